From an optimization exercise on the open Yosys and OpenROAD flow, aimed at small area; shortcuts taken in it are not production practice. Where RTL was checked, it was by simulation tests only, not by an equivalence proof against the original. Runs are listed by start time; runs that overlapped did not see each other's results, and the first one shown may already differ from the original design. Not every run is shown, and edits may drop behaviour that the tests do not exercise. No functional check of the RTL was part of runs 9 and 12. No activity file was given, so power comes from the tool's default toggle rates.

--- constraint.sdc ---
create_clock -name core_clock -period 4.0 [get_ports {clk_i}]
set_input_delay 0.8000 -clock core_clock [delete_from_list [all_inputs] [get_ports {clk_i}]]
set_output_delay 0.8000 -clock core_clock [all_outputs]
set_load 0.01 [all_outputs]
--- design.v ---
module ras #(
	parameter DATA_WIDTH = 64,
	parameter DATA_DEPTH = 4
)(
	input  logic                  rst_ni,
	input  logic                  clk_i,
	input  logic                  bp_flush_i,
	input  logic                  ras_push_i,
	input  logic                  ras_pop_i,
	input  logic [DATA_WIDTH-1:0] ras_data_i,
	output logic                  ras_data_vld_o,
	output logic [DATA_WIDTH-1:0] ras_data_o
);
	logic [DATA_DEPTH-1:0] [DATA_WIDTH-1:0] data_d, data_q;
	logic [DATA_DEPTH-1:0] data_vld_d, data_vld_q;
	assign ras_data_vld_o = data_vld_q[0];
	assign ras_data_o     = data_q[0];
  always_comb begin
    data_d     = data_q;
    data_vld_d = data_vld_q;
    if(ras_push_i) begin
      data_vld_d[0]              = 1'b1;
      data_d[0]                  = ras_data_i;
      data_vld_d[DATA_DEPTH-1:1] = data_vld_q[DATA_DEPTH-2:0];
      data_d[DATA_DEPTH-1:1]     = data_q[DATA_DEPTH-2:0];
    end
    if(ras_pop_i) begin
      data_vld_d[DATA_DEPTH-1]   = 1'b0;
      data_d[DATA_DEPTH-1]       = '0;
      data_vld_d[DATA_DEPTH-2:0] = data_vld_q[DATA_DEPTH-1:1];
      data_d[DATA_DEPTH-2:0]     = data_q[DATA_DEPTH-1:1];
    end
    if(ras_push_i && ras_pop_i) begin
      data_vld_d    = data_vld_q;
      data_d        = data_q;
      data_vld_d[0] = 1'b1;
      data_d[0]     = ras_data_i;
    end
    if(bp_flush_i) begin
      data_d     = '0;
      data_vld_d = '0;
    end
  end
  always_ff @(posedge clk_i or negedge rst_ni) begin
    if(~rst_ni) begin
        data_vld_q <= '0;
        data_q     <= '0;
    end
    else begin
        data_vld_q <= data_vld_d;
        data_q     <= data_d;
    end
  end
endmodule
--- run.sh ---
#!/bin/bash
# synth_recipe.tcl (not shown) runs the flow's synth.tcl, then flattens the netlist and writes it again
# the make line also repeats each setting of config.mk as NAME=value (left out here)
make -C /OpenROAD-flow-scripts/flow DESIGN_CONFIG=/design/flow/config.mk WORK_HOME=/design/flow/orfs CLKGATE_MAP_FILE= SYNTH_SCRIPT=/design/flow/synth_recipe.tcl finish
--- config.mk ---
export PLATFORM = sky130hd
export DESIGN_NAME = ras
export DESIGN_NICKNAME = ras
export VERILOG_FILES = /design/flow/design.v
export SDC_FILE = /design/flow/constraint.sdc
export NUM_CORES = 4
export LEC_CHECK = 0
export CAP_MARGIN = 20
export CORE_MARGIN = 2
export CORE_UTILIZATION = 40
export SLEW_MARGIN = 20
==> summary.md, run 1 <==
| Metric | Value |
|---|---|
| Run status | `complete, no violations` |
| Leak pwr | `6.14 nW` |
| Most frequent cell after synthesis | `dfrtp_1` |
| Fillers | `2,759` |
| Storage cell area | `6510 µm²` |
| Synth warn | `1` |
| FF-to-FF path depth | `2` |
| Area of the multi-input gates | `4610 µm²` |
| WL/cell | `18.0 µm` |
| Nets@finish | `1,104` |
| Unrepaired setup endpoints after global routing | `false` |
| Number of vias per cell | `5.40` |
| Syn Area/Cell | `12.2 µm²` |
| DRC errors left | `0` |
| Initial Utilization | `40.5%` |
| Core area | `30,500 µm²` |
| TNS Setup | `0 ns` |
| Final hold viol count | `0` |
| Overall Global Routing Usage | `16.0%` |
| CTS max path bufs | `3` |
| Drt total wl | `26,100 µm` |
| Rows | `64` |
| Maximum level of the CTS H-tree | `1` |
| Antenna cells | `0` |
| Crit-path max cell delay | `0.57 ns` |
| Vias in the first global route | `8,467` |
| Max stage delay cell, worst path | `clkdlybuf4s50_1` |
| Fmax | `0.427 GHz` |
| R2R Setup Slk | `3.07 ns` |
| Most frequent cells after synthesis | `dfrtp_1 (260), mux2i_1 (196), o22ai_1 (129), buf_4 (84)` |
| Syn Nets | `1,082` |
| Worst Path Arrival | `1.54 ns` |
| Placed cell area | `13,400 µm²` |
| Synth async-reset ratio | `100%` |
| Final setup viols | `0` |
| Synth area leaders | `dfrtp_1 (53%), mux2i_1 (16%), o22ai_1 (6.5%)` |
| Critical path required time | `3.20 ns` |
| Share of cells above drive strength 1 | `10.5%` |
| RePlAce Congestion | `0.692` |
| # hold bufs at CTS | `0` |
| First-pass GRT wire length | `43,500 µm` |
| Worst Max-Slew Pin Slew | `0.840 ns` |
| RR Startpoint | `data_q[103]` |
| DR vias | `7,841` |
| Num CTS Buffers | `29` |
| Mapped cell area | `12,300 µm²` |
| Clk Latency, worst-skew pair | `0.53 ns` |
| Synth cell types | `22` |
| Post-route ant nets | `0` |
| Cell chain of the critical path | `clkdlybuf4s50_1` |
| Place WS | `1.18 ns` |
| Antenna violations before repair | `1` |
| Post-synth EDFFs | `0` |
| Post-synthesis sequential area ratio | `52.7%` |
| Sinks on Clock Net | `260` |
| First DRT Iteration DRCs | `447` |
| Die area | `32,300 µm²` |
| Prevailing post-synth register cell | `dfrtp_1` |
| Final worst slack | `1.66 ns` |
| Power Density | `415 nW/µm²` |
| Largest delay share family, worst path | `buffers and inverters` |
| Cells after Synth | `1,013` |
| I/O Buffers | `133` |
| Clk slew on worst S/H paths | `0.06 ns` |
| Final period utilization | `58.6%` |
| PostCTS Resize Cnt | `0` |
| Grt ovf | `0` |
| Critical path capture point type | `output pin` |
| Maximum vdd drop | `0.314 mV` |
| Yosys top cell area share | `52.7%` |
| Slew Limit Fails | `0` |
| Final Critical Period | `2.34 ns` |
| Register bit total from synthesis | `260` |
| Die Ht | `180 µm` |
| Final Cell Area | `14,400 µm²` |
| Maxcap violations | `0` |
| Die W | `180 µm` |
| DP HPWL | `15,200 µm` |
| IO Count | `134` |
| Startpoint types | `flip-flop` |
| Crit Path Class | `flip-flop to output pin` |
| Crit path max fanout | `3` |
| Worst R2R End | `data_q[103]` |
| Largest net degree at the start of global routing | `105` |
| Worst min-delay path class | `input pin to async pin` |
| Setup Skew | `0.00837 ns` |
| Total iterations of the first detailed-routing run | `5` |
| Synth-to-Final Area Change | `16.3%` |
| Root buffer cell | `clkbuf_16` |
| Post-CTS setup buffer count | `0` |
| Max-Slew Margin vs Limit | `44.0%` |
| WP buf/inv | `1` |
| Area leader, netlist | `dfrtp_1` |
| CTS tree | `yes` |
final cells by class:
| cell class | instances | area share, % |
|---|---|---|
| flip-flops and latches | 260 | 45.3 |
| multi-input cells | 529 | 32.1 |
| repair buffers | 149 | 10.8 |
| clock buffers | 41 | 5.79 |
| well taps | 396 | 3.45 |
| inverters | 66 | 1.73 |
| clock inverters | 12 | 0.828 |
where the power goes:
group | total (mW) | leakage (nW) | internal [mW] | switching (mW)
logic | 0.596 | 2.10 | 0.264 | 0.333
registers | 2.74 | 3.56 | 2.70 | 0.0424
clock network | 2.63 | 0.473 | 1.57 | 1.06
total | 5.96 | 6.14 | 4.53 | 1.43
registers in the layout, indices dropped and copies added (netlist names):
name        flops
data_q        256
data_vld_q      4
cells in the final DEF, fill, tap and decap left out, drive strengths merged:
cell           count
clkbuf            41
o221ai             1
xor2               1
a21boi             1
nor2b             64
nand4bb            1
nand2b             3
bufinv             2
nand2              1
clkinv             8
dfrtp            260
buf               20
clkinvlp           1
mux2i            196
clkdlybuf4s50    129
or2                2
a211oi            65
o32ai             64
o22ai            129
inv               67
a21oi              1
worst reg2reg max path: cells and delay by family (launching register included):
kind            cells  cell delay, ns
mux                 1            0.24
flops               1            0.40
compound gates      1            0.14
stage by stage:
| stage | hold slack [ns] | util, % | power [mW] | cells |
|---|---|---|---|---|
| 6_report | 0.307 | 47.1 | 5.96 | 1453 |
| 5_1_grt | 0.391 | 47.1 | 6.20 | 1453 |
| 4_1_cts | 0.362 | 47.1 | 6.05 | 1453 |
| 3_5_place_dp | 0.541 | 44.0 | 3.39 | 1400 |
| 3_3_place_gp | 0.533 | 44.0 | 3.39 | 1400 |
| 2_1_floorplan | 0.504 | - | 3.16 | 1013 |
worst max path at each step:
stage	slack [ns]	end	cells after the start	start
floorplan	2.22	data_q[138]	5	ras_pop_i
global placement	1.19	data_q[191]	4	bp_flush_i
detailed placement	1.18	data_q[190]	4	bp_flush_i
CTS	1.64	ras_data_vld_o	1	data_vld_q[0]
global route	1.62	ras_data_vld_o	1	data_vld_q[0]
finish	1.66	ras_data_vld_o	1	data_vld_q[0]
layer usage:
layer	GRT usage, %	vias up	share of wire, %	routed length, µm
li1	-	3728	-	-
met1	21.5	3974	47	12200
met2	27.4	108	48	12600
met3	2.43	31	3.3	865
met4	3.51	0	1.7	443
met5	0	-	0	0
cells by family (layout without fill, tap and decap cells):
kind of cell / count (synthesis) / count (layout) / share of synthesized area [%]
buffers and inverters: 224 / 268 / 10.1
AO/OA/AOI/OAI: 261 / 261 / 17.6
flip-flops: 260 / 260 / 52.7
AND/OR/NAND/NOR: 71 / 71 / 3.62
XOR/XNOR: 1 / 1 / 0.0709
multiplexers: 196 / 196 / 15.9
==> inputs of run 2 (changes only) <==
==> design.v (replaced) <==
module ras #(
	parameter DATA_WIDTH = 64,
	parameter DATA_DEPTH = 4
)(
	input  logic                  rst_ni,
	input  logic                  clk_i,
	input  logic                  bp_flush_i,
	input  logic                  ras_push_i,
	input  logic                  ras_pop_i,
	input  logic [DATA_WIDTH-1:0] ras_data_i,
	output logic                  ras_data_vld_o,
	output logic [DATA_WIDTH-1:0] ras_data_o
);
  logic [DATA_DEPTH-1:0] [DATA_WIDTH-1:0] data_d, data_q;
  logic [DATA_DEPTH-1:0] data_vld_d, data_vld_q;
  assign ras_data_vld_o = data_vld_q[0];
  assign ras_data_o     = data_q[0];
  logic sel_push, sel_pop, sel_hold, sel_in;
  assign sel_push = ras_push_i & ~ras_pop_i;    
  assign sel_pop  = ras_pop_i  & ~ras_push_i;   
  assign sel_hold = ~(sel_push | sel_pop);      
  assign sel_in   = ras_push_i;                 
  always_comb begin
    data_d[0] = ({DATA_WIDTH{sel_in}}                    & ras_data_i)
              | ({DATA_WIDTH{sel_pop}}                   & data_q[1])
              | ({DATA_WIDTH{~ras_push_i & ~ras_pop_i}}  & data_q[0]);
    for (int i = 1; i < DATA_DEPTH-1; i++) begin
      data_d[i] = ({DATA_WIDTH{sel_push}} & data_q[i-1])
                | ({DATA_WIDTH{sel_pop}}  & data_q[i+1])
                | ({DATA_WIDTH{sel_hold}} & data_q[i]);
    end
    data_d[DATA_DEPTH-1] = sel_push ? data_q[DATA_DEPTH-2] : data_q[DATA_DEPTH-1];
  end
  always_comb begin
    data_vld_d = data_vld_q;
    if (bp_flush_i) begin
      data_vld_d = '0;
    end else if (ras_push_i && ras_pop_i) begin
      data_vld_d[0] = 1'b1;
    end else if (ras_push_i) begin
      data_vld_d = {data_vld_q[DATA_DEPTH-2:0], 1'b1};
    end else if (ras_pop_i) begin
      data_vld_d = {1'b0, data_vld_q[DATA_DEPTH-1:1]};
    end
  end
  always_ff @(posedge clk_i) begin
    data_q <= data_d;
  end
  always_ff @(posedge clk_i or negedge rst_ni) begin
    if (~rst_ni) data_vld_q <= '0;
    else         data_vld_q <= data_vld_d;
  end
endmodule
==> run 2 against run 1 <==
Synthesized cell count is 9.3% lower. Clock-buffer cell count is 3 lower. Routed wire length is 24% lower. Highest routed layer unchanged.
==> summary.md, run 2 <==
| Metric | Value |
|---|---|
| Overall Global Routing Usage | `15.2% (was 16.0%)` |
| Gr busiest metal | `met2 (unchanged)` |
| First-pass GRT wire length | `33,000 µm (was 43,500 µm)` |
| Final Cell Area | `11,800 µm² (was 14,400 µm²)` |
| Clk Latency, worst-skew pair | `0.52 ns (was 0.53 ns)` |
| Cells after Synth | `919 (was 1,013)` |
| GR Util met1 | `21.1% (was 21.5%)` |
| Final period utilization | `59.5% (was 58.6%)` |
| Max-Slew Margin vs Limit | `38.5% (was 44.0%)` |
| Rows | `57 (was 64)` |
| PostCTS Resize Cnt | `0 (unchanged)` |
| Clk slew on worst S/H paths | `0.06 ns (about the same)` |
| DP Cell Count | `1,257 (was 1,400)` |
| Drt total wl | `19,900 µm (was 26,100 µm)` |
| Final hold viol count | `0 (unchanged)` |
| Synth warn | `1 (unchanged)` |
| Worst Max-Slew Pin Slew | `0.922 ns (was 0.840 ns)` |
| Root buffer cell | `clkbuf_16 (unchanged)` |
| Met3 usage | `3.46% (was 2.43%)` |
| First DRT Iteration DRCs | `817 (was 447)` |
| CTS tree | `yes (unchanged)` |
| Largest delay share family, worst path | `buffers and inverters (unchanged)` |
| Max FFs per register | `256 (unchanged)` |
| Syn Nets | `992 (was 1,082)` |
| Most frequent cell after synthesis | `inv_1 (was dfrtp_1)` |
| Area leader, netlist | `dfxtp_1 (was dfrtp_1)` |
| I/O Buffers | `133 (unchanged)` |
| IO Count | `134 (unchanged)` |
| Maxcap violations | `0 (unchanged)` |
| WL/cell | `15.2 µm (was 18.0 µm)` |
| Most common cell after layout, fill and taps aside | `inv_1 (was dfrtp_1)` |
| TNS Setup | `0 ns (unchanged)` |
| Worst Path Arrival | `2.81 ns (was 1.54 ns)` |
| Die Ht | `161 µm (was 180 µm)` |
| Cell chain of the critical path | `clkdlybuf4s50_1 -> ha_4 -> buf_4 -> a22oi_1 -> o21ai_0 (was clkdlybuf4s50_1)` |
| Crit path max fanout | `67 (was 3)` |
| Num CTS Buffers | `27 (was 29)` |
| Regs by FF count | `data_q x256, data_vld_q x4 (unchanged)` |
| Vias in the first global route | `6,344 (was 8,467)` |
| Total iterations of the first detailed-routing run | `7 (was 5)` |
| Power Density | `567 nW/µm² (was 415 nW/µm²)` |
| Run status | `complete, no violations (unchanged)` |
| Register bit total from synthesis | `260 (unchanged)` |
| Fillers | `2,148 (was 2,759)` |
| Initial Utilization | `40.5% (about the same)` |
| Largest net degree at the start of global routing | `81 (was 105)` |
| Synth-to-Final Area Change | `20.3% (was 16.3%)` |
| Grt ovf | `0 (unchanged)` |
| Most frequent cells after synthesis | `inv_1 (194), dfxtp_1 (192), a22oi_1 (128), o21ai_0 (127), buf_4 (65) (was dfrtp_1 (260), mux2i_1 (196), o22ai_1 (129), buf_4 (84))` |
| Slew Limit Fails | `0 (unchanged)` |
| CTS max path bufs | `3 (unchanged)` |
| Unrepaired setup endpoints after global routing | `false (unchanged)` |
| DP HPWL | `11,300 µm (was 15,200 µm)` |
| Placed cell area | `10,900 µm² (was 13,400 µm²)` |
| Die area | `25,800 µm² (was 32,300 µm²)` |
| Yosys top cell area share | `39.2% (was 52.7%)` |
| Antenna cells | `0 (unchanged)` |
| Sinks on Clock Net | `260 (unchanged)` |
| Post-CTS setup buffer count | `0 (unchanged)` |
| Synth async-reset ratio | `1.54% (was 100%)` |
| Share of cells above drive strength 1 | `6.01% (was 10.5%)` |
| Post-route ant nets | `0 (unchanged)` |
| Critical path required time | `4.43 ns (was 3.20 ns)` |
| Worst min-delay path class | `flip-flop to flip-flop (was input pin to async pin)` |
| Max stage delay cell, worst path | `ha_4 (was clkdlybuf4s50_1)` |
| # hold bufs at CTS | `0 (unchanged)` |
| Largest Register | `data_q (unchanged)` |
| Critical path capture point type | `flip-flop (was output pin)` |
| Startpoint types | `input pin (was flip-flop)` |
| Final core utilization | `48.7% (was 47.1%)` |
| Final Critical Period | `2.38 ns (was 2.34 ns)` |
| Post-synth EDFFs | `64 (was 0)` |
| Post-synthesis sequential area ratio | `59.9% (was 52.7%)` |
| WP buf/inv | `2 (was 1)` |
| RePlAce Congestion | `0.708 (was 0.692)` |
| Final Non-Filler Cells | `1,306 (was 1,453)` |
| Setup Skew | `0.0137 ns (was 0.00837 ns)` |
| Nets@finish | `1,035 (was 1,104)` |
| Mapped cell area | `9800 µm² (was 12,300 µm²)` |
| Fmax | `0.420 GHz (was 0.427 GHz)` |
| Maximum vdd drop | `0.328 mV (was 0.314 mV)` |
| DR vias | `6,695 (was 7,841)` |
| Maximum level of the CTS H-tree | `1 (unchanged)` |
| Syn Area/Cell | `10.7 µm² (was 12.2 µm²)` |
| Design Power | `6.68 mW (was 5.96 mW)` |
| Number of vias per cell | `5.13 (was 5.40)` |
| Leak pwr | `4.77 nW (was 6.14 nW)` |
| Commonest cells after routing, fill and taps aside | `inv_1 (194), dfxtp_1 (192), clkdlybuf4s50_1 (132), a22oi_1 (128), o21ai_0 (127) (was dfrtp_1 (260), mux2i_1 (196), o22ai_1 (129), clkdlybuf4s50_1 (129))` |
| Synth cell types | `21 (was 22)` |
| Synth area leaders | `dfxtp_1 (39%), edfxtp_1 (20%), a22oi_1 (9.8%) (was dfrtp_1 (53%), mux2i_1 (16%), o22ai_1 (6.5%))` |
| Core area | `24,200 µm² (was 30,500 µm²)` |
| Crit-path max cell delay | `0.69 ns (was 0.57 ns)` |
| Grt met2 use | `24.2% (was 27.4%)` |
| Prevailing post-synth register cell | `dfxtp_1 (was dfrtp_1)` |
| Antenna violations before repair | `0 (was 1)` |
| DRC errors left | `0 (unchanged)` |
| Final setup viols | `0 (unchanged)` |
| Crit Path Class | `input pin to flip-flop (was flip-flop to output pin)` |
| Die W | `161 µm (was 180 µm)` |
==> run 2: cell count changes after synthesis, sizes merged, moves of 128 or more <==
| cell | before | now |
|---|---|---|
| a22oi | 0 | 128 |
| dfrtp | 260 | 4 |
| dfxtp | 0 | 192 |
| inv | 66 | 194 |
| mux2i | 196 | 3 |
| o21ai | 0 | 128 |
| o22ai | 129 | 0 |
==> run 2: cell families (layout without fill, tap and decap cells) <==
logic type	after synthesis	after routing	synth area share [%]
AO/OA/AOI/OAI	325	325	23.2
adder cells (fa/ha/maj)	4	4	0.511
buffers and inverters	322	385	15.8
flip-flops	260	260	59.9
multiplexers	3	3	0.306
AND/OR/NAND/NOR	5	5	0.255
==> run 2: through the flow <==
| stage | worst slack (ns) | hold slack [ns] |
|---|---|---|
| 2_1_floorplan | 0.646 | 0.431 |
| 5_1_grt | 1.41 | 0.471 |
| 3_3_place_gp | 1.16 | 0.441 |
| 4_1_cts | 1.61 | 0.457 |
| 6_report | 1.62 | 0.457 |
| 3_5_place_dp | 1.07 | 0.442 |
==> run 2: worst reg2reg max path, cell delays in order, from the launching register on <==
cell and delay, ns:
dfxtp_1 0.33, a222oi_1 0.34, inv_1 0.07
==> run 2: layout make-up <==
cell class | instances | area [µm²] | share of cell area (%)
Clock inverter | 11 | 113 | 0.956
Clock buffer | 38 | 810 | 6.87
Timing Repair Buffer | 142 | 1440 | 12.3
Multi-Input combinational cell | 337 | 2420 | 20.5
Inverter | 194 | 728 | 6.18
Tap cell | 324 | 405 | 3.44
Sequential cell | 260 | 5870 | 49.8
==> run 2: worst paths after layout <==
kind	startpoint	end	slack (ns)	cells after the start
min	data_q[128]	data_q[192]	0.46	0
max reg2reg	data_q[76]	data_q[12]	3.15	2
max in group asynchronous	rst_ni	data_vld_q[0]	3.34	1
min in group asynchronous	rst_ni	data_vld_q[1]	0.48	1
max	ras_pop_i	data_q[179]	1.62	5
min reg2reg	data_q[128]	data_q[192]	0.46	0
==> run 2: per-layer routing <==
layer | part of all wire [%] | vias up
li1 | - | 3294
met1 | 47 | 3211
met2 | 46 | 159
met3 | 5.9 | 31
met4 | 1.8 | 0
met5 | 0 | -
==> run 2: report_power, final <==
| group | switching (mW) | internal, mW | total [mW] |
|---|---|---|---|
| Sequential | 0.276 | 3.10 | 3.38 |
| Clock | 1.00 | 1.54 | 2.54 |
| Combinational | 0.357 | 0.401 | 0.758 |
==> inputs of run 3 (changes only) <==
--- a/config.mk
+++ b/config.mk
@@ -9,3 +9,5 @@
 export CORE_MARGIN = 2
 export CORE_UTILIZATION = 40
+export CTS_BUF_LIST = sky130_fd_sc_hd__clkbuf_4
+export CTS_CLUSTER_SIZE = 20
 export SLEW_MARGIN = 20
==> run 3 against run 2 <==
Still clean. Die area did not move. Maximum frequency is 1.8% lower. Non-clock buffer count unchanged. Largest cell class unchanged.
==> summary.md, run 3 <==
| Metric | Value |
|---|---|
| Core area | `24,200 µm² (unchanged)` |
| Worst Max-Slew Pin Slew | `0.918 ns (was 0.922 ns)` |
| Mapped cell area | `9800 µm² (unchanged)` |
| Crit-path max cell delay | `0.57 ns (was 0.69 ns)` |
| FF-to-FF path depth | `2 (unchanged)` |
| Total iterations of the first detailed-routing run | `7 (unchanged)` |
| I/O Buffers | `133 (unchanged)` |
| Largest net degree at the start of global routing | `81 (unchanged)` |
| Post-synthesis sequential area ratio | `59.9% (unchanged)` |
| Synth async-reset ratio | `1.54% (unchanged)` |
| Max FFs per register | `256 (unchanged)` |
| Final Critical Period | `2.42 ns (was 2.38 ns)` |
| Leak pwr | `4.86 nW (was 4.77 nW)` |
| Comb power frac | `11.7% (was 11.4%)` |
| Grt ovf | `0 (unchanged)` |
| Die area | `25,800 µm² (unchanged)` |
| Overall Global Routing Usage | `15.8% (was 15.2%)` |
| Area of the multi-input gates | `2420 µm² (unchanged)` |
| Synth warn | `1 (unchanged)` |
| Maximum level of the CTS H-tree | `3 (was 1)` |
| Final setup viols | `0 (unchanged)` |
| First-pass GRT wire length | `33,700 µm (was 33,000 µm)` |
| Fmax | `0.413 GHz (was 0.420 GHz)` |
| Most frequent cell after synthesis | `inv_1 (unchanged)` |
| Cell chain of the critical path | `clkdlybuf4s50_1 (was clkdlybuf4s50_1 -> ha_4 -> buf_4 -> a22oi_1 -> o21ai_0)` |
| Synth-to-Final Area Change | `20.2% (was 20.3%)` |
| Vias in the first global route | `6,716 (was 6,344)` |
| RR Startpoint | `data_q[13] (was data_q[76])` |
| Sw Pwr | `1.70 mW (was 1.63 mW)` |
| Final Non-Filler Cells | `1,387 (was 1,306)` |
| Max stage delay cell, worst path | `clkdlybuf4s50_1 (was ha_4)` |
| Yosys top cell area share | `39.2% (unchanged)` |
| IO Count | `134 (unchanged)` |
| Power Density | `552 nW/µm² (was 567 nW/µm²)` |
| Most common cell after layout, fill and taps aside | `inv_1 (unchanged)` |
| Fillers | `2,216 (was 2,148)` |
| Switching Fraction | `26.1% (was 24.5%)` |
| Startpoint types | `flip-flop (was input pin)` |
| CP endpoint | `ras_data_o[4] (was data_q[179])` |
| DRC errors left | `0 (unchanged)` |
| DP Cell Count | `1,257 (unchanged)` |
| Synth cell types | `21 (unchanged)` |
| CTS tree | `yes (unchanged)` |
| Maxcap violations | `0 (unchanged)` |
| Critical path required time | `3.20 ns (was 4.43 ns)` |
| CTS max path bufs | `3 (unchanged)` |
| WL/cell | `14.7 µm (was 15.2 µm)` |
| Sinks on Clock Net | `260 (unchanged)` |
| Critical path capture point type | `output pin (was flip-flop)` |
| DP HPWL | `11,300 µm (unchanged)` |
| Worst min-delay path class | `input pin to async pin (was flip-flop to flip-flop)` |
| Regs by FF count | `data_q x256, data_vld_q x4 (unchanged)` |
| Slew Limit Fails | `0 (unchanged)` |
| Synth area leaders | `dfxtp_1 (39%), edfxtp_1 (20%), a22oi_1 (9.8%) (unchanged)` |
| Clock Power Share | `36.3% (was 38.0%)` |
| Area leader, netlist | `dfxtp_1 (unchanged)` |
| Post-route ant nets | `0 (unchanged)` |
| Crit path from | `data_q[4] (was ras_pop_i)` |
| Largest delay share family, worst path | `buffers and inverters (unchanged)` |
| WP buf/inv | `1 (was 2)` |
| Syn Area/Cell | `10.7 µm² (unchanged)` |
| Register bit total from synthesis | `260 (unchanged)` |
| Most frequent cells after synthesis | `inv_1 (194), dfxtp_1 (192), a22oi_1 (128), o21ai_0 (127), buf_4 (65) (unchanged)` |
| Cells after Synth | `919 (unchanged)` |
| Final period utilization | `60.5% (was 59.5%)` |
| Num CTS Buffers | `69 (was 27)` |
| Sequential share of power | `52.0% (was 50.6%)` |
| Prevailing post-synth register cell | `dfxtp_1 (unchanged)` |
| Syn Nets | `992 (unchanged)` |
| Die Ht | `161 µm (unchanged)` |
| Clk Latency, worst-skew pair | `0.64 ns (was 0.52 ns)` |
| Worst R2R End | `data_q[13] (was data_q[12])` |
| WP depth | `1 (was 5)` |
| Initial Utilization | `40.5% (unchanged)` |
| Worst Path Arrival | `1.62 ns (was 2.81 ns)` |
| Antenna violations before repair | `1 (was 0)` |
| DR vias | `6,992 (was 6,695)` |
| Number of vias per cell | `5.04 (was 5.13)` |
| R2R Setup Slk | `3.13 ns (was 3.15 ns)` |
| First DRT Iteration DRCs | `858 (was 817)` |
| Final hold viol count | `0 (unchanged)` |
| Rows | `57 (unchanged)` |
| Crit path max fanout | `3 (was 67)` |
| Max-Slew Margin vs Limit | `38.8% (was 38.5%)` |
| Clk slew on worst S/H paths | `0.07 ns (was 0.06 ns)` |
| Post-synth EDFFs | `64 (unchanged)` |
| Unrepaired setup endpoints after global routing | `false (unchanged)` |
| Post-CTS setup buffer count | `0 (unchanged)` |
| Drt total wl | `20,400 µm (was 19,900 µm)` |
| TNS Setup | `0 ns (unchanged)` |
| Maximum vdd drop | `0.264 mV (was 0.328 mV)` |
| Commonest cells after routing, fill and taps aside | `inv_1 (194), dfxtp_1 (192), clkdlybuf4s50_1 (132), a22oi_1 (128), o21ai_0 (127) (unchanged)` |
| RePlAce Congestion | `0.708 (unchanged)` |
| Setup Skew | `0.0312 ns (was 0.0137 ns)` |
| Storage cell area | `5870 µm² (unchanged)` |
| Internal power | `4.80 mW (was 5.04 mW)` |
| PostCTS Resize Cnt | `0 (unchanged)` |
| Die W | `161 µm (unchanged)` |
| Run status | `complete, no violations (unchanged)` |
| # hold bufs at CTS | `0 (unchanged)` |
| Largest Register | `data_q (unchanged)` |
| Root buffer cell | `clkbuf_4 (was clkbuf_16)` |
| Share of cells above drive strength 1 | `12.2% (was 6.01%)` |
| Nets@finish | `1,077 (was 1,035)` |
| Crit Path Class | `flip-flop to output pin (was input pin to flip-flop)` |
-- run 3: cell types whose count changed in the layout (fill, tap and decap cells not counted) --
cell        previous run  this run
clkbuf_1               4         0
bufinv_16              2         1
clkbuf_4               0       108
clkinv_2               6         2
inv_4                  1         0
clkbuf_16             29         0
inv_2                  0         4
clkinvlp_4             1         0
clkinv_4               1         0
diode_2                0         3
clkbuf_8               5         0
clkinv_1               0        12
-- run 3: cell families after synthesis --
family / after synthesis / share of synthesized area (%)
AOI/OAI and AO/OA: 325 / 23.2
adders and majority gates: 4 / 0.511
buffers and inverters: 322 / 15.8
DFF: 260 / 59.9
muxes: 3 / 0.306
and+or+nand+nor: 5 / 0.255
-- run 3: layer usage --
metal  wire length, µm  track usage [%]  vias to the layer above
met2              9230             24.1                      222
met1              9400             20.9                     3289
li1                  -                -                     3441
met3              1420             5.24                       40
met4               383             5.98                        0
met5                 0                0                        -
-- run 3: metrics by stage --
stage          utilization [%]  power [mW]  instance area, µm²  worst slack, ns  hold slack (ns)
2_1_floorplan                -        3.91                9800            0.646            0.431
3_3_place_gp              44.9        4.17               10900             1.16            0.441
4_1_cts                   48.7        6.60               11800             1.53            0.317
3_5_place_dp              44.9        4.20               10900             1.07            0.442
5_1_grt                   48.7        6.89               11800             1.45            0.311
6_report                  48.7        6.50               11800             1.58            0.371
-- run 3: power groups by stage --
stage	Clock (mW)	Sequential (mW)	Combinational, mW
after floorplan	0	3.34	0.562
after global placement	0	3.43	0.743
after detailed placement	0	3.43	0.765
after CTS	2.45	3.38	0.770
after global routing	2.59	3.43	0.861
final	2.36	3.38	0.759
-- run 3: layout make-up --
| class | count | share of cell area, % |
|---|---|---|
| antenna | 3 | 0.0637 |
| inverter | 194 | 6.18 |
| tap | 324 | 3.44 |
| timing repair buffer | 142 | 12.3 |
| sequential | 260 | 49.8 |
| clock inverter | 19 | 0.850 |
| multi-input combinational | 337 | 20.5 |
| clock buffer | 108 | 6.88 |
-- run 3: worst min path at each step --
| stage | startpoint | to | slack, ns | cells past startpoint |
|---|---|---|---|---|
| floorplan | data_q[128] | data_q[192] | 0.43 | 0 |
| global placement | data_q[128] | data_q[192] | 0.44 | 0 |
| detailed placement | data_q[128] | data_q[192] | 0.44 | 0 |
| CTS | rst_ni | data_vld_q[3] | 0.32 | 1 |
| global route | rst_ni | data_vld_q[0] | 0.31 | 1 |
| finish | rst_ni | data_vld_q[0] | 0.37 | 1 |
==> inputs of run 4 (changes only) <==
==> flow/run.sh (new file) <==
#!/bin/bash
# Standard ORFS layout, with the smallest buffer on the ports and no CTS dummy loads.
set -euo pipefail
bash standard.sh \
  BUFFER_PORTS_ARGS="-buffer_cell sky130_fd_sc_hd__buf_1" \
  CTS_ARGS="-sink_clustering_enable -repair_clock_nets -sink_clustering_size 20 -buf_list sky130_fd_sc_hd__clkbuf_4 -dont_use_dummy_load" \
  finish > standard.log 2>&1
==> standard.sh (new file) <==
#!/bin/bash
# synth_recipe.tcl (not shown) runs the flow's synth.tcl, then flattens the netlist and writes it again
# the make line also repeats each setting of config.mk as NAME=value (left out here)
make -C /OpenROAD-flow-scripts/flow DESIGN_CONFIG=/design/flow/config.mk WORK_HOME=/design/flow/orfs CLKGATE_MAP_FILE= SYNTH_SCRIPT=/design/flow/synth_recipe.tcl "${@:-finish}"
removed: run.sh
==> run 4 against run 3 <==
Still clean. Worst setup slack improved by 0.43 ns. First-iteration DRC count is 8.7% lower. Routed wire length is 2.4% lower. Combinational power down 18%. Register-to-register slack better by 0.03 ns. Clock-buffer cell count shrank 36. Power decreased by 12%. Critical path type unchanged. Critical endpoint is now ras_data_o[0]. Largest cell class unchanged. Largest power group unchanged.
==> summary.md, run 4 <==
| Metric | Value |
|---|---|
| Initial Utilization | `40.5% (unchanged)` |
| Final setup viols | `0 (unchanged)` |
| Worst Path Arrival | `1.20 ns (was 1.62 ns)` |
| CTS max path bufs | `3 (unchanged)` |
| Fmax | `0.501 GHz (was 0.413 GHz)` |
| Cells after Synth | `919 (unchanged)` |
| Post-synthesis mux area share | `0.306% (unchanged)` |
| Post-route ant nets | `0 (unchanged)` |
| Slew Limit Fails | `0 (unchanged)` |
| Antenna violations before repair | `1 (unchanged)` |
| Maximum level of the CTS H-tree | `3 (unchanged)` |
| Max FFs per register | `256 (unchanged)` |
| Final hold viol count | `0 (unchanged)` |
| Nets@finish | `1,079 (was 1,077)` |
| TNS Setup | `0 ns (unchanged)` |
| # hold bufs at CTS | `1 (was 0)` |
| Post-synth EDFFs | `64 (unchanged)` |
| Crit-path max cell delay | `0.37 ns (was 0.57 ns)` |
| Place WS | `1.41 ns (was 1.07 ns)` |
| Area leader, netlist | `dfxtp_1 (unchanged)` |
| WP depth | `1 (unchanged)` |
| DRC errors left | `0 (unchanged)` |
| CTS tree | `yes (unchanged)` |
| Regs by FF count | `data_q x256, data_vld_q x4 (unchanged)` |
| Clk Latency, worst-skew pair | `0.62 ns (was 0.64 ns)` |
| First DRT Iteration DRCs | `783 (was 858)` |
| Largest net degree at the start of global routing | `88 (was 81)` |
| Maximum vdd drop | `0.274 mV (was 0.264 mV)` |
| IO Count | `134 (unchanged)` |
| Maxcap violations | `0 (unchanged)` |
| Largest family of logic cells by synthesized area | `compound AO/OA/AOI/OAI gates (unchanged)` |
| Most frequent cell after synthesis | `inv_1 (unchanged)` |
| Mapped cell area | `9800 µm² (unchanged)` |
| Largest Register | `data_q (unchanged)` |
| Critical path capture point type | `output pin (unchanged)` |
| Clk slew on worst S/H paths | `0.06 ns (was 0.07 ns)` |
| Leak pwr | `4.28 nW (was 4.86 nW)` |
| Synth cell types | `21 (unchanged)` |
| Drt total wl | `19,900 µm (was 20,400 µm)` |
| Unrepaired setup endpoints after global routing | `false (unchanged)` |
| Synth-to-Final Area Change | `7.98% (was 20.2%)` |
| Setup Skew | `0.0433 ns (was 0.0312 ns)` |
| Post-synthesis compound-gate area fraction | `23.2% (unchanged)` |
| Synth warn | `1 (unchanged)` |
| Final worst slack | `2.00 ns (was 1.58 ns)` |
| Storage cell area | `5870 µm² (unchanged)` |
| Rows | `57 (unchanged)` |
| Number of vias per cell | `5.18 (was 5.04)` |
| Startpoint types | `flip-flop (unchanged)` |
| Worst Max-Slew Pin Slew | `0.911 ns (was 0.918 ns)` |
| Register bit total from synthesis | `260 (unchanged)` |
| Hold path cells | `3` |
| Synth async-reset ratio | `1.54% (unchanged)` |
| Run status | `complete, no violations (unchanged)` |
| Commonest cells after routing, fill and taps aside | `inv_1 (194), dfxtp_1 (192), buf_1 (132), a22oi_1 (128), o21ai_0 (127) (was inv_1 (194), dfxtp_1 (192), clkdlybuf4s50_1 (132), a22oi_1 (128), o21ai_0 (127))` |
| Num CTS Buffers | `72 (was 69)` |
| Adder-Cell Fraction of Synth Area | `0.511% (unchanged)` |
| Overall Global Routing Usage | `15.4% (was 15.8%)` |
| Synth Area in Simple Gates | `0.255% (unchanged)` |
| Final period utilization | `49.9% (was 60.5%)` |
| Worst min-delay path class | `input pin to flip-flop (was input pin to async pin)` |
| Most frequent cells after synthesis | `inv_1 (194), dfxtp_1 (192), a22oi_1 (128), o21ai_0 (127), buf_4 (65) (unchanged)` |
| Vias in the first global route | `6,804 (was 6,716)` |
| DP HPWL | `11,100 µm (was 11,300 µm)` |
| Root buffer cell | `clkbuf_4 (unchanged)` |
| Prevailing post-synth register cell | `dfxtp_1 (unchanged)` |
| FF-to-FF path depth | `2 (unchanged)` |
| Total iterations of the first detailed-routing run | `8 (was 7)` |
| WL/cell | `15.0 µm (was 14.7 µm)` |
| Syn Nets | `992 (unchanged)` |
| Die area | `25,800 µm² (unchanged)` |
| Share of cells above drive strength 1 | `8.37% (was 12.2%)` |
| Post-CTS setup buffer count | `0 (unchanged)` |
| Final Cell Area | `10,600 µm² (was 11,800 µm²)` |
| RePlAce Congestion | `0.686 (was 0.708)` |
| Crit Path Class | `flip-flop to output pin (unchanged)` |
| Critical path required time | `3.20 ns (about the same)` |
| Cell chain of the critical path | `buf_1 (was clkdlybuf4s50_1)` |
| Xor and xnor area share after synthesis | `0% (unchanged)` |
| Crit path max fanout | `3 (unchanged)` |
| Sinks on Clock Net | `260 (unchanged)` |
| PostCTS Resize Cnt | `0 (unchanged)` |
| Grt ovf | `0 (unchanged)` |
| WP buf/inv | `1 (unchanged)` |
| Syn Area/Cell | `10.7 µm² (unchanged)` |
| Final Critical Period | `2.00 ns (was 2.42 ns)` |
| Power Density | `540 nW/µm² (was 552 nW/µm²)` |
| DR vias | `6,891 (was 6,992)` |
| Synth area leaders | `dfxtp_1 (39%), edfxtp_1 (20%), a22oi_1 (9.8%) (unchanged)` |
| Max stage delay cell, worst path | `dfxtp_1 (was clkdlybuf4s50_1)` |
| Die Ht | `161 µm (unchanged)` |
| Design Power | `5.72 mW (was 6.50 mW)` |
| Fillers | `2,352 (was 2,216)` |
| Max-Slew Margin vs Limit | `39.2% (was 38.8%)` |
| I/O Buffers | `133 (unchanged)` |
| First-pass GRT wire length | `32,900 µm (was 33,700 µm)` |
| Most common cell after layout, fill and taps aside | `inv_1 (unchanged)` |
| Post-synthesis sequential area ratio | `59.9% (unchanged)` |
| Area of the multi-input gates | `2420 µm² (unchanged)` |
| Placed cell area | `10,000 µm² (was 10,900 µm²)` |
| Largest delay share family, worst path | `flip-flops (was buffers and inverters)` |
| Die W | `161 µm (unchanged)` |
| Yosys top cell area share | `39.2% (unchanged)` |
| Core area | `24,200 µm² (unchanged)` |
-- run 4: cell counts after synthesis --
No cell type changed its count.
-- run 4: cell families after synthesis --
logic type	count (synthesis)
AOI/OAI and AO/OA	325
and+or+nand+nor	5
adders and majority gates	4
DFF	260
buffers and inverters	322
muxes	3
-- run 4: routing by layer --
layer,vias to the layer above,track usage (%),part of all wire (%)
met1,3286,19.8,46
met3,28,5.01,6.6
li1,3377,-,-
met5,-,0,0
met2,200,24.2,46
met4,0,6.10,1.5
-- run 4: power breakdown --
part / internal [mW] / leakage, nW / total [mW] / switching, mW
Sequential: 3.11 / 2.28 / 3.38 / 0.268
Clock: 0.816 / 0.331 / 1.72 / 0.903
Combinational: 0.262 / 1.67 / 0.622 / 0.361
Total: 4.19 / 4.28 / 5.72 / 1.53
-- run 4: path summary, 6_finish.rpt --
kind,from,end,slack [ns]
max in group asynchronous,rst_ni,data_vld_q[2],3.20
min reg2reg,data_q[153],data_q[217],0.45
min in group asynchronous,rst_ni,data_vld_q[0],0.58
min,ras_data_i[21],data_q[21],0.38
max reg2reg,data_q[90],data_q[26],3.16
max,data_q[0],ras_data_o[0],2.00
-- run 4: layout make-up --
| cell class | count | share of cell area [%] |
|---|---|---|
| clock buffer | 72 | 5.11 |
| sequential | 260 | 55.4 |
| tap | 324 | 3.83 |
| timing repair buffer | 141 | 5.79 |
| multi-input combinational | 337 | 22.9 |
| inverter | 194 | 6.88 |
| antenna | 3 | 0.0710 |
-- run 4: per-stage QoR --
stage | utilization, % | instances | hold WS (ns)
floorplan | - | 919 | 0.431
global placement | 41.5 | 1255 | 0.442
detailed placement | 41.5 | 1255 | 0.442
CTS | 43.7 | 1328 | 0.298
global route | 43.8 | 1331 | 0.312
finish | 43.8 | 1331 | 0.380
==> inputs of run 5 (changes only) <==
--- a/design.v
+++ b/design.v
@@ -21,15 +21,19 @@
   assign sel_hold = ~(sel_push | sel_pop);      
   assign sel_in   = ras_push_i;                 
-  always_comb begin
-    data_d[0] = ({DATA_WIDTH{sel_in}}                    & ras_data_i)
-              | ({DATA_WIDTH{sel_pop}}                   & data_q[1])
-              | ({DATA_WIDTH{~ras_push_i & ~ras_pop_i}}  & data_q[0]);
-    for (int i = 1; i < DATA_DEPTH-1; i++) begin
-      data_d[i] = ({DATA_WIDTH{sel_push}} & data_q[i-1])
-                | ({DATA_WIDTH{sel_pop}}  & data_q[i+1])
-                | ({DATA_WIDTH{sel_hold}} & data_q[i]);
-    end
-    data_d[DATA_DEPTH-1] = sel_push ? data_q[DATA_DEPTH-2] : data_q[DATA_DEPTH-1];
+  ras_sel3 #(.W(DATA_WIDTH)) u_sel_top (
+    .sa(sel_in),  .a(ras_data_i),
+    .sb(sel_pop), .b(data_q[1]),
+    .sc(~ras_push_i & ~ras_pop_i), .c(data_q[0]),
+    .y(data_d[0])
+  );
+  for (genvar i = 1; i < DATA_DEPTH-1; i++) begin : g_mid
+    ras_sel3 #(.W(DATA_WIDTH)) u_sel (
+      .sa(sel_push), .a(data_q[i-1]),
+      .sb(sel_pop),  .b(data_q[i+1]),
+      .sc(sel_hold), .c(data_q[i]),
+      .y(data_d[i])
+    );
   end
+  assign data_d[DATA_DEPTH-1] = sel_push ? data_q[DATA_DEPTH-2] : data_q[DATA_DEPTH-1];
   always_comb begin
     data_vld_d = data_vld_q;
@@ -52,2 +56,15 @@
   end
 endmodule
+module ras_sel3 #(
+	parameter W = 64
+)(
+	input  logic         sa,
+	input  logic [W-1:0] a,
+	input  logic         sb,
+	input  logic [W-1:0] b,
+	input  logic         sc,
+	input  logic [W-1:0] c,
+	output logic [W-1:0] y
+);
+  assign y = ({W{sa}} & a) | ({W{sb}} & b) | ({W{sc}} & c);
+endmodule
==> flow/run.sh (replaced) <==
#!/bin/bash
# Standard ORFS layout, with the smallest buffer on the ports and a clock tree
# of larger clusters and no dummy loads.
set -euo pipefail
bash standard.sh \
  BUFFER_PORTS_ARGS="-buffer_cell sky130_fd_sc_hd__buf_1" \
  CTS_ARGS="-sink_clustering_enable -repair_clock_nets -sink_clustering_size 20 -sink_clustering_max_diameter 200 -buf_list sky130_fd_sc_hd__clkbuf_8 -dont_use_dummy_load" \
  finish > standard.log 2>&1
--- a/config.mk
+++ b/config.mk
@@ -8,6 +8,6 @@
 export CAP_MARGIN = 20
 export CORE_MARGIN = 2
-export CORE_UTILIZATION = 40
-export CTS_BUF_LIST = sky130_fd_sc_hd__clkbuf_4
-export CTS_CLUSTER_SIZE = 20
+export CORE_UTILIZATION = 70
 export SLEW_MARGIN = 20
+export SYNTH_HIERARCHICAL = 1
+export SYNTH_MINIMUM_KEEP_SIZE = 0
==> run 5 against run 4 <==
Clock power is 37% lower. First-iteration DRC count is 60% higher. Still clean. Largest power group unchanged. Register-to-register slack worse by 0.08 ns. Final cell count is 24% lower. Maximum frequency is 19% lower. Worst hold slack worse by 0.28 ns. Non-clock buffer count is 5 higher. Power is 11% lower.
==> summary.md, run 5 <==
| Metric | Value |
|---|---|
| Run status | `complete, no violations (unchanged)` |
| Total iterations of the first detailed-routing run | `8 (unchanged)` |
| PostCTS Resize Cnt | `0 (unchanged)` |
| Final period utilization | `61.8% (was 49.9%)` |
| Maximum vdd drop | `0.315 mV (was 0.274 mV)` |
| First-pass GRT wire length | `28,800 µm (was 32,900 µm)` |
| Maxcap violations | `0 (unchanged)` |
| Critical path capture point type | `flip-flop (was output pin)` |
| Power Density | `520 nW/µm² (was 540 nW/µm²)` |
| TNS Setup | `0 ns (unchanged)` |
| RePlAce Congestion | `0.716 (was 0.686)` |
| Worst Max-Slew Pin Slew | `0.910 ns (was 0.911 ns)` |
| Register bit total from synthesis | `260 (unchanged)` |
| Core area | `13,700 µm² (was 24,200 µm²)` |
| Root buffer cell | `clkbuf_8 (was clkbuf_4)` |
| Synth-to-Final Area Change | `0.914% (was 7.98%)` |
| Nets@finish | `901 (was 1,079)` |
| Clk Latency, worst-skew pair | `0.50 ns (was 0.62 ns)` |
| Yosys top cell area share | `39.5% (was 39.2%)` |
| Worst R2R End | `data_q[98] (was data_q[26])` |
| Initial Utilization | `70.9% (was 40.5%)` |
| R2R Setup Slk | `3.08 ns (was 3.16 ns)` |
| Critical path required time | `4.18 ns (was 3.20 ns)` |
| Startpoint types | `input pin (was flip-flop)` |
| Synth area leaders | `dfxtp_1 (40%), a222oi_1 (20%), edfxtp_1 (20%) (was dfxtp_1 (39%), edfxtp_1 (20%), a22oi_1 (9.8%))` |
| CTS tree | `yes (unchanged)` |
| First DRT Iteration DRCs | `1,254 (was 783)` |
| Cell chain of the critical path | `clkbuf_2 -> buf_4 -> ha_4 -> buf_4 (was buf_1)` |
| Final setup viols | `0 (unchanged)` |
| Most frequent CP cell | `buf_4` |
| Die W | `122 µm (was 161 µm)` |
| Max FFs per register | `256 (unchanged)` |
| Crit path max fanout | `70 (was 3)` |
| DR vias | `6,436 (was 6,891)` |
| Die area | `14,900 µm² (was 25,800 µm²)` |
| FF-to-FF path depth | `2 (unchanged)` |
| Most frequent cell after synthesis | `inv_1 (unchanged)` |
| Post-synth EDFFs | `64 (unchanged)` |
| Overall Global Routing Usage | `23.7% (was 15.4%)` |
| Worst Path Arrival | `2.65 ns (was 1.20 ns)` |
| Clk slew on worst S/H paths | `0.12 ns (was 0.06 ns)` |
| Synth async-reset ratio | `1.54% (unchanged)` |
| Design Power | `5.10 mW (was 5.72 mW)` |
| Vias in the first global route | `5,914 (was 6,804)` |
| Regs by FF count | `data_q x256, data_vld_q x4 (unchanged)` |
| I/O Buffers | `133 (unchanged)` |
| Maximum level of the CTS H-tree | `1 (was 3)` |
| Fmax | `0.404 GHz (was 0.501 GHz)` |
| Final Critical Period | `2.47 ns (was 2.00 ns)` |
| Most common cell after layout, fill and taps aside | `inv_1 (unchanged)` |
| Synth cell types | `16 (was 21)` |
| Grt ovf | `0 (unchanged)` |
| Largest net degree at the start of global routing | `73 (was 88)` |
| Syn Nets | `864 (was 992)` |
| Sinks on Clock Net | `260 (unchanged)` |
| DRC errors left | `0 (unchanged)` |
| Crit Path Class | `input pin to flip-flop (was flip-flop to output pin)` |
| Die Ht | `122 µm (was 161 µm)` |
| RR Startpoint | `data_q[34] (was data_q[90])` |
| CTS max path bufs | `3 (unchanged)` |
| # hold bufs at CTS | `0 (was 1)` |
| Antenna cells | `0 (was 3)` |
| Number of vias per cell | `6.40 (was 5.18)` |
| Antenna violations before repair | `0 (was 1)` |
| Max stage delay cell, worst path | `buf_4 (was dfxtp_1)` |
| Final core utilization | `71.5% (was 43.8%)` |
| Share of cells above drive strength 1 | `4.24% (was 8.37%)` |
| Most frequent cells after synthesis | `inv_1 (195), a222oi_1 (192), dfxtp_1 (192), buf_4 (64), edfxtp_1 (64) (was inv_1 (194), dfxtp_1 (192), a22oi_1 (128), o21ai_0 (127), buf_4 (65))` |
| Cells after Synth | `791 (was 919)` |
| Slew Limit Fails | `0 (unchanged)` |
| IO Count | `134 (unchanged)` |
| Leak pwr | `4.50 nW (was 4.28 nW)` |
| Setup Skew | `0.0160 ns (was 0.0433 ns)` |
| Syn Area/Cell | `12.3 µm² (was 10.7 µm²)` |
| DP HPWL | `11,200 µm (was 11,100 µm)` |
| Post-synthesis sequential area ratio | `60.3% (was 59.9%)` |
| WL/cell | `18.2 µm (was 15.0 µm)` |
| Unrepaired setup endpoints after global routing | `false (unchanged)` |
| Max-Slew Margin vs Limit | `39.4% (was 39.2%)` |
| Post-CTS setup buffer count | `0 (unchanged)` |
| Mapped cell area | `9720 µm² (was 9800 µm²)` |
| Drt total wl | `18,300 µm (was 19,900 µm)` |
| Largest Register | `data_q (unchanged)` |
| Synth warn | `7 (was 1)` |
| Commonest cells after routing, fill and taps aside | `inv_1 (194), a222oi_1 (192), dfxtp_1 (192), buf_1 (132), edfxtp_1 (64) (was inv_1 (194), dfxtp_1 (192), buf_1 (132), a22oi_1 (128), o21ai_0 (127))` |
| Prevailing post-synth register cell | `dfxtp_1 (unchanged)` |
| Worst min-delay path class | `input pin to async pin (was input pin to flip-flop)` |
| Num CTS Buffers | `16 (was 72)` |
| Post-route ant nets | `0 (unchanged)` |
| Rows | `43 (was 57)` |
| Crit-path max cell delay | `0.69 ns (was 0.37 ns)` |
| Final hold viol count | `0 (unchanged)` |
| Area leader, netlist | `dfxtp_1 (unchanged)` |
==> run 5: cell count changes after synthesis, sizes merged <==
cell	delta
a222oi	+128
clkbuf	-24
inv	+1
a22oi	-128
buf	+23
o21ai	-128
==> run 5: stage by stage <==
| step | worst slack (ns) | instances | cell area (µm²) | hold slack [ns] |
|---|---|---|---|---|
| detailed placement | 1.01 | 990 | 9590 | 0.443 |
| floorplan | 0.912 | 791 | 9720 | 0.430 |
| global route | 1.42 | 1006 | 9810 | 0.0884 |
| CTS | 1.57 | 1006 | 9810 | 0.0894 |
| finish | 1.53 | 1006 | 9810 | 0.101 |
| global placement | 1.07 | 990 | 9590 | 0.433 |
==> run 5: how the worst max path moves through the flow <==
stage / from / end / slack, ns / depth (start not counted)
finish: ras_push_i / data_q[215] / 1.53 / 4
global route: ras_push_i / data_q[95] / 1.42 / 6
CTS: ras_push_i / data_q[215] / 1.57 / 4
detailed placement: ras_push_i / data_q[217] / 1.01 / 4
global placement: ras_push_i / data_q[221] / 1.07 / 4
floorplan: ras_pop_i / data_q[100] / 0.91 / 6
==> run 5: kinds of logic (layout without fill, tap and decap cells) <==
group / Yosys count / in the layout / share of synthesized area (%)
AO/OA/AOI/OAI: 197 / 197 / 20.2
adder cells (fa/ha/maj): 4 / 4 / 0.515
AND/OR/NAND/NOR: 5 / 5 / 0.257
buffers and inverters: 322 / 357 / 18.4
multiplexers: 3 / 3 / 0.309
flip-flops: 260 / 260 / 60.3
==> run 5: power breakdown <==
part	switching (mW)	total (mW)	internal (mW)
logic	0.362	0.658	0.296
clock network	0.716	1.08	0.365
registers	0.268	3.36	3.09
total	1.35	5.10	3.76
==> run 5: metal layers <==
| layer | GRT usage [%] | part of all wire [%] | up-vias | wire (µm) |
|---|---|---|---|---|
| met4 | 4.89 | 1.1 | 0 | 194 |
| li1 | - | - | 2990 | - |
| met3 | 3.75 | 7.8 | 16 | 1430 |
| met1 | 33.1 | 42 | 3136 | 7650 |
| met5 | 0 | 0 | - | 0 |
| met2 | 39.5 | 49 | 294 | 9050 |
==> run 5: area by class of cell <==
type                       instances  area [µm²]
tap                              180         225
clock buffer                      16         220
timing repair buffer             146         673
sequential                       260        5870
fill                            1036        3910
inverter                         195         733
multi-input combinational        209        2100
==> run 5: critical path, delay by kind of cell <==
kind	cells	cell delay (ns)
adders and majority gates	1	0.62
buffers and inverters	3	1.20
==> inputs of run 6 (changes only) <==
--- a/config.mk
+++ b/config.mk
@@ -8,5 +8,5 @@
 export CAP_MARGIN = 20
 export CORE_MARGIN = 2
-export CORE_UTILIZATION = 70
+export CORE_UTILIZATION = 40
 export SLEW_MARGIN = 20
 export SYNTH_HIERARCHICAL = 1
==> run 6 against run 5 <==
Utilization down 30 points. Area after synthesis unchanged. Die area rose by 72%. Maximum frequency up 7.4%. Largest power group unchanged. Final cell count grew 14%. Combinational power decreased by 4.0%. Critical path depth increased by 2.
==> summary.md, run 6 <==
| Metric | Value |
|---|---|
| Final hold viol count | `0 (unchanged)` |
| Final setup viols | `0 (unchanged)` |
| Die W | `160 µm (was 122 µm)` |
| DP Cell Count | `1,129 (was 990)` |
| Max FFs per register | `256 (unchanged)` |
| Cell chain of the critical path | `clkbuf_2 -> buf_4 -> ha_4 -> buf_12 -> a222oi_1 -> inv_1 (was clkbuf_2 -> buf_4 -> ha_4 -> buf_4)` |
| Largest Register | `data_q (unchanged)` |
| Grt ovf | `0 (unchanged)` |
| Final period utilization | `57.6% (was 61.8%)` |
| First-pass GRT wire length | `29,600 µm (was 28,800 µm)` |
| Max stage delay cell, worst path | `buf_4 (unchanged)` |
| Total iterations of the first detailed-routing run | `9 (was 8)` |
| DP HPWL | `10,700 µm (was 11,200 µm)` |
| Commonest cells after routing, fill and taps aside | `inv_1 (194), a222oi_1 (192), dfxtp_1 (192), buf_1 (132), edfxtp_1 (64) (unchanged)` |
| Post-CTS setup buffer count | `0 (unchanged)` |
| Largest delay share family, worst path | `buffers and inverters (unchanged)` |
| Rows | `57 (was 43)` |
| Crit path max fanout | `84 (was 70)` |
| Initial Utilization | `40.3% (was 70.9%)` |
| Drt total wl | `18,500 µm (was 18,300 µm)` |
| Regs by FF count | `data_q x256, data_vld_q x4 (unchanged)` |
| Maxcap violations | `0 (unchanged)` |
| Number of vias per cell | `5.57 (was 6.40)` |
| Critical path capture point type | `flip-flop (unchanged)` |
| Post-route ant nets | `0 (unchanged)` |
| Overall Global Routing Usage | `13.6% (was 23.7%)` |
| Max-Slew Margin vs Limit | `31.8% (was 39.4%)` |
| First DRT Iteration DRCs | `1,124 (was 1,254)` |
| Power Density | `516 nW/µm² (was 520 nW/µm²)` |
| Leak pwr | `4.47 nW (was 4.50 nW)` |
| Critical path required time | `4.44 ns (was 4.18 ns)` |
| Most frequent cells after synthesis | `inv_1 (195), a222oi_1 (192), dfxtp_1 (192), buf_4 (64), edfxtp_1 (64) (unchanged)` |
| Nets@finish | `896 (was 901)` |
| Die Ht | `160 µm (was 122 µm)` |
| Final core utilization | `41.2% (was 71.5%)` |
| Area leader, netlist | `dfxtp_1 (unchanged)` |
| Most frequent cell after synthesis | `inv_1 (unchanged)` |
| WP buf/inv | `4 (was 3)` |
| Core area | `24,100 µm² (was 13,700 µm²)` |
| Crit-path max cell delay | `0.65 ns (was 0.69 ns)` |
| Vias in the first global route | `5,764 (was 5,914)` |
| Most common cell after layout, fill and taps aside | `inv_1 (unchanged)` |
| Share of cells above drive strength 1 | `3.65% (was 4.24%)` |
| WL/cell | `16.2 µm (was 18.2 µm)` |
| WHS | `0.104 ns (was 0.101 ns)` |
| Startpoint types | `input pin (unchanged)` |
| DR vias | `6,373 (was 6,436)` |
| Antenna cells | `0 (unchanged)` |
| Synth cell types | `16 (unchanged)` |
| Antenna violations before repair | `0 (unchanged)` |
| Synth-to-Final Area Change | `2.14% (was 0.914%)` |
| Worst Max-Slew Pin Slew | `1.02 ns (was 0.910 ns)` |
| Final Critical Period | `2.30 ns (was 2.47 ns)` |
| Register bit total from synthesis | `260 (unchanged)` |
| Mapped cell area | `9720 µm² (unchanged)` |
| TNS Setup | `0 ns (unchanged)` |
| Unrepaired setup endpoints after global routing | `false (unchanged)` |
| Synth area leaders | `dfxtp_1 (40%), a222oi_1 (20%), edfxtp_1 (20%) (unchanged)` |
| Setup Skew | `0.0255 ns (was 0.0160 ns)` |
| Prevailing post-synth register cell | `dfxtp_1 (unchanged)` |
| Clk slew on worst S/H paths | `0.12 ns (about the same)` |
| Die area | `25,600 µm² (was 14,900 µm²)` |
| Final Non-Filler Cells | `1,145 (was 1,006)` |
| Largest net degree at the start of global routing | `107 (was 73)` |
| Yosys top cell area share | `39.5% (unchanged)` |
| Crit Path Class | `input pin to flip-flop (unchanged)` |
| Synth async-reset ratio | `1.54% (unchanged)` |
| Maximum vdd drop | `0.253 mV (was 0.315 mV)` |
| CTS tree | `yes (unchanged)` |
| Run status | `complete, no violations (unchanged)` |
| Syn Area/Cell | `12.3 µm² (unchanged)` |
| Root buffer cell | `clkbuf_8 (unchanged)` |
| Clk Latency, worst-skew pair | `0.52 ns (was 0.50 ns)` |
| Num CTS Buffers | `16 (unchanged)` |
| Post-synthesis sequential area ratio | `60.3% (unchanged)` |
| Worst min-delay path class | `input pin to async pin (unchanged)` |
| Post-synth EDFFs | `64 (unchanged)` |
| I/O Buffers | `133 (unchanged)` |
| Syn Nets | `864 (unchanged)` |
| DRC errors left | `0 (unchanged)` |
| Worst Path Arrival | `2.74 ns (was 2.65 ns)` |
| Design Power | `5.13 mW (was 5.10 mW)` |
| Sinks on Clock Net | `260 (unchanged)` |
| RePlAce Congestion | `0.675 (was 0.716)` |
| Synth warn | `7 (unchanged)` |
| CTS max path bufs | `3 (unchanged)` |
| PostCTS Resize Cnt | `0 (unchanged)` |
| Maximum level of the CTS H-tree | `1 (unchanged)` |
| Slew Limit Fails | `0 (unchanged)` |
| Cells after Synth | `791 (unchanged)` |
| # hold bufs at CTS | `0 (unchanged)` |
| IO Count | `134 (unchanged)` |
| Fmax | `0.434 GHz (was 0.404 GHz)` |
-- run 6: worst reg2reg max path, cell delays in order (launching register included) --
cell      delay, ns
dfxtp_1        0.35
a222oi_1       0.35
inv_1          0.08
-- run 6: worst paths after layout --
check	from	to	slack, ns	cells past startpoint
setup / recovery	ras_push_i	data_q[153]	1.70	6
hold / removal	rst_ni	data_vld_q[0]	0.10	1
setup reg to reg	data_q[89]	data_q[153]	3.11	2
hold reg to reg	data_q[135]	data_q[199]	0.47	0
max in group asynchronous	rst_ni	data_vld_q[3]	3.72	1
min in group core_clock	data_q[135]	data_q[199]	0.47	0
-- run 6: cell families (layout without fill, tap and decap cells) --
kind of cell / Yosys count / count (layout) / synth area share, %
mux: 3 / 3 / 0.309
fa+ha+maj: 4 / 4 / 0.515
buf+inv: 322 / 352 / 18.4
flops: 260 / 260 / 60.3
simple gates: 5 / 5 / 0.257
compound gates: 197 / 197 / 20.2
-- run 6: final cells by class --
type / count / area, µm²
Sequential cell: 260 / 5870
Fill cell: 2366 / 14200
Multi-Input combinational cell: 209 / 2100
Tap cell: 324 / 405
Clock buffer: 16 / 220
Timing Repair Buffer: 141 / 611
Inverter: 195 / 734
-- run 6: through the flow --
stage,cell area (µm²),setup WS [ns]
after global placement,9710,1.23
final,9930,1.70
after CTS,9930,1.76
after global routing,9930,1.59
after detailed placement,9710,1.20
after floorplan,9720,0.912
-- run 6: power by group --
part	switching [mW]	internal (mW)	leakage (nW)	total, mW
Sequential	0.277	3.09	2.27	3.37
Combinational	0.344	0.288	2.08	0.632
Clock	0.757	0.366	0.115	1.12
-- run 6: per-layer routing --
metal / track usage, % / wire (µm) / vias to the layer above
li1: - / - / 2985
met1: 20.0 / 8680 / 3138
met2: 21.3 / 8380 / 229
met3: 1.95 / 1190 / 21
met4: 3.19 / 272 / 0
met5: 0 / 0 / -
==> inputs of run 7 (changes only) <==
--- a/config.mk
+++ b/config.mk
@@ -6,8 +6,9 @@
 export NUM_CORES = 4
 export LEC_CHECK = 0
-export CAP_MARGIN = 20
+export CAP_MARGIN = 0
 export CORE_MARGIN = 2
 export CORE_UTILIZATION = 40
-export SLEW_MARGIN = 20
+export GPL_TIMING_DRIVEN = 0
+export SLEW_MARGIN = 0
 export SYNTH_HIERARCHICAL = 1
 export SYNTH_MINIMUM_KEEP_SIZE = 0
==> run 7 against run 6 <==
Still clean on timing, DRC and antenna. Via count increased by 7.7%. Sequential power about the same. Global-route usage increased by 3.3 points. Critical endpoint is now data_q[76]. Largest cell class unchanged.
==> summary.md, run 7 <==
| Metric | Value |
|---|---|
| Worst Path Arrival | `2.67 ns (was 2.74 ns)` |
| Synth cell types | `16 (unchanged)` |
| Die Ht | `160 µm (unchanged)` |
| Final setup viols | `0 (unchanged)` |
| Synth warn | `7 (unchanged)` |
| I/O Buffers | `133 (unchanged)` |
| DR WL met2 | `10,300 µm (was 8380 µm)` |
| Nets@finish | `1,016 (was 896)` |
| Critical path required time | `4.46 ns (was 4.44 ns)` |
| Drt total wl | `22,500 µm (was 18,500 µm)` |
| Maximum vdd drop | `0.197 mV (was 0.253 mV)` |
| WL met3 | `1750 µm (was 1190 µm)` |
| Final Non-Filler Cells | `1,265 (was 1,145)` |
| Run status | `complete, no violations (unchanged)` |
| Area leader, netlist | `dfxtp_1 (unchanged)` |
| CTS max path bufs | `3 (unchanged)` |
| Fmax | `0.452 GHz (was 0.434 GHz)` |
| Startpoint types | `input pin (unchanged)` |
| Overall Global Routing Usage | `16.9% (was 13.6%)` |
| # hold bufs at CTS | `0 (unchanged)` |
| Synth-to-Final Area Change | `11.9% (was 2.14%)` |
| Critical path capture point type | `flip-flop (unchanged)` |
| Most frequent cells after synthesis | `inv_1 (195), a222oi_1 (192), dfxtp_1 (192), buf_4 (64), edfxtp_1 (64) (unchanged)` |
| Worst R2R End | `data_q[183] (was data_q[153])` |
| Grt ovf | `0 (unchanged)` |
| Initial Utilization | `40.3% (unchanged)` |
| Worst Max-Slew Pin Slew | `0.550 ns (was 1.02 ns)` |
| FF-to-FF path depth | `2 (unchanged)` |
| Most frequent cell after synthesis | `inv_1 (unchanged)` |
| PostCTS Resize Cnt | `0 (unchanged)` |
| Maxcap violations | `0 (unchanged)` |
| Largest Register | `data_q (unchanged)` |
| Post-synthesis sequential area ratio | `60.3% (unchanged)` |
| Num CTS Buffers | `16 (unchanged)` |
| Final period utilization | `55.4% (was 57.6%)` |
| Final core utilization | `45.1% (was 41.2%)` |
| Power Density | `489 nW/µm² (was 516 nW/µm²)` |
| Die W | `160 µm (unchanged)` |
| CTS tree | `yes (unchanged)` |
| DRC errors left | `0 (unchanged)` |
| Core area | `24,100 µm² (unchanged)` |
| Largest net degree at the start of global routing | `35 (was 107)` |
| Sinks on Clock Net | `260 (unchanged)` |
| Post-CTS setup buffer count | `0 (unchanged)` |
| Post-route ant nets | `0 (unchanged)` |
| Root buffer cell | `clkbuf_8 (unchanged)` |
| Max-Slew Margin vs Limit | `63.4% (was 31.8%)` |
| Vias in the first global route | `6,457 (was 5,764)` |
| Synth async-reset ratio | `1.54% (unchanged)` |
| Most common cell after layout, fill and taps aside | `inv_1 (unchanged)` |
| Setup Skew | `0.0195 ns (was 0.0255 ns)` |
| Mapped cell area | `9720 µm² (unchanged)` |
| Unrepaired setup endpoints after global routing | `false (unchanged)` |
| Rows | `57 (unchanged)` |
| Final Critical Period | `2.21 ns (was 2.30 ns)` |
| WHS | `0.0975 ns (was 0.104 ns)` |
| Yosys top cell area share | `39.5% (unchanged)` |
| Clk Latency, worst-skew pair | `0.52 ns (about the same)` |
| Die area | `25,600 µm² (unchanged)` |
| Commonest cells after routing, fill and taps aside | `inv_1 (195), a222oi_1 (192), dfxtp_1 (192), buf_1 (133) (was inv_1 (194), a222oi_1 (192), dfxtp_1 (192), buf_1 (132), edfxtp_1 (64))` |
| R2R Setup Slk | `3.11 ns (about the same)` |
| Syn Area/Cell | `12.3 µm² (unchanged)` |
| Maximum level of the CTS H-tree | `1 (unchanged)` |
| RePlAce Congestion | `0.750 (was 0.675)` |
| Number of vias per cell | `5.43 (was 5.57)` |
| Syn Nets | `864 (unchanged)` |
| Leak pwr | `5.08 nW (was 4.47 nW)` |
| Crit path max fanout | `34 (was 84)` |
| Antenna violations before repair | `0 (unchanged)` |
| Final hold viol count | `0 (unchanged)` |
| Prevailing post-synth register cell | `dfxtp_1 (unchanged)` |
| TNS Setup | `0 ns (unchanged)` |
| Worst min-delay path class | `input pin to async pin (unchanged)` |
| First DRT Iteration DRCs | `1,228 (was 1,124)` |
| DR vias | `6,864 (was 6,373)` |
| Total iterations of the first detailed-routing run | `8 (was 9)` |
| Max FFs per register | `256 (unchanged)` |
| Post-synth EDFFs | `64 (unchanged)` |
| Metal1 wirelength | `10,100 µm (was 8680 µm)` |
| Clk slew on worst S/H paths | `0.11 ns (was 0.12 ns)` |
| DP Cell Count | `1,249 (was 1,129)` |
| Slew Limit Fails | `0 (unchanged)` |
| Fillers | `2,300 (was 2,366)` |
| Share of cells above drive strength 1 | `15.5% (was 3.65%)` |
| Register bit total from synthesis | `260 (unchanged)` |
| DP HPWL | `14,300 µm (was 10,700 µm)` |
| IO Count | `134 (unchanged)` |
| RR Startpoint | `data_q[119] (was data_q[89])` |
| WL/cell | `17.8 µm (was 16.2 µm)` |
| Cells after Synth | `791 (unchanged)` |
| Synth area leaders | `dfxtp_1 (40%), a222oi_1 (20%), edfxtp_1 (20%) (unchanged)` |
| Antenna cells | `0 (unchanged)` |
| First-pass GRT wire length | `35,300 µm (was 29,600 µm)` |
| Regs by FF count | `data_q x256, data_vld_q x4 (unchanged)` |
| Crit Path Class | `input pin to flip-flop (unchanged)` |
| Highest routed metal layer | `met4 (unchanged)` |
-- run 7: cell types whose count changed in the layout (fill, tap and decap cells not counted) --
cell      before  now
buf_1        132  133
buf_12         4    1
buf_2          0   21
buf_4          4   64
buf_6          0   42
clkbuf_2       1    0
ha_1           1    3
ha_2           1    0
ha_4           2    1
inv_1        194  195
inv_4          1    0
-- run 7: worst max path at each step --
stage	from	endpoint	slack [ns]	cells after the start
global placement	ras_push_i	data_q[76]	-0.68	6
floorplan	ras_pop_i	data_q[100]	0.91	6
detailed placement	ras_push_i	data_q[76]	1.23	7
global route	ras_push_i	data_q[145]	1.64	7
finish	ras_push_i	data_q[76]	1.79	7
CTS	ras_push_i	data_q[76]	1.76	7
-- run 7: cell type report --
type | count | area [µm²] | area share, %
sequential | 260 | 5870 | 53.9
multi-input combinational | 209 | 2080 | 19.1
buffer | 127 | 1060 | 9.73
inverter | 195 | 732 | 6.73
timing repair buffer | 134 | 519 | 4.77
tap | 324 | 405 | 3.73
clock buffer | 16 | 220 | 2.02
-- run 7: routing by layer --
metal  track usage [%]  vias up
li1                  -     3230
met1              24.6     3350
met2              27.2      264
met3              2.23       20
met4              3.36        0
met5                 0        -
-- run 7: power breakdown --
part	switching, mW	leakage (nW)	internal (mW)
Sequential	0.271	2.27	3.09
Combinational	0.402	2.69	0.414
Clock	0.768	0.115	0.366
-- run 7: metrics by stage --
stage	cell area, µm²	power (mW)	setup slack, ns
2_1_floorplan	9720	3.95	0.912
5_1_grt	10900	5.60	1.64
6_report	10900	5.32	1.79
4_1_cts	10900	5.38	1.76
3_3_place_gp	10600	4.21	-0.680
3_5_place_dp	10700	4.25	1.23
-- run 7: cells by family (layout without fill, tap and decap cells) --
group | Yosys count | in the layout | share of synthesized area, %
buffers and inverters | 322 | 472 | 18.4
AOI/OAI and AO/OA | 197 | 197 | 20.2
and+or+nand+nor | 5 | 5 | 0.257
muxes | 3 | 3 | 0.309
adders and majority gates | 4 | 4 | 0.515
DFF | 260 | 260 | 60.3
-- run 7: worst max-delay path, cell delays in order --
cell	delay [ns]
buf_1	0.41
ha_4	0.58
buf_12	0.30
buf_6	0.23
buf_6	0.17
a222oi_1	0.11
inv_1	0.06
==> inputs of run 8 (changes only) <==
--- a/config.mk
+++ b/config.mk
@@ -9,5 +9,4 @@
 export CORE_MARGIN = 2
 export CORE_UTILIZATION = 40
-export GPL_TIMING_DRIVEN = 0
 export SLEW_MARGIN = 0
 export SYNTH_HIERARCHICAL = 1
==> run 8 against run 7 <==
Global-route usage shrank 3.3 points. Final area down 8.7%. First-iteration DRC count down 8.5%. Non-clock buffer count decreased by 120. Routed wire length fell by 18%. Utilization is 3.9 points lower. Largest power group unchanged.
==> summary.md, run 8 <==
| Metric | Value |
|---|---|
| Run status | `complete, no violations (unchanged)` |
| Most common cell after layout, fill and taps aside | `inv_1 (unchanged)` |
| Num CTS Buffers | `16 (unchanged)` |
| Prevailing post-synth register cell | `dfxtp_1 (unchanged)` |
| Die W | `160 µm (unchanged)` |
| Grt ovf | `0 (unchanged)` |
| Post-synth EDFFs | `64 (unchanged)` |
| Antenna cells | `0 (unchanged)` |
| Post-CTS setup buffer count | `0 (unchanged)` |
| Maximum vdd drop | `0.253 mV (was 0.197 mV)` |
| DP HPWL | `10,700 µm (was 14,300 µm)` |
| Worst Max-Slew Pin Slew | `1.02 ns (was 0.550 ns)` |
| Clock Power Share | `21.9% (was 21.3%)` |
| Mapped cell area | `9720 µm² (unchanged)` |
| Nets@finish | `896 (was 1,016)` |
| Worst min-delay path class | `input pin to async pin (unchanged)` |
| Final Critical Period | `2.30 ns (was 2.21 ns)` |
| Sinks on Clock Net | `260 (unchanged)` |
| Clk Latency, worst-skew pair | `0.52 ns (about the same)` |
| First DRT Iteration DRCs | `1,124 (was 1,228)` |
| CTS max path bufs | `3 (unchanged)` |
| WHS | `0.104 ns (was 0.0975 ns)` |
| Post-route ant nets | `0 (unchanged)` |
| Root buffer cell | `clkbuf_8 (unchanged)` |
| Drt total wl | `18,500 µm (was 22,500 µm)` |
| Commonest cells after routing, fill and taps aside | `inv_1 (194), a222oi_1 (192), dfxtp_1 (192), buf_1 (132), edfxtp_1 (64) (was inv_1 (195), a222oi_1 (192), dfxtp_1 (192), buf_1 (133))` |
| Register bit total from synthesis | `260 (unchanged)` |
| Clk slew on worst S/H paths | `0.12 ns (was 0.11 ns)` |
| Crit path max fanout | `84 (was 34)` |
| Largest Register | `data_q (unchanged)` |
| Fmax | `0.434 GHz (was 0.452 GHz)` |
| Number of vias per cell | `5.57 (was 5.43)` |
| Maxcap violations | `0 (unchanged)` |
| Synth-to-Final Area Change | `2.14% (was 11.9%)` |
| First-pass GRT wire length | `29,600 µm (was 35,300 µm)` |
| Syn Area/Cell | `12.3 µm² (unchanged)` |
| # hold bufs at CTS | `0 (unchanged)` |
| Overall Global Routing Usage | `13.6% (was 16.9%)` |
| Syn Nets | `864 (unchanged)` |
| Vias in the first global route | `5,764 (was 6,457)` |
| Regs by FF count | `data_q x256, data_vld_q x4 (unchanged)` |
| Most frequent cell after synthesis | `inv_1 (unchanged)` |
| Switching Fraction | `26.9% (was 27.1%)` |
| Synth cell types | `16 (unchanged)` |
| Final hold viol count | `0 (unchanged)` |
| Synth async-reset ratio | `1.54% (unchanged)` |
| Startpoint types | `input pin (unchanged)` |
| Sw Pwr | `1.38 mW (was 1.44 mW)` |
| RePlAce Congestion | `0.675 (was 0.750)` |
| Critical path capture point type | `flip-flop (unchanged)` |
| Critical path required time | `4.44 ns (was 4.46 ns)` |
| Internal power | `3.75 mW (was 3.87 mW)` |
| Max-Slew Margin vs Limit | `31.8% (was 63.4%)` |
| Max FFs per register | `256 (unchanged)` |
| Place WS | `1.20 ns (was 1.23 ns)` |
| Power Density | `516 nW/µm² (was 489 nW/µm²)` |
| Maximum level of the CTS H-tree | `1 (unchanged)` |
| Comb power frac | `12.3% (was 15.4%)` |
| Antenna violations before repair | `0 (unchanged)` |
| Sequential share of power | `65.8% (was 63.3%)` |
| Setup Skew | `0.0255 ns (was 0.0195 ns)` |
| TNS Setup | `0 ns (unchanged)` |
| Final setup viols | `0 (unchanged)` |
| Cells after Synth | `791 (unchanged)` |
| Area leader, netlist | `dfxtp_1 (unchanged)` |
| DRC errors left | `0 (unchanged)` |
| DP Cell Count | `1,129 (was 1,249)` |
| Most frequent cells after synthesis | `inv_1 (195), a222oi_1 (192), dfxtp_1 (192), buf_4 (64), edfxtp_1 (64) (unchanged)` |
| WL/cell | `16.2 µm (was 17.8 µm)` |
| Leak pwr | `4.47 nW (was 5.08 nW)` |
| Core area | `24,100 µm² (unchanged)` |
| PostCTS Resize Cnt | `0 (unchanged)` |
| CTS tree | `yes (unchanged)` |
| DR vias | `6,373 (was 6,864)` |
| Crit Path Class | `input pin to flip-flop (unchanged)` |
| Yosys top cell area share | `39.5% (unchanged)` |
| Largest net degree at the start of global routing | `107 (was 35)` |
| Die Ht | `160 µm (unchanged)` |
| Final Non-Filler Cells | `1,145 (was 1,265)` |
| Slew Limit Fails | `0 (unchanged)` |
| Total iterations of the first detailed-routing run | `9 (was 8)` |
| Synth area leaders | `dfxtp_1 (40%), a222oi_1 (20%), edfxtp_1 (20%) (unchanged)` |
| I/O Buffers | `133 (unchanged)` |
| Unrepaired setup endpoints after global routing | `false (unchanged)` |
| Die area | `25,600 µm² (unchanged)` |
| Final worst slack | `1.70 ns (was 1.79 ns)` |
| Initial Utilization | `40.3% (unchanged)` |
| Post-synthesis sequential area ratio | `60.3% (unchanged)` |
| Synth warn | `7 (unchanged)` |
| Worst Path Arrival | `2.74 ns (was 2.67 ns)` |
| IO Count | `134 (unchanged)` |
| Rows | `57 (unchanged)` |
| Final period utilization | `57.6% (was 55.4%)` |
| Share of cells above drive strength 1 | `3.65% (was 15.5%)` |
## run 8: cell counts after synthesis
Identical to the previous run, type by type.
## run 8: metrics by stage
| step | total power [mW] | util, % | cell area, µm² |
|---|---|---|---|
| final | 5.13 | 41.2 | 9930 |
| after CTS | 5.21 | 41.2 | 9930 |
| after global placement | 4.03 | 40.3 | 9710 |
| after global routing | 5.42 | 41.2 | 9930 |
| after detailed placement | 4.07 | 40.3 | 9710 |
| after floorplan | 3.95 | - | 9720 |
## run 8: metal layers
| layer | part of all wire, % | GRT usage, % | wire length [µm] | up-vias |
|---|---|---|---|---|
| met5 | 0 | 0 | 0 | - |
| met4 | 1.5 | 3.19 | 272 | 0 |
| met3 | 6.4 | 1.95 | 1190 | 21 |
| met2 | 45 | 21.3 | 8380 | 229 |
| met1 | 47 | 20.0 | 8680 | 3138 |
| li1 | - | - | - | 2985 |
## run 8: final cells by class
class / count / area, µm²
Sequential cell: 260 / 5870
Clock buffer: 16 / 220
Multi-Input combinational cell: 209 / 2100
Timing Repair Buffer: 141 / 611
Tap cell: 324 / 405
Inverter: 195 / 734
Fill cell: 2366 / 14200
## run 8: cells by family after synthesis
kind of cell               Yosys count  synth area share, %
AOI/OAI and AO/OA                  197                 20.2
adders and majority gates            4                0.515
buffers and inverters              322                 18.4
DFF                                260                 60.3
muxes                                3                0.309
and+or+nand+nor                      5                0.257
## run 8: worst paths after layout
path | start | end | slack [ns] | depth (start not counted)
max | ras_push_i | data_q[153] | 1.70 | 6
max reg2reg | data_q[89] | data_q[153] | 3.11 | 2
max in group asynchronous | rst_ni | data_vld_q[3] | 3.72 | 1
min | rst_ni | data_vld_q[0] | 0.10 | 1
min in group core_clock | data_q[135] | data_q[199] | 0.47 | 0
min reg2reg | data_q[135] | data_q[199] | 0.47 | 0
## run 8: power by group through the flow
| stage | logic, mW | clock network, mW | registers [mW] |
|---|---|---|---|
| after global routing | 0.715 | 1.28 | 3.42 |
| after CTS | 0.638 | 1.20 | 3.37 |
| after detailed placement | 0.638 | 0 | 3.43 |
| after floorplan | 0.618 | 0 | 3.33 |
| after global placement | 0.618 | 0 | 3.41 |
| final | 0.632 | 1.12 | 3.37 |
## run 8: critical path: stages
cell and delay, ns:
clkbuf_2 0.09, buf_4 0.65, ha_4 0.47, buf_12 0.36, a222oi_1 0.19, inv_1 0.10
==> inputs of run 9 (changes only) <==
==> design.v (replaced) <==
module ras #(
	parameter DATA_WIDTH = 64,
	parameter DATA_DEPTH = 4
)(
	input  logic                  rst_ni,
	input  logic                  clk_i,
	input  logic                  bp_flush_i,
	input  logic                  ras_push_i,
	input  logic                  ras_pop_i,
	input  logic [DATA_WIDTH-1:0] ras_data_i,
	output logic                  ras_data_vld_o,
	output logic [DATA_WIDTH-1:0] ras_data_o
);
  localparam int NSLOT = DATA_DEPTH - 1;
  logic [DATA_WIDTH-1:0] top_q, top_d;
  logic [NSLOT-1:0] [DATA_WIDTH-1:0] slot_q;
  logic       vld_q;      
  logic [1:0] below_q;    
  logic [1:0] wp_q;       
  assign ras_data_vld_o = vld_q;
  assign ras_data_o     = top_q;
  logic push_only, pop_only, idle;
  assign push_only = ras_push_i & ~ras_pop_i;
  assign pop_only  = ras_pop_i  & ~ras_push_i;
  assign idle      = ~ras_push_i & ~ras_pop_i;
  logic [1:0] rp;
  assign rp = (wp_q == 2'd0) ? 2'd2 : wp_q - 2'd1;
  logic [NSLOT-1:0] slot_we, slot_re;
  for (genvar i = 0; i < NSLOT; i++) begin : g_sel
    assign slot_we[i] = push_only & (wp_q == i);
    assign slot_re[i] = pop_only  & (rp   == i);
  end
  ras_sel5 #(.W(DATA_WIDTH)) u_sel_top (
    .s0(ras_push_i), .d0(ras_data_i),
    .s1(idle),       .d1(top_q),
    .s2(slot_re[0]), .d2(slot_q[0]),
    .s3(slot_re[1]), .d3(slot_q[1]),
    .s4(slot_re[2]), .d4(slot_q[2]),
    .y(top_d)
  );
  always_ff @(posedge clk_i) begin
    top_q <= top_d;
    for (int i = 0; i < NSLOT; i++)
      if (slot_we[i]) slot_q[i] <= top_q;
  end
  always_ff @(posedge clk_i or negedge rst_ni) begin
    if (~rst_ni) begin
      vld_q   <= 1'b0;
      below_q <= '0;
      wp_q    <= '0;
    end else if (bp_flush_i) begin
      vld_q   <= 1'b0;
      below_q <= '0;
    end else if (push_only) begin
      vld_q <= 1'b1;
      if (vld_q) begin
        wp_q <= (wp_q == 2'd2) ? 2'd0 : wp_q + 2'd1;
        if (below_q != 2'd3) below_q <= below_q + 2'd1;
      end
    end else if (pop_only) begin
      if (below_q == 2'd0) begin
        vld_q <= 1'b0;
      end else begin
        wp_q    <= rp;
        below_q <= below_q - 2'd1;
      end
    end else if (ras_push_i) begin
      vld_q <= 1'b1;
    end
  end
endmodule
module ras_sel5 #(
	parameter W = 64
)(
	input  logic         s0,
	input  logic [W-1:0] d0,
	input  logic         s1,
	input  logic [W-1:0] d1,
	input  logic         s2,
	input  logic [W-1:0] d2,
	input  logic         s3,
	input  logic [W-1:0] d3,
	input  logic         s4,
	input  logic [W-1:0] d4,
	output logic [W-1:0] y
);
  assign y = ({W{s0}} & d0) | ({W{s1}} & d1) | ({W{s2}} & d2)
           | ({W{s3}} & d3) | ({W{s4}} & d4);
endmodule
--- a/config.mk
+++ b/config.mk
@@ -6,8 +6,8 @@
 export NUM_CORES = 4
 export LEC_CHECK = 0
-export CAP_MARGIN = 0
+export CAP_MARGIN = 20
 export CORE_MARGIN = 2
 export CORE_UTILIZATION = 40
-export SLEW_MARGIN = 0
+export SLEW_MARGIN = 20
 export SYNTH_HIERARCHICAL = 1
 export SYNTH_MINIMUM_KEEP_SIZE = 0
==> run 9 against run 8 <==
Still clean on timing, DRC and antenna. Clock skew rose by 0.048 ns. Sequential share of layout area rose by 12 points. Sequential cell count rose by 1. Register-to-register slack got worse by 1.4 ns. Final area rose by 1.8%. Critical path depth rose by 1. Synthesized cell count fell by 33%. Clock-buffer cell count rose by 1.
==> summary.md, run 9 <==
| Metric | Value |
|---|---|
| Run status | `complete, no violations (unchanged)` |
| Power Density | `583 nW/µm² (was 516 nW/µm²)` |
| Commonest cells after routing, fill and taps aside | `edfxtp_1 (192), buf_1 (132), nand2_1 (65) (was inv_1 (194), a222oi_1 (192), dfxtp_1 (192), buf_1 (132), edfxtp_1 (64))` |
| PostCTS Resize Cnt | `0 (unchanged)` |
| Largest net degree at the start of global routing | `66 (was 107)` |
| Clock Power Share | `19.2% (was 21.9%)` |
| RePlAce Congestion | `0.706 (was 0.675)` |
| Prevailing post-synth register cell | `edfxtp_1 (was dfxtp_1)` |
| Nets@finish | `736 (was 896)` |
| Share of cells above drive strength 1 | `5.65% (was 3.65%)` |
| Vias in the first global route | `5,457 (was 5,764)` |
| Number of vias per cell | `5.71 (was 5.57)` |
| Synth warn | `7 (unchanged)` |
| Die W | `155 µm (was 160 µm)` |
| I/O Buffers | `133 (unchanged)` |
| Maximum vdd drop | `0.332 mV (was 0.253 mV)` |
| Worst min-delay path class | `input pin to async pin (unchanged)` |
| Worst Path Arrival | `2.82 ns (was 2.74 ns)` |
| Final Critical Period | `2.37 ns (was 2.30 ns)` |
| Crit path max fanout | `42 (was 84)` |
| Cell chain of the critical path | `clkbuf_2 -> inv_1 -> ha_1 -> and2_2 -> buf_4 -> a222oi_1 -> nand2_1 (was clkbuf_2 -> buf_4 -> ha_4 -> buf_12 -> a222oi_1 -> inv_1)` |
| Startpoint types | `input pin (unchanged)` |
| Fillers | `1,973 (was 2,366)` |
| Crit-path max cell delay | `0.61 ns (was 0.65 ns)` |
| Area leader, netlist | `edfxtp_1 (was dfxtp_1)` |
| Sinks on Clock Net | `261 (was 260)` |
| Max stage delay cell, worst path | `buf_4 (unchanged)` |
| Final hold viol count | `0 (unchanged)` |
| CTS tree | `yes (unchanged)` |
| Critical path required time | `4.45 ns (was 4.44 ns)` |
| Most common cell after layout, fill and taps aside | `edfxtp_1 (was inv_1)` |
| WL/cell | `21.8 µm (was 16.2 µm)` |
| Synth area leaders | `edfxtp_1 (63%), dfxtp_1 (14%), a222oi_1 (7.0%) (was dfxtp_1 (40%), a222oi_1 (20%), edfxtp_1 (20%))` |
| Fmax | `0.423 GHz (was 0.434 GHz)` |
| Final setup viols | `0 (unchanged)` |
| Largest Register | `slot_q (was data_q)` |
| Clk slew on worst S/H paths | `0.11 ns (was 0.12 ns)` |
| Yosys top cell area share | `63.2% (was 39.5%)` |
| Slew Limit Fails | `0 (unchanged)` |
| Largest delay share family, worst path | `buffers and inverters (unchanged)` |
| Design Power | `5.90 mW (was 5.13 mW)` |
| Crit Path Class | `input pin to flip-flop (unchanged)` |
| Die Ht | `155 µm (was 160 µm)` |
| Clk Latency, worst-skew pair | `0.51 ns (was 0.52 ns)` |
| CTS max path bufs | `3 (unchanged)` |
| WP buf/inv | `3 (was 4)` |
| Post-synth EDFFs | `192 (was 64)` |
| TNS Setup | `0 ns (unchanged)` |
| Unrepaired setup endpoints after global routing | `false (unchanged)` |
| DRC errors left | `0 (unchanged)` |
| Synth async-reset ratio | `1.92% (was 1.54%)` |
| Num CTS Buffers | `17 (was 16)` |
| Total iterations of the first detailed-routing run | `6 (was 9)` |
| Synth cell types | `26 (was 16)` |
| Drt total wl | `20,500 µm (was 18,500 µm)` |
| Most frequent cells after synthesis | `edfxtp_1 (192), nand2_1 (65), a222oi_1 (64), a22oi_1 (64), dfxtp_1 (64) (was inv_1 (195), a222oi_1 (192), dfxtp_1 (192), buf_4 (64), edfxtp_1 (64))` |
| Post-CTS setup buffer count | `0 (unchanged)` |
| First DRT Iteration DRCs | `611 (was 1,124)` |
| Initial Utilization | `40.6% (was 40.3%)` |
| Rows | `55 (was 57)` |
| Sequential share of power | `64.3% (was 65.8%)` |
| Final period utilization | `59.1% (was 57.6%)` |
| # hold bufs at CTS | `0 (unchanged)` |
| Grt ovf | `0 (unchanged)` |
| IO Count | `134 (unchanged)` |
| Core area | `22,500 µm² (was 24,100 µm²)` |
| DP HPWL | `11,500 µm (was 10,700 µm)` |
| Maximum level of the CTS H-tree | `1 (unchanged)` |
| Max FFs per register | `192 (was 256)` |
| Root buffer cell | `clkbuf_8 (unchanged)` |
| Regs by FF count | `slot_q x192, top_q x64 (was data_q x256, data_vld_q x4)` |
| Mapped cell area | `9130 µm² (was 9720 µm²)` |
| Register bit total from synthesis | `261 (was 260)` |
| Sw Pwr | `1.69 mW (was 1.38 mW)` |
| Overall Global Routing Usage | `16.5% (was 13.6%)` |
| Setup Skew | `0.0734 ns (was 0.0255 ns)` |
| Die area | `24,000 µm² (was 25,600 µm²)` |
| Maxcap violations | `0 (unchanged)` |
| Leak pwr | `3.35 nW (was 4.47 nW)` |
| Worst Max-Slew Pin Slew | `0.864 ns (was 1.02 ns)` |
| Cells after Synth | `531 (was 791)` |
| Antenna violations before repair | `0 (unchanged)` |
| Switching Fraction | `28.7% (was 26.9%)` |
| DR vias | `5,369 (was 6,373)` |
| Most frequent cell after synthesis | `edfxtp_1 (was inv_1)` |
| Max-Slew Margin vs Limit | `42.4% (was 31.8%)` |
| Critical path capture point type | `flip-flop (unchanged)` |
| Comb power frac | `16.5% (was 12.3%)` |
| Syn Area/Cell | `17.2 µm² (was 12.3 µm²)` |
| First-pass GRT wire length | `30,900 µm (was 29,600 µm)` |
| Post-route ant nets | `0 (unchanged)` |
| Antenna cells | `0 (unchanged)` |
| Syn Nets | `610 (was 864)` |
| Synth-to-Final Area Change | `10.8% (was 2.14%)` |
| Internal power | `4.21 mW (was 3.75 mW)` |
| Post-synthesis sequential area ratio | `78.6% (was 60.3%)` |
## run 9: cell types whose count changed in the layout (fill, tap and decap cells not counted), moves of 8 or more
| cell | change |
|---|---|
| a222oi_1 | -128 |
| inv_1 | -189 |
| edfxtp_1 | +128 |
| a22oi_1 | +64 |
| dfxtp_1 | -128 |
| ha_1 | +8 |
| nand2_1 | +65 |
## run 9: metrics by stage
stage	instances	worst slack (ns)	instance area, µm²	utilization, %	hold WS [ns]
floorplan	531	0.927	9130	-	0.431
global placement	923	1.17	9880	43.9	0.433
detailed placement	923	1.13	9880	43.9	0.441
CTS	940	1.69	10100	44.9	0.108
global route	940	1.54	10100	44.9	0.137
finish	940	1.63	10100	44.9	0.132
## run 9: final cells by class
cell class	count	area, µm²	area share [%]
Tap cell	285	357	3.53
Sequential cell	261	7170	70.9
Timing Repair Buffer	142	643	6.36
Inverter	5	18.8	0.186
Multi-Input combinational cell	230	1690	16.7
Clock buffer	17	234	2.31
## run 9: metal layers
layer  up-vias  wire length (µm)  GRT usage (%)  share of wire, %
met4         0               289           3.75               1.4
li1       2403                 -              -                 -
met1      2753              8750           22.2                43
met2       189             10100           28.0                49
met3        24              1410           2.92               6.9
met5         -                 0              0                 0
## run 9: logic make-up after synthesis
logic type      share of synthesized area, %
buf+inv                                 3.09
simple gates                            3.80
compound gates                          12.9
mux                                    0.219
fa+ha+maj                               1.37
flops                                   78.6
## run 9: power by group through the flow
| stage | combinational [mW] | clock [mW] | sequential, mW |
|---|---|---|---|
| after floorplan | 0.501 | 0 | 3.87 |
| after global placement | 0.967 | 0 | 3.81 |
| after detailed placement | 0.990 | 0 | 3.85 |
| after CTS | 0.994 | 1.18 | 3.80 |
| after global routing | 1.07 | 1.27 | 3.85 |
| final | 0.974 | 1.13 | 3.79 |
## run 9: final timing paths
check | from | endpoint | slack [ns] | depth (start not counted)
setup / recovery | ras_push_i | top_q[61] | 1.63 | 7
hold / removal | rst_ni | wp_q[0] | 0.13 | 1
setup reg to reg | wp_q[0] | top_q[61] | 1.73 | 6
hold reg to reg | slot_q[151] | top_q[23] | 0.46 | 2
max in group asynchronous | rst_ni | below_q[0] | 3.54 | 1
min in group core_clock | slot_q[151] | top_q[23] | 0.46 | 2
==> inputs of run 10 (changes only) <==
==> design.v (replaced) <==
module ras #(
	parameter DATA_WIDTH = 64,
	parameter DATA_DEPTH = 4
)(
	input  logic                  rst_ni,
	input  logic                  clk_i,
	input  logic                  bp_flush_i,
	input  logic                  ras_push_i,
	input  logic                  ras_pop_i,
	input  logic [DATA_WIDTH-1:0] ras_data_i,
	output logic                  ras_data_vld_o,
	output logic [DATA_WIDTH-1:0] ras_data_o
);
  logic [DATA_DEPTH-1:0] [DATA_WIDTH-1:0] data_d, data_q;
  logic [DATA_DEPTH-1:0] data_vld_d, data_vld_q;
  assign ras_data_vld_o = data_vld_q[0];
  assign ras_data_o     = data_q[0];
  logic sel_push, sel_pop, sel_hold, sel_in;
  assign sel_push = ras_push_i & ~ras_pop_i;    
  assign sel_pop  = ras_pop_i  & ~ras_push_i;   
  assign sel_hold = ~(sel_push | sel_pop);      
  assign sel_in   = ras_push_i;                 
  ras_sel3 #(.W(DATA_WIDTH)) u_sel_top (
    .sa(sel_in),  .a(ras_data_i),
    .sb(sel_pop), .b(data_q[1]),
    .sc(~ras_push_i & ~ras_pop_i), .c(data_q[0]),
    .y(data_d[0])
  );
  for (genvar i = 1; i < DATA_DEPTH-1; i++) begin : g_mid
    ras_sel3 #(.W(DATA_WIDTH)) u_sel (
      .sa(sel_push), .a(data_q[i-1]),
      .sb(sel_pop),  .b(data_q[i+1]),
      .sc(sel_hold), .c(data_q[i]),
      .y(data_d[i])
    );
  end
  assign data_d[DATA_DEPTH-1] = sel_push ? data_q[DATA_DEPTH-2] : data_q[DATA_DEPTH-1];
  always_comb begin
    data_vld_d = data_vld_q;
    if (bp_flush_i) begin
      data_vld_d = '0;
    end else if (ras_push_i && ras_pop_i) begin
      data_vld_d[0] = 1'b1;
    end else if (ras_push_i) begin
      data_vld_d = {data_vld_q[DATA_DEPTH-2:0], 1'b1};
    end else if (ras_pop_i) begin
      data_vld_d = {1'b0, data_vld_q[DATA_DEPTH-1:1]};
    end
  end
  always_ff @(posedge clk_i) begin
    data_q <= data_d;
  end
  always_ff @(posedge clk_i or negedge rst_ni) begin
    if (~rst_ni) data_vld_q <= '0;
    else         data_vld_q <= data_vld_d;
  end
endmodule
module ras_sel3 #(
	parameter W = 64
)(
	input  logic         sa,
	input  logic [W-1:0] a,
	input  logic         sb,
	input  logic [W-1:0] b,
	input  logic         sc,
	input  logic [W-1:0] c,
	output logic [W-1:0] y
);
  assign y = ({W{sa}} & a) | ({W{sb}} & b) | ({W{sc}} & c);
endmodule
==> flow/run.sh (replaced) <==
#!/bin/bash
# Standard ORFS layout, with the smallest buffer on the ports, a clock tree
# of larger clusters and no dummy loads, and no large buffers after synthesis.
set -euo pipefail
PLATFORM_DONT_USE="$(make -s -C "$FLOW_HOME" DESIGN_CONFIG="$PWD/config.mk" WORK_HOME="$PWD/orfs" print-DONT_USE_CELLS | sed -n 's/^DONT_USE_CELLS: //p')"
EXTRA_DONT_USE="sky130_fd_sc_hd__buf_8 sky130_fd_sc_hd__buf_12 sky130_fd_sc_hd__buf_16 sky130_fd_sc_hd__bufbuf_8 sky130_fd_sc_hd__bufbuf_16 sky130_fd_sc_hd__inv_8 sky130_fd_sc_hd__inv_12 sky130_fd_sc_hd__inv_16 sky130_fd_sc_hd__ha_2 sky130_fd_sc_hd__ha_4 sky130_fd_sc_hd__bufinv_8 sky130_fd_sc_hd__bufinv_16"
bash standard.sh synth > synth.log 2>&1
bash standard.sh \
  DONT_USE_CELLS="$PLATFORM_DONT_USE $EXTRA_DONT_USE" \
  BUFFER_PORTS_ARGS="-buffer_cell sky130_fd_sc_hd__buf_1" \
  CTS_ARGS="-sink_clustering_enable -repair_clock_nets -sink_clustering_size 20 -sink_clustering_max_diameter 200 -buf_list sky130_fd_sc_hd__clkbuf_8 -dont_use_dummy_load" \
  finish > standard.log 2>&1
==> run 10 against run 9 <==
Maximum frequency up 13%. Highest routed layer unchanged. Sequential share of layout area shrank 12 points. Power fell by 13%. Critical path type unchanged. Clock power about the same.
==> summary.md, run 10 <==
| Metric | Value |
|---|---|
| Root buffer cell | `clkbuf_8 (unchanged)` |
| Maximum level of the CTS H-tree | `1 (unchanged)` |
| DRC errors left | `0 (unchanged)` |
| WL/cell | `16.4 µm (was 21.8 µm)` |
| Critical path capture point type | `flip-flop (unchanged)` |
| IO Count | `134 (unchanged)` |
| Synth warn | `7 (unchanged)` |
| Critical path required time | `4.44 ns (was 4.45 ns)` |
| Fillers | `2,357 (was 1,973)` |
| Comb power frac | `12.4% (was 16.5%)` |
| Overall Global Routing Usage | `13.9% (was 16.5%)` |
| Core area | `24,100 µm² (was 22,500 µm²)` |
| Antenna cells | `0 (unchanged)` |
| Most frequent cells after synthesis | `inv_1 (195), a222oi_1 (192), dfxtp_1 (192), buf_4 (64), edfxtp_1 (64) (was edfxtp_1 (192), nand2_1 (65), a222oi_1 (64), a22oi_1 (64), dfxtp_1 (64))` |
| Antenna violations before repair | `0 (unchanged)` |
| Startpoint types | `input pin (unchanged)` |
| Final setup viols | `0 (unchanged)` |
| Synth cell types | `16 (was 26)` |
| Sinks on Clock Net | `260 (was 261)` |
| Nets@finish | `911 (was 736)` |
| WHS | `0.0950 ns (was 0.132 ns)` |
| First DRT Iteration DRCs | `1,137 (was 611)` |
| Internal power | `3.74 mW (was 4.21 mW)` |
| Unrepaired setup endpoints after global routing | `false (unchanged)` |
| Worst Max-Slew Pin Slew | `0.847 ns (was 0.864 ns)` |
| Die area | `25,600 µm² (was 24,000 µm²)` |
| Die Ht | `160 µm (was 155 µm)` |
| Rows | `57 (was 55)` |
| Total iterations of the first detailed-routing run | `9 (was 6)` |
| Sw Pwr | `1.36 mW (was 1.69 mW)` |
| Die W | `160 µm (was 155 µm)` |
| Final core utilization | `41.2% (was 44.9%)` |
| Synth area leaders | `dfxtp_1 (40%), a222oi_1 (20%), edfxtp_1 (20%) (was edfxtp_1 (63%), dfxtp_1 (14%), a222oi_1 (7.0%))` |
| Most frequent cell after synthesis | `inv_1 (was edfxtp_1)` |
| Final worst slack | `1.90 ns (was 1.63 ns)` |
| Final Critical Period | `2.10 ns (was 2.37 ns)` |
| Clock Power Share | `21.7% (was 19.2%)` |
| Sequential share of power | `65.9% (was 64.3%)` |
| Drt total wl | `19,000 µm (was 20,500 µm)` |
| Clk slew on worst S/H paths | `0.12 ns (was 0.11 ns)` |
| Largest family of logic cells by synthesized area | `compound AO/OA/AOI/OAI gates (unchanged)` |
| Xor and xnor area share after synthesis | `0% (unchanged)` |
| Post-route ant nets | `0 (unchanged)` |
| # hold bufs at CTS | `0 (unchanged)` |
| RePlAce Congestion | `0.701 (was 0.706)` |
| Maxcap violations | `0 (unchanged)` |
| First-pass GRT wire length | `30,100 µm (was 30,900 µm)` |
| Crit Path Class | `input pin to flip-flop (unchanged)` |
| Syn Nets | `864 (was 610)` |
| Largest net degree at the start of global routing | `70 (was 66)` |
| Crit path max fanout | `18 (was 42)` |
| Synth Area in Simple Gates | `0.257% (was 3.80%)` |
| Largest Register | `data_q (was slot_q)` |
| CTS tree | `yes (unchanged)` |
| I/O Buffers | `133 (unchanged)` |
| Yosys top cell area share | `39.5% (was 63.2%)` |
| Num CTS Buffers | `16 (was 17)` |
| Most common cell after layout, fill and taps aside | `inv_1 (was edfxtp_1)` |
| Initial Utilization | `40.3% (was 40.6%)` |
| Max FFs per register | `256 (was 192)` |
| Post-synthesis mux area share | `0.309% (was 0.219%)` |
| Maximum vdd drop | `0.315 mV (was 0.332 mV)` |
| Synth async-reset ratio | `1.54% (was 1.92%)` |
| Final period utilization | `52.6% (was 59.1%)` |
| Worst Path Arrival | `2.55 ns (was 2.82 ns)` |
| Share of cells above drive strength 1 | `5.02% (was 5.65%)` |
| Post-synthesis sequential area ratio | `60.3% (was 78.6%)` |
| CTS max path bufs | `3 (unchanged)` |
| Clk Latency, worst-skew pair | `0.51 ns (about the same)` |
| Storage cell area | `5870 µm² (was 7170 µm²)` |
| Syn Area/Cell | `12.3 µm² (was 17.2 µm²)` |
| Regs by FF count | `data_q x256, data_vld_q x4 (was slot_q x192, top_q x64)` |
| Slew Limit Fails | `0 (unchanged)` |
| Register bit total from synthesis | `260 (was 261)` |
| Switching Fraction | `26.7% (was 28.7%)` |
| FF-to-FF path depth | `2 (was 6)` |
| Grt ovf | `0 (unchanged)` |
| Post-synthesis compound-gate area fraction | `20.2% (was 12.9%)` |
| Post-CTS setup buffer count | `0 (unchanged)` |
| Post-synth EDFFs | `64 (was 192)` |
| PostCTS Resize Cnt | `0 (unchanged)` |
| Prevailing post-synth register cell | `dfxtp_1 (was edfxtp_1)` |
| Power Density | `514 nW/µm² (was 583 nW/µm²)` |
| Leak pwr | `4.52 nW (was 3.35 nW)` |
| DR vias | `6,419 (was 5,369)` |
| Place WS | `1.34 ns (was 1.13 ns)` |
| Synth-to-Final Area Change | `2.16% (was 10.8%)` |
| Number of vias per cell | `5.53 (was 5.71)` |
| Worst min-delay path class | `input pin to async pin (unchanged)` |
| Adder-Cell Fraction of Synth Area | `0.515% (was 1.37%)` |
| DP HPWL | `11,500 µm (about the same)` |
| Fmax | `0.476 GHz (was 0.423 GHz)` |
| Final hold viol count | `0 (unchanged)` |
| Area leader, netlist | `dfxtp_1 (was edfxtp_1)` |
| Commonest cells after routing, fill and taps aside | `inv_1 (194), a222oi_1 (192), dfxtp_1 (192), buf_1 (132), edfxtp_1 (64) (was edfxtp_1 (192), buf_1 (132), nand2_1 (65))` |
| Vias in the first global route | `5,877 (was 5,457)` |
| Max-Slew Margin vs Limit | `43.5% (was 42.4%)` |
| Area of the multi-input gates | `2070 µm² (was 1690 µm²)` |
| Run status | `complete, no violations (unchanged)` |
| TNS Setup | `0 ns (unchanged)` |
| Setup Skew | `0.0142 ns (was 0.0734 ns)` |
| Cells after Synth | `791 (was 531)` |
| Mapped cell area | `9720 µm² (was 9130 µm²)` |
[run 10: cell types whose count changed after synthesis, sizes merged, moves of 2 or more]
cell    before  now
a222oi      64  192
a22oi       64    0
and2         6    0
buf         35  127
dfxtp       64  192
edfxtp     192   64
ha          10    4
inv          5  195
nand2       65    0
nor2         5    3
o21a         2    0
[run 10: stage by stage]
stage,total power [mW],instances,area [µm²]
2_1_floorplan,3.95,791,9720
3_3_place_gp,4.03,1144,9710
3_5_place_dp,4.07,1144,9710
4_1_cts,5.19,1160,9930
5_1_grt,5.40,1160,9930
6_report,5.11,1160,9930
[run 10: kinds of logic (layout without fill, tap and decap cells)]
family                   Yosys count  in the layout
flip-flops                       260            260
AO/OA/AOI/OAI                    197            197
multiplexers                       3              3
AND/OR/NAND/NOR                    5              5
buffers and inverters            322            367
adder cells (fa/ha/maj)            4              4
[run 10: final timing paths]
kind	start	to	slack, ns
hold reg to reg	data_q[172]	data_q[236]	0.47
setup reg to reg	data_q[12]	data_q[76]	3.11
max in group asynchronous	rst_ni	data_vld_q[3]	3.72
setup / recovery	ras_pop_i	data_q[45]	1.90
hold / removal	rst_ni	data_vld_q[0]	0.09
min in group core_clock	data_q[172]	data_q[236]	0.47
[run 10: routing by layer]
layer | vias to the layer above | GRT usage (%) | wire (µm)
met5 | - | 0 | 0
met2 | 217 | 22.8 | 8760
met4 | 0 | 3.28 | 263
met1 | 3170 | 19.5 | 8820
li1 | 3013 | - | -
met3 | 19 | 2.16 | 1140
[run 10: worst max-delay path, stage by stage]
cell,delay [ns]
buf_1,0.19
ha_1,0.64
buf_4,0.37
buf_2,0.31
a222oi_1,0.13
inv_1,0.10
[run 10: power groups by stage]
stage | Combinational, mW | Sequential (mW) | Clock, mW
CTS | 0.641 | 3.37 | 1.18
floorplan | 0.618 | 3.33 | 0
detailed placement | 0.640 | 3.43 | 0
finish | 0.633 | 3.37 | 1.11
global placement | 0.621 | 3.41 | 0
global route | 0.715 | 3.42 | 1.27
[run 10: layout make-up]
| type | instances | area share [%] |
|---|---|---|
| multi-input combinational | 209 | 20.8 |
| sequential | 260 | 59.0 |
| tap | 324 | 4.08 |
| clock buffer | 16 | 2.22 |
| timing repair buffer | 156 | 6.45 |
| inverter | 195 | 7.39 |
==> inputs of run 11 (changes only) <==
--- a/design.v
+++ b/design.v
@@ -38,20 +38,24 @@
   always_comb begin
     data_vld_d = data_vld_q;
-    if (bp_flush_i) begin
-      data_vld_d = '0;
-    end else if (ras_push_i && ras_pop_i) begin
-      data_vld_d[0] = 1'b1;
-    end else if (ras_push_i) begin
+    if (sel_push) begin
       data_vld_d = {data_vld_q[DATA_DEPTH-2:0], 1'b1};
-    end else if (ras_pop_i) begin
+    end else if (sel_pop) begin
       data_vld_d = {1'b0, data_vld_q[DATA_DEPTH-1:1]};
+      data_vld_d[0] = data_vld_q[1] & data_vld_q[0];
+    end else begin
+      if (ras_push_i) data_vld_d[0] = 1'b1;
+      data_vld_d[1] = data_vld_q[1] & data_vld_q[0];
     end
+    if (bp_flush_i) data_vld_d[0] = 1'b0;
+  end
+  always_ff @(posedge clk_i or negedge rst_ni) begin
+    if (~rst_ni) data_vld_q[0] <= 1'b0;
+    else         data_vld_q[0] <= data_vld_d[0];
+  end
+  always_ff @(posedge clk_i) begin
+    data_vld_q[DATA_DEPTH-1:1] <= data_vld_d[DATA_DEPTH-1:1];
   end
   always_ff @(posedge clk_i) begin
     data_q <= data_d;
-  end
-  always_ff @(posedge clk_i or negedge rst_ni) begin
-    if (~rst_ni) data_vld_q <= '0;
-    else         data_vld_q <= data_vld_d;
   end
 endmodule
==> flow/run.sh (replaced) <==
#!/bin/bash
# Standard ORFS layout, with the smallest buffer on the ports and a clock tree
# of larger clusters and no dummy loads.
set -euo pipefail
bash standard.sh \
  BUFFER_PORTS_ARGS="-buffer_cell sky130_fd_sc_hd__buf_1" \
  CTS_ARGS="-sink_clustering_enable -repair_clock_nets -sink_clustering_size 20 -sink_clustering_max_diameter 200 -buf_list sky130_fd_sc_hd__clkbuf_8 -dont_use_dummy_load" \
  finish > standard.log 2>&1
==> run 11 against run 10 <==
Still clean on timing, DRC and antenna. Die area fell by 0.36%. Sequential cell count unchanged. Non-clock buffer count down 11. Maximum frequency is 9.1% lower. Critical path depth shrank 2. Clock skew increased by 0.0054 ns. Synthesized cell count down 0.38%. Area after synthesis is 0.37% lower. Worst setup slack lost 0.21 ns. Sequential power about the same. First-iteration DRC count down 8.3%. Critical path type unchanged. Largest cell class unchanged.
==> summary.md, run 11 <==
| Metric | Value |
|---|---|
| Run status | `complete, no violations (unchanged)` |
| Syn Area/Cell | `12.3 µm² (about the same)` |
| Sw Pwr | `1.36 mW (about the same)` |
| Grt ovf | `0 (unchanged)` |
| Number of vias per cell | `5.45 (was 5.53)` |
| Final Cell Area | `9920 µm² (was 9930 µm²)` |
| Internal power | `3.75 mW (was 3.74 mW)` |
| Hold Path End | `data_vld_q[0]` |
| WP buf/inv | `3 (was 4)` |
| Cell chain of the critical path | `clkbuf_2 -> buf_4 -> ha_4 -> buf_12 (was buf_1 -> ha_1 -> buf_4 -> buf_2 -> a222oi_1 -> inv_1)` |
| WL/cell | `16.2 µm (was 16.4 µm)` |
| Hold path cells | `2` |
| Post-CTS setup buffer count | `0 (unchanged)` |
| Synth async-reset ratio | `0.385% (was 1.54%)` |
| Nets@finish | `896 (was 911)` |
| Largest net degree at the start of global routing | `112 (was 70)` |
| Crit-path max cell delay | `0.64 ns (about the same)` |
| DP Cell Count | `1,124 (was 1,144)` |
| Max-Slew Margin vs Limit | `39.3% (was 43.5%)` |
| Antenna violations before repair | `0 (unchanged)` |
| Crit path max fanout | `67 (was 18)` |
| Final Non-Filler Cells | `1,141 (was 1,160)` |
| Vias in the first global route | `5,779 (was 5,877)` |
| Max FFs per register | `256 (unchanged)` |
| Post-route ant nets | `0 (unchanged)` |
| FF-to-FF path depth | `1 (was 2)` |
| Post-synthesis sequential area ratio | `60.6% (was 60.3%)` |
| Regs by FF count | `data_q x256, data_vld_q x4 (unchanged)` |
| RePlAce Congestion | `0.670 (was 0.701)` |
| Register bit total from synthesis | `260 (unchanged)` |
| Die Ht | `160 µm (about the same)` |
| Antenna cells | `0 (unchanged)` |
| Prevailing post-synth register cell | `dfxtp_1 (unchanged)` |
| Final Critical Period | `2.31 ns (was 2.10 ns)` |
| First-pass GRT wire length | `29,700 µm (was 30,100 µm)` |
| Worst hold start | `bp_flush_i` |
| Core area | `23,600 µm² (was 24,100 µm²)` |
| Clk Latency, worst-skew pair | `0.52 ns (was 0.51 ns)` |
| Synth cell types | `17 (was 16)` |
| Share of cells above drive strength 1 | `4.14% (was 5.02%)` |
| Synth warn | `7 (unchanged)` |
| First DRT Iteration DRCs | `1,043 (was 1,137)` |
| Final core utilization | `42.0% (was 41.2%)` |
| Worst Max-Slew Pin Slew | `0.910 ns (was 0.847 ns)` |
| Most frequent cell after synthesis | `inv_1 (unchanged)` |
| Die area | `25,500 µm² (was 25,600 µm²)` |
| Drt total wl | `18,500 µm (was 19,000 µm)` |
| Power Density | `515 nW/µm² (was 514 nW/µm²)` |
| Cells after Synth | `788 (was 791)` |
| Final worst slack | `1.69 ns (was 1.90 ns)` |
| Startpoint types | `input pin (unchanged)` |
| Comb power frac | `12.5% (was 12.4%)` |
| Maxcap violations | `0 (unchanged)` |
| Place WS | `1.09 ns (was 1.34 ns)` |
| Synth-to-Final Area Change | `2.42% (was 2.16%)` |
| Total iterations of the first detailed-routing run | `9 (unchanged)` |
| Area leader, netlist | `dfxtp_1 (unchanged)` |
| Critical path capture point type | `flip-flop (unchanged)` |
| IO Count | `134 (unchanged)` |
| Max stage delay cell, worst path | `buf_4 (was ha_1)` |
| Clk slew on worst S/H paths | `0.12 ns (about the same)` |
| Maximum level of the CTS H-tree | `1 (unchanged)` |
| DR vias | `6,215 (was 6,419)` |
| Worst min-delay path class | `input pin to flip-flop (was input pin to async pin)` |
| CTS max path bufs | `3 (unchanged)` |
| Yosys top cell area share | `39.9% (was 39.5%)` |
| DP HPWL | `10,500 µm (was 11,500 µm)` |
| Most frequent cells after synthesis | `inv_1 (197), dfxtp_1 (193), a222oi_1 (192), edfxtp_1 (66), buf_4 (64) (was inv_1 (195), a222oi_1 (192), dfxtp_1 (192), buf_4 (64), edfxtp_1 (64))` |
| Clock Power Share | `21.8% (was 21.7%)` |
| Largest Register | `data_q (unchanged)` |
| Sequential share of power | `65.8% (was 65.9%)` |
| Final setup viols | `0 (unchanged)` |
| Worst R2R End | `data_vld_q[2] (was data_q[76])` |
| I/O Buffers | `133 (unchanged)` |
| Sinks on Clock Net | `260 (unchanged)` |
| RR Startpoint | `data_vld_q[3] (was data_q[12])` |
| DRC errors left | `0 (unchanged)` |
| Maximum vdd drop | `0.284 mV (was 0.315 mV)` |
| Slew Limit Fails | `0 (unchanged)` |
| Initial Utilization | `41.0% (was 40.3%)` |
| Final period utilization | `57.8% (was 52.6%)` |
| Leak pwr | `4.46 nW (was 4.52 nW)` |
| CTS tree | `yes (unchanged)` |
| Commonest cells after routing, fill and taps aside | `inv_1 (196), dfxtp_1 (193), a222oi_1 (192), buf_1 (132), edfxtp_1 (66) (was inv_1 (194), a222oi_1 (192), dfxtp_1 (192), buf_1 (132), edfxtp_1 (64))` |
| Die W | `160 µm (about the same)` |
| Unrepaired setup endpoints after global routing | `false (unchanged)` |
| Post-synth EDFFs | `66 (was 64)` |
| Mapped cell area | `9690 µm² (was 9720 µm²)` |
| Syn Nets | `860 (was 864)` |
| TNS Setup | `0 ns (unchanged)` |
| Overall Global Routing Usage | `13.8% (was 13.9%)` |
| Final hold viol count | `0 (unchanged)` |
| Largest delay share family, worst path | `buffers and inverters (unchanged)` |
| Placed cell area | `9690 µm² (was 9710 µm²)` |
| Most common cell after layout, fill and taps aside | `inv_1 (unchanged)` |
| Switching Fraction | `26.6% (was 26.7%)` |
| Critical path required time | `4.19 ns (was 4.44 ns)` |
| R2R Setup Slk | `3.11 ns (about the same)` |
| Crit Path Class | `input pin to flip-flop (unchanged)` |
| PostCTS Resize Cnt | `0 (unchanged)` |
| Setup Skew | `0.0196 ns (was 0.0142 ns)` |
| Rows | `56 (was 57)` |
| Synth area leaders | `dfxtp_1 (40%), edfxtp_1 (20%), a222oi_1 (20%) (was dfxtp_1 (40%), a222oi_1 (20%), edfxtp_1 (20%))` |
| Num CTS Buffers | `16 (unchanged)` |
| Root buffer cell | `clkbuf_8 (unchanged)` |
| Worst Path Arrival | `2.51 ns (was 2.55 ns)` |
| Fmax | `0.433 GHz (was 0.476 GHz)` |
run 11: cell count changes after synthesis, sizes merged, moves of 2 or more:
cell,previous run,this run
inv,195,197
mux2i,3,0
nor2,3,1
edfxtp,64,66
a211oi,2,0
dfrtp,4,1
o21ai,0,2
run 11: power groups by stage:
stage	Clock [mW]	Sequential, mW	Combinational, mW
2_1_floorplan	0	3.34	0.618
3_3_place_gp	0	3.41	0.624
3_5_place_dp	0	3.42	0.645
4_1_cts	1.20	3.36	0.646
5_1_grt	1.27	3.42	0.727
6_report	1.11	3.36	0.637
run 11: layout make-up:
class                      count  area [µm²]
clock buffer                  16         220
fill                        2244       13700
inverter                     197         742
multi-input combinational    204        2050
sequential                   260        5870
tap                          319         399
timing repair buffer         145         643
run 11: metrics by stage:
step                hold slack (ns)  power (mW)
floorplan                     0.430        3.96
global placement              0.439        4.03
detailed placement            0.443        4.07
CTS                           0.368        5.20
global route                  0.383        5.42
finish                        0.415        5.11
run 11: metal layers:
metal  share of wire, %  wire length [µm]  global-route usage, %
met5                  0                 0                      0
met4                2.4               435                   3.93
met3                5.8              1070                   2.13
met2                 45              8390                   22.0
met1                 46              8580                   19.4
run 11: cells by family after synthesis:
family,synth area share (%)
simple gates,0.194
fa+ha+maj,0.387
mux,0.155
buf+inv,18.6
compound gates,20.1
flops,60.6
run 11: worst max path at each step:
stage / start / cells after the start / slack, ns / endpoint
after floorplan: ras_pop_i / 3 / 0.82 / data_vld_q[2]
after global placement: ras_push_i / 4 / 1.13 / data_q[206]
after detailed placement: ras_push_i / 4 / 1.09 / data_q[206]
after CTS: ras_push_i / 6 / 1.69 / data_q[128]
after global routing: ras_push_i / 6 / 1.52 / data_q[67]
final: ras_push_i / 4 / 1.69 / data_q[254]
run 11: timing repair:
action	CTS	global route
hold buffers	1	0
endpoints found under the hold margin	1	0
setup endpoints to repair	0	0
==> inputs of run 12 (changes only) <==
--- a/design.v
+++ b/design.v
@@ -1,5 +1,6 @@
 module ras #(
 	parameter DATA_WIDTH = 64,
-	parameter DATA_DEPTH = 4
+	parameter DATA_DEPTH = 4,
+	parameter SLICE      = 16
 )(
 	input  logic                  rst_ni,
@@ -16,24 +17,26 @@
   assign ras_data_vld_o = data_vld_q[0];
   assign ras_data_o     = data_q[0];
-  logic sel_push, sel_pop, sel_hold, sel_in;
+  logic sel_push, sel_pop;
   assign sel_push = ras_push_i & ~ras_pop_i;    
   assign sel_pop  = ras_pop_i  & ~ras_push_i;   
-  assign sel_hold = ~(sel_push | sel_pop);      
-  assign sel_in   = ras_push_i;                 
-  ras_sel3 #(.W(DATA_WIDTH)) u_sel_top (
-    .sa(sel_in),  .a(ras_data_i),
-    .sb(sel_pop), .b(data_q[1]),
-    .sc(~ras_push_i & ~ras_pop_i), .c(data_q[0]),
-    .y(data_d[0])
-  );
-  for (genvar i = 1; i < DATA_DEPTH-1; i++) begin : g_mid
-    ras_sel3 #(.W(DATA_WIDTH)) u_sel (
-      .sa(sel_push), .a(data_q[i-1]),
-      .sb(sel_pop),  .b(data_q[i+1]),
-      .sc(sel_hold), .c(data_q[i]),
-      .y(data_d[i])
+  logic [DATA_WIDTH/SLICE-1:0] en3;
+  for (genvar s = 0; s < DATA_WIDTH / SLICE; s++) begin : g_slice
+    ras_slice #(.W(SLICE)) u_slice (
+      .push_i (ras_push_i),
+      .pop_i  (ras_pop_i),
+      .data_i (ras_data_i[s*SLICE +: SLICE]),
+      .q0_i   (data_q[0][s*SLICE +: SLICE]),
+      .q1_i   (data_q[1][s*SLICE +: SLICE]),
+      .q2_i   (data_q[2][s*SLICE +: SLICE]),
+      .q3_i   (data_q[3][s*SLICE +: SLICE]),
+      .d0_o   (data_d[0][s*SLICE +: SLICE]),
+      .d1_o   (data_d[1][s*SLICE +: SLICE]),
+      .d2_o   (data_d[2][s*SLICE +: SLICE]),
+      .en3_o  (en3[s])
     );
+    always_ff @(posedge clk_i) begin
+      if (en3[s]) data_q[3][s*SLICE +: SLICE] <= data_q[2][s*SLICE +: SLICE];
+    end
   end
-  assign data_d[DATA_DEPTH-1] = sel_push ? data_q[DATA_DEPTH-2] : data_q[DATA_DEPTH-1];
   always_comb begin
     data_vld_d = data_vld_q;
@@ -57,6 +60,46 @@
   end
   always_ff @(posedge clk_i) begin
-    data_q <= data_d;
+    data_q[DATA_DEPTH-2:0] <= data_d[DATA_DEPTH-2:0];
   end
+endmodule
+module ras_slice #(
+	parameter W = 16
+)(
+	input  logic         push_i,
+	input  logic         pop_i,
+	input  logic [W-1:0] data_i,
+	input  logic [W-1:0] q0_i,
+	input  logic [W-1:0] q1_i,
+	input  logic [W-1:0] q2_i,
+	input  logic [W-1:0] q3_i,
+	output logic [W-1:0] d0_o,
+	output logic [W-1:0] d1_o,
+	output logic [W-1:0] d2_o,
+	output logic         en3_o
+);
+  logic push_only, pop_only, same, idle;
+  assign push_only = push_i & ~pop_i;
+  assign pop_only  = pop_i  & ~push_i;
+  assign same      = ~(push_only | pop_only);
+  assign idle      = ~push_i & ~pop_i;
+  ras_sel3 #(.W(W)) u_sel_top (
+    .sa(push_i),   .a(data_i),
+    .sb(pop_only), .b(q1_i),
+    .sc(idle),     .c(q0_i),
+    .y(d0_o)
+  );
+  ras_sel3 #(.W(W)) u_sel_1 (
+    .sa(push_only), .a(q0_i),
+    .sb(pop_only),  .b(q2_i),
+    .sc(same),      .c(q1_i),
+    .y(d1_o)
+  );
+  ras_sel3 #(.W(W)) u_sel_2 (
+    .sa(push_only), .a(q1_i),
+    .sb(pop_only),  .b(q3_i),
+    .sc(same),      .c(q2_i),
+    .y(d2_o)
+  );
+  assign en3_o = push_only;
 endmodule
 module ras_sel3 #(
==> run 12 against run 11 <==
Clock-buffer cell count did not move. Highest routed layer unchanged. Clock skew fell by 0.00097 ns. First-iteration DRC count fell by 2.9%. Still clean on timing, DRC and antenna. Critical endpoint is now data_vld_q[0]. Area after synthesis fell by 0.57%. Combinational power barely moved. Utilization rose by 0.73 points. Sequential share of layout area fell by 0.84 points. Global-route usage fell by 0.33 points. Worst setup slack improved by 0.049 ns.
==> summary.md, run 12 <==
| Metric | Value |
|---|---|
| Vias in the first global route | `5,764 (was 5,779)` |
| R2R Setup Slk | `3.11 ns (about the same)` |
| Mapped cell area | `9630 µm² (was 9690 µm²)` |
| Hold path cells | `2 (unchanged)` |
| Final period utilization | `56.6% (was 57.8%)` |
| Total iterations of the first detailed-routing run | `13 (was 9)` |
| Die area | `25,300 µm² (was 25,500 µm²)` |
| CTS tree | `yes (unchanged)` |
| RePlAce Congestion | `0.677 (was 0.670)` |
| Synth warn | `7 (unchanged)` |
| Startpoint types | `input pin (unchanged)` |
| Unrepaired setup endpoints after global routing | `false (unchanged)` |
| WL/cell | `15.7 µm (was 16.2 µm)` |
| Grt ovf | `0 (unchanged)` |
| Slew Limit Fails | `0 (unchanged)` |
| WP depth | `7 (was 4)` |
| Syn Area/Cell | `12.3 µm² (about the same)` |
| DRC errors left | `0 (unchanged)` |
| Register bit total from synthesis | `260 (unchanged)` |
| Worst Path Arrival | `2.67 ns (was 2.51 ns)` |
| Die W | `159 µm (was 160 µm)` |
| Root buffer cell | `clkbuf_8 (unchanged)` |
| Final Cell Area | `10,100 µm² (was 9920 µm²)` |
| Clk slew on worst S/H paths | `0.12 ns (about the same)` |
| Design Power | `5.13 mW (was 5.11 mW)` |
| Power Density | `510 nW/µm² (was 515 nW/µm²)` |
| Max FFs per register | `256 (unchanged)` |
| Fillers | `2,284 (was 2,244)` |
| Most frequent cells after synthesis | `inv_1 (209), dfxtp_1 (193), a222oi_1 (192), edfxtp_1 (66), buf_4 (64) (was inv_1 (197), dfxtp_1 (193), a222oi_1 (192), edfxtp_1 (66), buf_4 (64))` |
| Number of vias per cell | `5.48 (was 5.45)` |
| Synth area leaders | `dfxtp_1 (40%), edfxtp_1 (21%), a222oi_1 (20%) (was dfxtp_1 (40%), edfxtp_1 (20%), a222oi_1 (20%))` |
| DP HPWL | `10,600 µm (was 10,500 µm)` |
| Synth async-reset ratio | `0.385% (unchanged)` |
| Maxcap violations | `0 (unchanged)` |
| Crit-path max cell delay | `0.63 ns (was 0.64 ns)` |
| First-pass GRT wire length | `29,000 µm (was 29,700 µm)` |
| Drt total wl | `18,400 µm (was 18,500 µm)` |
| Post-synth EDFFs | `66 (unchanged)` |
| Clk Latency, worst-skew pair | `0.52 ns (about the same)` |
| Sinks on Clock Net | `260 (unchanged)` |
| Yosys top cell area share | `40.1% (was 39.9%)` |
| Crit Path Class | `input pin to flip-flop (unchanged)` |
| Final setup viols | `0 (unchanged)` |
| Fmax | `0.442 GHz (was 0.433 GHz)` |
| I/O Buffers | `133 (unchanged)` |
| Nets@finish | `936 (was 896)` |
| DP Cell Count | `1,152 (was 1,124)` |
| Worst min-delay path class | `input pin to flip-flop (unchanged)` |
| Antenna cells | `0 (unchanged)` |
| First DRT Iteration DRCs | `1,013 (was 1,043)` |
| PostCTS Resize Cnt | `0 (unchanged)` |
| Maximum level of the CTS H-tree | `1 (unchanged)` |
| Largest net degree at the start of global routing | `56 (was 112)` |
| Leak pwr | `4.62 nW (was 4.46 nW)` |
| Final Critical Period | `2.26 ns (was 2.31 ns)` |
| Core area | `23,500 µm² (was 23,600 µm²)` |
| TNS Setup | `0 ns (unchanged)` |
| Largest delay share family, worst path | `buffers and inverters (unchanged)` |
| Post-synthesis sequential area ratio | `60.9% (was 60.6%)` |
| Antenna violations before repair | `0 (unchanged)` |
| Commonest cells after routing, fill and taps aside | `inv_1 (209), dfxtp_1 (193), a222oi_1 (192), buf_1 (132), edfxtp_1 (66) (was inv_1 (196), dfxtp_1 (193), a222oi_1 (192), buf_1 (132), edfxtp_1 (66))` |
| Final Non-Filler Cells | `1,169 (was 1,141)` |
| Critical path required time | `4.40 ns (was 4.19 ns)` |
| Most frequent cell after synthesis | `inv_1 (unchanged)` |
| Synth-to-Final Area Change | `4.48% (was 2.42%)` |
| Final core utilization | `42.8% (was 42.0%)` |
| Num CTS Buffers | `16 (unchanged)` |
| Post-route ant nets | `0 (unchanged)` |
| WP buf/inv | `3 (unchanged)` |
| Critical path capture point type | `flip-flop (unchanged)` |
| Overall Global Routing Usage | `13.4% (was 13.8%)` |
| Cell chain of the critical path | `buf_2 -> buf_4 -> inv_1 -> ha_1 -> nor2b_1 -> o21ai_1 -> a21oi_1 (was clkbuf_2 -> buf_4 -> ha_4 -> buf_12)` |
| Max stage delay cell, worst path | `buf_4 (unchanged)` |
| Die Ht | `159 µm (was 160 µm)` |
| Area leader, netlist | `dfxtp_1 (unchanged)` |
| Share of cells above drive strength 1 | `3.88% (was 4.14%)` |
| Crit path max fanout | `55 (was 67)` |
| Run status | `complete, no violations (unchanged)` |
| Rows | `56 (unchanged)` |
| Setup Skew | `0.0186 ns (was 0.0196 ns)` |
| Worst Max-Slew Pin Slew | `0.751 ns (was 0.910 ns)` |
| CTS max path bufs | `3 (unchanged)` |
| Cells after Synth | `785 (was 788)` |
| Maximum vdd drop | `0.277 mV (was 0.284 mV)` |
| DR vias | `6,408 (was 6,215)` |
| Regs by FF count | `data_q x256, data_vld_q x4 (unchanged)` |
| Placed cell area | `9830 µm² (was 9690 µm²)` |
| Syn Nets | `869 (was 860)` |
| Largest Register | `data_q (unchanged)` |
| Initial Utilization | `40.9% (was 41.0%)` |
| Prevailing post-synth register cell | `dfxtp_1 (unchanged)` |
| Max-Slew Margin vs Limit | `49.9% (was 39.3%)` |
| FF-to-FF path depth | `1 (unchanged)` |
| Final hold viol count | `0 (unchanged)` |
| Most common cell after layout, fill and taps aside | `inv_1 (unchanged)` |
| Synth cell types | `17 (unchanged)` |
| IO Count | `134 (unchanged)` |
run 12: cell types whose count changed after synthesis:
| cell | previous run | this run |
|---|---|---|
| mux2_4 | 1 | 0 |
| inv_1 | 197 | 209 |
| and2_2 | 1 | 0 |
| buf_2 | 21 | 12 |
| buf_6 | 42 | 24 |
| ha_1 | 3 | 15 |
| mux2_2 | 0 | 1 |
| and2_1 | 0 | 1 |
| nor2b_1 | 0 | 1 |
| nor2_1 | 1 | 0 |
run 12: final cells by class:
| class | count | area (µm²) | area share [%] |
|---|---|---|---|
| sequential | 260 | 5870 | 58.3 |
| multi-input combinational | 216 | 2170 | 21.5 |
| inverter | 209 | 785 | 7.79 |
| timing repair buffer | 149 | 623 | 6.19 |
| tap | 319 | 399 | 3.97 |
| clock buffer | 16 | 220 | 2.19 |
run 12: cells by family after synthesis:
kind of cell	count (synthesis)	share of synthesized area, %
AOI/OAI and AO/OA	197	20.2
adders and majority gates	15	1.95
buffers and inverters	309	16.6
DFF	260	60.9
muxes	1	0.117
and+or+nand+nor	3	0.208
run 12: metal layers:
layer	global-route usage, %	vias to the layer above	share of wire [%]	wire [µm]
li1	-	3052	-	-
met1	18.9	3092	45	8340
met2	21.4	243	45	8350
met3	2.37	21	7.0	1290
met4	3.72	0	2.1	389
met5	0	-	0	0
run 12: power by group:
part / total (mW) / switching [mW] / internal [mW]
clock: 1.13 / 0.762 / 0.366
sequential: 3.36 / 0.264 / 3.10
combinational: 0.638 / 0.349 / 0.289
total: 5.13 / 1.37 / 3.75
run 12: final timing paths:
check,start,end
hold / removal,bp_flush_i,data_vld_q[0]
setup / recovery,ras_push_i,data_vld_q[0]
hold reg to reg,data_q[188],data_q[252]
min in group asynchronous,rst_ni,data_vld_q[0]
setup reg to reg,data_vld_q[3],data_vld_q[2]
max in group asynchronous,rst_ni,data_vld_q[0]
run 12: per-stage QoR:
step / hold WS (ns) / setup slack [ns]
5_1_grt: 0.402 / 1.64
2_1_floorplan: 0.430 / 1.96
6_report: 0.440 / 1.74
3_5_place_dp: 0.444 / 1.18
4_1_cts: 0.412 / 1.75
3_3_place_gp: 0.433 / 1.19
run 12: timing repair:
item | CTS | global route
endpoints found under the hold margin | 1 | 0
hold buffers | 1 | 0
setup buffers | 0 | 0
==> inputs of run 13 (changes only) <==
==> design.v (replaced) <==
module ras #(
	parameter DATA_WIDTH = 64,
	parameter DATA_DEPTH = 4
)(
	input  logic                  rst_ni,
	input  logic                  clk_i,
	input  logic                  bp_flush_i,
	input  logic                  ras_push_i,
	input  logic                  ras_pop_i,
	input  logic [DATA_WIDTH-1:0] ras_data_i,
	output logic                  ras_data_vld_o,
	output logic [DATA_WIDTH-1:0] ras_data_o
);
  logic [DATA_DEPTH-1:0] [DATA_WIDTH-1:0] data_d, data_q;
  logic [DATA_DEPTH-1:0] data_vld_d, data_vld_q;
  assign ras_data_vld_o = data_vld_q[0];
  assign ras_data_o     = data_q[0];
  logic sel_push, sel_pop, sel_hold, sel_in;
  assign sel_push = ras_push_i & ~ras_pop_i;    
  assign sel_pop  = ras_pop_i  & ~ras_push_i;   
  assign sel_hold = ~(sel_push | sel_pop);      
  assign sel_in   = ras_push_i;                 
  ras_sel3 #(.W(DATA_WIDTH)) u_sel_top (
    .sa(sel_in),  .a(ras_data_i),
    .sb(sel_pop), .b(data_q[1]),
    .sc(~ras_push_i & ~ras_pop_i), .c(data_q[0]),
    .y(data_d[0])
  );
  for (genvar i = 1; i < DATA_DEPTH-1; i++) begin : g_mid
    ras_sel3 #(.W(DATA_WIDTH)) u_sel (
      .sa(sel_push), .a(data_q[i-1]),
      .sb(sel_pop),  .b(data_q[i+1]),
      .sc(sel_hold), .c(data_q[i]),
      .y(data_d[i])
    );
  end
  assign data_d[DATA_DEPTH-1] = sel_push ? data_q[DATA_DEPTH-2] : data_q[DATA_DEPTH-1];
  always_comb begin
    data_vld_d = data_vld_q;
    if (sel_push) begin
      data_vld_d = {data_vld_q[DATA_DEPTH-2:0], 1'b1};
    end else if (sel_pop) begin
      data_vld_d = {1'b0, data_vld_q[DATA_DEPTH-1:1]};
      data_vld_d[0] = data_vld_q[1] & data_vld_q[0];
    end else begin
      if (ras_push_i) data_vld_d[0] = 1'b1;
      data_vld_d[1] = data_vld_q[1] & data_vld_q[0];
    end
    if (bp_flush_i) data_vld_d[0] = 1'b0;
  end
  always_ff @(posedge clk_i or negedge rst_ni) begin
    if (~rst_ni) data_vld_q[0] <= 1'b0;
    else         data_vld_q[0] <= data_vld_d[0];
  end
  always_ff @(posedge clk_i) begin
    data_vld_q[DATA_DEPTH-1:1] <= data_vld_d[DATA_DEPTH-1:1];
  end
  always_ff @(posedge clk_i) begin
    data_q <= data_d;
  end
endmodule
module ras_sel3 #(
	parameter W = 64
)(
	input  logic         sa,
	input  logic [W-1:0] a,
	input  logic         sb,
	input  logic [W-1:0] b,
	input  logic         sc,
	input  logic [W-1:0] c,
	output logic [W-1:0] y
);
  assign y = ({W{sa}} & a) | ({W{sb}} & b) | ({W{sc}} & c);
endmodule
--- a/config.mk
+++ b/config.mk
@@ -8,5 +8,5 @@
 export CAP_MARGIN = 20
 export CORE_MARGIN = 2
-export CORE_UTILIZATION = 40
+export CORE_UTILIZATION = 75
 export SLEW_MARGIN = 20
 export SYNTH_HIERARCHICAL = 1
==> run 13 against run 12 <==
Synthesized cell count increased by 0.38%. Critical path type unchanged. Combinational power rose by 2%. First-iteration DRC count grew 30%. Utilization is 34 points higher. Worst setup slack lost 0.11 ns.
==> summary.md, run 13 <==
| Metric | Value |
|---|---|
| Largest Register | `data_q (unchanged)` |
| Initial Utilization | `76.8% (was 40.9%)` |
| DRC errors left | `0 (unchanged)` |
| DR vias | `6,508 (was 6,408)` |
| Most frequent cell after synthesis | `inv_1 (unchanged)` |
| Clk Latency, worst-skew pair | `0.49 ns (was 0.52 ns)` |
| PostCTS Resize Cnt | `0 (unchanged)` |
| Area leader, netlist | `dfxtp_1 (unchanged)` |
| Root buffer cell | `clkbuf_8 (unchanged)` |
| Die W | `118 µm (was 159 µm)` |
| Grt ovf | `0 (unchanged)` |
| Slew Limit Fails | `0 (unchanged)` |
| Final Non-Filler Cells | `991 (was 1,169)` |
| R2R Setup Slk | `3.07 ns (was 3.11 ns)` |
| Syn Area/Cell | `12.3 µm² (about the same)` |
| Commonest cells after routing, fill and taps aside | `inv_1 (196), dfxtp_1 (193), a222oi_1 (192), buf_1 (132), edfxtp_1 (66) (was inv_1 (209), dfxtp_1 (193), a222oi_1 (192), buf_1 (132), edfxtp_1 (66))` |
| Mapped cell area | `9690 µm² (was 9630 µm²)` |
| Synth area leaders | `dfxtp_1 (40%), edfxtp_1 (20%), a222oi_1 (20%) (was dfxtp_1 (40%), edfxtp_1 (21%), a222oi_1 (20%))` |
| Vias in the first global route | `6,035 (was 5,764)` |
| Die area | `13,800 µm² (was 25,300 µm²)` |
| Antenna cells | `0 (unchanged)` |
| Prevailing post-synth register cell | `dfxtp_1 (unchanged)` |
| I/O Buffers | `133 (unchanged)` |
| Synth async-reset ratio | `0.385% (unchanged)` |
| First DRT Iteration DRCs | `1,315 (was 1,013)` |
| Final period utilization | `59.4% (was 56.6%)` |
| Drt total wl | `18,100 µm (was 18,400 µm)` |
| Power Density | `525 nW/µm² (was 510 nW/µm²)` |
| Die Ht | `118 µm (was 159 µm)` |
| Post-route ant nets | `0 (unchanged)` |
| Crit path max fanout | `64 (was 55)` |
| CTS tree | `yes (unchanged)` |
| Post-CTS setup buffer count | `0 (unchanged)` |
| Fmax | `0.421 GHz (was 0.442 GHz)` |
| Yosys top cell area share | `39.9% (was 40.1%)` |
| Core area | `12,600 µm² (was 23,500 µm²)` |
| Synth cell types | `17 (unchanged)` |
| RePlAce Congestion | `0.722 (was 0.677)` |
| Worst min-delay path class | `input pin to async pin (was input pin to flip-flop)` |
| Sinks on Clock Net | `260 (unchanged)` |
| Antenna violations before repair | `0 (unchanged)` |
| DP Cell Count | `975 (was 1,152)` |
| Maximum vdd drop | `0.409 mV (was 0.277 mV)` |
| Total iterations of the first detailed-routing run | `12 (was 13)` |
| Synth warn | `7 (unchanged)` |
| Unrepaired setup endpoints after global routing | `false (unchanged)` |
| Post-synth EDFFs | `66 (unchanged)` |
| Syn Nets | `860 (was 869)` |
| Overall Global Routing Usage | `25.0% (was 13.4%)` |
| Share of cells above drive strength 1 | `3.91% (was 3.88%)` |
| Synth-to-Final Area Change | `0.245% (was 4.48%)` |
| CTS max path bufs | `3 (unchanged)` |
| Final core utilization | `77.0% (was 42.8%)` |
| Startpoint types | `input pin (unchanged)` |
| Max FFs per register | `256 (unchanged)` |
| WL/cell | `18.3 µm (was 15.7 µm)` |
| IO Count | `134 (unchanged)` |
| Regs by FF count | `data_q x256, data_vld_q x4 (unchanged)` |
| Fillers | `878 (was 2,284)` |
| Cells after Synth | `788 (was 785)` |
| FF-to-FF path depth | `2 (was 1)` |
| TNS Setup | `0 ns (unchanged)` |
| RR Startpoint | `data_q[0] (was data_vld_q[3])` |
| Number of vias per cell | `6.57 (was 5.48)` |
| Worst R2R End | `data_q[64] (was data_vld_q[2])` |
| Num CTS Buffers | `16 (unchanged)` |
| DP HPWL | `10,900 µm (was 10,600 µm)` |
| Setup Skew | `0.00943 ns (was 0.0186 ns)` |
| Worst Max-Slew Pin Slew | `0.850 ns (was 0.751 ns)` |
| Critical path required time | `4.38 ns (was 4.40 ns)` |
| Most frequent cells after synthesis | `inv_1 (197), dfxtp_1 (193), a222oi_1 (192), edfxtp_1 (66), buf_4 (64) (was inv_1 (209), dfxtp_1 (193), a222oi_1 (192), edfxtp_1 (66), buf_4 (64))` |
| Maximum level of the CTS H-tree | `1 (unchanged)` |
| Nets@finish | `893 (was 936)` |
| Rows | `41 (was 56)` |
| Maxcap violations | `0 (unchanged)` |
| Final hold viol count | `0 (unchanged)` |
| Critical path capture point type | `flip-flop (unchanged)` |
| Register bit total from synthesis | `260 (unchanged)` |
| Worst Path Arrival | `2.76 ns (was 2.67 ns)` |
| Final setup viols | `0 (unchanged)` |
| Max-Slew Margin vs Limit | `43.3% (was 49.9%)` |
| Final Critical Period | `2.38 ns (was 2.26 ns)` |
| # hold bufs at CTS | `0 (was 1)` |
| Run status | `complete, no violations (unchanged)` |
| Largest net degree at the start of global routing | `89 (was 56)` |
| Leak pwr | `4.44 nW (was 4.62 nW)` |
| First-pass GRT wire length | `29,300 µm (was 29,000 µm)` |
| Crit Path Class | `input pin to flip-flop (unchanged)` |
| Clk slew on worst S/H paths | `0.11 ns (was 0.12 ns)` |
| Most common cell after layout, fill and taps aside | `inv_1 (unchanged)` |
| Post-synthesis sequential area ratio | `60.6% (was 60.9%)` |
[run 13: routing by layer]
layer | vias to the layer above | global-route usage (%) | routed length, µm
li1 | 2972 | - | -
met2 | 326 | 42.3 | 8940
met5 | - | 0 | 0
met4 | 0 | 6.25 | 297
met1 | 3180 | 33.3 | 7300
met3 | 30 | 5.18 | 1590
[run 13: kinds of logic after synthesis]
kind of cell	count (synthesis)	share of synthesized area [%]
fa+ha+maj	3	0.387
flops	260	60.6
compound gates	197	20.1
simple gates	3	0.194
mux	1	0.155
buf+inv	324	18.6
[run 13: area by class of cell]
class                   count  area (µm²)  share of cell area, %
flip-flops and latches    260        5870                   60.4
multi-input cells         204        2050                   21.1
inverters                 197         741                   7.63
repair buffers            142         618                   6.36
clock buffers              16         220                   2.27
well taps                 172         215                   2.22
[run 13: how the worst max path moves through the flow]
stage,startpoint,to,slack [ns]
2_1_floorplan,ras_pop_i,data_vld_q[2],0.82
3_3_place_gp,ras_push_i,data_q[211],1.17
3_5_place_dp,ras_pop_i,data_q[174],1.12
4_1_cts,ras_pop_i,data_q[170],1.65
5_1_grt,ras_pop_i,data_q[179],1.50
6_report,ras_pop_i,data_q[169],1.62
[run 13: metrics by stage]
step                      power (mW)  area (µm²)  hold WS [ns]  setup slack [ns]
final                           5.10        9710        0.0523              1.62
after global routing            5.35        9710        0.0334              1.50
after CTS                       5.12        9710        0.0304              1.65
after detailed placement        4.08        9490         0.445              1.12
after global placement          4.00        9490         0.436              1.17
after floorplan                 3.96        9690         0.430             0.816
[run 13: critical path: stages]
cell      delay [ns]
buf_1           0.14
inv_1           0.11
ha_2            0.40
clkinv_2        0.45
buf_12          0.41
a222oi_1        0.34
inv_1           0.08
[run 13: where the power goes]
part           switching, mW  leakage (nW)  internal [mW]
clock                  0.713         0.115          0.365
sequential             0.272          2.26           3.10
combinational          0.363          2.07          0.288
total                   1.35          4.44           3.75
==> inputs of run 14 (changes only) <==
--- a/config.mk
+++ b/config.mk
@@ -8,5 +8,5 @@
 export CAP_MARGIN = 20
 export CORE_MARGIN = 2
-export CORE_UTILIZATION = 75
+export CORE_UTILIZATION = 55
 export SLEW_MARGIN = 20
 export SYNTH_HIERARCHICAL = 1
==> run 14 against run 13 <==
Critical path type unchanged. Worst hold slack worse by 0.0093 ns. Utilization shrank 20 points. Area after synthesis is the same. Maximum frequency increased by 22%. Via count decreased by 2.3%. Final cell count up 5.4%. Routed wire length is 2.3% higher. Clock power is essentially flat. Largest power group unchanged. Clock-buffer cell count is the same.
==> summary.md, run 14 <==
| Metric | Value |
|---|---|
| Mapped cell area | `9690 µm² (unchanged)` |
| Share of cells above drive strength 1 | `4.02% (was 3.91%)` |
| Critical path required time | `4.39 ns (was 4.38 ns)` |
| Leak pwr | `4.45 nW (was 4.44 nW)` |
| Overall Global Routing Usage | `19.2% (was 25.0%)` |
| Largest Register | `data_q (unchanged)` |
| DRC errors left | `0 (unchanged)` |
| Sinks on Clock Net | `260 (unchanged)` |
| DR vias | `6,361 (was 6,508)` |
| Clk Latency, worst-skew pair | `0.51 ns (was 0.49 ns)` |
| Synth async-reset ratio | `0.385% (unchanged)` |
| TNS Setup | `0 ns (unchanged)` |
| Max FFs per register | `256 (unchanged)` |
| Yosys top cell area share | `39.9% (unchanged)` |
| Number of vias per cell | `6.09 (was 6.57)` |
| Slew Limit Fails | `0 (unchanged)` |
| Synth cell types | `17 (unchanged)` |
| Startpoint types | `input pin (unchanged)` |
| Final setup viols | `0 (unchanged)` |
| Post-synthesis sequential area ratio | `60.6% (unchanged)` |
| Largest net degree at the start of global routing | `109 (was 89)` |
| Root buffer cell | `clkbuf_8 (unchanged)` |
| Post-route ant nets | `0 (unchanged)` |
| Sequential share of power | `66.1% (about the same)` |
| Clk slew on worst S/H paths | `0.12 ns (was 0.11 ns)` |
| Syn Area/Cell | `12.3 µm² (unchanged)` |
| Worst Path Arrival | `2.33 ns (was 2.76 ns)` |
| Vias in the first global route | `5,884 (was 6,035)` |
| Cell chain of the critical path | `clkbuf_2 -> inv_1 -> ha_4 -> buf_12 -> inv_1 -> o22ai_1 -> a21oi_1 (was buf_1 -> inv_1 -> ha_2 -> clkinv_2 -> buf_12 -> a222oi_1 -> inv_1)` |
| Worst Max-Slew Pin Slew | `0.808 ns (was 0.850 ns)` |
| Drt total wl | `18,500 µm (was 18,100 µm)` |
| Post-synth EDFFs | `66 (unchanged)` |
| Synth area leaders | `dfxtp_1 (40%), edfxtp_1 (20%), a222oi_1 (20%) (unchanged)` |
| Commonest cells after routing, fill and taps aside | `inv_1 (196), dfxtp_1 (193), a222oi_1 (192), buf_1 (132), edfxtp_1 (66) (unchanged)` |
| R2R Setup Slk | `3.09 ns (was 3.07 ns)` |
| Worst R2R End | `data_q[105] (was data_q[64])` |
| Nets@finish | `894 (was 893)` |
| DP Cell Count | `1,029 (was 975)` |
| Core area | `17,200 µm² (was 12,600 µm²)` |
| Die Ht | `137 µm (was 118 µm)` |
| Internal power | `3.75 mW (about the same)` |
| Crit path max fanout | `80 (was 64)` |
| Register bit total from synthesis | `260 (unchanged)` |
| Fmax | `0.514 GHz (was 0.421 GHz)` |
| Post-CTS setup buffer count | `0 (unchanged)` |
| Clock Power Share | `21.4% (was 21.1%)` |
| Antenna violations before repair | `0 (unchanged)` |
| Cells after Synth | `788 (unchanged)` |
| Num CTS Buffers | `16 (unchanged)` |
| Maxcap violations | `0 (unchanged)` |
| Final Non-Filler Cells | `1,045 (was 991)` |
| Comb power frac | `12.5% (was 12.8%)` |
| Final hold viol count | `0 (unchanged)` |
| Syn Nets | `860 (unchanged)` |
| Crit Path Class | `input pin to flip-flop (unchanged)` |
| Grt ovf | `0 (unchanged)` |
| Switching Fraction | `26.4% (about the same)` |
| Critical path capture point type | `flip-flop (unchanged)` |
| Area leader, netlist | `dfxtp_1 (unchanged)` |
| RR Startpoint | `data_q[41] (was data_q[0])` |
| Final Critical Period | `1.94 ns (was 2.38 ns)` |
| WP buf/inv | `4 (was 5)` |
| Most common cell after layout, fill and taps aside | `inv_1 (unchanged)` |
| Initial Utilization | `56.2% (was 76.8%)` |
| Most frequent cell after synthesis | `inv_1 (unchanged)` |
| Most frequent CP cell | `inv_1 (unchanged)` |
| Maximum vdd drop | `0.322 mV (was 0.409 mV)` |
| Total iterations of the first detailed-routing run | `9 (was 12)` |
| CTS max path bufs | `3 (unchanged)` |
| Die W | `137 µm (was 118 µm)` |
| Crit-path max cell delay | `0.53 ns (was 0.45 ns)` |
| Rows | `48 (was 41)` |
| Synth-to-Final Area Change | `0.878% (was 0.245%)` |
| First DRT Iteration DRCs | `1,088 (was 1,315)` |
| # hold bufs at CTS | `0 (unchanged)` |
| DP HPWL | `10,900 µm (about the same)` |
| Fillers | `1,486 (was 878)` |
| WL/cell | `17.7 µm (was 18.3 µm)` |
| Most frequent cells after synthesis | `inv_1 (197), dfxtp_1 (193), a222oi_1 (192), edfxtp_1 (66), buf_4 (64) (unchanged)` |
| Largest delay share family, worst path | `buffers and inverters (unchanged)` |
| Max stage delay cell, worst path | `ha_4 (was clkinv_2)` |
| Max-Slew Margin vs Limit | `46.2% (was 43.3%)` |
| WP depth | `7 (unchanged)` |
| Maximum level of the CTS H-tree | `1 (unchanged)` |
| Regs by FF count | `data_q x256, data_vld_q x4 (unchanged)` |
| Power Density | `522 nW/µm² (was 525 nW/µm²)` |
| Prevailing post-synth register cell | `dfxtp_1 (unchanged)` |
| Antenna cells | `0 (unchanged)` |
| RePlAce Congestion | `0.693 (was 0.722)` |
| Unrepaired setup endpoints after global routing | `false (unchanged)` |
| First-pass GRT wire length | `29,300 µm (about the same)` |
| Final period utilization | `48.6% (was 59.4%)` |
| I/O Buffers | `133 (unchanged)` |
| PostCTS Resize Cnt | `0 (unchanged)` |
| CTS tree | `yes (unchanged)` |
| Run status | `complete, no violations (unchanged)` |
| FF-to-FF path depth | `2 (unchanged)` |
| IO Count | `134 (unchanged)` |
| Worst min-delay path class | `input pin to async pin (unchanged)` |
| Sw Pwr | `1.35 mW (about the same)` |
| Setup Skew | `0.0284 ns (was 0.00943 ns)` |
| Die area | `18,700 µm² (was 13,800 µm²)` |
| Synth warn | `7 (unchanged)` |
[run 14: cell counts after synthesis]
No cell type changed its count.
[run 14: how the worst max path moves through the flow]
stage / start / to
3_3_place_gp: ras_push_i / data_q[62]
6_report: ras_push_i / data_vld_q[0]
5_1_grt: ras_push_i / data_vld_q[1]
2_1_floorplan: ras_pop_i / data_vld_q[2]
3_5_place_dp: ras_pop_i / data_q[190]
4_1_cts: data_q[43] / ras_data_o[43]
[run 14: kinds of logic (layout without fill, tap and decap cells)]
kind of cell	Yosys count	in the layout	share of synthesized area, %
AOI/OAI and AO/OA	197	197	20.1
adders and majority gates	3	3	0.387
buffers and inverters	324	356	18.6
DFF	260	260	60.6
muxes	1	1	0.155
and+or+nand+nor	3	3	0.194
[run 14: stage by stage]
stage | power [mW] | setup WS, ns | instance area (µm²) | hold WS, ns | util [%]
2_1_floorplan | 3.96 | 0.816 | 9690 | 0.430 | -
4_1_cts | 5.17 | 2.06 | 9770 | 0.0105 | 56.7
3_5_place_dp | 4.07 | 1.53 | 9550 | 0.444 | 55.4
5_1_grt | 5.39 | 1.92 | 9770 | 0.0117 | 56.7
3_3_place_gp | 4.01 | 1.56 | 9550 | 0.436 | 55.4
6_report | 5.10 | 2.06 | 9770 | 0.0430 | 56.7
[run 14: worst register-to-register path: stages (launching register included)]
cell	delay (ns)
dfxtp_1	0.35
a222oi_1	0.37
inv_1	0.08
[run 14: layout make-up]
type                       count  area, µm²  share of cell area, %
sequential                   260       5870                   60.1
multi-input combinational    204       2050                   20.9
inverter                     197        741                   7.58
timing repair buffer         143        613                   6.27
tap                          225        282                   2.88
clock buffer                  16        220                   2.25
[run 14: metal layers]
layer / track usage (%) / vias up / routed length (µm) / share of wire (%)
li1: - / 2977 / - / -
met1: 26.4 / 3114 / 7940 / 43
met2: 31.3 / 249 / 8820 / 48
met3: 4.11 / 21 / 1500 / 8.1
met4: 4.22 / 0 / 273 / 1.5
met5: 0 / - / 0 / 0
[run 14: power by group through the flow]
stage	Combinational [mW]	Sequential, mW	Clock [mW]
4_1_cts	0.646	3.37	1.15
6_report	0.640	3.37	1.09
2_1_floorplan	0.618	3.34	0
3_3_place_gp	0.614	3.40	0
3_5_place_dp	0.644	3.43	0
5_1_grt	0.727	3.42	1.25
==> inputs of run 15 (changes only) <==
--- a/design.v
+++ b/design.v
@@ -35,5 +35,9 @@
     );
   end
-  assign data_d[DATA_DEPTH-1] = sel_push ? data_q[DATA_DEPTH-2] : data_q[DATA_DEPTH-1];
+  ras_sel2 #(.W(DATA_WIDTH)) u_sel_bottom (
+    .sa(sel_push), .sa_n(~sel_push), .a(data_q[DATA_DEPTH-2]),
+    .b(data_q[DATA_DEPTH-1]),
+    .y(data_d[DATA_DEPTH-1])
+  );
   always_comb begin
     data_vld_d = data_vld_q;
@@ -73,2 +77,13 @@
   assign y = ({W{sa}} & a) | ({W{sb}} & b) | ({W{sc}} & c);
 endmodule
+module ras_sel2 #(
+	parameter W = 64
+)(
+	input  logic         sa,
+	input  logic         sa_n,
+	input  logic [W-1:0] a,
+	input  logic [W-1:0] b,
+	output logic [W-1:0] y
+);
+  assign y = ({W{sa_n}} | a) & ({W{sa}} | b);
+endmodule
==> run 15 against run 14 <==
Non-clock buffer count is 3 higher. Area after synthesis is 0.53% higher. Clock-buffer cell count stayed put. Clock power hardly changed. Final cell count is 6.3% higher. Worst hold slack better by 0.43 ns. Global-route usage is 1.6 points higher. Still clean. Clock skew is 0.011 ns lower. Via count is 8.5% higher. Power is 6.2% higher. Largest power group unchanged. Sequential power is 3% higher. Maximum frequency is 18% lower.
==> summary.md, run 15 <==
| Metric | Value |
|---|---|
| Maximum level of the CTS H-tree | `1 (unchanged)` |
| WL/cell | `18.1 µm (was 17.7 µm)` |
| Critical path required time | `4.39 ns (about the same)` |
| Cells after Synth | `865 (was 788)` |
| Most frequent cells after synthesis | `dfxtp_1 (257), inv_1 (196), a222oi_1 (192), buf_4 (71), o22a_1 (64) (was inv_1 (197), dfxtp_1 (193), a222oi_1 (192), edfxtp_1 (66), buf_4 (64))` |
| Area leader, netlist | `dfxtp_1 (unchanged)` |
| Switching Fraction | `28.1% (was 26.4%)` |
| Synth async-reset ratio | `0.385% (unchanged)` |
| DP Cell Count | `1,094 (was 1,029)` |
| Yosys top cell area share | `52.8% (was 39.9%)` |
| Crit-path max cell delay | `0.46 ns (was 0.53 ns)` |
| Final hold viol count | `0 (unchanged)` |
| I/O Buffers | `133 (unchanged)` |
| Largest net degree at the start of global routing | `136 (was 109)` |
| Core area | `17,300 µm² (was 17,200 µm²)` |
| Final setup viols | `0 (unchanged)` |
| Post-synthesis sequential area ratio | `53.7% (was 60.6%)` |
| Maximum vdd drop | `0.282 mV (was 0.322 mV)` |
| Crit path from | `ras_push_i (unchanged)` |
| Synth-to-Final Area Change | `-0.0771% (was 0.878%)` |
| Largest Register | `data_q (unchanged)` |
| Die area | `18,800 µm² (was 18,700 µm²)` |
| Worst Path Arrival | `2.77 ns (was 2.33 ns)` |
| Slew Limit Fails | `0 (unchanged)` |
| Fmax | `0.420 GHz (was 0.514 GHz)` |
| Clk slew on worst S/H paths | `0.12 ns (about the same)` |
| Cell chain of the critical path | `clkbuf_2 -> inv_1 -> ha_2 -> inv_4 -> buf_4 -> a222oi_1 -> inv_1 (was clkbuf_2 -> inv_1 -> ha_4 -> buf_12 -> inv_1 -> o22ai_1 -> a21oi_1)` |
| Antenna cells | `0 (unchanged)` |
| Xor and xnor area share after synthesis | `0% (unchanged)` |
| Most frequent CP cell | `inv_1 (unchanged)` |
| Adder-Cell Fraction of Synth Area | `0.385% (was 0.387%)` |
| Worst hold start | `bp_flush_i` |
| Max-Slew Margin vs Limit | `46.7% (was 46.2%)` |
| Leak pwr | `4.56 nW (was 4.45 nW)` |
| Grt ovf | `0 (unchanged)` |
| Fillers | `1,490 (was 1,486)` |
| Design Power | `5.41 mW (was 5.10 mW)` |
| Register bit total from synthesis | `260 (unchanged)` |
| First DRT Iteration DRCs | `1,052 (was 1,088)` |
| Root buffer cell | `clkbuf_8 (unchanged)` |
| Setup Skew | `0.0175 ns (was 0.0284 ns)` |
| Sinks on Clock Net | `260 (unchanged)` |
| Antenna violations before repair | `0 (unchanged)` |
| Sw Pwr | `1.52 mW (was 1.35 mW)` |
| Final Cell Area | `9730 µm² (was 9770 µm²)` |
| Internal power | `3.89 mW (was 3.75 mW)` |
| RePlAce Congestion | `0.709 (was 0.693)` |
| Total iterations of the first detailed-routing run | `13 (was 9)` |
| RR Startpoint | `data_q[8] (was data_q[41])` |
| Clock Power Share | `20.2% (was 21.4%)` |
| Syn Nets | `937 (was 860)` |
| Die W | `137 µm (about the same)` |
| Max stage delay cell, worst path | `clkbuf_2 (was ha_4)` |
| DR vias | `6,904 (was 6,361)` |
| Mapped cell area | `9740 µm² (was 9690 µm²)` |
| CTS tree | `yes (unchanged)` |
| Syn Area/Cell | `11.3 µm² (was 12.3 µm²)` |
| Prevailing post-synth register cell | `dfxtp_1 (unchanged)` |
| Final Non-Filler Cells | `1,111 (was 1,045)` |
| Synth warn | `7 (unchanged)` |
| PostCTS Resize Cnt | `0 (unchanged)` |
| Synth area leaders | `dfxtp_1 (53%), a222oi_1 (20%), inv_1 (7.6%) (was dfxtp_1 (40%), edfxtp_1 (20%), a222oi_1 (20%))` |
| Maxcap violations | `0 (unchanged)` |
| Overall Global Routing Usage | `20.8% (was 19.2%)` |
| Number of vias per cell | `6.21 (was 6.09)` |
| Final Critical Period | `2.38 ns (was 1.94 ns)` |
| Placed cell area | `9500 µm² (was 9550 µm²)` |
| WP buf/inv | `5 (was 4)` |
| Drt total wl | `20,100 µm (was 18,500 µm)` |
| WHS | `0.474 ns (was 0.0430 ns)` |
| Num CTS Buffers | `16 (unchanged)` |
| Most common cell after layout, fill and taps aside | `dfxtp_1 (was inv_1)` |
| Initial Utilization | `56.3% (was 56.2%)` |
| CTS max path bufs | `3 (unchanged)` |
| Share of cells above drive strength 1 | `4.29% (was 4.02%)` |
| Final period utilization | `59.5% (was 48.6%)` |
| Startpoint types | `input pin (unchanged)` |
| Post-synth EDFFs | `2 (was 66)` |
| IO Count | `134 (unchanged)` |
| Crit path max fanout | `51 (was 80)` |
| Die Ht | `137 µm (about the same)` |
| Most frequent cell after synthesis | `dfxtp_1 (was inv_1)` |
| Unrepaired setup endpoints after global routing | `false (unchanged)` |
| TNS Setup | `0 ns (unchanged)` |
| Rows | `48 (unchanged)` |
| Worst min-delay path class | `input pin to flip-flop (was input pin to async pin)` |
| Power Density | `556 nW/µm² (was 522 nW/µm²)` |
| First-pass GRT wire length | `32,300 µm (was 29,300 µm)` |
| Run status | `complete, no violations (unchanged)` |
| Clk Latency, worst-skew pair | `0.50 ns (was 0.51 ns)` |
| Vias in the first global route | `6,415 (was 5,884)` |
| Synth cell types | `18 (was 17)` |
| WP depth | `7 (unchanged)` |
| Commonest cells after routing, fill and taps aside | `dfxtp_1 (257), inv_1 (195), a222oi_1 (192), buf_1 (132), o22a_1 (64) (was inv_1 (196), dfxtp_1 (193), a222oi_1 (192), buf_1 (132), edfxtp_1 (66))` |
| Post-synthesis mux area share | `0.116% (was 0.155%)` |
| Post-synthesis compound-gate area fraction | `25.9% (was 20.1%)` |
| Hold path cells | `2` |
| FF-to-FF path depth | `2 (unchanged)` |
| DRC errors left | `0 (unchanged)` |
| Max FFs per register | `256 (unchanged)` |
| Post-route ant nets | `0 (unchanged)` |
| Comb power frac | `15.5% (was 12.5%)` |
| DP HPWL | `11,900 µm (was 10,900 µm)` |
| Sequential share of power | `64.3% (was 66.1%)` |
| Worst Max-Slew Pin Slew | `0.800 ns (was 0.808 ns)` |
| Nets@finish | `960 (was 894)` |
| Crit Path Class | `input pin to flip-flop (unchanged)` |
| Critical path capture point type | `flip-flop (unchanged)` |
| Regs by FF count | `data_q x256, data_vld_q x4 (unchanged)` |
| Largest family of logic cells by synthesized area | `compound AO/OA/AOI/OAI gates (unchanged)` |
| Synth Area in Simple Gates | `0.116% (was 0.194%)` |
| Largest delay share family, worst path | `buffers and inverters (unchanged)` |
==> run 15: stage by stage <==
step           setup slack, ns  utilization [%]
3_5_place_dp              1.05             54.9
4_1_cts                   1.60             56.2
2_1_floorplan             2.08                -
3_3_place_gp              1.17             54.9
5_1_grt                   1.47             56.3
6_report                  1.62             56.3
==> run 15: routing by layer <==
metal / up-vias / track usage [%] / wire [µm]
li1: 3240 / - / -
met3: 20 / 3.56 / 1420
met4: 0 / 4.75 / 244
met2: 253 / 33.9 / 9480
met1: 3391 / 28.8 / 8930
met5: - / 0 / 0
==> run 15: kinds of logic (layout without fill, tap and decap cells) <==
family                     count (synthesis)  after routing
adders and majority gates                  3              3
AOI/OAI and AO/OA                        261            261
and+or+nand+nor                            2              2
buffers and inverters                    338            359
DFF                                      260            260
muxes                                      1              1
==> run 15: path summary, 6_finish.rpt <==
kind	endpoint	slack, ns
worst min register to register	data_q[211]	0.49
worst min-delay path	data_vld_q[0]	0.47
worst max register to register	data_q[72]	3.09
min in group asynchronous	data_vld_q[0]	0.58
max in group asynchronous	data_vld_q[0]	3.31
worst max-delay path	data_q[72]	1.62
==> run 15: power groups by stage <==
stage | registers (mW) | logic (mW) | clock network [mW]
after floorplan | 3.42 | 0.799 | 0
after global placement | 3.50 | 0.795 | 0
after detailed placement | 3.53 | 0.843 | 0
after CTS | 3.47 | 0.846 | 1.15
after global routing | 3.55 | 0.951 | 1.24
final | 3.48 | 0.837 | 1.09
==> run 15: cell type report <==
cell class,instances,area [µm²],share of cell area [%]
inverter,197,742,7.62
timing repair buffer,146,651,6.69
clock buffer,16,220,2.26
multi-input combinational,267,2610,26.8
sequential,260,5230,53.7
tap,225,282,2.89
==> run 15: repair_timing <==
| action | CTS | global route |
|---|---|---|
| hold buffers | 0 | 1 |
| endpoints found under the hold margin | 0 | 1 |
| buffers inserted | 0 | 0 |
==> inputs of run 16 (changes only) <==
==> flow/run.sh (replaced) <==
#!/bin/bash
# Standard ORFS layout, with the smallest buffer on the ports, the select
# nets' fanout trees rebuilt from small buffers before repair_design, and a
# clock tree of larger clusters and no dummy loads.
set -euo pipefail
bash standard.sh \
  BUFFER_PORTS_ARGS="-buffer_cell sky130_fd_sc_hd__buf_1" \
  PRE_RESIZE_TCL="$PWD/flow/pre_resize.tcl" \
  CTS_ARGS="-sink_clustering_enable -repair_clock_nets -sink_clustering_size 20 -sink_clustering_max_diameter 200 -buf_list sky130_fd_sc_hd__clkbuf_8 -dont_use_dummy_load" \
  finish > standard.log 2>&1
==> flow/fanout.tcl (new file) <==
# Replace the resizer's fanout trees on the high-fanout select nets by a few
# small buffers, each driving the loads of one region of the die.
proc my_rebuffer { max_loads buf_cell {min_loads -1} } {
  set ::my_rebuffered_drivers {}
  if {$min_loads < 0} { set min_loads $max_loads }
  set block [ord::get_db_block]
  # 1. take out every buffer that is not a port buffer
  set bufs {}
  foreach inst [$block getInsts] {
    set m [[$inst getMaster] getName]
    set n [$inst getName]
    if {[regexp {__(buf|clkbuf)_[0-9]+$} $m] && ![string match input* $n] && ![string match output* $n]} {
      lappend bufs $inst
    }
  }
  puts "rebuffer: removing [llength $bufs] buffers"
  foreach inst $bufs {
    set in_net ""; set out_net ""
    foreach it [$inst getITerms] {
      if {[$it isInputSignal]} { set in_net [$it getNet] }
      if {[$it isOutputSignal]} { set out_net [$it getNet] }
    }
    if {$in_net eq "" || $out_net eq "" || $in_net eq "NULL" || $out_net eq "NULL"} continue
    if {[llength [$out_net getBTerms]]} continue
    set moved {}
    foreach it [$out_net getITerms] {
      if {[$it getInst] ne $inst} { lappend moved $it }
    }
    foreach it $moved { $it disconnect; $it connect $in_net }
    odb::dbInst_destroy $inst
    odb::dbNet_destroy $out_net
  }
  # 2. split each high-fanout net's loads into groups by position
  set cnt 0
  foreach net [$block getNets] {
    set sig [$net getSigType]
    if {$sig eq "POWER" || $sig eq "GROUND" || $sig eq "CLOCK"} continue
    set loads {}
    foreach it [$net getITerms] {
      if {[$it isInputSignal]} {
        set inst [$it getInst]
        if {[string match *CLK* [[$it getMTerm] getName]]} { set loads {}; break }
        set loc [$inst getLocation]
        lappend loads [list [lindex $loc 0] [lindex $loc 1] "[$inst getName]/[[$it getMTerm] getName]"]
      }
    }
    set n [llength $loads]
    if {$n <= $min_loads} continue
    set k [expr {int(ceil(double($n) / $max_loads))}]
    # recursive bisection on the wider side
    set groups [list $loads]
    while {[llength $groups] < $k} {
      # split the largest group
      set gi 0; set gm 0
      for {set i 0} {$i < [llength $groups]} {incr i} { if {[llength [lindex $groups $i]] > $gm} { set gm [llength [lindex $groups $i]]; set gi $i } }
      set g [lindex $groups $gi]
      set xs [lsort -integer [lmap l $g {lindex $l 0}]]
      set ys [lsort -integer [lmap l $g {lindex $l 1}]]
      set ax [expr {[lindex $xs end] - [lindex $xs 0] >= [lindex $ys end] - [lindex $ys 0] ? 0 : 1}]
      set g [lsort -integer -index $ax $g]
      set h [expr {[llength $g] / 2}]
      set groups [lreplace $groups $gi $gi [lrange $g 0 [expr {$h-1}]] [lrange $g $h end]]
    }
    foreach g $groups {
      set sx 0; set sy 0
      foreach l $g { set sx [expr {$sx + [lindex $l 0]}]; set sy [expr {$sy + [lindex $l 1]}] }
      set cx [expr {double($sx) / [llength $g] / 1000.0}]
      set cy [expr {double($sy) / [llength $g] / 1000.0}]
      set pins [lmap l $g {get_pins [lindex $l 2]}]
      insert_buffer -buffer_cell $buf_cell -net [get_nets [$net getName]] -load_pins $pins -location [list $cx $cy]
      incr cnt
    }
    puts "rebuffer: net [$net getName] $n loads in $k groups"
    foreach it [$net getITerms] { if {[$it isOutputSignal]} { lappend ::my_rebuffered_drivers [$it getInst] } }
  }
  puts "rebuffer: inserted $cnt buffers"
}

# Size every logic cell the resizer made larger back to its smallest size;
# repair_design afterwards upsizes again whatever then drives too much.
proc my_downsize {} {
  set db [ord::get_db]
  set cnt 0
  foreach inst $::my_rebuffered_drivers {
    set m [[$inst getMaster] getName]
    if {![regexp {^(sky130_fd_sc_hd__[a-z0-9]+)_([0-9]+)$} $m -> base size]} continue
    if {$size <= 1 || [string match *df* $base] || [string match *clk* $base] || [string match *dly* $base]} continue
    set small ""
    foreach s {1 0} { if {[$db findMaster ${base}_$s] ne "NULL"} { set small ${base}_$s; break } }
    if {$small eq ""} continue
    replace_cell [get_cells [$inst getName]] $small
    incr cnt
  }
  puts "downsize: $cnt cells"
}
==> flow/pre_resize.tcl (new file) <==
# Before repair_design: rebuild the select nets' fanout trees from small
# buffers.
source [file join [file dirname [info script]] fanout.tcl]
my_rebuffer 100 sky130_fd_sc_hd__buf_4 24
==> run 16 against run 15 <==
Final area fell by 0.85%. First-iteration DRC count increased by 12%. Sequential share of layout area is 0.46 points higher. Via count is 0.54% higher. Final cell count down 0.36%. Maximum frequency shrank 22%. Register-to-register slack barely moved. Worst setup slack worse by 0.67 ns. Utilization down 0.48 points. Critical path type unchanged.
==> summary.md, run 16 <==
| Metric | Value |
|---|---|
| Crit path max fanout | `97 (was 51)` |
| IO Count | `134 (unchanged)` |
| Final setup viols | `0 (unchanged)` |
| WL/cell | `18.0 µm (was 18.1 µm)` |
| Largest family of logic cells by synthesized area | `compound AO/OA/AOI/OAI gates (unchanged)` |
| Synth warn | `7 (unchanged)` |
| Core area | `17,300 µm² (unchanged)` |
| Synth async-reset ratio | `0.385% (unchanged)` |
| Synth Area in Simple Gates | `0.116% (unchanged)` |
| Vias in the first global route | `6,261 (was 6,415)` |
| Final Critical Period | `3.05 ns (was 2.38 ns)` |
| Mapped cell area | `9740 µm² (unchanged)` |
| CTS max path bufs | `3 (unchanged)` |
| Initial Utilization | `56.3% (unchanged)` |
| Startpoint types | `input pin (unchanged)` |
| Post-CTS setup buffer count | `0 (unchanged)` |
| Run status | `complete, no violations (unchanged)` |
| GR Util met1 | `28.3% (was 28.8%)` |
| Number of vias per cell | `6.27 (was 6.21)` |
| Sequential share of power | `64.5% (was 64.3%)` |
| PostCTS Resize Cnt | `0 (unchanged)` |
| Overall Global Routing Usage | `20.4% (was 20.8%)` |
| Grt met2 use | `32.8% (was 33.9%)` |
| Final Cell Area | `9650 µm² (was 9730 µm²)` |
| Met3 usage | `3.48% (was 3.56%)` |
| Comb power frac | `15.2% (was 15.5%)` |
| Final Non-Filler Cells | `1,107 (was 1,111)` |
| Nets@finish | `956 (was 960)` |
| Maximum vdd drop | `0.352 mV (was 0.282 mV)` |
| Largest Register | `data_q (unchanged)` |
| Most frequent cell after synthesis | `dfxtp_1 (unchanged)` |
| Xor and xnor area share after synthesis | `0% (unchanged)` |
| Rows | `48 (unchanged)` |
| Leak pwr | `4.53 nW (was 4.56 nW)` |
| Prevailing post-synth register cell | `dfxtp_1 (unchanged)` |
| Max-Slew Margin vs Limit | `32.4% (was 46.7%)` |
| Fmax | `0.328 GHz (was 0.420 GHz)` |
| Cells after Synth | `865 (unchanged)` |
| Clk slew on worst S/H paths | `0.12 ns (about the same)` |
| Worst Max-Slew Pin Slew | `1.01 ns (was 0.800 ns)` |
| Syn Nets | `937 (unchanged)` |
| Synth cell types | `18 (unchanged)` |
| Critical path capture point type | `flip-flop (unchanged)` |
| Area of the multi-input gates | `2610 µm² (unchanged)` |
| Num CTS Buffers | `16 (unchanged)` |
| Internal power | `3.88 mW (was 3.89 mW)` |
| Setup Skew | `0.0208 ns (was 0.0175 ns)` |
| Clock Power Share | `20.3% (was 20.2%)` |
| Antenna violations before repair | `0 (unchanged)` |
| Slew Limit Fails | `0 (unchanged)` |
| Area leader, netlist | `dfxtp_1 (unchanged)` |
| Fillers | `1,513 (was 1,490)` |
| Post-route ant nets | `0 (unchanged)` |
| First-pass GRT wire length | `31,500 µm (was 32,300 µm)` |
| Post-synth EDFFs | `2 (unchanged)` |
| Sw Pwr | `1.52 mW (about the same)` |
| CTS tree | `yes (unchanged)` |
| Critical path required time | `4.42 ns (was 4.39 ns)` |
| Crit Path Class | `input pin to flip-flop (unchanged)` |
| RePlAce Congestion | `0.709 (unchanged)` |
| Post-synthesis sequential area ratio | `53.7% (unchanged)` |
| Most common cell after layout, fill and taps aside | `dfxtp_1 (unchanged)` |
| # hold bufs at CTS | `0 (unchanged)` |
| Grt ovf | `0 (unchanged)` |
| Maxcap violations | `0 (unchanged)` |
| Drt total wl | `20,000 µm (was 20,100 µm)` |
| Most frequent cells after synthesis | `dfxtp_1 (257), inv_1 (196), a222oi_1 (192), buf_4 (71), o22a_1 (64) (unchanged)` |
| Syn Area/Cell | `11.3 µm² (unchanged)` |
| Die W | `137 µm (unchanged)` |
| Yosys top cell area share | `52.8% (unchanged)` |
| Register bit total from synthesis | `260 (unchanged)` |
| Total iterations of the first detailed-routing run | `11 (was 13)` |
| Gr busiest metal | `met2 (unchanged)` |
| Maximum level of the CTS H-tree | `1 (unchanged)` |
| Share of cells above drive strength 1 | `3.97% (was 4.29%)` |
| DR vias | `6,941 (was 6,904)` |
| DRC errors left | `0 (unchanged)` |
| Commonest cells after routing, fill and taps aside | `dfxtp_1 (257), inv_1 (195), a222oi_1 (192), buf_1 (132), o22a_1 (64) (unchanged)` |
| First DRT Iteration DRCs | `1,174 (was 1,052)` |
| Adder-Cell Fraction of Synth Area | `0.385% (unchanged)` |
| TNS Setup | `0 ns (unchanged)` |
| Regs by FF count | `data_q x256, data_vld_q x4 (unchanged)` |
| Placed cell area | `9430 µm² (was 9500 µm²)` |
| Die Ht | `137 µm (unchanged)` |
| Antenna cells | `0 (unchanged)` |
| Final period utilization | `76.3% (was 59.5%)` |
| Power Density | `560 nW/µm² (was 556 nW/µm²)` |
| Unrepaired setup endpoints after global routing | `false (unchanged)` |
| Die area | `18,800 µm² (unchanged)` |
| Synth area leaders | `dfxtp_1 (53%), a222oi_1 (20%), inv_1 (7.6%) (unchanged)` |
| Post-synthesis mux area share | `0.116% (unchanged)` |
| DP HPWL | `11,300 µm (was 11,900 µm)` |
| Clk Latency, worst-skew pair | `0.51 ns (was 0.50 ns)` |
| Storage cell area | `5230 µm² (unchanged)` |
| Switching Fraction | `28.1% (about the same)` |
| Max FFs per register | `256 (unchanged)` |
| Worst min-delay path class | `input pin to async pin (was input pin to flip-flop)` |
| Largest net degree at the start of global routing | `99 (was 136)` |
| Post-synthesis compound-gate area fraction | `25.9% (unchanged)` |
| Root buffer cell | `clkbuf_8 (unchanged)` |
| Synth-to-Final Area Change | `-0.925% (was -0.0771%)` |
| Final hold viol count | `0 (unchanged)` |
| Worst Path Arrival | `3.47 ns (was 2.77 ns)` |
| I/O Buffers | `133 (unchanged)` |
| DP Cell Count | `1,091 (was 1,094)` |
| Sinks on Clock Net | `260 (unchanged)` |
[run 16: changes by cell type in the layout (fill, tap and decap cells not counted)]
cell | before | now
dlygate4sd3_1 | 1 | 0
buf_4 | 8 | 9
buf_12 | 4 | 0
[run 16: layout make-up]
class                           instances  area share, %
Clock buffer                           16           2.28
Inverter                              197           7.69
Multi-Input combinational cell        267           27.0
Sequential cell                       260           54.2
Tap cell                              225           2.92
Timing Repair Buffer                  142           5.89
[run 16: path summary, 6_finish.rpt]
kind	from	to	slack (ns)	depth (start not counted)
max reg2reg	data_q[102]	data_q[166]	3.09	2
min reg2reg	data_q[213]	data_q[149]	0.48	2
max	ras_push_i	data_vld_q[1]	0.95	7
min in group core_clock	bp_flush_i	data_vld_q[0]	0.47	2
min	rst_ni	data_vld_q[0]	0.04	1
max in group asynchronous	rst_ni	data_vld_q[0]	3.85	1
[run 16: cell families (layout without fill, tap and decap cells)]
logic type	count (synthesis)	in the layout
buffers and inverters	338	355
AO/OA/AOI/OAI	261	261
flip-flops	260	260
adder cells (fa/ha/maj)	3	3
AND/OR/NAND/NOR	2	2
multiplexers	1	1
[run 16: metrics by stage]
stage / power, mW / utilization, % / hold slack (ns) / worst slack (ns)
floorplan: 4.22 / - / 0.437 / 2.08
global placement: 4.29 / 54.9 / 0.445 / 1.17
detailed placement: 4.36 / 54.5 / 0.464 / 0.405
CTS: 5.46 / 55.8 / 0.00984 / 0.970
global route: 5.72 / 55.8 / 0.00403 / 0.824
finish: 5.40 / 55.8 / 0.0360 / 0.947
[run 16: power by group through the flow]
stage                     Combinational (mW)  Clock [mW]  Sequential [mW]
after floorplan                        0.799           0             3.42
after global placement                 0.795           0             3.50
after detailed placement               0.829           0             3.53
after CTS                              0.832        1.15             3.47
after global routing                   0.934        1.24             3.55
final                                  0.824        1.09             3.48
[run 16: worst max-delay path, cell delays in order]
cell and delay [ns]:
clkbuf_2 0.11, buf_4 0.67, ha_4 0.26, buf_4 0.75
inv_2 0.06, buf_4 0.42, a32o_2 0.37
[run 16: metal layers]
metal  vias to the layer above  share of wire [%]
met1                      3418                 45
li1                       3229                  -
met4                         0                2.1
met5                         -                  0
met2                       264                 46
met3                        30                7.2
==> inputs of run 17 (changes only) <==
==> flow/pre_resize.tcl (replaced) <==
# Before repair_design: rebuild the select nets' fanout trees from small
# buffers and shrink their drivers back.
source [file join [file dirname [info script]] fanout.tcl]
my_rebuffer 100 sky130_fd_sc_hd__buf_4 24
my_downsize
==> run 17 against run 16 <==
Still clean. Worst hold slack improved by 0.0031 ns. Non-clock buffer count unchanged. Final area is 0.31% lower. Final cell count stayed put. Global-route usage is 0.37 points higher. Combinational power is essentially flat. First-iteration DRC count down 0.77%. Routed wire length increased by 0.28%. Register-to-register slack about the same. Power decreased by 0.19%. Critical path depth unchanged. Largest power group unchanged.
==> summary.md, run 17 <==
| Metric | Value |
|---|---|
| Syn Area/Cell | `11.3 µm² (unchanged)` |
| Post-synthesis compound-gate area fraction | `25.9% (unchanged)` |
| Root buffer cell | `clkbuf_8 (unchanged)` |
| Crit-path max cell delay | `0.76 ns (was 0.75 ns)` |
| Maximum level of the CTS H-tree | `1 (unchanged)` |
| Worst R2R End | `data_q[122] (was data_q[166])` |
| Total iterations of the first detailed-routing run | `13 (was 11)` |
| Clk slew on worst S/H paths | `0.12 ns (about the same)` |
| Most frequent cell after synthesis | `dfxtp_1 (unchanged)` |
| Adder-Cell Fraction of Synth Area | `0.385% (unchanged)` |
| Clk Latency, worst-skew pair | `0.50 ns (was 0.51 ns)` |
| Sequential share of power | `64.6% (was 64.5%)` |
| Register bit total from synthesis | `260 (unchanged)` |
| Synth async-reset ratio | `0.385% (unchanged)` |
| Antenna violations before repair | `0 (unchanged)` |
| Final period utilization | `81.0% (was 76.3%)` |
| Slew Limit Fails | `0 (unchanged)` |
| Cell chain of the critical path | `clkbuf_2 -> buf_4 -> ha_1 -> buf_4 -> inv_1 -> buf_4 -> a32o_2 (was clkbuf_2 -> buf_4 -> ha_4 -> buf_4 -> inv_2 -> buf_4 -> a32o_2)` |
| Crit path from | `ras_push_i (unchanged)` |
| Most frequent CP cell | `buf_4 (unchanged)` |
| WHS | `0.0391 ns (was 0.0360 ns)` |
| Largest family of logic cells by synthesized area | `compound AO/OA/AOI/OAI gates (unchanged)` |
| Nets@finish | `956 (unchanged)` |
| Xor and xnor area share after synthesis | `0% (unchanged)` |
| Post-route ant nets | `0 (unchanged)` |
| Worst min-delay path class | `input pin to async pin (unchanged)` |
| Synth warn | `7 (unchanged)` |
| Worst Path Arrival | `3.65 ns (was 3.47 ns)` |
| Post-synthesis mux area share | `0.116% (unchanged)` |
| I/O Buffers | `133 (unchanged)` |
| Most frequent cells after synthesis | `dfxtp_1 (257), inv_1 (196), a222oi_1 (192), buf_4 (71), o22a_1 (64) (unchanged)` |
| Setup Skew | `0.0147 ns (was 0.0208 ns)` |
| Die area | `18,800 µm² (unchanged)` |
| Most common cell after layout, fill and taps aside | `dfxtp_1 (unchanged)` |
| Final hold viol count | `0 (unchanged)` |
| Synth Area in Simple Gates | `0.116% (unchanged)` |
| Cells after Synth | `865 (unchanged)` |
| Power Density | `560 nW/µm² (about the same)` |
| R2R Setup Slk | `3.09 ns (about the same)` |
| Startpoint types | `input pin (unchanged)` |
| RePlAce Congestion | `0.709 (unchanged)` |
| DR vias | `6,890 (was 6,941)` |
| Synth cell types | `18 (unchanged)` |
| Drt total wl | `20,000 µm (about the same)` |
| Overall Global Routing Usage | `20.7% (was 20.4%)` |
| Vias in the first global route | `6,310 (was 6,261)` |
| TNS Setup | `0 ns (unchanged)` |
| Max stage delay cell, worst path | `buf_4 (unchanged)` |
| RR Startpoint | `data_q[58] (was data_q[102])` |
| DRC errors left | `0 (unchanged)` |
| Max-Slew Margin vs Limit | `33.5% (was 32.4%)` |
| Final Critical Period | `3.24 ns (was 3.05 ns)` |
| Maxcap violations | `0 (unchanged)` |
| Mapped cell area | `9740 µm² (unchanged)` |
| Core area | `17,300 µm² (unchanged)` |
| DP HPWL | `11,300 µm (about the same)` |
| Sinks on Clock Net | `260 (unchanged)` |
| Run status | `complete, no violations (unchanged)` |
| Unrepaired setup endpoints after global routing | `false (unchanged)` |
| FF-to-FF path depth | `2 (unchanged)` |
| Yosys top cell area share | `52.8% (unchanged)` |
| Grt ovf | `0 (unchanged)` |
| First DRT Iteration DRCs | `1,165 (was 1,174)` |
| Rows | `48 (unchanged)` |
| IO Count | `134 (unchanged)` |
| Synth area leaders | `dfxtp_1 (53%), a222oi_1 (20%), inv_1 (7.6%) (unchanged)` |
| Post-synth EDFFs | `2 (unchanged)` |
| Largest Register | `data_q (unchanged)` |
| Post-synthesis sequential area ratio | `53.7% (unchanged)` |
| Internal power | `3.88 mW (about the same)` |
| Comb power frac | `15.2% (about the same)` |
| CTS max path bufs | `3 (unchanged)` |
| PostCTS Resize Cnt | `0 (unchanged)` |
| Regs by FF count | `data_q x256, data_vld_q x4 (unchanged)` |
| Maximum vdd drop | `0.295 mV (was 0.352 mV)` |
| Critical path required time | `4.41 ns (was 4.42 ns)` |
| Area leader, netlist | `dfxtp_1 (unchanged)` |
| Num CTS Buffers | `16 (unchanged)` |
| Prevailing post-synth register cell | `dfxtp_1 (unchanged)` |
| WL/cell | `18.1 µm (was 18.0 µm)` |
| Leak pwr | `4.53 nW (about the same)` |
| Post-CTS setup buffer count | `0 (unchanged)` |
| Largest net degree at the start of global routing | `99 (unchanged)` |
| Die Ht | `137 µm (unchanged)` |
| CP endpoint | `data_vld_q[1] (unchanged)` |
| Antenna cells | `0 (unchanged)` |
| First-pass GRT wire length | `32,100 µm (was 31,500 µm)` |
| # hold bufs at CTS | `0 (unchanged)` |
| Clock Power Share | `20.2% (was 20.3%)` |
| Critical path capture point type | `flip-flop (unchanged)` |
| Number of vias per cell | `6.22 (was 6.27)` |
| Final setup viols | `0 (unchanged)` |
| Share of cells above drive strength 1 | `3.40% (was 3.97%)` |
| Fmax | `0.309 GHz (was 0.328 GHz)` |
| Syn Nets | `937 (unchanged)` |
| Sw Pwr | `1.51 mW (was 1.52 mW)` |
| Crit Path Class | `input pin to flip-flop (unchanged)` |
| Max FFs per register | `256 (unchanged)` |
| Worst Max-Slew Pin Slew | `0.997 ns (was 1.01 ns)` |
| Switching Fraction | `28.0% (was 28.1%)` |
| Commonest cells after routing, fill and taps aside | `dfxtp_1 (257), inv_1 (197), a222oi_1 (192), buf_1 (132), o22a_1 (64) (was dfxtp_1 (257), inv_1 (195), a222oi_1 (192), buf_1 (132), o22a_1 (64))` |
| Initial Utilization | `56.3% (unchanged)` |
| CTS tree | `yes (unchanged)` |
| Die W | `137 µm (unchanged)` |
| Synth-to-Final Area Change | `-1.23% (was -0.925%)` |
| Crit path max fanout | `97 (unchanged)` |
run 17: cell families (layout without fill, tap and decap cells):
logic type,Yosys count,count (layout)
buf+inv,338,355
compound gates,261,261
flops,260,260
fa+ha+maj,3,3
simple gates,2,2
mux,1,1
run 17: layout make-up:
cell class              instances  area [µm²]
multi-input cells             267        2580
flip-flops and latches        260        5230
inverters                     197         739
clock buffers                  16         220
fillers                      1525        7680
well taps                     225         282
repair buffers                142         568
run 17: layer usage:
| metal | GRT usage [%] | routed length [µm] |
|---|---|---|
| met1 | 29.1 | 8830 |
| met2 | 33.5 | 9330 |
| met3 | 3.48 | 1550 |
| met4 | 4.75 | 299 |
| met5 | 0 | 0 |
run 17: power by group through the flow:
stage	clock network [mW]	registers, mW	logic [mW]
2_1_floorplan	0	3.42	0.799
3_3_place_gp	0	3.50	0.795
3_5_place_dp	0	3.53	0.828
4_1_cts	1.15	3.47	0.831
5_1_grt	1.24	3.55	0.934
6_report	1.09	3.48	0.821
run 17: critical path, delay by kind of cell:
family / cells / cell delay, ns
AOI/OAI and AO/OA: 1 / 0.37
adders and majority gates: 1 / 0.34
buffers and inverters: 5 / 2.11
run 17: through the flow:
step	setup WS (ns)	cells	power, mW	instance area [µm²]	util, %
after floorplan	2.08	865	4.22	9740	-
after global placement	1.17	1094	4.29	9500	54.9
after detailed placement	0.220	1091	4.36	9400	54.3
after CTS	0.769	1107	5.45	9620	55.6
after global routing	0.579	1107	5.72	9620	55.6
final	0.762	1107	5.39	9620	55.6
run 17: worst min path at each step:
stage / start / to / slack [ns] / cells past startpoint
floorplan: data_q[254] / data_q[190] / 0.44 / 2
global placement: data_q[254] / data_q[190] / 0.45 / 2
detailed placement: data_q[224] / data_q[160] / 0.46 / 2
CTS: rst_ni / data_vld_q[0] / 0.008 / 1
global route: rst_ni / data_vld_q[0] / 0.009 / 1
finish: rst_ni / data_vld_q[0] / 0.04 / 1
==> inputs of run 18 (changes only) <==
--- a/design.v
+++ b/design.v
@@ -13,6 +13,4 @@
 );
   logic [DATA_DEPTH-1:0] [DATA_WIDTH-1:0] data_d, data_q;
-  logic [DATA_DEPTH-1:0] data_vld_d, data_vld_q;
-  assign ras_data_vld_o = data_vld_q[0];
   assign ras_data_o     = data_q[0];
   logic sel_push, sel_pop, sel_hold, sel_in;
@@ -40,23 +38,20 @@
     .y(data_d[DATA_DEPTH-1])
   );
-  always_comb begin
-    data_vld_d = data_vld_q;
-    if (sel_push) begin
-      data_vld_d = {data_vld_q[DATA_DEPTH-2:0], 1'b1};
-    end else if (sel_pop) begin
-      data_vld_d = {1'b0, data_vld_q[DATA_DEPTH-1:1]};
-      data_vld_d[0] = data_vld_q[1] & data_vld_q[0];
-    end else begin
-      if (ras_push_i) data_vld_d[0] = 1'b1;
-      data_vld_d[1] = data_vld_q[1] & data_vld_q[0];
-    end
-    if (bp_flush_i) data_vld_d[0] = 1'b0;
-  end
+  logic       vld_q;
+  logic [1:0] below_q;
+  assign ras_data_vld_o = vld_q;
   always_ff @(posedge clk_i or negedge rst_ni) begin
-    if (~rst_ni) data_vld_q[0] <= 1'b0;
-    else         data_vld_q[0] <= data_vld_d[0];
+    if (~rst_ni)                 vld_q <= 1'b0;
+    else if (bp_flush_i)         vld_q <= 1'b0;
+    else if (ras_push_i)         vld_q <= 1'b1;
+    else if (ras_pop_i)          vld_q <= vld_q & (below_q != 2'd0);
   end
   always_ff @(posedge clk_i) begin
-    data_vld_q[DATA_DEPTH-1:1] <= data_vld_d[DATA_DEPTH-1:1];
+    if (ras_push_i && !vld_q)
+      below_q <= 2'd0;
+    else if (sel_push && below_q != 2'd3)
+      below_q <= below_q + 2'd1;
+    else if (sel_pop)
+      below_q <= below_q - 2'd1;
   end
   always_ff @(posedge clk_i) begin
==> run 18 against run 17 <==
Final area hardly changed. Critical endpoint is now below_q[1]. Sequential power hardly changed. Still clean on timing, DRC and antenna. Maximum frequency decreased by 1.9%. Largest power group unchanged. Highest routed layer unchanged.
==> summary.md, run 18 <==
| Metric | Value |
|---|---|
| Run status | `complete, no violations (unchanged)` |
| Cell chain of the critical path | `clkbuf_2 -> buf_4 -> ha_1 -> buf_4 -> inv_1 -> buf_4 -> a21boi_1 -> nor3_2 (was clkbuf_2 -> buf_4 -> ha_1 -> buf_4 -> inv_1 -> buf_4 -> a32o_2)` |
| Final core utilization | `55.6% (about the same)` |
| Share of cells above drive strength 1 | `3.16% (was 3.40%)` |
| Post-synthesis sequential area ratio | `53.4% (was 53.7%)` |
| PostCTS Resize Cnt | `0 (unchanged)` |
| First-pass GRT wire length | `31,100 µm (was 32,100 µm)` |
| Post-route ant nets | `0 (unchanged)` |
| Core area | `17,300 µm² (unchanged)` |
| Comb power frac | `15.3% (was 15.2%)` |
| Die W | `137 µm (about the same)` |
| WL/cell | `17.7 µm (was 18.1 µm)` |
| Register bit total from synthesis | `259 (was 260)` |
| DR vias | `6,888 (was 6,890)` |
| Syn Nets | `939 (was 937)` |
| Internal power | `3.87 mW (was 3.88 mW)` |
| DRC errors left | `0 (unchanged)` |
| Crit Path Class | `input pin to flip-flop (unchanged)` |
| Grt ovf | `0 (unchanged)` |
| Antenna cells | `0 (unchanged)` |
| Crit path max fanout | `98 (was 97)` |
| Mapped cell area | `9720 µm² (was 9740 µm²)` |
| Sequential share of power | `64.5% (was 64.6%)` |
| Area leader, netlist | `dfxtp_1 (unchanged)` |
| Max-Slew Margin vs Limit | `33.0% (was 33.5%)` |
| Final period utilization | `82.5% (was 81.0%)` |
| Die Ht | `137 µm (about the same)` |
| Most frequent CP cell | `buf_4 (unchanged)` |
| Worst R2R End | `below_q[1] (was data_q[122])` |
| RR Startpoint | `below_q[0] (was data_q[58])` |
| Crit-path max cell delay | `0.77 ns (was 0.76 ns)` |
| Synth cell types | `19 (was 18)` |
| Synth warn | `7 (unchanged)` |
| Sinks on Clock Net | `259 (was 260)` |
| Hold path cells | `2` |
| Commonest cells after routing, fill and taps aside | `dfxtp_1 (258), inv_1 (195), a222oi_1 (192), buf_1 (132), o22a_1 (64) (was dfxtp_1 (257), inv_1 (197), a222oi_1 (192), buf_1 (132), o22a_1 (64))` |
| Critical path capture point type | `flip-flop (unchanged)` |
| Vias in the first global route | `6,206 (was 6,310)` |
| Power Density | `561 nW/µm² (was 560 nW/µm²)` |
| Num CTS Buffers | `16 (unchanged)` |
| Maximum level of the CTS H-tree | `1 (unchanged)` |
| Number of vias per cell | `6.21 (was 6.22)` |
| Synth-to-Final Area Change | `-1.12% (was -1.23%)` |
| Max stage delay cell, worst path | `buf_4 (unchanged)` |
| Worst min-delay path class | `input pin to flip-flop (was input pin to async pin)` |
| IO Count | `134 (unchanged)` |
| Most frequent cells after synthesis | `dfxtp_1 (258), inv_1 (196), a222oi_1 (192), buf_4 (71), o22a_1 (64) (was dfxtp_1 (257), inv_1 (196), a222oi_1 (192), buf_4 (71), o22a_1 (64))` |
| Nets@finish | `959 (was 956)` |
| Regs by FF count | `data_q x256, below_q x2, vld_q x1 (was data_q x256, data_vld_q x4)` |
| Maximum vdd drop | `0.348 mV (was 0.295 mV)` |
| Switching Fraction | `28.2% (was 28.0%)` |
| Setup Skew | `0.0191 ns (was 0.0147 ns)` |
| Drt total wl | `19,600 µm (was 20,000 µm)` |
| Cells after Synth | `867 (was 865)` |
| DP Cell Count | `1,093 (was 1,091)` |
| CTS max path bufs | `3 (unchanged)` |
| I/O Buffers | `133 (unchanged)` |
| Post-synth EDFFs | `0 (was 2)` |
| Most frequent cell after synthesis | `dfxtp_1 (unchanged)` |
| R2R Setup Slk | `3.06 ns (was 3.09 ns)` |
| RePlAce Congestion | `0.738 (was 0.709)` |
| Clk slew on worst S/H paths | `0.11 ns (was 0.12 ns)` |
| Max FFs per register | `256 (unchanged)` |
| Root buffer cell | `clkbuf_8 (unchanged)` |
| Rows | `48 (unchanged)` |
| Die area | `18,800 µm² (about the same)` |
| Critical path required time | `4.40 ns (was 4.41 ns)` |
| Clock Power Share | `20.3% (was 20.2%)` |
| Fillers | `1,538 (was 1,525)` |
| Largest Register | `data_q (unchanged)` |
| Largest net degree at the start of global routing | `100 (was 99)` |
| Worst hold start | `bp_flush_i` |
| Clk Latency, worst-skew pair | `0.50 ns (about the same)` |
| Worst Path Arrival | `3.70 ns (was 3.65 ns)` |
| Initial Utilization | `56.2% (was 56.3%)` |
| Final setup viols | `0 (unchanged)` |
| Startpoint types | `input pin (unchanged)` |
| Unrepaired setup endpoints after global routing | `false (unchanged)` |
| Total iterations of the first detailed-routing run | `11 (was 13)` |
| First DRT Iteration DRCs | `1,194 (was 1,165)` |
| Sw Pwr | `1.52 mW (was 1.51 mW)` |
| Yosys top cell area share | `53.1% (was 52.8%)` |
| Syn Area/Cell | `11.2 µm² (was 11.3 µm²)` |
| FF-to-FF path depth | `3 (was 2)` |
| Fmax | `0.303 GHz (was 0.309 GHz)` |
| Overall Global Routing Usage | `20.1% (was 20.7%)` |
| TNS Setup | `0 ns (unchanged)` |
| Most common cell after layout, fill and taps aside | `dfxtp_1 (unchanged)` |
| DP HPWL | `11,400 µm (was 11,300 µm)` |
| Synth area leaders | `dfxtp_1 (53%), a222oi_1 (20%), inv_1 (7.6%) (unchanged)` |
| Maxcap violations | `0 (unchanged)` |
| Worst Max-Slew Pin Slew | `1.00 ns (was 0.997 ns)` |
| Leak pwr | `4.52 nW (was 4.53 nW)` |
| Synth async-reset ratio | `0.386% (was 0.385%)` |
| Slew Limit Fails | `0 (unchanged)` |
| CTS tree | `yes (unchanged)` |
| Final Non-Filler Cells | `1,110 (was 1,107)` |
| Final Critical Period | `3.30 ns (was 3.24 ns)` |
| Prevailing post-synth register cell | `dfxtp_1 (unchanged)` |
| Final hold viol count | `0 (unchanged)` |
| Antenna violations before repair | `0 (unchanged)` |
| Hold Path End | `vld_q` |
-- run 18: logic make-up after synthesis --
family / share of synthesized area (%)
adder cells (fa/ha/maj): 0.386
AO/OA/AOI/OAI: 25.9
buffers and inverters: 19.8
flip-flops: 53.4
AND/OR/NAND/NOR: 0.502
-- run 18: worst max path at each step --
stage / from / end / slack (ns) / cells past startpoint
2_1_floorplan: ras_push_i / data_q[100] / 2.13 / 6
3_3_place_gp: ras_push_i / data_q[110] / 1.33 / 6
3_5_place_dp: ras_push_i / below_q[1] / 0.18 / 8
4_1_cts: ras_push_i / below_q[1] / 0.75 / 8
5_1_grt: ras_push_i / below_q[1] / 0.56 / 8
6_report: ras_push_i / below_q[1] / 0.70 / 8
-- run 18: repair_timing --
item,in CTS,in global routing
hold buffers,0,1
endpoints found under the hold margin,0,1
setup endpoints to repair,0,0
setup buffers,0,0
-- run 18: power groups by stage --
stage | Combinational [mW] | Clock [mW] | Sequential (mW)
after CTS | 0.832 | 1.15 | 3.47
after global placement | 0.793 | 0 | 3.49
final | 0.823 | 1.09 | 3.48
after floorplan | 0.805 | 0 | 3.41
after global routing | 0.936 | 1.24 | 3.54
after detailed placement | 0.829 | 0 | 3.53
-- run 18: area by class of cell --
| type | count | area [µm²] | share of cell area, % |
|---|---|---|---|
| Inverter | 196 | 737 | 7.67 |
| Timing Repair Buffer | 143 | 578 | 6.01 |
| Clock buffer | 16 | 220 | 2.29 |
| Multi-Input combinational cell | 271 | 2610 | 27.1 |
| Sequential cell | 259 | 5190 | 54.0 |
| Tap cell | 225 | 282 | 2.93 |
-- run 18: worst max-delay path: cells and delay by family --
family	cells	cell delay (ns)
buffers and inverters	5	2.15
adder cells (fa/ha/maj)	1	0.37
AO/OA/AOI/OAI	1	0.27
AND/OR/NAND/NOR	1	0.07
-- run 18: layer usage --
layer | part of all wire (%) | global-route usage [%]
met5 | 0 | 0
met1 | 44 | 27.9
met4 | 1.6 | 5.73
met3 | 7.8 | 3.19
met2 | 47 | 32.4
-- run 18: stage by stage --
step                      setup slack, ns  area, µm²  hold WS (ns)  power [mW]
after global placement               1.33       9470         0.449        4.29
after floorplan                      2.13       9720         0.437        4.21
after global routing                0.559       9610         0.443        5.72
final                               0.699       9610         0.431        5.39
after CTS                           0.748       9600       0.00196        5.45
after detailed placement            0.175       9380         0.465        4.36
==> inputs of run 19 (changes only) <==
--- a/config.mk
+++ b/config.mk
@@ -8,5 +8,5 @@
 export CAP_MARGIN = 20
 export CORE_MARGIN = 2
-export CORE_UTILIZATION = 55
+export CORE_UTILIZATION = 48
 export SLEW_MARGIN = 20
 export SYNTH_HIERARCHICAL = 1
==> run 19 against run 18 <==
Critical endpoint unchanged. Combinational power fell by 2%. Sequential cell count did not move. Non-clock buffer count fell by 1. Still clean on timing, DRC and antenna. Highest routed layer unchanged. Largest cell class unchanged.
==> summary.md, run 19 <==
| Metric | Value |
|---|---|
| Nets@finish | `958 (was 959)` |
| Worst min-delay path class | `input pin to async pin (was input pin to flip-flop)` |
| Maximum level of the CTS H-tree | `1 (unchanged)` |
| TNS Setup | `0 ns (unchanged)` |
| Critical path required time | `4.39 ns (was 4.40 ns)` |
| Startpoint types | `input pin (unchanged)` |
| WL/cell | `16.9 µm (was 17.7 µm)` |
| Clock Power Share | `20.6% (was 20.3%)` |
| Comb power frac | `15.0% (was 15.3%)` |
| Sinks on Clock Net | `259 (unchanged)` |
| Most frequent cells after synthesis | `dfxtp_1 (258), inv_1 (196), a222oi_1 (192), buf_4 (71), o22a_1 (64) (unchanged)` |
| PostCTS Resize Cnt | `0 (unchanged)` |
| Core area | `20,000 µm² (was 17,300 µm²)` |
| IO Count | `134 (unchanged)` |
| Design Power | `5.39 mW (about the same)` |
| Critical path capture point type | `flip-flop (unchanged)` |
| Post-synthesis mux area share | `0% (unchanged)` |
| Final period utilization | `83.3% (was 82.5%)` |
| Switching Fraction | `28.1% (was 28.2%)` |
| Initial Utilization | `48.5% (was 56.2%)` |
| # hold bufs at CTS | `0 (unchanged)` |
| Synth async-reset ratio | `0.386% (unchanged)` |
| Regs by FF count | `data_q x256, below_q x2, vld_q x1 (unchanged)` |
| Unrepaired setup endpoints after global routing | `false (unchanged)` |
| Leak pwr | `4.52 nW (about the same)` |
| Clk Latency, worst-skew pair | `0.51 ns (was 0.50 ns)` |
| Num CTS Buffers | `16 (unchanged)` |
| I/O Buffers | `133 (unchanged)` |
| DR vias | `6,788 (was 6,888)` |
| Antenna cells | `0 (unchanged)` |
| Fmax | `0.300 GHz (was 0.303 GHz)` |
| Total iterations of the first detailed-routing run | `14 (was 11)` |
| First DRT Iteration DRCs | `1,131 (was 1,194)` |
| RePlAce Congestion | `0.682 (was 0.738)` |
| FF-to-FF path depth | `3 (unchanged)` |
| Worst R2R End | `below_q[1] (unchanged)` |
| Die W | `146 µm (was 137 µm)` |
| Clk slew on worst S/H paths | `0.11 ns (about the same)` |
| Sequential share of power | `64.4% (was 64.5%)` |
| Cells after Synth | `867 (unchanged)` |
| Largest Register | `data_q (unchanged)` |
| Root buffer cell | `clkbuf_8 (unchanged)` |
| Synth cell types | `19 (unchanged)` |
| Post-CTS setup buffer count | `0 (unchanged)` |
| Largest family of logic cells by synthesized area | `compound AO/OA/AOI/OAI gates (unchanged)` |
| Post-synthesis sequential area ratio | `53.4% (unchanged)` |
| Drt total wl | `19,500 µm (was 19,600 µm)` |
| Final worst slack | `0.667 ns (was 0.699 ns)` |
| Prevailing post-synth register cell | `dfxtp_1 (unchanged)` |
| Grt ovf | `0 (unchanged)` |
| Most frequent cell after synthesis | `dfxtp_1 (unchanged)` |
| Run status | `complete, no violations (unchanged)` |
| Register bit total from synthesis | `259 (unchanged)` |
| Final Critical Period | `3.33 ns (was 3.30 ns)` |
| Final Non-Filler Cells | `1,154 (was 1,110)` |
| Adder-Cell Fraction of Synth Area | `0.386% (unchanged)` |
| CTS tree | `yes (unchanged)` |
| Synth warn | `7 (unchanged)` |
| Syn Nets | `939 (unchanged)` |
| Syn Area/Cell | `11.2 µm² (unchanged)` |
| Synth Area in Simple Gates | `0.502% (unchanged)` |
| Most common cell after layout, fill and taps aside | `dfxtp_1 (unchanged)` |
| Number of vias per cell | `5.88 (was 6.21)` |
| DP HPWL | `10,800 µm (was 11,400 µm)` |
| Maxcap violations | `0 (unchanged)` |
| Die area | `21,400 µm² (was 18,800 µm²)` |
| Overall Global Routing Usage | `17.1% (was 20.1%)` |
| Power Density | `558 nW/µm² (was 561 nW/µm²)` |
| Post-synth EDFFs | `0 (unchanged)` |
| Worst Path Arrival | `3.73 ns (was 3.70 ns)` |
| Mapped cell area | `9720 µm² (unchanged)` |
| DRC errors left | `0 (unchanged)` |
| R2R Setup Slk | `3.09 ns (was 3.06 ns)` |
| DP Cell Count | `1,138 (was 1,093)` |
| Final setup viols | `0 (unchanged)` |
| Final hold viol count | `0 (unchanged)` |
| Setup Skew | `0.0279 ns (was 0.0191 ns)` |
| Sw Pwr | `1.52 mW (about the same)` |
| Max-Slew Margin vs Limit | `32.8% (was 33.0%)` |
| Die Ht | `146 µm (was 137 µm)` |
| Vias in the first global route | `6,102 (was 6,206)` |
| Post-route ant nets | `0 (unchanged)` |
| First-pass GRT wire length | `31,300 µm (was 31,100 µm)` |
| Commonest cells after routing, fill and taps aside | `dfxtp_1 (258), inv_1 (196), a222oi_1 (192), buf_1 (132), o22a_1 (64) (was dfxtp_1 (258), inv_1 (195), a222oi_1 (192), buf_1 (132), o22a_1 (64))` |
| Yosys top cell area share | `53.1% (unchanged)` |
| Largest net degree at the start of global routing | `100 (unchanged)` |
| Max FFs per register | `256 (unchanged)` |
| Area leader, netlist | `dfxtp_1 (unchanged)` |
| Xor and xnor area share after synthesis | `0% (unchanged)` |
| Internal power | `3.87 mW (about the same)` |
| Rows | `52 (was 48)` |
| Worst Max-Slew Pin Slew | `1.01 ns (was 1.00 ns)` |
| Slew Limit Fails | `0 (unchanged)` |
| Place WS | `0.0790 ns (was 0.175 ns)` |
| CTS max path bufs | `3 (unchanged)` |
| Crit Path Class | `input pin to flip-flop (unchanged)` |
| Synth area leaders | `dfxtp_1 (53%), a222oi_1 (20%), inv_1 (7.6%) (unchanged)` |
| Crit path max fanout | `99 (was 98)` |
| Antenna violations before repair | `0 (unchanged)` |
| Share of cells above drive strength 1 | `3.05% (was 3.16%)` |
| Maximum vdd drop | `0.231 mV (was 0.348 mV)` |
| Post-synthesis compound-gate area fraction | `25.9% (unchanged)` |
| Synth-to-Final Area Change | `-0.656% (was -1.12%)` |
| RR Startpoint | `below_q[0] (unchanged)` |
-- run 19: cells by family (layout without fill, tap and decap cells) --
logic type | after synthesis | count (layout)
buffers and inverters | 337 | 354
flip-flops | 259 | 259
AO/OA/AOI/OAI | 261 | 261
AND/OR/NAND/NOR | 7 | 7
adder cells (fa/ha/maj) | 3 | 3
-- run 19: how the worst max path moves through the flow --
stage,start,to,cells after the start
after floorplan,ras_push_i,data_q[100],6
after global placement,ras_push_i,data_q[41],6
after detailed placement,ras_push_i,below_q[1],8
after CTS,ras_push_i,below_q[1],8
after global routing,ras_push_i,below_q[1],8
final,ras_push_i,below_q[1],8
-- run 19: area by class of cell --
class,count,area (µm²)
tap,270,338
inverter,196,736
clock buffer,16,220
timing repair buffer,142,568
sequential,259,5190
fill,1900,10400
multi-input combinational,271,2610
-- run 19: routing by layer --
metal | vias up | global-route usage [%] | part of all wire [%]
met2 | 189 | 28.1 | 47
met5 | - | 0 | 0
li1 | 3243 | - | -
met1 | 3334 | 24.0 | 47
met4 | 0 | 3.93 | 1.3
met3 | 22 | 2.34 | 5.2
-- run 19: critical path, cell delays in order --
cell	delay, ns
clkbuf_2	0.11
buf_4	0.65
ha_1	0.39
buf_4	0.79
inv_1	0.19
buf_4	0.43
a21boi_1	0.25
nor3_2	0.07
-- run 19: per-stage QoR --
stage | cell area [µm²] | hold slack (ns) | util (%)
after floorplan | 9720 | 0.437 | -
after global placement | 9520 | 0.458 | 47.5
after detailed placement | 9440 | 0.454 | 47.1
after CTS | 9660 | 0.00234 | 48.2
after global routing | 9660 | 0.0120 | 48.2
final | 9660 | 0.0433 | 48.2
-- run 19: power by group through the flow --
stage               clock [mW]  combinational [mW]  sequential [mW]
floorplan                    0               0.805             3.41
global placement             0               0.804             3.52
detailed placement           0               0.821             3.52
CTS                       1.17               0.821             3.46
global route              1.25               0.920             3.54
finish                    1.11               0.810             3.47
==> inputs of run 20 (changes only) <==
--- a/config.mk
+++ b/config.mk
@@ -8,5 +8,5 @@
 export CAP_MARGIN = 20
 export CORE_MARGIN = 2
-export CORE_UTILIZATION = 48
+export CORE_UTILIZATION = 62
 export SLEW_MARGIN = 20
 export SYNTH_HIERARCHICAL = 1
==> run 20 against run 19 <==
Critical path depth down 1. Global-route usage grew 5.1 points. Routed wire length decreased by 1.2%. Via count up 2.5%. Clock-buffer cell count unchanged. Non-clock buffer count stayed put. Combinational power rose by 2%. Sequential power hardly changed. Area after synthesis is the same. Critical endpoint is now data_q[221]. Highest routed layer unchanged. Register-to-register slack hardly changed.
==> summary.md, run 20 <==
| Metric | Value |
|---|---|
| Largest Register | `data_q (unchanged)` |
| DP HPWL | `11,200 µm (was 10,800 µm)` |
| Drt total wl | `19,200 µm (was 19,500 µm)` |
| Final period utilization | `83.7% (was 83.3%)` |
| IO Count | `134 (unchanged)` |
| Regs by FF count | `data_q x256, below_q x2, vld_q x1 (unchanged)` |
| Synth area leaders | `dfxtp_1 (53%), a222oi_1 (20%), inv_1 (7.6%) (unchanged)` |
| Antenna cells | `0 (unchanged)` |
| Synth async-reset ratio | `0.386% (unchanged)` |
| Unrepaired setup endpoints after global routing | `false (unchanged)` |
| Core area | `15,300 µm² (was 20,000 µm²)` |
| Final setup viols | `0 (unchanged)` |
| Largest delay share family, worst path | `buffers and inverters (unchanged)` |
| Fmax | `0.299 GHz (was 0.300 GHz)` |
| Cell chain of the critical path | `clkbuf_2 -> buf_4 -> ha_1 -> buf_4 -> inv_1 -> buf_4 -> o22a_1 (was clkbuf_2 -> buf_4 -> ha_1 -> buf_4 -> inv_1 -> buf_4 -> a21boi_1 -> nor3_2)` |
| Yosys top cell area share | `53.1% (unchanged)` |
| I/O Buffers | `133 (unchanged)` |
| Final worst slack | `0.653 ns (was 0.667 ns)` |
| Vias in the first global route | `6,154 (was 6,102)` |
| Post-synthesis sequential area ratio | `53.4% (unchanged)` |
| Worst min-delay path class | `input pin to async pin (unchanged)` |
| PostCTS Resize Cnt | `0 (unchanged)` |
| # hold bufs at CTS | `0 (unchanged)` |
| Critical path required time | `4.38 ns (was 4.39 ns)` |
| Clk Latency, worst-skew pair | `0.50 ns (was 0.51 ns)` |
| Total iterations of the first detailed-routing run | `12 (was 14)` |
| Worst Path Arrival | `3.73 ns (about the same)` |
| Placed cell area | `9360 µm² (was 9440 µm²)` |
| Critical path capture point type | `flip-flop (unchanged)` |
| Leak pwr | `4.52 nW (about the same)` |
| Rows | `45 (was 52)` |
| Mapped cell area | `9720 µm² (unchanged)` |
| Syn Area/Cell | `11.2 µm² (unchanged)` |
| Crit-path max cell delay | `0.77 ns (was 0.79 ns)` |
| TNS Setup | `0 ns (unchanged)` |
| Overall Global Routing Usage | `22.1% (was 17.1%)` |
| DR vias | `6,955 (was 6,788)` |
| Place WS | `0.192 ns (was 0.0790 ns)` |
| Synth cell types | `19 (unchanged)` |
| Final core utilization | `62.8% (was 48.2%)` |
| Syn Nets | `939 (unchanged)` |
| Max FFs per register | `256 (unchanged)` |
| Root buffer cell | `clkbuf_8 (unchanged)` |
| Post-CTS setup buffer count | `0 (unchanged)` |
| Grt ovf | `0 (unchanged)` |
| Sinks on Clock Net | `259 (unchanged)` |
| First DRT Iteration DRCs | `1,226 (was 1,131)` |
| Most frequent cells after synthesis | `dfxtp_1 (258), inv_1 (196), a222oi_1 (192), buf_4 (71), o22a_1 (64) (unchanged)` |
| Die Ht | `129 µm (was 146 µm)` |
| Final Non-Filler Cells | `1,095 (was 1,154)` |
| CTS tree | `yes (unchanged)` |
| Most frequent CP cell | `buf_4 (unchanged)` |
| DP Cell Count | `1,079 (was 1,138)` |
| Post-route ant nets | `0 (unchanged)` |
| Storage cell area | `5190 µm² (unchanged)` |
| Fillers | `1,323 (was 1,900)` |
| Power Density | `561 nW/µm² (was 558 nW/µm²)` |
| Post-synth EDFFs | `0 (unchanged)` |
| WHS | `0.0549 ns (was 0.0433 ns)` |
| WL/cell | `17.6 µm (was 16.9 µm)` |
| Synth warn | `7 (unchanged)` |
| Num CTS Buffers | `16 (unchanged)` |
| Crit Path Class | `input pin to flip-flop (unchanged)` |
| Run status | `complete, no violations (unchanged)` |
| Final Critical Period | `3.35 ns (was 3.33 ns)` |
| Cells after Synth | `867 (unchanged)` |
| Most common cell after layout, fill and taps aside | `dfxtp_1 (unchanged)` |
| Register bit total from synthesis | `259 (unchanged)` |
| Slew Limit Fails | `0 (unchanged)` |
| Most frequent cell after synthesis | `dfxtp_1 (unchanged)` |
| Maximum vdd drop | `0.360 mV (was 0.231 mV)` |
| Largest net degree at the start of global routing | `100 (unchanged)` |
| CTS max path bufs | `3 (unchanged)` |
| Clk slew on worst S/H paths | `0.11 ns (about the same)` |
| Synth-to-Final Area Change | `-1.40% (was -0.656%)` |
| Area of the multi-input gates | `2610 µm² (unchanged)` |
| Prevailing post-synth register cell | `dfxtp_1 (unchanged)` |
| Share of cells above drive strength 1 | `3.17% (was 3.05%)` |
| Antenna violations before repair | `0 (unchanged)` |
| Commonest cells after routing, fill and taps aside | `dfxtp_1 (258), inv_1 (195), a222oi_1 (192), buf_1 (132), o22a_1 (64) (was dfxtp_1 (258), inv_1 (196), a222oi_1 (192), buf_1 (132), o22a_1 (64))` |
| First-pass GRT wire length | `30,600 µm (was 31,300 µm)` |
| Maximum level of the CTS H-tree | `1 (unchanged)` |
| Worst Max-Slew Pin Slew | `0.972 ns (was 1.01 ns)` |
| Design Power | `5.38 mW (was 5.39 mW)` |
| Max-Slew Margin vs Limit | `35.2% (was 32.8%)` |
| Die W | `129 µm (was 146 µm)` |
| DRC errors left | `0 (unchanged)` |
| Max stage delay cell, worst path | `buf_4 (unchanged)` |
| Initial Utilization | `63.7% (was 48.5%)` |
| WP buf/inv | `5 (unchanged)` |
| Number of vias per cell | `6.35 (was 5.88)` |
| Startpoint types | `input pin (unchanged)` |
| Area leader, netlist | `dfxtp_1 (unchanged)` |
| Final Cell Area | `9580 µm² (was 9660 µm²)` |
| Final hold viol count | `0 (unchanged)` |
| Nets@finish | `958 (unchanged)` |
| Crit path max fanout | `98 (was 99)` |
| Maxcap violations | `0 (unchanged)` |
| Setup Skew | `0.0130 ns (was 0.0279 ns)` |
| Die area | `16,700 µm² (was 21,400 µm²)` |
| RePlAce Congestion | `0.744 (was 0.682)` |
[run 20: cell counts after synthesis]
No cell type changed its count.
[run 20: power breakdown]
group          total, mW  internal, mW  switching, mW
registers           3.48          3.09          0.381
logic              0.825         0.413          0.412
clock network       1.08         0.365          0.711
[run 20: final timing paths]
path | start | end | slack [ns] | depth (start not counted)
max | ras_push_i | data_q[221] | 0.65 | 7
min | rst_ni | vld_q | 0.05 | 1
max reg2reg | below_q[0] | below_q[1] | 3.09 | 3
min reg2reg | data_q[254] | data_q[254] | 0.48 | 1
max in group asynchronous | rst_ni | vld_q | 3.84 | 1
min in group core_clock | bp_flush_i | vld_q | 0.45 | 2
[run 20: metal layers]
layer / global-route usage, % / vias up / wire length, µm
met5: 0 / - / 0
met1: 30.4 / 3398 / 8290
li1: - / 3240 / -
met4: 6.97 / 0 / 507
met3: 3.80 / 34 / 1440
met2: 35.8 / 283 / 9000
[run 20: worst register-to-register path, stage by stage (launching register included)]
cell	delay [ns]
dfxtp_1	0.41
nor2_1	0.09
a21boi_1	0.14
nor3_2	0.20
[run 20: layout make-up]
type	instances	area share, %
inverter	196	7.69
sequential	259	54.2
clock buffer	16	2.30
timing repair buffer	142	5.93
tap	211	2.75
multi-input combinational	271	27.2
[run 20: cells by family (layout without fill, tap and decap cells)]
kind of cell / count (synthesis) / after routing / synth area share (%)
fa+ha+maj: 3 / 3 / 0.386
simple gates: 7 / 7 / 0.502
flops: 259 / 259 / 53.4
buf+inv: 337 / 354 / 19.8
compound gates: 261 / 261 / 25.9

## port drivers added, routing unchanged
No port has a modelled driver above. Below, the same layouts with a new extraction and two added sets of constraints.
Step 1 assumes that a clkbuf_16 drives the clock port and a buf_2 every other input.
Step 2, shift: input delay + t, output delay - t, t = (earliest + latest rising clock arrival at the registers) / 2. This alone moves slack from input paths to output paths.
Three values: ideal, step 1, step 2; two values: the first two.
| run | t (ns) | setup WS [ns] | clock arrival spread, ns | worst data-port slew with drivers (ns) |
|---|---|---|---|---|
| run 1 | 0.577 | 1.658 / 1.609 / 1.106 | 0.013 / 0.012 | 0.10 |
| run 2 | 0.558 | 1.621 / 1.627 / 1.069 | 0.015 / 0.015 | 0.07 |
| run 3 | 0.660 | 1.578 / 1.537 / 1.048 | 0.040 / 0.040 | 0.07 |
| run 4 | 0.643 | 2.004 / 1.964 / 1.408 | 0.049 / 0.049 | 0.07 |
| run 5 | 0.533 | 1.527 / 1.542 / 1.009 | 0.021 / 0.020 | 0.06 |
| run 6 | 0.544 | 1.697 / 1.712 / 1.168 | 0.029 / 0.029 | 0.04 |
| run 7 | 0.553 | 1.785 / 1.804 / 1.251 | 0.020 / 0.020 | 0.04 |
| run 8 | 0.544 | 1.697 / 1.712 / 1.168 | 0.029 / 0.029 | 0.04 |
| run 9 | 0.509 | 1.635 / 1.648 / 1.139 | 0.076 / 0.076 | 0.06 |
| run 10 | 0.540 | 1.898 / 1.915 / 1.375 | 0.018 / 0.018 | 0.05 |
| run 11 | 0.548 | 1.688 / 1.704 / 1.156 | 0.027 / 0.026 | 0.05 |
| run 12 | 0.548 | 1.737 / 1.755 / 1.206 | 0.022 / 0.021 | 0.04 |
| run 13 | 0.525 | 1.624 / 1.637 / 1.112 | 0.012 / 0.012 | 0.07 |
| run 14 | 0.531 | 2.056 / 2.052 / 1.539 | 0.034 / 0.034 | 0.06 |
| run 15 | 0.536 | 1.621 / 1.637 / 1.101 | 0.026 / 0.026 | 0.06 |
| run 16 | 0.538 | 0.947 / 0.958 / 0.420 | 0.025 / 0.025 | 0.05 |
| run 17 | 0.535 | 0.762 / 0.776 / 0.241 | 0.020 / 0.020 | 0.05 |
| run 18 | 0.530 | 0.699 / 0.713 / 0.182 | 0.024 / 0.023 | 0.05 |
| run 19 | 0.536 | 0.667 / 0.682 / 0.146 | 0.031 / 0.031 | 0.04 |
| run 20 | 0.530 | 0.653 / 0.659 / 0.130 | 0.019 / 0.019 | 0.05 |
After both steps setup and hold are still met in every run listed. The setup slack of run 4, which loses most, moves by -0.040 ns with the drivers and by -0.596 ns with both steps.
